From an optimization exercise on the open Yosys and OpenROAD flow, aimed at small area, a short achievable clock period and few clock cycles; shortcuts taken in it are not production practice. Only simulation tests tie the RTL to the original design; equivalence was not proved. The runs stand in the order in which they began. Some may have run side by side, so a run need not build on the results above it, and the first need not be the original design. Not every run is shown, and edits may drop behaviour that the tests do not exercise. No activity file was given, so power comes from the tool's default toggle rates.

==> flow/design.v <==
module ALU32 (
    in1, in2, op, out
);
    input wire [31:0] in1, in2;
    input wire [5:0] op;
    output reg [31:0] out;
    always @(*) begin
        case(op)
				1: out = in1+in2;							 
				2: out = in1-in2;							 
				3: out = in1&in2;							 
				4: out = in1|in2;							 
				5: out = in1^in2;							 
				6: out = in1<<in2[4:0];					 
				7: out = in1>>in2[4:0];					 
				8: out = $signed(in1)>>>in2[4:0];			 
				9: out = ($signed(in1)<$signed(in2))? 1:0;	 
				10: out = (in1<in2)? 1:0;					 
				11: out = (in1==in2) ? 1:0; 					 
				12: out = (in1!=in2) ? 1:0; 					 
				13: out = ($signed(in1)>=$signed(in2))? 1:0;	 
				14: out = (in1>=in2)? 1:0;					 
				15: out = in2;
				default: out = 0;
		  endcase
    end
endmodule
module Decoder (
    input [31:0] idata,
    output reg [5:0] op,         
    output reg alu_in2_sel,
    output reg [31:0] imm,
    output reg [4:0] ld_st,     
    output reg [1:0] rd_sel,
    output we_rf,            
    output reg [1:0] pc_sel     
);
    reg rf_we;
    assign we_rf = rf_we&(idata[11:7]!=0);
    always @(*) begin
        imm=0;
        op=0;
        alu_in2_sel=1; 
        rd_sel=0;   
        rf_we=0;    
        pc_sel=0;   
        ld_st=0;
        casez (idata[6:0])
            7'b0110111: begin  
                            imm = idata&32'hfffff000;
                            op = 15;
                            rf_we=1;
                        end
            7'b0010111: begin  
                            imm = idata&32'hfffff000;
                            rd_sel = 3;
                            rf_we=1;
                        end 
            7'b1101111: begin   
                            rf_we = 1;
                            rd_sel = 2;
                            pc_sel = 1;
                            imm = {{12{idata[31]}},idata[19:12],idata[20],idata[30:21],1'b0};
                        end
            7'b1100111: begin  
                            rf_we = 1;
                            rd_sel = 2;
                            pc_sel = 2;  
                            op=1;        
                            imm = {{20{idata[31]}},idata[31:20]};
                        end
            7'b1100011: begin
                            imm = {{20{idata[31]}},idata[7],idata[30:25],idata[11:8],1'b0};
                            case (idata[14:12])
                                3'b000 : op=11;     
                                3'b001 : op=12;     
                                3'b100 : op=9;      
                                3'b101 : op=13;     
                                3'b110 : op=10;      
                                3'b111 : op=14;     
                                default: op=0;
                            endcase
                            alu_in2_sel=0;  
                            pc_sel =3;  
                        end
            7'b0000011: begin 
                        imm = {{20{idata[31]}},idata[31:20]}; 
                        op=1 ;  
                        rd_sel=1;
                        ld_st[4]=idata[14];  
                        rf_we=1;  
                        casez (idata[14:12])
                            3'bz00: ld_st[3:2]=1;  
                            3'bz01: ld_st[3:2]=2;  
                            3'b010: ld_st[3:2]=3;    
                            default: begin ld_st[3:2]=0;
                                        rf_we=0; 
                                     end
                        endcase
                        end
            7'b0100011: begin  
                        imm = {{20{idata[31]}},idata[31:25],idata[11:7]};
                        op=1;
                        case (idata[14:12])
                            3'b000: ld_st[1:0]=1;
                            3'b001: ld_st[1:0]=2;
                            3'b010: ld_st[1:0]=3;
                            default: begin ld_st[1:0]=0;
                                     end
                        endcase                     
                        end
            7'b0010011: begin
                rf_we = 1;  
                rd_sel = 0;  
                alu_in2_sel =1; 
                casez({idata[31:25],idata[14:12]})
                    10'bzzzzzzz000: begin op=1;  
                                        imm = {{20{idata[31]}},idata[31:20]};
                                    end
                    10'bzzzzzzz010: begin op=9;  
                                        imm = {{20{idata[31]}},idata[31:20]};
                                    end
                    10'bzzzzzzz011: begin op=10;  
                                        imm = {{20{idata[31]}},idata[31:20]};  
                                    end
                    10'bzzzzzzz100: begin op=5;  
                                        imm = {{20{idata[31]}},idata[31:20]};  
                                    end
                    10'bzzzzzzz110: begin op=4;  
                                        imm = {{20{idata[31]}},idata[31:20]};
                                    end
                    10'bzzzzzzz111: begin op=3;  
                                        imm = {{20{idata[31]}},idata[31:20]};
                                    end
                    10'b0000000001: begin op=6;  
                                        imm = {27'b0,idata[24:20]};
                                    end 
                    10'b0000000101: begin op=7;  
                                        imm = {27'b0,idata[24:20]};
                                    end
                    10'b0100000101: begin op=8;  
                                        imm = {27'b0,idata[24:20]};
                                    end
                    default: rf_we = 0; 
                endcase
                end
            7'b0110011: begin
                rf_we = 1;
                rd_sel = 0;  
                alu_in2_sel =0;
                case({idata[31:25],idata[14:12]})
                    10'b0000000000: op=1;  
                    10'b0100000000: op=2;  
                    17'b0000000001: op=6;  
                    17'b0000000010: op=9;  
                    17'b0000000011: op=10;  
                    17'b0000000100: op=5;  
                    17'b0000000101: op=7;  
                    17'b0100000101: op=8;  
                    17'b0000000110: op=4;  
                    17'b0000000111: op=3;  
                    default: rf_we=0;
                endcase
                end
            default: op=0;
        endcase
    end
endmodule
module forwarder(
	input [4:0] rs1,rs2,   
	input [4:0] rd1,rd2,		 
	input rd_valid1,rd_valid2,	
	output reg [1:0] rv1_sel,rv2_sel
);
	always @(*) begin
		if (rs1==rd1 && rd_valid1==1)
			rv1_sel=1;
		else if (rs1==rd2 && rd_valid2==1) 
			rv1_sel=2;	
		else
			rv1_sel=0;
		if (rs2==rd1 && rd_valid1==1)
			rv2_sel=1; 
		else if (rs2==rd2 && rd_valid2==1) 
			rv2_sel=2; 
		else
			rv2_sel=0; 
	end
endmodule
module RF (
    input wire [4:0] rs1,rs2,rd,
    input wire we,
    input clk,
    input wire [31:0] rwdata,
    output wire [31:0] rv1,rv2,x31
);
    reg[31:0] rf_mem [0:31];
    assign x31 = rf_mem[5'b11111];
    assign rv1 = (rs1==0) ? 32'b0 : rf_mem[rs1];
    assign rv2 = (rs2==0) ? 32'b0 : rf_mem[rs2];
    always @(posedge clk) begin
        if (we==1) begin
            if(rd)
                rf_mem[rd]<=rwdata;
            else
                rf_mem[rd]<=0;
        end
    end
endmodule
module shifter(
    input [31:0] rv2,
    output reg [31:0] mod_drdata,
    input [4:0] ld_st,
    input [31:0] daddr,
    input [31:0] drdata,
    output reg [3:0] we,
    output reg [31:0] dwdata
);
    always @(*) begin
    dwdata=0;
    mod_drdata=0;
    we=0;
    casez({ld_st[1:0],daddr[1:0]}) 
        4'b0100: begin dwdata[7:0]  =rv2[7:0];  we=1; end
        4'b0101: begin dwdata[15:8] =rv2[7:0];  we=2; end
        4'b0110: begin dwdata[23:16]=rv2[7:0];  we=4; end
        4'b0111: begin dwdata[31:24]=rv2[7:0];  we=8; end
        4'b100z: begin dwdata[15:0] =rv2[15:0]; we=3; end
        4'b101z: begin dwdata[31:16]=rv2[15:0]; we=12; end
        4'b11zz: begin dwdata=rv2; we=15; end
    endcase
    casez({ld_st[3:2],daddr[1:0]}) 
        4'b0100: mod_drdata = {{24{ld_st[4]? 1'b0:drdata[7]}},drdata[7:0]};
        4'b0101: mod_drdata = {{24{ld_st[4]? 1'b0:drdata[15]}},drdata[15:8]};
        4'b0110: mod_drdata = {{24{ld_st[4]? 1'b0:drdata[23]}},drdata[23:16]};
        4'b0111: mod_drdata = {{24{ld_st[4]? 1'b0:drdata[31]}},drdata[31:24]};
        4'b100z: mod_drdata = {{16{ld_st[4]? 1'b0:drdata[15]}},drdata[15:0]};
        4'b101z: mod_drdata = {{16{ld_st[4]? 1'b0:drdata[31]}},drdata[31:16]};
        4'b11zz: mod_drdata = drdata;
    endcase
    end
endmodule
module stage1(
    input clk,reset,
    input stall, 
    input [31:0] idata, 
    output [31:0] idata_out, 
    input branch_taken, 
    input [31:0] branch_addr, 
    output [31:0] iaddr,
    output reg [31:0] pc,
    output [31:0] address_predicted 
);
    reg [31:0] imm;
    assign iaddr = pc;
    assign idata_out = idata;
    assign address_predicted = pc + imm;
    always @(*) begin
        imm = 32'h4;
        case(idata[6:0])
            7'b1101111 : imm = {{12{idata[31]}},idata[19:12],idata[20],idata[30:21],1'b0}; 
            7'b1100011 : imm = {{20{idata[31]}},idata[7],idata[30:25],idata[11:8],1'b0}; 
        endcase
    end
    always @(posedge clk) begin
        if(reset) begin
            pc <= 0;
        end else begin
            casez ({stall,branch_taken})
                2'b0z : pc <= pc;                
                2'b11 : pc <= branch_addr;       
                2'b10 : pc <= address_predicted; 
            endcase
        end
    end
endmodule
module stage2(
	input [31:0] idata, 
	input branch_taken, state1,  
    output [1:0] rd_sel,
    output reg [1:0] pc_sel,
	output alu_in2_sel,
	output [5:0] op,
	output [31:0] imm,
	output reg [4:0] ld_st,
  	output [4:0] rs1,rs2,rd,
    output reg we_rf,            
	output reg next_state1,
	input we_rf_prev,
	input [1:0] rd_sel_prev,
	input [4:0] rd_prev,
	output reg stall
);
	reg set_nop;
	wire [4:0] ld_st_d; 
	wire we_rf_d;	    
	wire [1:0] pc_sel_d; 
	Decoder dut(.idata(idata),.op(op),.alu_in2_sel(alu_in2_sel),.imm(imm),
			.ld_st(ld_st_d),.rd_sel(rd_sel),.pc_sel(pc_sel_d),.we_rf(we_rf_d));
	assign rs1 = idata[19:15];
	assign rs2 = idata[24:20];
	assign rd  = idata[11:7];
	always @ (*) begin
		case((rd_sel_prev==1)&&(we_rf_prev)&&((rs1==rd_prev)||((alu_in2_sel==0||ld_st_d[1:0]!=0)&&(rs2==rd_prev))))
			1'b0 : stall = 1;  
			1'b1 : stall = 0;  
		endcase
		casez({branch_taken,state1}) 
			2'b1z : begin next_state1 = 1; set_nop = 1; end
			2'b01 : begin next_state1 = 0; set_nop = 1; end
			2'b00 : begin next_state1 = 0; set_nop = 0; end		
		endcase
		case({set_nop,stall}) 
			2'b01: begin we_rf=we_rf_d; ld_st=ld_st_d;pc_sel=pc_sel_d; end
			default: begin we_rf=0; ld_st=0;pc_sel=0; end
		endcase
	end
endmodule
module stage3(
    input [5:0] op,
    input alu_in2_sel,
    input [31:0] imm,  
    output [31:0] alu_out,
    input [31:0] rv1, rv2,
    input [4:0] rs1,rs2,
    input [4:0] rd_em,
    input [31:0] rwdata_em,
    input rd_valid_em,  
    input [4:0] rd_mw,
    input [31:0] rwdata_mw,
    input rd_valid_mw,
    output reg [31:0] frv2, 
    input we_rf, 
    input [1:0] rd_sel,
    output reg rd_valid,
    output reg [31:0] rwdata,
    input [31:0] pc,
    input [1:0] pc_sel,
    input [31:0] address_predicted,
    output reg branch_taken,
    output reg [31:0] branch_address
);
    reg [31:0] in2;
    reg [31:0] frv1;
    wire [1:0] rv1_sel,rv2_sel;
    ALU32 a1(.in1(frv1),.in2(in2),.op(op),.out(alu_out));
    forwarder alu_f1(.rs1(rs1),.rs2(rs2),.rd1(rd_em),.rd2(rd_mw),
        .rd_valid1(rd_valid_em),.rd_valid2(rd_valid_mw),
        .rv1_sel(rv1_sel),.rv2_sel(rv2_sel));
    always @(*) begin
        case(rv1_sel)
            1: frv1 = rwdata_em;
            2: frv1 = rwdata_mw;
            default: frv1 = rv1;
        endcase
        case(rv2_sel)
            1: frv2 = rwdata_em;
            2: frv2 = rwdata_mw;
            default: frv2 = rv2;
        endcase
        case(alu_in2_sel)
            1'b0: in2=frv2;
            1'b1: in2=imm;
        endcase
        rd_valid = 0;
        rwdata = 0;
            case({we_rf,rd_sel})
                3'b100 : begin rd_valid=1; rwdata=alu_out; end           
                3'b110 : begin rd_valid=1; rwdata=pc+4; end  
                3'b111 : begin rd_valid=1; rwdata=pc+imm; end  
            endcase
        branch_taken = 0;  
        casez(pc_sel)
            2'b00 : begin branch_address = pc+4; end 
            2'b01 : begin branch_address = pc+imm; end 
            2'b10 : begin branch_address = (alu_out)&32'hfffffffe; end  
            2'b11 : case (alu_out[0])
                        1'b0: branch_address = pc+4;
                        1'b1: branch_address = pc + imm;
                    endcase
        endcase
        branch_taken = (pc_sel!=0)&&(branch_address!=address_predicted);
    end
endmodule
module stage4(
	input [1:0] rd_sel,
	input [31:0] rwdata_em,
	input [31:0] rv2,
	output reg [31:0] rwdata,
	input [31:0] daddr,
    input [4:0] ld_st,
	input [31:0] drdata,
	output [3:0] we,
	output [31:0] dwdata
);
	wire [31:0] mod_drdata;
	shifter s1(.rv2(rv2),.mod_drdata(mod_drdata),.ld_st(ld_st),.daddr(daddr),
			   .drdata(drdata),.we(we),.dwdata(dwdata));
	always @(*) begin
		casez(rd_sel)
			2'b01 : rwdata = mod_drdata;
			default : rwdata = rwdata_em;
		endcase
	end
endmodule
module CPU(
    input clk,
    input reset,
    input [31:0] idata,    
    output [31:0] iaddr,   
    input [31:0] drdata,   
    output [31:0] daddr,   
    output [31:0] dwdata,  
    output [3:0] we,       
    output [31:0] x31,
    output [31:0] pc    
);  
wire stall;
    wire [95:0] wire1;
    wire [192:0] wire2;
    wire [142:0] wire3;
    wire [37:0] wire4;
    reg [95:0] buf1;
    reg [192:0] buf2;
    reg [109:0] buf3;
    reg [37:0] buf4;
assign daddr = buf3[102:71];
    stage1 I1(.clk(clk),.reset(reset),.idata(idata),.idata_out(wire1[63:32]),
        .address_predicted(wire1[95:64]),.branch_taken(wire3[110]),
        .branch_addr(wire3[142:111]),.iaddr(iaddr),.pc(wire1[31:0]),.stall(stall));
    stage2 I2 (.idata(buf1[63:32]),.branch_taken(wire3[110]),.state1(buf2[0]),
        .rd_sel(wire2[154:153]),.pc_sel(wire2[152:151]),.alu_in2_sel(wire2[7]),.op(wire2[6:1]),
        .imm(wire2[39:8]),.ld_st(wire2[160:156]),.rs1(wire2[108:104]),.rs2(wire2[113:109]),.rd(wire2[118:114]),
        .we_rf(wire2[155]),.next_state1(wire2[0]),
        .we_rf_prev(buf2[155]),.rd_sel_prev(buf2[154:153]),.rd_prev(buf2[118:114]),.stall(stall));
    RF R1(.rs1(wire2[108:104]),.rs2(wire2[113:109]),
        .clk(clk),.rv1(wire2[71:40]),.rv2(wire2[103:72]),.x31(x31),
        .rd(wire4[4:0]),.we(wire4[37]),.rwdata(wire4[36:5]));
    stage3 I3(.op(buf2[6:1]),
              .alu_in2_sel(buf2[7]),
              .imm(buf2[39:8]),
              .alu_out(wire3[102:71]),
              .rv1(buf2[71:40]),
              .rv2(buf2[103:72]),
              .rs1(buf2[108:104]),
              .rs2(buf2[113:109]),
              .rd_em(buf3[4:0]),
              .rwdata_em(buf3[36:5]),
              .rd_valid_em(buf3[37]),
              .rd_mw(buf4[4:0]),
              .rwdata_mw(buf4[36:5]),
              .rd_valid_mw(buf4[37]),
              .frv2(wire3[70:39]),
              .we_rf(buf2[155]),
              .rd_sel(buf2[154:153]),
              .rd_valid(wire3[37]),
              .rwdata(wire3[36:5]),
              .pc(buf2[150:119]),
              .pc_sel(buf2[152:151]),
              .branch_taken(wire3[110]),
              .branch_address(wire3[142:111]),
              .address_predicted(buf2[192:161])
              );
    stage4 I4(.rd_sel(buf3[109:108]),
              .rwdata_em(buf3[36:5]),
              .rv2(buf3[70:39]),
              .rwdata(wire4[36:5]),
              .ld_st(buf3[107:103]),
              .drdata(drdata),
              .we(we),
              .daddr(buf3[102:71]),
              .dwdata(dwdata)
              );
assign pc = wire1[31:0];
assign wire2[192:161] = buf1[95:64]; 
assign wire2[150:119] = buf1[31:0]; 
assign wire3[4:0] = buf2[118:114]; 
assign wire3[38] = buf2[155]; 
assign wire3[107:103] = buf2[160:156]; 
assign wire3[109:108] = buf2[154:153]; 
assign wire4[4:0] = buf3[4:0]; 
assign wire4[37] = buf3[38]; 
always @(posedge clk) begin
    if(reset) begin
        buf1 <= 0;
        buf2 <= 0;
        buf3 <= 0;
        buf4 <= 0;
    end else begin
        if(stall) begin 
            buf1 <= wire1;
        end
            buf2 <= wire2;
            buf3 <= wire3[109:0];
            buf4 <= wire4;
    end
end
endmodule
==> flow/run.sh <==
#!/bin/bash
# synth_recipe.tcl (not shown) runs the flow's synth.tcl, then flattens the netlist and writes it again
# the make line also repeats each setting of config.mk as NAME=value (left out here)
make -C /OpenROAD-flow-scripts/flow DESIGN_CONFIG=/design/flow/config.mk WORK_HOME=/design/flow/orfs CLKGATE_MAP_FILE= SYNTH_SCRIPT=/design/flow/synth_recipe.tcl finish
==> flow/config.mk <==
export PLATFORM = sky130hd
export DESIGN_NAME = CPU
export DESIGN_NICKNAME = CPU
export VERILOG_FILES = /design/flow/design.v
export SDC_FILE = /design/flow/constraint.sdc
export NUM_CORES = 4
export LEC_CHECK = 0
export CAP_MARGIN = 20
export CORE_MARGIN = 2
export CORE_UTILIZATION = 40
export PLACE_DENSITY = 0.6
export SLEW_MARGIN = 20
==> flow/constraint.sdc <==
create_clock -name core_clock -period 10.0 [get_ports {clk}]
set_input_delay 2.0000 -clock core_clock [delete_from_list [all_inputs] [get_ports {clk}]]
set_output_delay 2.0000 -clock core_clock [all_outputs]
set_load 0.01 [all_outputs]
==> summary.txt, run 1 <==
Outcome
  • Outcome: finished clean

Timing
  • RSZ-0062 raised after global routing: false
  • Slew margin rel.: 16.25%
  • Minimum clock period: 9.123 ns
  • Period utilization: 91.23%
  • Setup TNS: 0 ns
  • Fin. max-slew vios: 0
  • Worst Setup Slack, final: 0.8774 ns
  • Final Hold Fails: 0
  • Worst-Margin Slew: 1.243 ns
  • Achievable Freq: 109.6 MHz
  • Final Skew: 0.06484 ns
  • Setup-failing EPs final: 0

Global route
  • Initial antenna violation count: 18
  • GRT Util Overall: 36.08%
  • First-pass GRT wire length: 520600 um
  • Vias in the first global route: 63049
  • Total gr overflow: 0
  • Largest net degree at the start of global routing: 99

Yosys
  • Syn. warnings: 10
  • Seq/Total Area, Yosys: 49.23%
  • Synth cell types: 113
  • Dominant cells by area after synthesis: edfxtp_1 38%, mux4_2 14%, dfxtp_1 11%
  • Share of flip-flops with an asynchronous set or reset: 0%
  • Syn Area/Cell: 11.89 um^2
  • Yosys reg bits: 1489
  • Top cell type's share of synthesized area: 37.79%
  • Mapped cell area: 81380 um^2
  • Cell taking the most area after synthesis: edfxtp_1
  • Post-Syn Instances: 6847
  • Most common flop cell mapped by yosys: edfxtp_1
  • EDFF count, synth: 1024

Setup path
  • CP most frequent cell: mux2i_1
  • Crit Path Max Fanout: 15
  • Reg2Reg Setup Slack: 0.88 ns
  • CP max stage cell: nor2_4
  • CP startpoint kind: flop
  • Setup crit end kind: flop
  • Setup CP Type: reg2reg
  • Crit path largest cell delay: 0.63 ns
  • WP data arrival: 9.87 ns
  • Reg2reg start: buf4[1]$_SDFF_PP0_
  • Required @ worst endpoint: 10.75 ns
  • CP Launch Point: buf4[1]$_SDFF_PP0_

Floorplan
  • Die Ht: 455.0 um
  • Initial Util: 40.26%
  • Site row count: 165
  • # IOs: 230
  • Die width: 455.0 um
  • Core region area: 202100 um^2
  • Die Footprint: 207100 um^2

Place
  • Pre-CTS WS: 1.159 ns
  • Area post-placement: 87580 um^2
  • Port Buffer Count: 229
  • Post-DP HPWL: 268300 um
  • RePlAce Congestion: 1.086

Run
  • Max Cap Viol: 0

Clock tree
  • Post CTS Setup Buffer Count: 0
  • Total CTS buffers: 160
  • Max clock buf depth: 3
  • Clock transition at the registers of the reported paths: 0.06 ns
  • CTS resizes: 0
  • H-tree depth: 4
  • Clock Sinks: 1489
  • Post-CTS Hold Buffers: 0
  • TritonCTS clock tree: done
  • Clk Latency, worst-skew pair: 0.86 ns
  • CTS Root Cell: clkbuf_16

Worst hold path
  • Min-delay src: buf1[73]$_SDFFE_PP0N_
  • Worst min path class: reg2reg

Final layout
  • Fin nets: 7215
  • Commonest non-fill, non-tap cell in the layout: edfxtp_1
  • Share of cells above drive strength 1: 18.79%
  • Final instance area: 93080 um^2
  • Most frequent cells in the layout: 1024 x edfxtp_1, 508 x mux4_2, 465 x a21oi_1
  • Syn-to-layout area delta: 14.38%

Drt
  • Routed WL: 379600 um
  • Routed wire per std cell: 38.75 um
  • Vias: 65886
  • Antenna viol nets, final: 0
  • 1st-iter DRT viols: 9631
  • Detailed-route vias per instance: 6.725
  • Initial DRT Pass Iterations: 10
  • DR DRC count: 0

Pwr
  • Lkg Pwr: 0.02793 uW
  • Flop pwr share: 48.2%
  • Switching share of total power: 24.93%
  • Int Power: 10340 uW
  • Part of the power in combinational logic: 7.8%
  • Clk pwr share: 44.1%
  • P_sw: 3433 uW
  • Pwr/cell area: 147.9 nW/um^2
  • Maximum VDD drop: 0.2004 mV
## power by group through the flow
| stage | combinational (uW) | sequential, uW | clock (uW) |
|---|---|---|---|
| floorplan | 623 | 6710 | 0 |
| global placement | 1050 | 6760 | 0 |
| detailed placement | 1040 | 6760 | 0 |
| CTS | 1040 | 6630 | 6120 |
| global route | 1100 | 6630 | 6350 |
| finish | 1070 | 6630 | 6070 |
## path summary, 6_finish.rpt
| kind | cells past startpoint | endpoint |
|---|---|---|
| max | 28 | buf2[157]$_SDFF_PP0_ |
| min | 1 | buf2[170]$_SDFF_PP0_ |
| max reg2reg | 28 | buf2[157]$_SDFF_PP0_ |
| min reg2reg | 1 | buf2[170]$_SDFF_PP0_ |
## Yosys cell counts (159+ instances only)
cell      count
clkbuf_1    360
a21oi_1     466
nand3_1     171
edfxtp_1   1024
mux2i_1     227
nor2_1      536
dfxtp_1     465
o21ai_0     269
mux4_2      508
nand2_1     437
nor3_1      176
ha_1        159
## worst max-delay path, delay by kind of cell (launching register included)
family          cells  cell delay, ns
xor+xnor            1            0.22
mux                 3            0.85
fa+ha+maj           1            0.45
flops               1            0.33
buf+inv             3            0.56
simple gates       14            4.85
compound gates      6            1.68
## state kept, by name, summed over array words and instances (netlist names)
signal     count
R1.rf_mem   1024
buf2         190
buf3         110
buf1          95
buf4          38
I1.pc         32
## final cells by class
type                    instances  area, um^2
clock buffers                 229        4523
inverters                     150       565.5
flip-flops and latches       1489       40100
clock inverters                67       787.0
multi-input cells            4647       39030
fillers                     18269      109000
repair buffers                538        4723
diodes                          5       12.51
well taps                    2672        3343
## per-layer routing
metal	up-vias	global-route usage, %	routed length [um]
met4	16	20.73	26420
met2	4152	54.38	166700
li1	27038	-	-
met3	904	8.250	37970
met1	33776	47.85	148400
met5	-	0	109
## cells by family (layout without fill, tap and decap cells)
| kind of cell | Yosys count | in the layout | share of synthesized area [%] |
|---|---|---|---|
| compound gates | 1717 | 1717 | 14.41 |
| xor+xnor | 136 | 136 | 1.482 |
| fa+ha+maj | 163 | 163 | 2.543 |
| buf+inv | 711 | 984 | 3.675 |
| flops | 1489 | 1489 | 49.23 |
| mux | 816 | 816 | 17.97 |
| other cells | 0 | 5 | 0 |
| simple gates | 1815 | 1815 | 10.69 |
## per-stage QoR
step	hold slack (ns)	util (%)	cells	power, uW
global route	0.4471	46.05	9793	14090
global placement	0.4335	43.30	9490	7808
floorplan	0.4138	-	6847	7329
detailed placement	0.4398	43.33	9493	7801
CTS	0.4354	45.96	9789	13790
finish	0.4325	46.05	9797	13770
Testbench counts, summed over its fixed seeds: cycles 46,718.
==> run 2: changes to the inputs <==
==> flow/design.v (replaced) <==
module CPU(
    input clk,
    input reset,
    input [31:0] idata,    
    output [31:0] iaddr,   
    input [31:0] drdata,   
    output [31:0] daddr,   
    output [31:0] dwdata,  
    output [3:0] we,       
    output [31:0] x31,
    output [31:0] pc
);
    reg  [31:2] f_pc;
    assign iaddr = {f_pc, 2'b00};
    assign pc    = iaddr;
    reg  [31:0] d_ins;
    reg         d_v;
    reg d_lui, d_auipc, d_jal, d_jalr, d_br, d_load, d_store, d_opimm, d_op;
    reg d_use1, d_use2, d_wr;
    reg  [31:0] e_a, e_b, e_c;
    reg         e_fam, e_fbm, e_fcm;    
    reg  [4:0]  e_rd;
    reg         e_wen, e_load, e_store, e_br, e_jalr;
    reg  [2:0]  e_f3;
    reg         e_sub, e_sra, e_sgn;
    reg  [7:0]  e_sel;               
    reg  [31:0] m_res;
    reg  [31:0] m_sd;
    reg  [3:0]  m_we;
    reg  [4:0]  m_rd;
    reg         m_wen;
    reg         m_res_sel;                      
    reg  [3:0]  m_b0;                           
    reg         m_b1_1, m_b1_3, m_b1_sx;        
    reg         m_hi_d, m_hi_sx;                
    reg  [3:0]  m_sg;                           
    wire [31:0] d = drdata;
    wire ld_sign = |(m_sg & {d[31], d[23], d[15], d[7]});
    wire [31:0] m_val;
    assign m_val[7:0]   = ({8{m_b0[0]}} & d[7:0])   | ({8{m_b0[1]}} & d[15:8]) |
                          ({8{m_b0[2]}} & d[23:16]) | ({8{m_b0[3]}} & d[31:24]) |
                          ({8{m_res_sel}} & m_res[7:0]);
    assign m_val[15:8]  = ({8{m_b1_1}} & d[15:8]) | ({8{m_b1_3}} & d[31:24]) |
                          ({8{m_b1_sx & ld_sign}}) |
                          ({8{m_res_sel}} & m_res[15:8]);
    assign m_val[31:16] = ({16{m_hi_d}} & d[31:16]) |
                          ({16{m_hi_sx & ld_sign}}) |
                          ({16{m_res_sel}} & m_res[31:16]);
    reg [31:0] rf [1:31];
    genvar gi;
    generate
        for (gi = 1; gi < 32; gi = gi + 1) begin : g_rf
            always @(posedge clk)
                if (m_wen && m_rd == gi)
                    rf[gi] <= m_val;
        end
    endgenerate
    assign x31 = rf[31];
    wire [4:0] rs1  = d_ins[19:15];
    wire [4:0] rs2  = d_ins[24:20];
    wire [4:0] rd   = d_ins[11:7];
    wire [2:0] f3   = d_ins[14:12];
    wire is_lui   = d_lui;
    wire is_auipc = d_auipc;
    wire is_jal   = d_jal;
    wire is_jalr  = d_jalr;
    wire is_br    = d_br;
    wire is_load  = d_load;
    wire is_store = d_store;
    wire is_opimm = d_opimm;
    wire is_op    = d_op;
    wire use1 = d_use1;
    wire use2 = d_use2;
    wire wr   = d_wr;
    wire [4:0] f_op = idata[6:2];
    wire f_lui   = f_op == 5'b01101;
    wire f_auipc = f_op == 5'b00101;
    wire f_jal   = f_op == 5'b11011;
    wire f_jalr  = f_op == 5'b11001;
    wire f_br    = f_op == 5'b11000;
    wire f_load  = f_op == 5'b00000;
    wire f_store = f_op == 5'b01000;
    wire f_opimm = f_op == 5'b00100;
    wire f_opr   = f_op == 5'b01100;
    wire [31:0] imm_i = {{20{d_ins[31]}}, d_ins[31:20]};
    wire [31:0] imm_s = {{20{d_ins[31]}}, d_ins[31:25], d_ins[11:7]};
    wire [31:0] imm_b = {{20{d_ins[31]}}, d_ins[7], d_ins[30:25], d_ins[11:8], 1'b0};
    wire [31:0] imm_u = {d_ins[31:12], 12'b0};
    wire [31:0] imm_j = {{12{d_ins[31]}}, d_ins[19:12], d_ins[20], d_ins[30:21], 1'b0};
    wire [31:0] d_rel_imm = ({32{is_jal}} & imm_j) | ({32{is_br}} & imm_b) |
                            ({32{is_auipc}} & imm_u);
    wire [31:2] rel_s = ~(f_pc ^ d_rel_imm[31:2]);
    wire [31:2] rel_c = f_pc | d_rel_imm[31:2];
    wire [31:2] rel_w = rel_s + {rel_c[30:2], 1'b0};
    wire [31:0] d_rel = {rel_w, d_rel_imm[1:0]};
    wire [31:0] rf1, rf2;
    reg  [31:0] r1, r2;
    integer k;
    always @(*) begin
        r1 = 32'b0;
        r2 = 32'b0;
        for (k = 1; k < 32; k = k + 1) begin
            r1 = r1 | ({32{rs1 == k}} & rf[k]);
            r2 = r2 | ({32{rs2 == k}} & rf[k]);
        end
    end
    assign rf1 = r1;
    assign rf2 = r2;
    wire wm1 = m_wen && (rs1 == m_rd);
    wire wm2 = m_wen && (rs2 == m_rd);
    wire [31:0] v1 = rf1;
    wire [31:0] v2 = rf2;
    wire [31:0] a_n = use1 ? v1 : 32'b0;
    wire [31:0] b_n = (is_op | is_br) ? v2 :
                      is_auipc ? d_rel :
                      is_store ? imm_s :
                      is_lui   ? imm_u : imm_i;
    wire [31:0] c_n = is_store ? v2 : is_br ? d_rel : {f_pc, 2'b00};
    wire stall = d_v && e_load && e_wen &&
                 ((use1 && rs1 == e_rd) || (use2 && rs2 == e_rd));
    wire d_jump = d_v && is_jal;
    wire [31:0] A = e_fam ? m_res : e_a;
    wire [31:0] B = e_fbm ? m_res : e_b;
    wire [31:0] C = e_fcm ? m_res : e_c;
    wire [31:0] Bx = e_sub ? ~B : B;
    wire [32:0] sum33 = {A, 1'b1} + {Bx, e_sub};
    wire [31:0] sum = sum33[32:1];
    wire [31:0] ca = {A[31] ^ e_sgn, A[30:0]};
    wire [31:0] cb = {B[31] ^ e_sgn, B[30:0]};
    wire [31:0] l0 = ~ca & cb;
    wire [31:0] g0 = ca & ~cb;
    wire [15:0] l1, g1;
    wire [7:0]  l2, g2;
    wire [3:0]  l3, g3;
    wire [1:0]  l4, g4;
    genvar gc;
    generate
        for (gc = 0; gc < 16; gc = gc + 1) begin : g_c1
            assign l1[gc] = l0[2*gc+1] | (~g0[2*gc+1] & l0[2*gc]);
            assign g1[gc] = g0[2*gc+1] | (~l0[2*gc+1] & g0[2*gc]);
        end
        for (gc = 0; gc < 8; gc = gc + 1) begin : g_c2
            assign l2[gc] = l1[2*gc+1] | (~g1[2*gc+1] & l1[2*gc]);
            assign g2[gc] = g1[2*gc+1] | (~l1[2*gc+1] & g1[2*gc]);
        end
        for (gc = 0; gc < 4; gc = gc + 1) begin : g_c3
            assign l3[gc] = l2[2*gc+1] | (~g2[2*gc+1] & l2[2*gc]);
            assign g3[gc] = g2[2*gc+1] | (~l2[2*gc+1] & g2[2*gc]);
        end
        for (gc = 0; gc < 2; gc = gc + 1) begin : g_c4
            assign l4[gc] = l3[2*gc+1] | (~g3[2*gc+1] & l3[2*gc]);
            assign g4[gc] = g3[2*gc+1] | (~l3[2*gc+1] & g3[2*gc]);
        end
    endgenerate
    wire lt = l4[1] | (~g4[1] & l4[0]);
    wire gt = g4[1] | (~l4[1] & g4[0]);
    wire eq = ~(lt | gt);
    wire [4:0]  sh  = B[4:0];
    wire [31:0] sll = A << sh;
    wire [63:0] srx = {{32{e_sra & A[31]}}, A} >> sh;
    wire [31:0] sr  = srx[31:0];
    wire [31:0] res = ({32{e_sel[0]}} & sum)
                    | ({32{e_sel[1]}} & {31'b0, lt})
                    | ({32{e_sel[2]}} & (A ^ B))
                    | ({32{e_sel[3]}} & (A | B))
                    | ({32{e_sel[4]}} & (A & B))
                    | ({32{e_sel[5]}} & sll)
                    | ({32{e_sel[6]}} & sr)
                    | ({32{e_sel[7]}} & C);
    wire cond  = (e_f3[2] ? lt : eq) ^ e_f3[0];
    wire redir = (e_br & cond) | e_jalr;
    wire [31:2] redir_pc = e_jalr ? sum[31:2] : e_c[31:2];
    wire ld_b = e_f3[1:0] == 2'b00;
    wire ld_h = e_f3[1:0] == 2'b01;
    wire ld_w = e_f3[1];
    reg [3:0] be;
    always @(*) begin
        case (e_f3[1:0])
            2'b00:   be = 4'b0001 << sum[1:0];
            2'b01:   be = sum[1] ? 4'b1100 : 4'b0011;
            default: be = 4'b1111;
        endcase
    end
    wire [31:0] sd = (e_f3[1:0] == 2'b00) ? {4{C[7:0]}} :
                     (e_f3[1:0] == 2'b01) ? {2{C[15:0]}} : C;
    always @(posedge clk) begin
        if (reset)
            f_pc <= 30'b0;
        else if (redir)
            f_pc <= redir_pc;
        else if (!stall) begin
            if (d_jump)
                f_pc <= d_rel[31:2];
            else
                f_pc <= f_pc + 30'd1;
        end
        if (reset || redir)
            d_v <= 1'b0;
        else if (!stall)
            d_v <= !d_jump;
        if (!stall) begin
            d_ins   <= idata;
            d_lui   <= f_lui;
            d_auipc <= f_auipc;
            d_jal   <= f_jal;
            d_jalr  <= f_jalr;
            d_br    <= f_br;
            d_load  <= f_load;
            d_store <= f_store;
            d_opimm <= f_opimm;
            d_op    <= f_opr;
            d_use1  <= ~(f_lui | f_auipc | f_jal);
            d_use2  <= f_br | f_store | f_opr;
            d_wr    <= ~(f_br | f_store) & (idata[11:7] != 5'd0);
        end
        e_a  <= (use1 && wm1) ? m_val : a_n;
        e_b  <= ((is_op | is_br) && wm2) ? m_val : b_n;
        e_c  <= (is_store && wm2) ? m_val : c_n;
        e_fam <= use1 && e_wen && (rs1 == e_rd);
        e_fbm <= (is_op | is_br) && e_wen && (rs2 == e_rd);
        e_fcm <= is_store && e_wen && (rs2 == e_rd);
        e_rd <= rd;
        e_f3 <= f3;
        e_sub <= is_op && d_ins[30] && f3 == 3'b000;
        e_sra <= d_ins[30];
        e_sgn <= is_br ? ~f3[1] : ~f3[0];
        e_sel[0] <= ~((is_op | is_opimm) && f3 != 3'b000) & ~(is_jal | is_jalr);
        e_sel[1] <= (is_op | is_opimm) && f3[2:1] == 2'b01;
        e_sel[2] <= (is_op | is_opimm) && f3 == 3'b100;
        e_sel[3] <= (is_op | is_opimm) && f3 == 3'b110;
        e_sel[4] <= (is_op | is_opimm) && f3 == 3'b111;
        e_sel[5] <= (is_op | is_opimm) && f3 == 3'b001;
        e_sel[6] <= (is_op | is_opimm) && f3 == 3'b101;
        e_sel[7] <= is_jal | is_jalr;
        if (reset || redir || stall || !d_v) begin
            e_wen   <= 1'b0;
            e_load  <= 1'b0;
            e_store <= 1'b0;
            e_br    <= 1'b0;
            e_jalr  <= 1'b0;
        end else begin
            e_wen   <= wr;
            e_load  <= is_load;
            e_store <= is_store;
            e_br    <= is_br;
            e_jalr  <= is_jalr;
        end
        m_res  <= res;
        m_sd   <= sd;
        m_rd   <= e_rd;
        m_res_sel <= ~e_load;
        m_b0[0] <= e_load & (ld_w | (ld_h & ~sum[1]) | (ld_b & sum[1:0] == 2'd0));
        m_b0[1] <= e_load & ld_b & sum[1:0] == 2'd1;
        m_b0[2] <= e_load & ((ld_b & sum[1:0] == 2'd2) | (ld_h & sum[1]));
        m_b0[3] <= e_load & ld_b & sum[1:0] == 2'd3;
        m_b1_1  <= e_load & (ld_w | (ld_h & ~sum[1]));
        m_b1_3  <= e_load & ld_h & sum[1];
        m_b1_sx <= e_load & ld_b & ~e_f3[2];
        m_hi_d  <= e_load & ld_w;
        m_hi_sx <= e_load & ~ld_w & ~e_f3[2];
        m_sg[0] <= ld_b & sum[1:0] == 2'd0;
        m_sg[1] <= (ld_b & sum[1:0] == 2'd1) | (ld_h & ~sum[1]);
        m_sg[2] <= ld_b & sum[1:0] == 2'd2;
        m_sg[3] <= (ld_b & sum[1:0] == 2'd3) | (ld_h & sum[1]);
        if (reset) begin
            m_wen <= 1'b0;
            m_we  <= 4'b0;
        end else begin
            m_wen <= e_wen;
            m_we  <= e_store ? be : 4'b0;
        end
    end
    assign daddr  = m_res;
    assign dwdata = m_sd;
    assign we     = m_we;
endmodule
--- a/flow/config.mk
+++ b/flow/config.mk
@@ -9,4 +9,5 @@
 export CORE_MARGIN = 2
 export CORE_UTILIZATION = 40
 export PLACE_DENSITY = 0.6
+export SETUP_SLACK_MARGIN = 5
 export SLEW_MARGIN = 20
==> run 2 against run 1 <==
Flip-flop and latch count is 218 lower. Synthesized cell count shrank 19%. Wire length is 12% lower. Worst hold slack got worse by 0.031 ns. Global-route usage grew 3.3 points. Count of clock-buffer cells in the layout fell by 48. Utilization grew 1.1 points. Final area decreased by 20%. Largest power group unchanged.
==> summary.txt, run 2 <==
Worst hold path
  • WHS Path Cells: 0 (-1)
  • Worst min path class: reg2reg
  • Worst hold path endpoint: m_rd[0]$_DFF_P_
  • Min-delay src: e_rd[0]$_DFF_P_

Place
  • Area post-placement: 69310 um^2 (-21%)
  • Port Buffer Count: 223 (-2.6%)
  • Post-DP HPWL: 205000 um (-24%)
  • RePlAce Congestion: 1.034 (-4.8%)

Drt
  • 1st-iter DRT viols: 13169 (+37%)
  • Routed WL: 333100 um (-12%)
  • Initial DRT Pass Iterations: 13 (+3)
  • Vias: 58221 (-12%)
  • DR DRC count: 0 (unchanged)
  • Routed wire per std cell: 42.05 um (+8.5%)
  • Detailed-route vias per instance: 7.350 (+9.3%)
  • Antenna viol nets, final: 0 (unchanged)

Clock tree
  • Clock transition at the registers of the reported paths: 0.06 ns (about the same)
  • Clk Latency, worst-skew pair: 0.83 ns (-0.03 ns)
  • TritonCTS clock tree: done
  • Max clock buf depth: 3 (unchanged)
  • Total CTS buffers: 141 (-12%)
  • CTS Root Cell: clkbuf_16
  • Clock Sinks: 1271 (-15%)
  • H-tree depth: 4 (unchanged)

Pwr
  • Flop pwr share: 43.5% (-4.7 points)
  • P_sw: 5093 uW (+48%)
  • Post-layout power: 15720 uW (+14%)
  • Switching share of total power: 32.40% (+7.5 points)
  • Part of the power in combinational logic: 21.0% (+13 points)
  • Lkg Pwr: 0.02544 uW (-8.9%)
  • Pwr/cell area: 210.4 nW/um^2 (+42%)
  • Clk pwr share: 35.5% (-8.6 points)
  • Maximum VDD drop: 0.1970 mV (-1.7%)
  • Int Power: 10630 uW (+2.8%)

Timing
  • Hold slack: 0.4019 ns (-0.03060 ns)
  • Worst-Margin Slew: 1.334 ns (+0.09035 ns)
  • Achievable Freq: 199.0 MHz (+82%)
  • Final Skew: 0.05343 ns (-0.01140 ns)
  • Final Hold Fails: 0 (unchanged)
  • Slew margin rel.: 10.42% (-5.8 points)
  • Period utilization: 50.26% (-41 points)
  • Setup-failing EPs final: 0 (unchanged)
  • RSZ-0062 raised after global routing: true
  • Fin. max-slew vios: 0 (unchanged)
  • Setup TNS: 0 ns (unchanged)
  • Minimum clock period: 5.026 ns (-4.097 ns)

Yosys
  • Post-Syn Instances: 5559 (-19%)
  • Most common cell in the synthesized netlist: edfxtp_1
  • Yosys reg bits: 1271 (-15%)
  • Synth cell types: 85 (-25%)
  • Dominant cells by area after synthesis: edfxtp_1 48%, dfxtp_1 7.6%, a22oi_1 5.1%
  • Share of flip-flops with an asynchronous set or reset: 0% (unchanged)
  • Post-Synth Simple-Gate Area: 8.851% (-1.8 points)
  • Seq/Total Area, Yosys: 55.98% (+6.8 points)
  • Cell taking the most area after synthesis: edfxtp_1
  • Syn Area/Cell: 11.49 um^2 (-3.3%)
  • XOR/XNOR share of the synthesized area: 1.701% (+0.22 points)
  • Mapped cell area: 63860 um^2 (-22%)
  • Synth Area in Compound Gates: 22.18% (+7.8 points)
  • EDFF count, synth: 1029 (+0.49%)
  • Post-Synth Adder-Cell Area: 4.244% (+1.7 points)
  • Main combinational cell family by area after synthesis: compound AO/OA/AOI/OAI gates
  • Top cell type's share of synthesized area: 48.39% (+11 points)
  • Syn. warnings: 2 (-8)
  • Most common flop cell mapped by yosys: edfxtp_1
  • Mux cell area share after synthesis: 3.115% (-15 points)
  • Top cells by count, synth: 1029 x edfxtp_1, 434 x a22oi_1, 365 x nor2_1

Final layout
  • Number of flip-flops in the largest register: 992 (-3.1%)
  • Share of cells above drive strength 1: 11.86% (-6.9 points)
  • Syn-to-layout area delta: 17.04%
  • Most frequent cells in the layout: 1029 x edfxtp_1, 434 x a22oi_1, 339 x nand2_1
  • Largest Register: rf
  • Final instance area: 74740 um^2 (-20%)
  • Commonest non-fill, non-tap cell in the layout: edfxtp_1
  • Fin nets: 6009 (-17%)

Setup path
  • Setup CP Type: reg2reg
  • Crit path largest cell delay: 0.59 ns (-0.04 ns)
  • Reg2Reg Setup Slack: 4.97 ns (+4.10 ns)
  • Crit-path cells: buf_12 -> mux2i_4 -> inv_1 -> buf_4 -> ha_1 -> nor4_1 -> nand4_1 -> a2111oi_1 -> and4_1 -> a21oi_2 -> o2111ai_4 -> buf_12 -> o21ai_4 -> buf_4 -> o2bb2ai_1 -> a2111oi_1
  • Crit Path Max Fanout: 49 (+34)
  • Critical path's top delay family: compound AO/OA/AOI/OAI gates
  • Reg-to-Reg End: f_pc[27]$_SDFFE_PP0P_
  • Worst r2r path cells: 16 (-43%)
  • Required @ worst endpoint: 10.69 ns (-0.06 ns)
  • Setup crit end kind: flop
  • Worst path bufs/invs: 5 (+2)
  • Reg2reg start: e_fbm$_DFF_P_
  • WP data arrival: 5.71 ns (-4.16 ns)
  • CP max stage cell: dfxtp_4
  • CP startpoint kind: flop

Outcome
  • Outcome: finished clean

Floorplan
  • Die Footprint: 162900 um^2 (-21%)
  • Core region area: 158400 um^2 (-22%)
  • # IOs: 230 (unchanged)
  • Die width: 403.6 um (-11%)
  • Site row count: 146 (-12%)
  • Initial Util: 40.32% (+0.055 points)
  • Die Ht: 403.6 um (-11%)

Global route
  • GRT Util Overall: 39.39% (+3.3 points)
  • First-pass GRT wire length: 443300 um (-15%)
  • Vias in the first global route: 53645 (-15%)
  • Largest net degree at the start of global routing: 70 (-29%)
  • Total gr overflow: 0 (unchanged)
  • Initial antenna violation count: 21 (+3)

Run
  • Max Cap Viol: 0 (unchanged)
## run 2: cell types whose count changed after synthesis, sizes merged, moves of 96 or more
cell    before  now
nand4       40  139
nand2      438  342
dfxtp      465  242
nor2       537  367
o22ai      109    5
nor2b      137   21
mux4       508    0
a22o        43  247
a22oi       34  434
buf        201  101
a21oi      468  271
nor3       179   74
a221oi      75  263
## run 2: cell families after synthesis
family / after synthesis
adder cells (fa/ha/maj): 216
AO/OA/AOI/OAI: 1916
XOR/XNOR: 124
AND/OR/NAND/NOR: 1217
multiplexers: 190
buffers and inverters: 624
other: 1
flip-flops: 1271
## run 2: worst max path at each step
stage | cells past startpoint | endpoint | start | slack (ns)
2_1_floorplan | 18 | f_pc[27]$_SDFFE_PP0P_ | d_br$_DFFE_PN_ | 5.35
3_3_place_gp | 15 | f_pc[31]$_SDFFE_PP0P_ | e_fbm$_DFF_P_ | 4.02
3_5_place_dp | 15 | f_pc[31]$_SDFFE_PP0P_ | e_fbm$_DFF_P_ | 3.97
4_1_cts | 14 | f_pc[23]$_SDFFE_PP0P_ | e_fam$_DFF_P_ | 5.01
5_1_grt | 16 | f_pc[27]$_SDFFE_PP0P_ | e_fbm$_DFF_P_ | 4.96
6_report | 16 | f_pc[27]$_SDFFE_PP0P_ | e_fbm$_DFF_P_ | 4.97
## run 2: layout make-up
cell class | instances | area [um^2]
antenna | 8 | 20.02
fill | 14248 | 83640
timing repair buffer | 450 | 4074
tap | 2072 | 2592
sequential | 1271 | 35760
inverter | 196 | 738.2
clock buffer | 181 | 3825
multi-input combinational | 3667 | 26650
clock inverter | 76 | 1082
## run 2: layer usage
metal | vias up | share of wire (%) | track usage (%)
li1 | 22403 | - | -
met2 | 6052 | 41 | 57.36
met3 | 1790 | 16 | 15.74
met5 | - | 0.052 | 0.4460
met1 | 27960 | 34 | 47.20
met4 | 16 | 9.5 | 28.23
## run 2: worst reg2reg max path, cell delays in order, from the launching register on
cell       delay [ns]
dfxtp_4          0.59
buf_12           0.32
mux2i_4          0.43
inv_1            0.07
buf_4            0.31
ha_1             0.34
nor4_1           0.30
nand4_1          0.32
a2111oi_1        0.51
and4_1           0.27
a21oi_2          0.09
o2111ai_4        0.26
buf_12           0.17
o21ai_4          0.17
buf_4            0.20
o2bb2ai_1        0.19
a2111oi_1        0.37
## run 2: power by group through the flow
stage,logic [uW],clock network (uW),registers (uW)
after floorplan,1590,0,6700
after global placement,3080,0,6920
after detailed placement,3100,0,6920
after CTS,3120,5580,6810
after global routing,3390,5790,6810
final,3300,5580,6840
## run 2: through the flow
stage,utilization (%),cells,setup slack (ns)
floorplan,-,5562,5.353
global placement,43.72,7630,4.024
detailed placement,43.76,7633,3.974
CTS,46.94,7891,5.007
global route,47.18,7913,4.957
finish,47.19,7921,4.974
## run 2: repair_timing
| action | 4_1_cts | 5_1_grt |
|---|---|---|
| setup buffers | 1 | 19 |
| hold buffers | 0 | 0 |
| resized for setup | 31 | 35 |
| setup endpoints to repair | 54 | 44 |
| pin swaps | 1 | 4 |
Testbench counts for the RTL of run 2, summed over its fixed seeds: cycles 50,036.
==> run 3: changes to the inputs <==
--- a/flow/design.v
+++ b/flow/design.v
@@ -17,12 +17,15 @@
     reg         d_v;
     reg d_lui, d_auipc, d_jal, d_jalr, d_br, d_load, d_store, d_opimm, d_op;
     reg d_use1, d_use2, d_wr;
+    reg  [31:2] d_rel;       
+    reg  [31:2] d_link;      
+    reg         d_pred;      
     reg  [31:0] e_a, e_b, e_c;
     reg         e_fam, e_fbm, e_fcm;    
     reg  [4:0]  e_rd;
     reg         e_wen, e_load, e_store, e_br, e_jalr;
     reg  [2:0]  e_f3;
-    reg         e_sub, e_sra, e_sgn;
+    reg         e_sub, e_sra, e_sgn, e_pred;
     reg  [7:0]  e_sel;               
     reg  [31:0] m_res;
     reg  [31:0] m_sd;
@@ -87,12 +90,18 @@
     wire [31:0] imm_b = {{20{d_ins[31]}}, d_ins[7], d_ins[30:25], d_ins[11:8], 1'b0};
     wire [31:0] imm_u = {d_ins[31:12], 12'b0};
     wire [31:0] imm_j = {{12{d_ins[31]}}, d_ins[19:12], d_ins[20], d_ins[30:21], 1'b0};
-    wire [31:0] d_rel_imm = ({32{is_jal}} & imm_j) | ({32{is_br}} & imm_b) |
-                            ({32{is_auipc}} & imm_u);
-    wire [31:2] rel_s = ~(f_pc ^ d_rel_imm[31:2]);
-    wire [31:2] rel_c = f_pc | d_rel_imm[31:2];
-    wire [31:2] rel_w = rel_s + {rel_c[30:2], 1'b0};
-    wire [31:0] d_rel = {rel_w, d_rel_imm[1:0]};
+    wire [31:0] f_imm_j = {{12{idata[31]}}, idata[19:12], idata[20], idata[30:21], 1'b0};
+    wire [31:0] f_imm_b = {{20{idata[31]}}, idata[7], idata[30:25], idata[11:8], 1'b0};
+    wire [31:0] f_imm_u = {idata[31:12], 12'b0};
+    wire f_sel_j = idata[6] & idata[3];
+    wire f_sel_b = idata[6] & ~idata[3];
+    wire f_sel_u = ~idata[6];
+    wire [31:2] f_imm = ({30{f_sel_j}} & f_imm_j[31:2]) | ({30{f_sel_b}} & f_imm_b[31:2]) |
+                        ({30{f_sel_u}} & f_imm_u[31:2]);
+    wire [31:2] f_rel = f_pc + f_imm;
+    wire [31:2] f_inc = f_pc + 30'd1;
+    wire f_taken = idata[6] & idata[5] &
+                   (idata[3] | (~idata[2] & (idata[31] | idata[12])));
     wire [31:0] rf1, rf2;
     reg  [31:0] r1, r2;
     integer k;
@@ -112,13 +121,12 @@
     wire [31:0] v2 = rf2;
     wire [31:0] a_n = use1 ? v1 : 32'b0;
     wire [31:0] b_n = (is_op | is_br) ? v2 :
-                      is_auipc ? d_rel :
+                      is_auipc ? {d_rel, 2'b00} :
                       is_store ? imm_s :
                       is_lui   ? imm_u : imm_i;
-    wire [31:0] c_n = is_store ? v2 : is_br ? d_rel : {f_pc, 2'b00};
+    wire [31:0] c_n = is_store ? v2 : (is_br & ~d_pred) ? {d_rel, 2'b00} : {d_link, 2'b00};
     wire stall = d_v && e_load && e_wen &&
                  ((use1 && rs1 == e_rd) || (use2 && rs2 == e_rd));
-    wire d_jump = d_v && is_jal;
     wire [31:0] A = e_fam ? m_res : e_a;
     wire [31:0] B = e_fbm ? m_res : e_b;
     wire [31:0] C = e_fcm ? m_res : e_c;
@@ -168,7 +176,7 @@
                     | ({32{e_sel[6]}} & sr)
                     | ({32{e_sel[7]}} & C);
     wire cond  = (e_f3[2] ? lt : eq) ^ e_f3[0];
-    wire redir = (e_br & cond) | e_jalr;
+    wire redir = (e_br & (cond ^ e_pred)) | e_jalr;
     wire [31:2] redir_pc = e_jalr ? sum[31:2] : e_c[31:2];
     wire ld_b = e_f3[1:0] == 2'b00;
     wire ld_h = e_f3[1:0] == 2'b01;
@@ -189,17 +197,20 @@
         else if (redir)
             f_pc <= redir_pc;
         else if (!stall) begin
-            if (d_jump)
-                f_pc <= d_rel[31:2];
+            if (f_taken)
+                f_pc <= f_rel;
             else
-                f_pc <= f_pc + 30'd1;
+                f_pc <= f_inc;
         end
         if (reset || redir)
             d_v <= 1'b0;
         else if (!stall)
-            d_v <= !d_jump;
+            d_v <= 1'b1;
         if (!stall) begin
             d_ins   <= idata;
+            d_rel   <= f_rel;
+            d_link  <= f_inc;
+            d_pred  <= f_taken;
             d_lui   <= f_lui;
             d_auipc <= f_auipc;
             d_jal   <= f_jal;
@@ -223,6 +234,7 @@
         e_f3 <= f3;
         e_sub <= is_op && d_ins[30] && f3 == 3'b000;
         e_sra <= d_ins[30];
+        e_pred <= d_pred;
         e_sgn <= is_br ? ~f3[1] : ~f3[0];
         e_sel[0] <= ~((is_op | is_opimm) && f3 != 3'b000) & ~(is_jal | is_jalr);
         e_sel[1] <= (is_op | is_opimm) && f3[2:1] == 2'b01;
==> run 3 against run 2 <==
Via count is 1.9% higher. Worst setup slack better by 0.097 ns. Worst hold slack worse by 0.0019 ns. Die area up 2.9%. The layout now fails its checks (capacitance limit, slew limit). Cell count is 1.6% higher. Clock power down 1%. Maximum frequency is 2.0% higher. Sequential power is 4.7% higher.
==> summary.txt, run 3 <==
Clock tree
  • CTS Root Cell: clkbuf_16
  • Clk Latency, worst-skew pair: 0.83 ns (about the same)
  • Clock transition at the registers of the reported paths: 0.06 ns (about the same)
  • Max clock buf depth: 3 (unchanged)
  • TritonCTS clock tree: done
  • Total CTS buffers: 142 (+0.71%)
  • H-tree depth: 4 (unchanged)
  • Clock Sinks: 1333 (+4.9%)

Timing
  • Setup TNS: 0 ns (unchanged)
  • Final Skew: 0.06339 ns (+0.009962 ns)
  • Achievable Freq: 202.9 MHz (+2.0%)
  • Worst-Margin Slew: 1.482 ns (+0.1489 ns)
  • RSZ-0062 raised after global routing: true
  • Slew margin rel.: -0.07913% (-10 points)
  • Hold slack: 0.4000 ns (-0.001889 ns)
  • Setup-failing EPs final: 0 (unchanged)
  • Fin. max-slew vios: 1 (+1)
  • Minimum clock period: 4.929 ns (-0.09708 ns)
  • Final Hold Fails: 0 (unchanged)
  • Period utilization: 49.29% (-0.97 points)

Yosys
  • XOR/XNOR share of the synthesized area: 1.799% (+0.099 points)
  • Dominant cells by area after synthesis: edfxtp_1 50%, dfxtp_1 7.4%, a22oi_1 4.8%
  • Top cell type's share of synthesized area: 49.81% (+1.4 points)
  • Syn. warnings: 2 (unchanged)
  • Cell taking the most area after synthesis: edfxtp_1
  • Most common flop cell mapped by yosys: edfxtp_1
  • Post-Synth Adder-Cell Area: 3.591% (-0.65 points)
  • Syn Area/Cell: 11.75 um^2 (+2.3%)
  • Yosys reg bits: 1333 (+4.9%)
  • Most common cell in the synthesized netlist: edfxtp_1
  • Mapped cell area: 65710 um^2 (+2.9%)
  • Main combinational cell family by area after synthesis: compound AO/OA/AOI/OAI gates
  • Synth Area in Compound Gates: 21.65% (-0.53 points)
  • Mux cell area share after synthesis: 3.294% (+0.18 points)
  • Post-Synth Simple-Gate Area: 8.753% (-0.098 points)
  • Post-Syn Instances: 5591 (+0.58%)
  • Top cells by count, synth: 1090 x edfxtp_1, 423 x a22oi_1, 357 x nand2_1
  • EDFF count, synth: 1090 (+5.9%)
  • Synth cell types: 92 (+8.2%)
  • Share of flip-flops with an asynchronous set or reset: 0% (unchanged)
  • Seq/Total Area, Yosys: 57.21% (+1.2 points)

Global route
  • Total gr overflow: 0 (unchanged)
  • First-pass GRT wire length: 446200 um (+0.65%)
  • Largest net degree at the start of global routing: 120 (+71%)
  • GRT Util Overall: 38.19% (-1.2 points)
  • Vias in the first global route: 54991 (+2.5%)
  • Initial antenna violation count: 28 (+33%)

Final layout
  • Fin nets: 6005 (-0.067%)
  • Syn-to-layout area delta: 16.36%
  • Multi-input logic area: 26690 um^2 (+0.15%)
  • Sequential Area: 37610 um^2 (+5.2%)
  • Most frequent cells in the layout: 1090 x edfxtp_1, 423 x a22oi_1, 350 x nand2_1
  • Fillers: 14691 (+3.1%)
  • Share of cells above drive strength 1: 11.92% (+0.054 points)
  • Number of flip-flops in the largest register: 992 (unchanged)
  • Commonest non-fill, non-tap cell in the layout: edfxtp_1
  • Largest Register: rf

Pwr
  • Lkg Pwr: 0.02630 uW (+3.3%)
  • Maximum VDD drop: 0.1817 mV (-7.8%)
  • Pwr/cell area: 208.8 nW/um^2 (-0.75%)

Drt
  • Initial DRT Pass Iterations: 13 (unchanged)
  • Antenna viol nets, final: 0 (unchanged)
  • Routed WL: 334000 um (+0.27%)
  • Vias: 59336 (+1.9%)
  • 1st-iter DRT viols: 14303 (+8.6%)
  • Detailed-route vias per instance: 7.376 (+0.36%)
  • Routed wire per std cell: 41.52 um (-1.3%)
  • DR DRC count: 0 (unchanged)

Floorplan
  • # IOs: 230 (unchanged)
  • Site row count: 148 (+1.4%)
  • Core region area: 163000 um^2 (+2.9%)
  • Initial Util: 40.33% (about the same)
  • Die width: 409.3 um (+1.4%)
  • Die Footprint: 167500 um^2 (+2.9%)
  • Die Ht: 409.3 um (+1.4%)

Place
  • RePlAce Congestion: 1.022 (-1.1%)
  • Port Buffer Count: 223 (unchanged)
  • Post-DP HPWL: 203000 um (-0.97%)

Worst hold path
  • Worst min path class: reg2reg

Setup path
  • Crit Path Max Fanout: 4 (-92%)
  • Setup CP Type: in2reg
  • Required @ worst endpoint: 10.73 ns (+0.04 ns)
  • WP data arrival: 5.66 ns (-0.05 ns)
  • Setup crit end kind: flop
  • CP startpoint kind: input port

Run
  • Max Cap Viol: 1 (+1)

Outcome
  • Violated checks: capacitance limit, slew limit
  • Outcome: finished with violations
-- run 3: changes by cell type in the layout (fill, tap and decap cells not counted), sizes merged, moves of 15 or more --
cell and change:
inv -30, ha -28, o41ai -20, nand2 +15
nor3 -26, a21oi -39, mux2i +15, o311ai +30
clkinv +21, edfxtp +61, nand3 +21, a221oi +25
-- run 3: worst paths after layout --
path | startpoint | to | slack, ns | cells past startpoint
hold / removal | e_rd[0]$_DFF_P_ | m_rd[0]$_DFF_P_ | 0.40 | 0
setup reg to reg | e_fam$_DFF_P_ | f_pc[11]$_SDFFE_PP0P_ | 5.11 | 14
hold reg to reg | e_rd[0]$_DFF_P_ | m_rd[0]$_DFF_P_ | 0.40 | 0
setup / recovery | idata[22] | f_pc[30]$_SDFFE_PP0P_ | 5.07 | 15
-- run 3: kinds of logic (layout without fill, tap and decap cells) --
family                     Yosys count  in the layout
and+or+nand+nor                   1227           1227
muxes                              205            205
other                                1              8
DFF                               1333           1333
adders and majority gates          188            188
buffers and inverters              599            870
xor gates and xnor gates           135            135
AOI/OAI and AO/OA                 1903           1903
-- run 3: report_power, final --
part | switching, uW | internal [uW] | leakage, uW | total, uW
Combinational | 2370 | 927 | 0.0119 | 3290
Sequential | 381 | 6770 | 0.0121 | 7160
Clock | 2430 | 3090 | 0.00235 | 5520
Total | 5170 | 10800 | 0.0263 | 16000
-- run 3: repair_timing --
item / 4_1_cts / 5_1_grt
resized for setup: 26 / 23
buffers inserted: 0 / 18
setup endpoints to repair: 56 / 34
pin swaps: 0 / 6
cloned: 0 / 0
hold buffers: 0 / 0
-- run 3: worst max-delay path, stage by stage --
cell and delay, ns:
clkdlybuf4s50_1 0.49, mux2i_1 0.17, nor2_1 0.08, ha_1 0.22
fa_2 0.41, a211oi_2 0.28, o21ai_0 0.19, a32o_1 0.31
o2111a_1 0.32, o21ai_0 0.21, a21boi_0 0.16, o31a_1 0.26
a21oi_1 0.22, nand3_1 0.13, a31oi_1 0.19
-- run 3: cell type report --
type,count,share of cell area [%]
tap,2175,3.559
clock inverter,92,1.409
inverter,161,0.8002
antenna,4,0.01309
clock buffer,166,4.890
timing repair buffer,451,5.238
multi-input combinational,3662,34.91
sequential,1333,49.18
-- run 3: metrics by stage --
step | utilization [%] | instance area [um^2] | cells | setup slack, ns | power (uW)
2_1_floorplan | - | 65750 | 5594 | 5.025 | 8600
3_3_place_gp | 43.73 | 71260 | 7763 | 3.383 | 10280
3_5_place_dp | 43.73 | 71270 | 7763 | 3.406 | 10310
4_1_cts | 46.74 | 76170 | 8021 | 4.933 | 15720
5_1_grt | 46.92 | 76450 | 8041 | 4.865 | 16230
6_report | 46.92 | 76460 | 8044 | 5.071 | 15960
-- run 3: metal layers --
metal | vias to the layer above | wire length, um | global-route usage (%)
met5 | - | 477 | 0.7471
met4 | 32 | 29960 | 25.92
met3 | 1758 | 57130 | 16.72
met2 | 6433 | 135300 | 54.62
met1 | 28506 | 111100 | 46.16
li1 | 22607 | - | -
Testbench counts for the RTL of run 3, summed over its fixed seeds: cycles 45,895.
==> run 4: changes to the inputs <==
--- a/flow/design.v
+++ b/flow/design.v
@@ -17,8 +17,7 @@
     reg         d_v;
     reg d_lui, d_auipc, d_jal, d_jalr, d_br, d_load, d_store, d_opimm, d_op;
     reg d_use1, d_use2, d_wr;
-    reg  [31:2] d_rel;       
-    reg  [31:2] d_link;      
+    reg  [31:2] d_alt;
     reg         d_pred;      
     reg  [31:0] e_a, e_b, e_c;
     reg         e_fam, e_fbm, e_fcm;    
@@ -100,8 +99,15 @@
                         ({30{f_sel_u}} & f_imm_u[31:2]);
     wire [31:2] f_rel = f_pc + f_imm;
     wire [31:2] f_inc = f_pc + 30'd1;
+    wire f_same  = idata[19:15] == idata[24:20];
+    wire f_br_t  = f_same ? ~(idata[14] ^ idata[12]) : (idata[31] | idata[12]);
+    wire f_fuse  = idata[6] & idata[5] & idata[2] & ~idata[3] &
+                   d_v & d_auipc & (d_ins[11:7] == idata[19:15]) &
+                   (idata[19:15] != 5'd0);
+    wire [31:2] f_jt = d_alt + {{10{idata[31]}}, idata[31:22]};
     wire f_taken = idata[6] & idata[5] &
-                   (idata[3] | (~idata[2] & (idata[31] | idata[12])));
+                   (idata[3] | (~idata[2] & f_br_t));
+    wire f_link  = idata[6] & idata[5] & (idata[3] | idata[2] | f_br_t);
     wire [31:0] rf1, rf2;
     reg  [31:0] r1, r2;
     integer k;
@@ -121,10 +127,10 @@
     wire [31:0] v2 = rf2;
     wire [31:0] a_n = use1 ? v1 : 32'b0;
     wire [31:0] b_n = (is_op | is_br) ? v2 :
-                      is_auipc ? {d_rel, 2'b00} :
+                      is_auipc ? {d_alt, 2'b00} :
                       is_store ? imm_s :
                       is_lui   ? imm_u : imm_i;
-    wire [31:0] c_n = is_store ? v2 : (is_br & ~d_pred) ? {d_rel, 2'b00} : {d_link, 2'b00};
+    wire [31:0] c_n = is_store ? v2 : {d_alt, 2'b00};
     wire stall = d_v && e_load && e_wen &&
                  ((use1 && rs1 == e_rd) || (use2 && rs2 == e_rd));
     wire [31:0] A = e_fam ? m_res : e_a;
@@ -176,7 +182,7 @@
                     | ({32{e_sel[6]}} & sr)
                     | ({32{e_sel[7]}} & C);
     wire cond  = (e_f3[2] ? lt : eq) ^ e_f3[0];
-    wire redir = (e_br & (cond ^ e_pred)) | e_jalr;
+    wire redir = (e_br & (cond ^ e_pred)) | (e_jalr & ~e_pred);
     wire [31:2] redir_pc = e_jalr ? sum[31:2] : e_c[31:2];
     wire ld_b = e_f3[1:0] == 2'b00;
     wire ld_h = e_f3[1:0] == 2'b01;
@@ -199,6 +205,8 @@
         else if (!stall) begin
             if (f_taken)
                 f_pc <= f_rel;
+            else if (f_fuse)
+                f_pc <= f_jt;
             else
                 f_pc <= f_inc;
         end
@@ -208,9 +216,8 @@
             d_v <= 1'b1;
         if (!stall) begin
             d_ins   <= idata;
-            d_rel   <= f_rel;
-            d_link  <= f_inc;
-            d_pred  <= f_taken;
+            d_alt   <= f_link ? f_inc : f_rel;
+            d_pred  <= f_taken | f_fuse;
             d_lui   <= f_lui;
             d_auipc <= f_auipc;
             d_jal   <= f_jal;
--- a/flow/config.mk
+++ b/flow/config.mk
@@ -5,9 +5,9 @@
 export SDC_FILE = /design/flow/constraint.sdc
 export NUM_CORES = 4
 export LEC_CHECK = 0
-export CAP_MARGIN = 20
+export CAP_MARGIN = 30
 export CORE_MARGIN = 2
 export CORE_UTILIZATION = 40
 export PLACE_DENSITY = 0.6
 export SETUP_SLACK_MARGIN = 5
-export SLEW_MARGIN = 20
+export SLEW_MARGIN = 30
==> run 4 against run 3 <==
Now clean on timing, DRC and antenna. Sequential power is 1% higher. First-iteration DRC count fell by 1.9%. Global-route usage fell by 0.17 points. Flip-flop and latch count is 30 lower. Clock power down 3%. Critical path depth down 1. Worst setup slack got worse by 0.032 ns. Final area grew 0.13%. Via count increased by 0.86%. Wire length fell by 0.54%. Total power up 1.1%. Die area is essentially flat. Critical endpoint is now e_wen$_SDFF_PP0_. Largest power group unchanged.
==> summary.txt, run 4 <==
Outcome
  • Outcome: finished clean

Yosys
  • Most common cell in the synthesized netlist: edfxtp_1
  • Share of flip-flops with an asynchronous set or reset: 0% (unchanged)
  • Yosys reg bits: 1303 (-2.3%)
  • Seq/Total Area, Yosys: 55.83% (-1.4 points)
  • EDFF count, synth: 1060 (-2.8%)
  • Mapped cell area: 65730 um^2 (about the same)
  • Synth cell types: 87 (-5.4%)
  • Most common flop cell mapped by yosys: edfxtp_1
  • Post-Syn Instances: 5708 (+2.1%)
  • Syn. warnings: 2 (unchanged)
  • Dominant cells by area after synthesis: edfxtp_1 48%, dfxtp_1 7.4%, a221oi_1 4.1%
  • Cell taking the most area after synthesis: edfxtp_1
  • Top cell type's share of synthesized area: 48.43% (-1.4 points)
  • Top cells by count, synth: 1060 x edfxtp_1, 382 x nand2_1, 356 x nor2_1
  • Syn Area/Cell: 11.52 um^2 (-2.0%)

Clock tree
  • Clock Sinks: 1303 (-2.3%)
  • Total CTS buffers: 140 (-1.4%)
  • Clock transition at the registers of the reported paths: 0.06 ns (about the same)
  • CTS Root Cell: clkbuf_16
  • H-tree depth: 4 (unchanged)
  • Max clock buf depth: 3 (unchanged)
  • Clk Latency, worst-skew pair: 0.82 ns (about the same)
  • Post-CTS Hold Buffers: 0 (unchanged)
  • TritonCTS clock tree: done

Final layout
  • Share of cells above drive strength 1: 11.71% (-0.21 points)
  • Most frequent cells in the layout: 1060 x edfxtp_1, 382 x nand2_1, 333 x a22oi_1
  • Largest Register: rf
  • Syn-to-layout area delta: 16.48%
  • Cell Count, Final, Fillers Out: 8149 (+1.3%)
  • Commonest non-fill, non-tap cell in the layout: edfxtp_1
  • Fin nets: 6121 (+1.9%)
  • Number of flip-flops in the largest register: 992 (unchanged)

Setup path
  • Crit path largest cell delay: 0.81 ns (+0.32 ns)
  • CP most frequent cell: or3_1
  • Crit Path Max Fanout: 7 (+3)
  • CP startpoint kind: flop
  • Setup crit end kind: flop
  • Crit-path cells: mux2i_2 -> inv_1 -> ha_1 -> nand2b_1 -> a221oi_1 -> a22oi_1 -> a311oi_2 -> o221ai_1 -> nand3_1 -> a21oi_1 -> or3_1 -> or3_1 -> clkinv_2 -> and4_1
  • Setup CP Type: reg2reg
  • CP max stage cell: dfxtp_1
  • WP data arrival: 5.65 ns (about the same)
  • Required @ worst endpoint: 10.69 ns (-0.04 ns)

Drt
  • Routed wire per std cell: 40.76 um (-1.8%)
  • Antenna viol nets, final: 0 (unchanged)
  • Initial DRT Pass Iterations: 13 (unchanged)
  • DR DRC count: 0 (unchanged)
  • Detailed-route vias per instance: 7.344 (-0.44%)
  • Vias: 59848 (+0.86%)
  • 1st-iter DRT viols: 14025 (-1.9%)
  • Routed WL: 332200 um (-0.54%)

Floorplan
  • Initial Util: 40.33% (about the same)
  • Die width: 409.4 um (about the same)
  • Die Ht: 409.4 um (about the same)
  • Core region area: 163000 um^2 (unchanged)
  • # IOs: 230 (unchanged)
  • Die Footprint: 167600 um^2 (about the same)
  • Site row count: 148 (unchanged)

Global route
  • Initial antenna violation count: 15 (-46%)
  • Total gr overflow: 0 (unchanged)
  • First-pass GRT wire length: 444800 um (-0.29%)
  • Vias in the first global route: 54545 (-0.81%)
  • Largest net degree at the start of global routing: 76 (-37%)
  • GRT Util Overall: 38.02% (-0.17 points)

Worst hold path
  • Worst min path class: reg2reg

Place
  • Post-DP HPWL: 200700 um (-1.1%)
  • RePlAce Congestion: 1.019 (-0.26%)
  • Port Buffer Count: 223 (unchanged)
  • Cell Count Post-Placement: 7871 (+1.4%)

Timing
  • Setup-failing EPs final: 0 (unchanged)
  • RSZ-0062 raised after global routing: false
  • Period utilization: 49.61% (+0.32 points)
  • Slew margin rel.: 19.47% (+20 points)
  • Minimum clock period: 4.961 ns (+0.03208 ns)
  • Fin. max-slew vios: 0 (-1)
  • Worst-Margin Slew: 1.195 ns (-0.2871 ns)
  • Final Hold Fails: 0 (unchanged)
  • Hold slack: 0.3645 ns (-0.03545 ns)
  • Setup TNS: 0 ns (unchanged)
  • Achievable Freq: 201.6 MHz (-0.65%)
  • Final Skew: 0.06292 ns (-0.0004762 ns)

Pwr
  • Clk pwr share: 33.1% (-1.5 points)
  • Switching share of total power: 33.25% (+0.83 points)
  • Int Power: 10780 uW (-0.10%)
  • Post-layout power: 16150 uW (+1.1%)
  • Lkg Pwr: 0.02596 uW (-1.3%)
  • P_sw: 5369 uW (+3.8%)
  • Flop pwr share: 44.8% (about the same)
  • Maximum VDD drop: 0.1482 mV (-18%)
  • Part of the power in combinational logic: 22.1% (+1.5 points)
  • Pwr/cell area: 210.9 nW/um^2 (+1.0%)

Run
  • Max Cap Viol: 0 (-1)
==> run 4: stage by stage <==
| step | util (%) | cell area (um^2) | setup slack, ns |
|---|---|---|---|
| 3_5_place_dp | 43.75 | 71300 | 3.706 |
| 5_1_grt | 46.96 | 76530 | 5.004 |
| 3_3_place_gp | 43.72 | 71250 | 3.705 |
| 2_1_floorplan | - | 65810 | 4.965 |
| 6_report | 46.98 | 76560 | 5.039 |
| 4_1_cts | 46.78 | 76240 | 5.001 |
==> run 4: power groups by stage <==
stage	registers, uW	logic (uW)	clock network, uW
finish	7240	3570	5340
global placement	7290	3320	0
CTS	7190	3380	5340
floorplan	7010	1770	0
global route	7210	3700	5540
detailed placement	7290	3340	0
==> run 4: worst paths after layout <==
path | depth (start not counted) | slack [ns] | startpoint | end
setup reg to reg | 14 | 5.04 | m_res[20]$_DFF_P_ | e_wen$_SDFF_PP0_
setup / recovery | 14 | 5.04 | m_res[20]$_DFF_P_ | e_wen$_SDFF_PP0_
hold / removal | 0 | 0.36 | d_pred$_DFFE_PN_ | e_pred$_DFF_P_
hold reg to reg | 0 | 0.36 | d_pred$_DFFE_PN_ | e_pred$_DFF_P_
==> run 4: metal layers <==
metal | GRT usage, % | part of all wire [%]
met5 | 1.178 | 0.081
met4 | 25.33 | 9.0
met3 | 15.90 | 17
met2 | 52.27 | 39
met1 | 48.39 | 35
==> run 4: critical path: cells and delay by family, from the launching register on <==
kind	cells	cell delay, ns
AND/OR/NAND/NOR	5	1.57
AO/OA/AOI/OAI	5	1.41
flip-flops	1	0.81
multiplexers	1	0.44
buffers and inverters	2	0.43
adder cells (fa/ha/maj)	1	0.17
==> run 4: layout make-up <==
class	count	area (um^2)
flip-flops and latches	1303	36700
fillers	14711	86400
diodes	12	30.03
inverters	126	475.5
repair buffers	429	3943
well taps	2175	2721
clock buffers	189	3842
multi-input cells	3846	27980
clock inverters	69	862.1
==> run 4: repair_timing <==
action	4_1_cts	5_1_grt
setup buffers	3	3
gates resized for setup	56	55
pin swaps	2	10
endpoints found under the setup margin	45	39
cloned	0	1
==> run 4: cell families (layout without fill, tap and decap cells) <==
logic type	count (synthesis)	in the layout	share of synthesized area (%)
AO/OA/AOI/OAI	1992	1992	22.11
XOR/XNOR	170	170	2.265
adder cells (fa/ha/maj)	209	209	4.001
buffers and inverters	562	813	3.463
flip-flops	1303	1303	55.83
multiplexers	195	195	3.147
other	1	16	0.005705
AND/OR/NAND/NOR	1276	1276	9.181
Testbench counts for the RTL of run 4, summed over its fixed seeds: cycles 44,035.
==> run 5: changes to the inputs <==
==> flow/flow/run.sh (new file) <==
#!/bin/bash
set -euo pipefail
bash standard.sh SETUP_SLACK_MARGIN=6 finish > standard_flow.log 2>&1
==> flow/standard.sh (new file) <==
#!/bin/bash
# synth_recipe.tcl (not shown) runs the flow's synth.tcl, then flattens the netlist and writes it again
# the make line also repeats each setting of config.mk as NAME=value (left out here)
make -C /OpenROAD-flow-scripts/flow DESIGN_CONFIG=/design/flow/config.mk WORK_HOME=/design/flow/orfs CLKGATE_MAP_FILE= SYNTH_SCRIPT=/design/flow/synth_recipe.tcl "${@:-finish}"
--- a/flow/config.mk
+++ b/flow/config.mk
@@ -9,5 +9,4 @@
 export CORE_MARGIN = 2
 export CORE_UTILIZATION = 40
 export PLACE_DENSITY = 0.6
-export SETUP_SLACK_MARGIN = 5
 export SLEW_MARGIN = 30
removed: flow/run.sh
==> run 5 against run 4 <==
Cell count increased by 3.2%. Highest routed layer unchanged. Still clean on timing, DRC and antenna. Count of clock-buffer cells in the layout decreased by 18. Critical path depth up 6. Global-route usage is 2.2 points higher. Maximum frequency rose by 14%. Sequential power hardly changed. First-iteration DRC count decreased by 1.6%. Wire length grew 6.3%. Flip-flop and latch count is the same. Sequential share of layout area down 3.0 points. Worst hold slack got worse by 0.051 ns. Largest power group unchanged.
==> summary.txt, run 5 <==
Outcome
  • Outcome: finished clean

Yosys
  • EDFF count, synth: 1060 (unchanged)
  • Syn. warnings: 2 (unchanged)
  • Post-Syn Instances: 5708 (unchanged)
  • Yosys reg bits: 1303 (unchanged)
  • Seq/Total Area, Yosys: 55.83% (unchanged)
  • Top cell type's share of synthesized area: 48.43% (unchanged)
  • Cell taking the most area after synthesis: edfxtp_1
  • Top cells by count, synth: 1060 x edfxtp_1, 382 x nand2_1, 356 x nor2_1
  • Share of flip-flops with an asynchronous set or reset: 0% (unchanged)
  • Dominant cells by area after synthesis: edfxtp_1 48%, dfxtp_1 7.4%, a221oi_1 4.1%
  • Mapped cell area: 65730 um^2 (unchanged)
  • Synth cell types: 87 (unchanged)
  • Syn Area/Cell: 11.52 um^2 (unchanged)
  • Most common flop cell mapped by yosys: edfxtp_1
  • Most common cell in the synthesized netlist: edfxtp_1

Global route
  • Total gr overflow: 0 (unchanged)
  • GRT Util Overall: 40.26% (+2.2 points)
  • Vias in the first global route: 56284 (+3.2%)
  • Initial antenna violation count: 23 (+8)
  • Largest net degree at the start of global routing: 66 (-13%)
  • First-pass GRT wire length: 467600 um (+5.1%)

Drt
  • DR DRC count: 0 (unchanged)
  • Routed wire per std cell: 41.98 um (+3.0%)
  • Routed WL: 353100 um (+6.3%)
  • Initial DRT Pass Iterations: 10 (-3)
  • Antenna viol nets, final: 0 (unchanged)
  • Detailed-route vias per instance: 7.353 (+0.12%)
  • Vias: 61848 (+3.3%)
  • 1st-iter DRT viols: 13807 (-1.6%)

Setup path
  • Setup CP Type: reg2reg
  • Setup crit end kind: flop
  • WP data arrival: 5.01 ns (-0.64 ns)
  • Crit Path Max Fanout: 6 (-1)
  • Required @ worst endpoint: 10.65 ns (-0.04 ns)
  • CP startpoint kind: flop

Clock tree
  • H-tree depth: 4 (unchanged)
  • Max clock buf depth: 3 (unchanged)
  • Total CTS buffers: 139 (-0.71%)
  • Clk Latency, worst-skew pair: 0.82 ns (about the same)
  • TritonCTS clock tree: done
  • Clock transition at the registers of the reported paths: 0.07 ns (about the same)
  • Clock Sinks: 1303 (unchanged)
  • CTS Root Cell: clkbuf_16
  • Post-CTS Hold Buffers: 0 (unchanged)

Final layout
  • Number of flip-flops in the largest register: 992 (unchanged)
  • Syn-to-layout area delta: 24.52%
  • Fin nets: 6382 (+4.3%)
  • Commonest non-fill, non-tap cell in the layout: edfxtp_1
  • Share of cells above drive strength 1: 21.31% (+9.6 points)
  • Fillers: 14279 (-2.9%)
  • Most frequent cells in the layout: 1060 x edfxtp_1, 365 x buf_4, 363 x nand2_1
  • Largest Register: rf
  • Final instance area: 81850 um^2 (+6.9%)

Place
  • RePlAce Congestion: 1.025 (+0.58%)
  • Pre-CTS WS: 3.718 ns (+0.01175 ns)
  • Post-DP HPWL: 211900 um (+5.6%)
  • Area post-placement: 71480 um^2 (+0.25%)
  • Port Buffer Count: 223 (unchanged)

Timing
  • Setup-failing EPs final: 0 (unchanged)
  • Setup TNS: 0 ns (unchanged)
  • Slew margin rel.: 26.95% (+7.5 points)
  • Final Skew: 0.05759 ns (-0.005330 ns)
  • Achievable Freq: 229.1 MHz (+14%)
  • Worst Setup Slack, final: 5.635 ns (+0.5960 ns)
  • RSZ-0062 raised after global routing: true
  • Final Hold Fails: 0 (unchanged)
  • Fin. max-slew vios: 0 (unchanged)
  • Period utilization: 43.65% (-6.0 points)
  • Minimum clock period: 4.365 ns (-0.5960 ns)
  • Worst-Margin Slew: 1.096 ns (-0.09946 ns)

Run
  • Max Cap Viol: 0 (unchanged)

Worst hold path
  • Worst min path class: reg2reg

Pwr
  • Pwr/cell area: 207.4 nW/um^2 (-1.7%)
  • Lkg Pwr: 0.02789 uW (+7.4%)
  • Maximum VDD drop: 0.1955 mV (+32%)
  • Post-layout power: 16980 uW (+5.1%)

Floorplan
  • Die width: 409.4 um (unchanged)
  • Die Footprint: 167600 um^2 (unchanged)
  • Core region area: 163000 um^2 (unchanged)
  • Die Ht: 409.4 um (unchanged)
  • Initial Util: 40.33% (unchanged)
  • Site row count: 148 (unchanged)
  • # IOs: 230 (unchanged)
## run 5: final timing paths
check / startpoint / endpoint / slack (ns) / depth (start not counted)
min: d_pred$_DFFE_PN_ / e_pred$_DFF_P_ / 0.31 / 0
max: e_fam$_DFF_P_ / f_pc[31]$_SDFFE_PP0P_ / 5.64 / 20
min reg2reg: d_pred$_DFFE_PN_ / e_pred$_DFF_P_ / 0.31 / 0
max reg2reg: e_fam$_DFF_P_ / f_pc[31]$_SDFFE_PP0P_ / 5.64 / 20
## run 5: final cells by class
type	instances	area [um^2]	share of cell area, %
diodes	15	37.54	0.04586
well taps	2175	2721	3.325
repair buffers	691	6709	8.197
clock inverters	84	1017	1.243
clock buffers	171	3752	4.585
inverters	126	516.7	0.6314
flip-flops and latches	1303	36780	44.93
multi-input cells	3846	30320	37.04
## run 5: where the power goes
group          total, uW  internal (uW)  switching [uW]
clock network       5490           3100            2390
registers           7250           6710             538
logic               4240           1450            2790
## run 5: cells by family after synthesis
| kind of cell | after synthesis | share of synthesized area (%) |
|---|---|---|
| compound gates | 1992 | 22.11 |
| flops | 1303 | 55.83 |
| simple gates | 1276 | 9.181 |
| buf+inv | 562 | 3.463 |
| fa+ha+maj | 209 | 4.001 |
| mux | 195 | 3.147 |
| xor+xnor | 170 | 2.265 |
| other cells | 1 | 0.005705 |
## run 5: what timing repair did
item / in CTS / in global routing
pin swaps: 94 / 124
cloned: 16 / 3
setup buffers: 146 / 98
resized for setup: 518 / 237
setup endpoints to repair: 200 / 108
## run 5: layer usage
layer / GRT usage, % / up-vias / part of all wire [%]
met5: 0 / - / 0.047
met4: 27.06 / 22 / 8.9
met3: 17.39 / 1838 / 17
met2: 54.97 / 6607 / 39
met1: 51.23 / 29853 / 35
li1: - / 23528 / -
## run 5: through the flow
stage / util, % / std cells / hold slack [ns]
after floorplan: - / 5711 / 0.3233
after global placement: 43.83 / 7875 / 0.3281
after detailed placement: 43.87 / 7877 / 0.3286
after CTS: 49.00 / 8294 / 0.3098
after global routing: 50.20 / 8396 / 0.3334
final: 50.23 / 8411 / 0.3138
## run 5: critical path, cell delays in order, from the launching register on
cell and delay (ns):
dfxtp_4 0.44, buf_6 0.14, buf_16 0.10, mux2i_4 0.28, inv_2 0.13, ha_4 0.18
nand2b_4 0.13, a221o_1 0.38, a22oi_2 0.24, a311oi_4 0.12, buf_6 0.16, buf_6 0.12
o221ai_4 0.18, nand3_2 0.13, o221a_1 0.17, or3_4 0.42, nor2_4 0.28, buf_6 0.18
buf_16 0.14, and4_4 0.23, a2111oi_4 0.05
==> run 6: changes to the inputs <==
--- a/flow/design.v
+++ b/flow/design.v
@@ -24,7 +24,7 @@
     reg  [4:0]  e_rd;
     reg         e_wen, e_load, e_store, e_br, e_jalr;
     reg  [2:0]  e_f3;
-    reg         e_sub, e_sra, e_sgn, e_pred;
+    reg         e_sub, e_sra, e_sgn, e_inv;    
     reg  [7:0]  e_sel;               
     reg  [31:0] m_res;
     reg  [31:0] m_sd;
@@ -89,22 +89,28 @@
     wire [31:0] imm_b = {{20{d_ins[31]}}, d_ins[7], d_ins[30:25], d_ins[11:8], 1'b0};
     wire [31:0] imm_u = {d_ins[31:12], 12'b0};
     wire [31:0] imm_j = {{12{d_ins[31]}}, d_ins[19:12], d_ins[20], d_ins[30:21], 1'b0};
-    wire [31:0] f_imm_j = {{12{idata[31]}}, idata[19:12], idata[20], idata[30:21], 1'b0};
-    wire [31:0] f_imm_b = {{20{idata[31]}}, idata[7], idata[30:25], idata[11:8], 1'b0};
-    wire [31:0] f_imm_u = {idata[31:12], 12'b0};
-    wire f_sel_j = idata[6] & idata[3];
-    wire f_sel_b = idata[6] & ~idata[3];
-    wire f_sel_u = ~idata[6];
-    wire [31:2] f_imm = ({30{f_sel_j}} & f_imm_j[31:2]) | ({30{f_sel_b}} & f_imm_b[31:2]) |
-                        ({30{f_sel_u}} & f_imm_u[31:2]);
-    wire [31:2] f_rel = f_pc + f_imm;
+    wire [20:2] f_off = idata[3] ?
+        {idata[31], idata[19:12], idata[20], idata[30:25], idata[24:22]} :
+        {{9{idata[31]}}, idata[7], idata[30:25], idata[11:9]};
+    wire [19:0] f_lo = {1'b0, f_pc[20:2]} + {1'b0, f_off};
+    wire [31:21] f_hi_p1 = f_pc[31:21] + 11'd1;
+    wire [31:21] f_hi_m1 = f_pc[31:21] - 11'd1;
+    wire [31:21] f_hi = (f_lo[19] & ~idata[31]) ? f_hi_p1 :
+                        (~f_lo[19] & idata[31]) ? f_hi_m1 : f_pc[31:21];
+    wire [31:2] f_rel = {f_hi, f_lo[18:0]};        
+    wire [31:2] f_relu = {f_pc[31:12] + idata[31:12], f_pc[11:2]};
     wire [31:2] f_inc = f_pc + 30'd1;
     wire f_same  = idata[19:15] == idata[24:20];
     wire f_br_t  = f_same ? ~(idata[14] ^ idata[12]) : (idata[31] | idata[12]);
     wire f_fuse  = idata[6] & idata[5] & idata[2] & ~idata[3] &
                    d_v & d_auipc & (d_ins[11:7] == idata[19:15]) &
                    (idata[19:15] != 5'd0);
-    wire [31:2] f_jt = d_alt + {{10{idata[31]}}, idata[31:22]};
+    wire [10:0] f_jlo = {1'b0, d_alt[11:2]} + {1'b0, idata[31:22]};
+    wire [31:12] d_alt_p1 = d_alt[31:12] + 20'd1;
+    wire [31:12] d_alt_m1 = d_alt[31:12] - 20'd1;
+    wire [31:12] f_jhi = (f_jlo[10] & ~idata[31]) ? d_alt_p1 :
+                         (~f_jlo[10] & idata[31]) ? d_alt_m1 : d_alt[31:12];
+    wire [31:2] f_jt = {f_jhi, f_jlo[9:0]};
     wire f_taken = idata[6] & idata[5] &
                    (idata[3] | (~idata[2] & f_br_t));
     wire f_link  = idata[6] & idata[5] & (idata[3] | idata[2] | f_br_t);
@@ -181,8 +187,7 @@
                     | ({32{e_sel[5]}} & sll)
                     | ({32{e_sel[6]}} & sr)
                     | ({32{e_sel[7]}} & C);
-    wire cond  = (e_f3[2] ? lt : eq) ^ e_f3[0];
-    wire redir = (e_br & (cond ^ e_pred)) | (e_jalr & ~e_pred);
+    wire redir = (e_br & ((e_f3[2] ? lt : eq) ^ e_inv)) | e_jalr;
     wire [31:2] redir_pc = e_jalr ? sum[31:2] : e_c[31:2];
     wire ld_b = e_f3[1:0] == 2'b00;
     wire ld_h = e_f3[1:0] == 2'b01;
@@ -216,7 +221,7 @@
             d_v <= 1'b1;
         if (!stall) begin
             d_ins   <= idata;
-            d_alt   <= f_link ? f_inc : f_rel;
+            d_alt   <= f_link ? f_inc : idata[6] ? f_rel : f_relu;
             d_pred  <= f_taken | f_fuse;
             d_lui   <= f_lui;
             d_auipc <= f_auipc;
@@ -241,7 +246,7 @@
         e_f3 <= f3;
         e_sub <= is_op && d_ins[30] && f3 == 3'b000;
         e_sra <= d_ins[30];
-        e_pred <= d_pred;
+        e_inv <= f3[0] ^ d_pred;
         e_sgn <= is_br ? ~f3[1] : ~f3[0];
         e_sel[0] <= ~((is_op | is_opimm) && f3 != 3'b000) & ~(is_jal | is_jalr);
         e_sel[1] <= (is_op | is_opimm) && f3[2:1] == 2'b01;
@@ -262,7 +267,7 @@
             e_load  <= is_load;
             e_store <= is_store;
             e_br    <= is_br;
-            e_jalr  <= is_jalr;
+            e_jalr  <= is_jalr & ~d_pred;
         end
         m_res  <= res;
         m_sd   <= sd;
==> flow/flow/run.sh (replaced) <==
#!/bin/bash
set -euo pipefail
bash standard.sh SETUP_SLACK_MARGIN=6 \
  "BUFFER_PORTS_ARGS=-buffer_cell sky130_fd_sc_hd__buf_1" \
  finish > standard_flow.log 2>&1
==> run 6 against run 5 <==
Critical path type unchanged. Cell count up 0.92%. Maximum frequency up 0.67%. Wire length down 0.41%. Synthesized cell count up 2.4%. Worst setup slack better by 0.029 ns. Largest power group unchanged. Count of clock-buffer cells in the layout down 1. Non-clock buffer count down 55. Clock skew up 0.0086 ns. Die area up 0.94%. Final area down 2.0%.
==> summary.txt, run 6 <==
Timing
  • Setup-failing EPs final: 0 (unchanged)
  • Fin. max-slew vios: 0 (unchanged)
  • RSZ-0062 raised after global routing: true
  • Minimum clock period: 4.336 ns (-0.02915 ns)
  • Final Hold Fails: 0 (unchanged)
  • Slew margin rel.: 2.779% (-24 points)
  • Achievable Freq: 230.6 MHz (+0.67%)
  • Final Skew: 0.06624 ns (+0.008650 ns)
  • Setup TNS: 0 ns (unchanged)
  • Worst-Margin Slew: 1.443 ns (+0.3472 ns)
  • Period utilization: 43.36% (-0.29 points)

Yosys
  • Most common cell in the synthesized netlist: edfxtp_1
  • Top cells by count, synth: 1060 x edfxtp_1, 408 x nand2_1, 399 x a22oi_1
  • Mapped cell area: 66350 um^2 (+0.95%)
  • Top cell type's share of synthesized area: 47.97% (-0.46 points)
  • Share of flip-flops with an asynchronous set or reset: 0% (unchanged)
  • Cell taking the most area after synthesis: edfxtp_1
  • Seq/Total Area, Yosys: 55.30% (-0.53 points)
  • Synth cell types: 93 (+6.9%)
  • Syn. warnings: 2 (unchanged)
  • Most common flop cell mapped by yosys: edfxtp_1
  • EDFF count, synth: 1060 (unchanged)
  • Syn Area/Cell: 11.36 um^2 (-1.4%)
  • Dominant cells by area after synthesis: edfxtp_1 48%, dfxtp_1 7.3%, a22oi_1 4.5%
  • Yosys reg bits: 1303 (unchanged)
  • Post-Syn Instances: 5843 (+2.4%)

Drt
  • Routed WL: 351600 um (-0.41%)
  • Routed wire per std cell: 41.43 um (-1.3%)
  • DR DRC count: 0 (unchanged)
  • M1 wire length: 120200 um (-2.6%)
  • Met3 wire length: 57200 um (-3.5%)
  • Vias: 62351 (+0.81%)
  • Antenna viol nets, final: 0 (unchanged)
  • Detailed-route vias per instance: 7.346 (-0.10%)
  • Initial DRT Pass Iterations: 11 (+1)
  • Highest routed layer: met5
  • Met2 Wirelength: 141800 um (+2.2%)
  • 1st-iter DRT viols: 14056 (+1.8%)

Clock tree
  • Clk Latency, worst-skew pair: 0.83 ns (about the same)
  • TritonCTS clock tree: done
  • Post-CTS Hold Buffers: 0 (unchanged)
  • Total CTS buffers: 142 (+2.2%)
  • Clock Sinks: 1303 (unchanged)
  • Clock transition at the registers of the reported paths: 0.06 ns (about the same)
  • CTS Root Cell: clkbuf_16
  • Max clock buf depth: 3 (unchanged)
  • H-tree depth: 4 (unchanged)

Setup path
  • Setup CP Type: reg2reg
  • Crit Path Max Fanout: 8 (+2)
  • Setup crit end kind: flop
  • WP data arrival: 5.05 ns (+0.04 ns)
  • CP max stage cell: nand4_1
  • Required @ worst endpoint: 10.72 ns (+0.07 ns)
  • Crit-path cells: buf_12 -> buf_16 -> buf_8 -> mux2i_1 -> buf_4 -> xnor2_1 -> ha_1 -> a21o_1 -> a21o_1 -> a21oi_2 -> o21ai_4 -> a221oi_4 -> buf_12 -> o211ai_1 -> a31oi_2 -> mux2i_1 -> nand4_1 -> and4b_1
  • Crit path largest cell delay: 0.44 ns (about the same)
  • CP startpoint kind: flop

Floorplan
  • Site row count: 149 (+0.68%)
  • Initial Util: 40.26% (-0.073 points)
  • # IOs: 230 (unchanged)
  • Die width: 411.3 um (+0.47%)
  • Core region area: 164800 um^2 (+1.1%)
  • Die Ht: 411.3 um (+0.47%)
  • Die Footprint: 169200 um^2 (+0.94%)

Final layout
  • Post-layout util: 48.68% (-1.5 points)
  • Fin nets: 6456 (+1.2%)
  • Number of flip-flops in the largest register: 992 (unchanged)
  • Largest Register: rf
  • Most frequent cells in the layout: 1060 x edfxtp_1, 394 x nand2_1, 394 x a22oi_1
  • Commonest non-fill, non-tap cell in the layout: edfxtp_1
  • Share of cells above drive strength 1: 18.87% (-2.4 points)
  • Syn-to-layout area delta: 20.92%

Pwr
  • Switching share of total power: 34.57% (+0.92 points)
  • Flop pwr share: 43.7% (+1.0 points)
  • Clk pwr share: 32.3% (about the same)
  • Int Power: 10820 uW (-3.9%)
  • Pwr/cell area: 206.1 nW/um^2 (-0.62%)
  • Maximum VDD drop: 0.3020 mV (+54%)
  • P_sw: 5717 uW (about the same)
  • Lkg Pwr: 0.02761 uW (-1.0%)
  • Part of the power in combinational logic: 24.0% (-1.0 points)

Run
  • Max Cap Viol: 0 (unchanged)

Global route
  • Initial antenna violation count: 14 (-39%)
  • GRT Util Overall: 39.85% (-0.41 points)
  • First-pass GRT wire length: 468500 um (+0.18%)
  • Total gr overflow: 0 (unchanged)
  • Largest net degree at the start of global routing: 65 (-1.5%)
  • Vias in the first global route: 57165 (+1.6%)

Place
  • RePlAce Congestion: 1.067 (+4.0%)
  • Port Buffer Count: 223 (unchanged)
  • Post-DP HPWL: 213300 um (+0.68%)

Worst hold path
  • Worst min path class: reg2reg

Outcome
  • Outcome: finished clean
-- run 6: cell count changes after synthesis, sizes merged, moves of 24 or more --
cell	delta
a22o	-28
nand2	+26
nor3	+42
a211oi	-49
nand3	+43
nor2	+29
a221oi	-24
a22oi	+66
-- run 6: worst max-delay path: cells and delay by family (launching register included) --
kind	cells	cell delay [ns]
fa+ha+maj	1	0.34
simple gates	2	0.83
mux	2	0.39
xor+xnor	1	0.12
flops	1	0.36
compound gates	7	1.40
buf+inv	5	0.78
-- run 6: kinds of logic after synthesis --
family	after synthesis	synth area share, %
multiplexers	188	2.991
other	1	0.005652
buffers and inverters	582	3.538
AND/OR/NAND/NOR	1404	9.898
XOR/XNOR	185	2.442
flip-flops	1303	55.30
adder cells (fa/ha/maj)	213	4.050
AO/OA/AOI/OAI	1967	21.77
-- run 6: path summary, 6_finish.rpt --
| path | startpoint | end | slack, ns | cells after the start |
|---|---|---|---|---|
| worst min-delay path | e_rd[4]$_DFF_P_ | m_rd[4]$_DFF_P_ | 0.40 | 0 |
| worst max-delay path | e_fbm$_DFF_P_ | f_pc[31]$_SDFFE_PP0P_ | 5.66 | 18 |
| worst min register to register | e_rd[4]$_DFF_P_ | m_rd[4]$_DFF_P_ | 0.40 | 0 |
| worst max register to register | e_fbm$_DFF_P_ | f_pc[31]$_SDFFE_PP0P_ | 5.66 | 18 |
-- run 6: area by class of cell --
| cell class | count | area (um^2) |
|---|---|---|
| clock inverters | 88 | 972.2 |
| diodes | 8 | 20.02 |
| well taps | 2189 | 2739 |
| inverters | 129 | 523.0 |
| clock buffers | 170 | 3731 |
| repair buffers | 636 | 5020 |
| flip-flops and latches | 1303 | 36710 |
| multi-input cells | 3965 | 30510 |
| fillers | 14679 | 84570 |
-- run 6: power by group through the flow --
stage               Clock [uW]  Sequential [uW]  Combinational, uW
finish                    5340             7230               3970
global route              5530             7200               4050
CTS                       5330             7180               3630
detailed placement           0             7250               3300
global placement             0             7260               3270
floorplan                    0             6990               1790
-- run 6: routing by layer --
layer / vias up / global-route usage (%)
li1: 23866 / -
met1: 30101 / 48.71
met2: 6479 / 56.57
met3: 1891 / 16.94
met4: 14 / 27.50
met5: - / 0.7349
-- run 6: repair_timing --
action,in CTS,in global routing
setup buffers,133,48
gates cloned,19,7
pin swaps,72,80
endpoints found under the setup margin,139,110
resized for setup,345,150
-- run 6: per-stage QoR --
stage | area, um^2 | hold WS (ns) | setup WS [ns] | total power [uW] | std cells
after detailed placement | 70810 | 0.3880 | 3.610 | 10550 | 8011
after floorplan | 66900 | 0.3730 | 5.311 | 8776 | 5846
after global placement | 70760 | 0.3872 | 3.386 | 10520 | 8009
after global routing | 80210 | 0.4095 | 5.687 | 16790 | 8481
final | 80230 | 0.4026 | 5.664 | 16540 | 8488
after CTS | 78790 | 0.4009 | 5.768 | 16130 | 8421
Testbench counts for the RTL of run 6, summed over its fixed seeds: cycles 44,035.
==> run 7: changes to the inputs <==
--- a/flow/design.v
+++ b/flow/design.v
@@ -17,6 +17,7 @@
     reg         d_v;
     reg d_lui, d_auipc, d_jal, d_jalr, d_br, d_load, d_store, d_opimm, d_op;
     reg d_use1, d_use2, d_wr;
+    reg  [4:0]  d_rs1, d_rs2;
     reg  [31:2] d_alt;
     reg         d_pred;      
     reg  [31:0] e_a, e_b, e_c;
@@ -31,6 +32,8 @@
     reg  [3:0]  m_we;
     reg  [4:0]  m_rd;
     reg         m_wen;
+    reg         m_jr;        
+    reg  [31:2] m_jt;
     reg         m_res_sel;                      
     reg  [3:0]  m_b0;                           
     reg         m_b1_1, m_b1_3, m_b1_sx;        
@@ -121,8 +124,8 @@
         r1 = 32'b0;
         r2 = 32'b0;
         for (k = 1; k < 32; k = k + 1) begin
-            r1 = r1 | ({32{rs1 == k}} & rf[k]);
-            r2 = r2 | ({32{rs2 == k}} & rf[k]);
+            r1 = r1 | ({32{d_rs1 == k}} & rf[k]);
+            r2 = r2 | ({32{d_rs2 == k}} & rf[k]);
         end
     end
     assign rf1 = r1;
@@ -139,6 +142,8 @@
     wire [31:0] c_n = is_store ? v2 : {d_alt, 2'b00};
     wire stall = d_v && e_load && e_wen &&
                  ((use1 && rs1 == e_rd) || (use2 && rs2 == e_rd));
+    wire [4:0] n_rs1 = stall ? rs1 : idata[19:15];
+    wire [4:0] n_rs2 = stall ? rs2 : idata[24:20];
     wire [31:0] A = e_fam ? m_res : e_a;
     wire [31:0] B = e_fbm ? m_res : e_b;
     wire [31:0] C = e_fcm ? m_res : e_c;
@@ -187,8 +192,8 @@
                     | ({32{e_sel[5]}} & sll)
                     | ({32{e_sel[6]}} & sr)
                     | ({32{e_sel[7]}} & C);
-    wire redir = (e_br & ((e_f3[2] ? lt : eq) ^ e_inv)) | e_jalr;
-    wire [31:2] redir_pc = e_jalr ? sum[31:2] : e_c[31:2];
+    wire redir = e_br & ((e_f3[2] ? lt : eq) ^ e_inv) & ~m_jr;
+    wire flush = redir | m_jr;
     wire ld_b = e_f3[1:0] == 2'b00;
     wire ld_h = e_f3[1:0] == 2'b01;
     wire ld_w = e_f3[1];
@@ -205,8 +210,10 @@
     always @(posedge clk) begin
         if (reset)
             f_pc <= 30'b0;
+        else if (m_jr)
+            f_pc <= m_jt;
         else if (redir)
-            f_pc <= redir_pc;
+            f_pc <= e_c[31:2];
         else if (!stall) begin
             if (f_taken)
                 f_pc <= f_rel;
@@ -215,7 +222,9 @@
             else
                 f_pc <= f_inc;
         end
-        if (reset || redir)
+        d_rs1 <= n_rs1;
+        d_rs2 <= n_rs2;
+        if (reset || flush)
             d_v <= 1'b0;
         else if (!stall)
             d_v <= 1'b1;
@@ -256,7 +265,7 @@
         e_sel[5] <= (is_op | is_opimm) && f3 == 3'b001;
         e_sel[6] <= (is_op | is_opimm) && f3 == 3'b101;
         e_sel[7] <= is_jal | is_jalr;
-        if (reset || redir || stall || !d_v) begin
+        if (reset || flush || stall || !d_v) begin
             e_wen   <= 1'b0;
             e_load  <= 1'b0;
             e_store <= 1'b0;
@@ -272,6 +281,7 @@
         m_res  <= res;
         m_sd   <= sd;
         m_rd   <= e_rd;
+        m_jt   <= sum[31:2];
         m_res_sel <= ~e_load;
         m_b0[0] <= e_load & (ld_w | (ld_h & ~sum[1]) | (ld_b & sum[1:0] == 2'd0));
         m_b0[1] <= e_load & ld_b & sum[1:0] == 2'd1;
@@ -289,9 +299,11 @@
         if (reset) begin
             m_wen <= 1'b0;
             m_we  <= 4'b0;
+            m_jr  <= 1'b0;
         end else begin
-            m_wen <= e_wen;
-            m_we  <= e_store ? be : 4'b0;
+            m_wen <= e_wen & ~m_jr;
+            m_we  <= (e_store & ~m_jr) ? be : 4'b0;
+            m_jr  <= e_jalr & ~m_jr;
         end
     end
     assign daddr  = m_res;
--- a/flow/config.mk
+++ b/flow/config.mk
@@ -8,5 +8,7 @@
 export CAP_MARGIN = 30
 export CORE_MARGIN = 2
 export CORE_UTILIZATION = 40
+export CTS_CLUSTER_DIAMETER = 100
+export CTS_CLUSTER_SIZE = 24
 export PLACE_DENSITY = 0.6
 export SLEW_MARGIN = 30
==> run 7 against run 6 <==
Cell count fell by 0.11%. Clock skew rose by 0.030 ns. Critical path depth did not move. Wire length rose by 0.54%. Area after synthesis rose by 2.1%. Via count rose by 1.6%. Critical path type is now in2reg. Critical endpoint is now f_pc[25]$_SDFFE_PP0P_. Largest cell class unchanged.
==> summary.txt, run 7 <==
Outcome
  • Outcome: finished clean

Place
  • RePlAce Congestion: 1.027 (-3.7%)
  • Port Buffer Count: 223 (unchanged)
  • Area post-placement: 72370 um^2 (+2.2%)
  • Post-DP HPWL: 212500 um (-0.36%)

Setup path
  • CP max stage cell: o41ai_2
  • Crit Path Max Fanout: 7 (-1)
  • Setup CP Type: in2reg
  • Required @ worst endpoint: 10.63 ns (-0.09 ns)
  • Crit-path cells: buf_4 -> buf_12 -> nand2b_4 -> nand2_4 -> ha_4 -> nand2_4 -> o21ai_4 -> nor4_4 -> o41ai_2 -> buf_4 -> a21oi_4 -> buf_12 -> buf_6 -> nor2_4 -> o2bb2ai_4 -> mux2i_1 -> and4_1 -> o32a_1
  • Setup crit end kind: flop
  • CP startpoint kind: input port
  • Worst path bufs/invs: 5 (unchanged)
  • Critical path's top delay family: compound AO/OA/AOI/OAI gates
  • Crit path largest cell delay: 0.36 ns (-0.08 ns)
  • WP data arrival: 4.97 ns (-0.08 ns)

Yosys
  • Top cell type's share of synthesized area: 47.00% (-0.97 points)
  • Mapped cell area: 67720 um^2 (+2.1%)
  • Share of flip-flops with an asynchronous set or reset: 0% (unchanged)
  • Seq/Total Area, Yosys: 55.40% (+0.097 points)
  • Cell taking the most area after synthesis: edfxtp_1
  • Top cells by count, synth: 1060 x edfxtp_1, 431 x nand2_1, 394 x nor2_1
  • Most common flop cell mapped by yosys: edfxtp_1
  • Syn Area/Cell: 11.42 um^2 (+0.54%)
  • Yosys reg bits: 1344 (+3.1%)
  • Synth cell types: 98 (+5.4%)
  • Post-Syn Instances: 5931 (+1.5%)
  • Dominant cells by area after synthesis: edfxtp_1 47%, dfxtp_1 8.4%, a22oi_1 4.3%
  • Syn. warnings: 2 (unchanged)
  • Most common cell in the synthesized netlist: edfxtp_1
  • EDFF count, synth: 1060 (unchanged)

Timing
  • Setup-failing EPs final: 0 (unchanged)
  • RSZ-0062 raised after global routing: true
  • Achievable Freq: 230.7 MHz (about the same)
  • Period utilization: 43.35% (about the same)
  • Final Hold Fails: 0 (unchanged)
  • Final Skew: 0.09587 ns (+0.02963 ns)
  • Worst-Margin Slew: 1.188 ns (-0.2550 ns)
  • Setup TNS: 0 ns (unchanged)
  • Fin. max-slew vios: 0 (unchanged)
  • Minimum clock period: 4.335 ns (-0.0008300 ns)
  • Hold slack: 0.4001 ns (-0.002509 ns)
  • Slew margin rel.: 20.61% (+18 points)

Clock tree
  • Post-CTS Hold Buffers: 0 (unchanged)
  • Clock Sinks: 1344 (+3.1%)
  • Clk Latency, worst-skew pair: 0.80 ns (-0.03 ns)
  • Max clock buf depth: 3 (unchanged)
  • Clock transition at the registers of the reported paths: 0.10 ns (+0.04 ns)
  • H-tree depth: 3 (-1)
  • TritonCTS clock tree: done
  • Total CTS buffers: 70 (-51%)
  • CTS Root Cell: clkbuf_16

Run
  • Max Cap Viol: 0 (unchanged)

Pwr
  • Int Power: 9414 uW (-13%)
  • Pwr/cell area: 185.4 nW/um^2 (-10%)
  • Post-layout power: 14650 uW (-11%)
  • Part of the power in combinational logic: 27.0% (+3.0 points)
  • Flop pwr share: 50.2% (+6.5 points)
  • Switching share of total power: 35.76% (+1.2 points)
  • Lkg Pwr: 0.02679 uW (-3.0%)
  • Clk pwr share: 22.8% (-9.5 points)
  • P_sw: 5240 uW (-8.3%)
  • Maximum VDD drop: 0.1604 mV (-47%)

Drt
  • Antenna viol nets, final: 0 (unchanged)
  • Routed WL: 353500 um (+0.54%)
  • Initial DRT Pass Iterations: 12 (+1)
  • DR DRC count: 0 (unchanged)
  • Vias: 63325 (+1.6%)
  • Detailed-route vias per instance: 7.468 (+1.7%)
  • 1st-iter DRT viols: 14030 (-0.18%)
  • Routed wire per std cell: 41.69 um (+0.64%)

Final layout
  • Fin nets: 6492 (+0.56%)
  • Most frequent cells in the layout: 1060 x edfxtp_1, 410 x nand2_1, 383 x a22oi_1
  • Largest Register: rf
  • Share of cells above drive strength 1: 17.86% (-1.0 points)
  • Final instance area: 79060 um^2 (-1.5%)
  • Commonest non-fill, non-tap cell in the layout: edfxtp_1
  • Syn-to-layout area delta: 16.75%
  • Number of flip-flops in the largest register: 992 (unchanged)

Floorplan
  • Core region area: 168700 um^2 (+2.4%)
  • Die width: 415.5 um (+1.0%)
  • Initial Util: 40.14% (-0.12 points)
  • Die Footprint: 172600 um^2 (+2.0%)
  • Site row count: 151 (+1.3%)
  • # IOs: 230 (unchanged)
  • Die Ht: 415.5 um (+1.0%)

Global route
  • Vias in the first global route: 57238 (+0.13%)
  • Largest net degree at the start of global routing: 67 (+3.1%)
  • Initial antenna violation count: 34 (+20)
  • GRT Util Overall: 39.01% (-0.84 points)
  • Total gr overflow: 0 (unchanged)
  • First-pass GRT wire length: 469100 um (+0.13%)

Worst hold path
  • Worst min path class: reg2reg
run 7: changes by cell type after synthesis, moves of 10 or more:
cell and change:
nor3_1 -24, nand4_1 +12, o211ai_1 +12, buf_1 -12, nand2_1 +23, dfxtp_1 +41, a22oi_1 -15, nand3_1 -25
mux2i_1 +10
run 7: what timing repair did:
item,4_1_cts,5_1_grt
gates cloned,18,6
pin swaps,65,94
setup buffers,116,65
setup endpoints to repair,145,106
gates resized for setup,314,203
run 7: metal layers:
metal | part of all wire (%) | routed length [um] | global-route usage (%)
met1 | 33 | 115900 | 46.48
met2 | 40 | 141600 | 55.46
met3 | 17 | 59290 | 17.23
met4 | 10 | 36350 | 28.85
met5 | 0.11 | 396 | 0
run 7: stage by stage:
step           setup WS (ns)  util, %  cells
2_1_floorplan          5.180        -   5934
3_3_place_gp           4.028    42.85   8154
3_5_place_dp           4.159    42.90   8154
4_1_cts                5.716    45.82   8389
5_1_grt                5.580    46.83   8461
6_report               5.665    46.86   8479
run 7: worst paths after layout:
| path | from | end | slack [ns] | cells past startpoint |
|---|---|---|---|---|
| max reg2reg | m_res[23]$_DFF_P_ | f_pc[25]$_SDFFE_PP0P_ | 5.67 | 17 |
| min reg2reg | e_rd[3]$_DFF_P_ | m_rd[3]$_DFF_P_ | 0.40 | 0 |
| max | idata[31] | f_pc[25]$_SDFFE_PP0P_ | 5.67 | 18 |
| min | e_rd[3]$_DFF_P_ | m_rd[3]$_DFF_P_ | 0.40 | 0 |
run 7: power by group through the flow:
stage          Clock [uW]  Sequential, uW  Combinational (uW)
3_3_place_gp            0            7420                3250
5_1_grt              3500            7350                4040
2_1_floorplan           0            7200                1790
4_1_cts              3310            7310                3550
6_report             3340            7360                3950
3_5_place_dp            0            7420                3300
run 7: kinds of logic after synthesis:
kind of cell	synth area share [%]
mux	3.137
compound gates	21.87
other cells	0.005538
xor+xnor	2.354
flops	55.40
fa+ha+maj	3.969
buf+inv	3.575
simple gates	9.691
run 7: area by class of cell:
cell class | instances | area, um^2
antenna | 19 | 47.55
clock buffer | 81 | 1793
clock inverter | 20 | 320.3
fill | 15118 | 89650
inverter | 133 | 539.3
multi-input combinational | 4006 | 30890
sequential | 1344 | 37540
tap | 2218 | 2775
timing repair buffer | 658 | 5156
Testbench counts for the RTL of run 7, summed over its fixed seeds: cycles 44,035.
==> run 8: changes to the inputs <==
==> flow/flow/run.sh (replaced) <==
#!/bin/bash
set -euo pipefail
bash standard.sh SETUP_SLACK_MARGIN=6.5 \
  "BUFFER_PORTS_ARGS=-buffer_cell sky130_fd_sc_hd__buf_1" \
  finish > standard_flow.log 2>&1
==> run 8 against run 7 <==
First-iteration DRC count is 0.63% higher. Sequential power increased by 1%. Worst setup slack lost 0.083 ns. Clock power is 1% higher. Count of clock-buffer cells in the layout rose by 1. Maximum frequency down 1.9%. Highest routed layer unchanged. Total power up 3.5%. Critical path depth up 3. Area after synthesis did not move.
==> summary.txt, run 8 <==
Outcome
  • Outcome: finished clean

Yosys
  • Synth cell types: 98 (unchanged)
  • Top cell type's share of synthesized area: 47.00% (unchanged)
  • Dominant cells by area after synthesis: edfxtp_1 47%, dfxtp_1 8.4%, a22oi_1 4.3%
  • Syn. warnings: 2 (unchanged)
  • Yosys reg bits: 1344 (unchanged)
  • Seq/Total Area, Yosys: 55.40% (unchanged)
  • Share of flip-flops with an asynchronous set or reset: 0% (unchanged)
  • Top cells by count, synth: 1060 x edfxtp_1, 431 x nand2_1, 394 x nor2_1
  • Syn Area/Cell: 11.42 um^2 (unchanged)
  • EDFF count, synth: 1060 (unchanged)
  • Post-Syn Instances: 5931 (unchanged)
  • Most common cell in the synthesized netlist: edfxtp_1
  • Cell taking the most area after synthesis: edfxtp_1
  • Most common flop cell mapped by yosys: edfxtp_1
  • Mapped cell area: 67720 um^2 (unchanged)

Run
  • Max Cap Viol: 0 (unchanged)

Final layout
  • Number of flip-flops in the largest register: 992 (unchanged)
  • Cell Count, Final, Fillers Out: 8602 (+1.5%)
  • Largest Register: rf
  • Commonest non-fill, non-tap cell in the layout: edfxtp_1
  • Syn-to-layout area delta: 20.71%
  • Fillers: 14890 (-1.5%)
  • Most frequent cells in the layout: 1060 x edfxtp_1, 404 x nand2_1, 398 x buf_4
  • Share of cells above drive strength 1: 22.02% (+4.2 points)
  • Fin nets: 6616 (+1.9%)

Floorplan
  • Initial Util: 40.14% (unchanged)
  • Site row count: 151 (unchanged)
  • # IOs: 230 (unchanged)
  • Die width: 415.5 um (unchanged)
  • Core region area: 168700 um^2 (unchanged)
  • Die Footprint: 172600 um^2 (unchanged)
  • Die Ht: 415.5 um (unchanged)

Setup path
  • Crit Path Max Fanout: 6 (-1)
  • CP startpoint kind: flop
  • Required @ worst endpoint: 10.64 ns (about the same)
  • Reg2reg start: e_fam$_DFF_P_
  • Setup crit end kind: flop
  • Setup CP Type: reg2reg
  • WP data arrival: 5.05 ns (+0.08 ns)
  • CP Launch Point: e_fam$_DFF_P_

Drt
  • 1st-iter DRT viols: 14119 (+0.63%)
  • Detailed-route vias per instance: 7.425 (-0.59%)
  • Antenna viol nets, final: 0 (unchanged)
  • Routed WL: 368100 um (+4.1%)
  • Initial DRT Pass Iterations: 13 (+1)
  • Routed wire per std cell: 42.79 um (+2.6%)
  • DR DRC count: 0 (unchanged)
  • Vias: 63866 (+0.85%)

Clock tree
  • Max clock buf depth: 3 (unchanged)
  • Total CTS buffers: 72 (+2.9%)
  • CTS Root Cell: clkbuf_16
  • Clock Sinks: 1344 (unchanged)
  • H-tree depth: 3 (unchanged)
  • TritonCTS clock tree: done
  • Clk Latency, worst-skew pair: 0.78 ns (-0.02 ns)
  • Clock transition at the registers of the reported paths: 0.10 ns (about the same)

Global route
  • First-pass GRT wire length: 483100 um (+3.0%)
  • Largest net degree at the start of global routing: 66 (-1.5%)
  • GRT Util Overall: 40.31% (+1.3 points)
  • Vias in the first global route: 58213 (+1.7%)
  • Initial antenna violation count: 22 (-35%)
  • Total gr overflow: 0 (unchanged)

Place
  • RePlAce Congestion: 1.026 (about the same)
  • Pre-CTS WS: 4.106 ns (-0.05320 ns)
  • Cell Count Post-Placement: 8131 (-0.28%)
  • Port Buffer Count: 223 (unchanged)
  • Post-DP HPWL: 214200 um (+0.77%)

Timing
  • Worst Setup Slack, final: 5.582 ns (-0.08341 ns)
  • Final Skew: 0.07404 ns (-0.02183 ns)
  • Worst-Margin Slew: 1.187 ns (-0.001215 ns)
  • Minimum clock period: 4.418 ns (+0.08341 ns)
  • Achievable Freq: 226.3 MHz (-1.9%)
  • Slew margin rel.: 20.88% (+0.27 points)
  • Setup-failing EPs final: 0 (unchanged)
  • Period utilization: 44.18% (+0.83 points)
  • Final Hold Fails: 0 (unchanged)
  • Fin. max-slew vios: 0 (unchanged)
  • Setup TNS: 0 ns (unchanged)
  • RSZ-0062 raised after global routing: true

Pwr
  • Pwr/cell area: 185.6 nW/um^2 (+0.11%)
  • Maximum VDD drop: 0.1552 mV (-3.2%)
  • Post-layout power: 15170 uW (+3.5%)
  • Lkg Pwr: 0.02790 uW (+4.2%)

Worst hold path
  • Worst min path class: reg2reg
  • Min-delay src: e_rd[4]$_DFF_P_
==> run 8: cell count changes in the layout (fill, tap and decap cells not counted), moves of 11 or more <==
| cell | before | now |
|---|---|---|
| xnor2_1 | 107 | 95 |
| a21oi_4 | 11 | 26 |
| a221o_4 | 4 | 16 |
| dfxtp_1 | 272 | 223 |
| dfxtp_2 | 9 | 28 |
| buf_16 | 7 | 22 |
| dfxtp_4 | 3 | 33 |
| o21ai_0 | 231 | 214 |
| buf_1 | 202 | 191 |
| buf_6 | 31 | 71 |
| a21oi_1 | 253 | 239 |
| buf_4 | 355 | 398 |
==> run 8: path summary, 6_finish.rpt <==
check                                             to  slack (ns)  depth (start not counted)
worst max-delay path            f_pc[9]$_SDFFE_PP0P_        5.58                         21
worst min-delay path                 m_rd[4]$_DFF_P_        0.40                          0
worst max register to register  f_pc[9]$_SDFFE_PP0P_        5.58                         21
worst min register to register       m_rd[4]$_DFF_P_        0.40                          0
==> run 8: metal layers <==
metal	vias up	share of wire [%]	track usage, %
met5	-	0.23	1.750
met4	30	11	32.53
met3	2139	16	15.61
met2	6700	41	57.90
met1	30700	33	47.76
li1	24297	-	-
==> run 8: cells by family (layout without fill, tap and decap cells) <==
family	after synthesis	count (layout)	synth area share, %
adders and majority gates	213	213	3.969
xor gates and xnor gates	182	182	2.354
other	1	25	0.005538
AOI/OAI and AO/OA	2004	2011	21.87
muxes	202	202	3.137
DFF	1344	1344	55.40
and+or+nand+nor	1401	1403	9.691
buffers and inverters	584	1004	3.575
==> run 8: critical path: stages (launching register included) <==
cell and delay (ns):
dfxtp_4 0.41, buf_12 0.13, buf_16 0.13, mux2i_1 0.18
buf_4 0.19, clkinvlp_4 0.20, ha_4 0.22, a221o_1 0.38
a22o_1 0.24, o311ai_4 0.35, a21boi_2 0.10, buf_4 0.15
a21bo_4 0.20, a2111oi_4 0.30, buf_6 0.15, buf_6 0.10
buf_12 0.11, buf_6 0.10, clkinvlp_4 0.14, buf_6 0.18
o211ai_1 0.18, a311oi_1 0.13
==> run 8: layout make-up <==
cell class | count | area, um^2 | share of cell area (%)
clock inverter | 18 | 252.7 | 0.3092
tap | 2218 | 2775 | 3.395
antenna | 21 | 52.55 | 0.06429
multi-input combinational | 4015 | 32000 | 39.15
inverter | 133 | 550.5 | 0.6735
clock buffer | 82 | 1862 | 2.278
timing repair buffer | 771 | 6574 | 8.042
sequential | 1344 | 37670 | 46.09
==> run 8: repair_timing <==
item                       in CTS  in global routing
hold buffers                    0                  0
gates cloned                   31                  8
buffers inserted              230                 78
setup endpoints to repair     319                192
gates resized for setup       601                209
pin swaps                     136                104
==> run 8: through the flow <==
step	util, %	hold WS (ns)	cell area [um^2]
after global routing	48.42	0.4114	81690
after global placement	42.93	0.3856	72430
after CTS	47.36	0.4024	79900
after detailed placement	43.02	0.3886	72580
final	48.45	0.4022	81740
after floorplan	-	0.3730	68810
==> run 8: power by group <==
part	internal (uW)	switching, uW
combinational	1430	2890
clock	1400	1980
sequential	6890	572
total	9730	5440
==> run 9: changes to the inputs <==
==> flow/design.v: back to that of run 6 <==
==> flow/flow/run.sh (replaced) <==
#!/bin/bash
set -euo pipefail
bash standard.sh SETUP_SLACK_MARGIN=6 \
  "BUFFER_PORTS_ARGS=-buffer_cell sky130_fd_sc_hd__buf_1" \
  finish > standard_flow.log 2>&1
==> run 9 against run 8 <==
Still clean on timing, DRC and antenna. Area after synthesis down 2.0%. Total power shrank 4.9%. Final area decreased by 4.9%. Synthesized cell count is 1.5% lower. Via count down 3.4%. Worst setup slack better by 0.044 ns. Clock skew down 0.0084 ns. Critical path depth decreased by 7.
==> summary.txt, run 9 <==
Global route
  • Initial antenna violation count: 18 (-18%)
  • Largest net degree at the start of global routing: 65 (-1.5%)
  • Vias in the first global route: 56330 (-3.2%)
  • First-pass GRT wire length: 466300 um (-3.5%)
  • Total gr overflow: 0 (unchanged)
  • GRT Util Overall: 39.67% (-0.64 points)

Timing
  • Minimum clock period: 4.374 ns (-0.04429 ns)
  • RSZ-0062 raised after global routing: true
  • Period utilization: 43.74% (-0.44 points)
  • Slew margin rel.: 10.93% (-9.9 points)
  • Final Skew: 0.06560 ns (-0.008441 ns)
  • Setup TNS: 0 ns (unchanged)
  • Fin. max-slew vios: 0 (unchanged)
  • Setup-failing EPs final: 0 (unchanged)
  • Worst-Margin Slew: 1.322 ns (+0.1352 ns)
  • Final Hold Fails: 0 (unchanged)
  • Achievable Freq: 228.6 MHz (+1.0%)

Drt
  • Routed WL: 350100 um (-4.9%)
  • Detailed-route vias per instance: 7.394 (-0.41%)
  • Vias: 61665 (-3.4%)
  • DR DRC count: 0 (unchanged)
  • Routed wire per std cell: 41.97 um (-1.9%)
  • 1st-iter DRT viols: 13551 (-4.0%)
  • Antenna viol nets, final: 0 (unchanged)
  • Initial DRT Pass Iterations: 11 (-2)

Clock tree
  • CTS Root Cell: clkbuf_16
  • Total CTS buffers: 68 (-5.6%)
  • Clock transition at the registers of the reported paths: 0.10 ns (about the same)
  • Post-CTS Hold Buffers: 0 (unchanged)
  • Max clock buf depth: 3 (unchanged)
  • Clock Sinks: 1303 (-3.1%)
  • Clk Latency, worst-skew pair: 0.76 ns (-0.02 ns)
  • H-tree depth: 3 (unchanged)
  • TritonCTS clock tree: done

Final layout
  • Fin nets: 6389 (-3.4%)
  • Largest Register: rf
  • Syn-to-layout area delta: 17.11%
  • Commonest non-fill, non-tap cell in the layout: edfxtp_1
  • Share of cells above drive strength 1: 17.57% (-4.4 points)
  • Cell Count, Final, Fillers Out: 8340 (-3.0%)
  • Most frequent cells in the layout: 1060 x edfxtp_1, 397 x a22oi_1, 393 x nand2_1
  • Number of flip-flops in the largest register: 992 (unchanged)

Yosys
  • Most common flop cell mapped by yosys: edfxtp_1
  • Share of flip-flops with an asynchronous set or reset: 0% (unchanged)
  • Top cell type's share of synthesized area: 47.97% (+0.97 points)
  • Synth cell types: 93 (-5.1%)
  • Cell taking the most area after synthesis: edfxtp_1
  • Syn. warnings: 2 (unchanged)
  • Dominant cells by area after synthesis: edfxtp_1 48%, dfxtp_1 7.3%, a22oi_1 4.5%
  • EDFF count, synth: 1060 (unchanged)
  • Syn Area/Cell: 11.36 um^2 (-0.54%)
  • Yosys reg bits: 1303 (-3.1%)
  • Seq/Total Area, Yosys: 55.30% (-0.097 points)
  • Most common cell in the synthesized netlist: edfxtp_1
  • Post-Syn Instances: 5843 (-1.5%)
  • Mapped cell area: 66350 um^2 (-2.0%)
  • Top cells by count, synth: 1060 x edfxtp_1, 408 x nand2_1, 399 x a22oi_1

Setup path
  • Worst path bufs/invs: 3 (-8)
  • CP max stage cell: xor2_1
  • WP data arrival: 5.05 ns (about the same)
  • Crit path largest cell delay: 0.69 ns (+0.28 ns)
  • Crit Path Max Fanout: 12 (+6)
  • Required @ worst endpoint: 10.68 ns (+0.04 ns)
  • CP startpoint kind: flop
  • Critical path's top delay family: compound AO/OA/AOI/OAI gates
  • Setup CP Type: reg2reg
  • Setup crit end kind: flop
  • Crit-path cells: buf_12 -> mux2i_1 -> buf_4 -> clkinvlp_4 -> ha_1 -> and4_1 -> and3_1 -> o311ai_4 -> a21oi_4 -> a21o_1 -> xor2_1 -> o21a_1 -> o31a_1 -> o211a_1

Place
  • Cell Count Post-Placement: 8011 (-1.5%)
  • Post-DP HPWL: 213300 um (-0.41%)
  • Port Buffer Count: 223 (unchanged)
  • RePlAce Congestion: 1.067 (+3.9%)

Pwr
  • Pwr/cell area: 185.6 nW/um^2 (about the same)
  • Lkg Pwr: 0.02639 uW (-5.4%)
  • Maximum VDD drop: 0.2744 mV (+77%)
  • Post-layout power: 14420 uW (-4.9%)

Run
  • Max Cap Viol: 0 (unchanged)

Worst hold path
  • Worst min path class: reg2reg

Floorplan
  • Die width: 411.3 um (-1.0%)
  • Die Footprint: 169200 um^2 (-2.0%)
  • Die Ht: 411.3 um (-1.0%)
  • Initial Util: 40.26% (+0.12 points)
  • Core region area: 164800 um^2 (-2.3%)
  • Site row count: 149 (-1.3%)
  • # IOs: 230 (unchanged)

Outcome
  • Outcome: finished clean
-- run 9: cell type report --
cell class	count	area (um^2)
diodes	10	25.02
clock buffers	82	1754
clock inverters	19	287.8
fillers	14942	87100
inverters	129	523.0
multi-input cells	3966	30620
flip-flops and latches	1303	36710
well taps	2189	2739
repair buffers	642	5044
-- run 9: layer usage --
metal | wire length [um] | GRT usage [%] | vias up
met1 | 119500 | 48.98 | 29624
li1 | - | - | 23661
met3 | 57290 | 16.34 | 1829
met5 | 370 | 0.2826 | -
met4 | 31670 | 26.86 | 22
met2 | 141200 | 56.44 | 6529
-- run 9: repair_timing --
item | in CTS | in global routing
cloned | 24 | 0
pin swaps | 91 | 89
setup endpoints to repair | 142 | 116
buffers inserted | 130 | 61
gates resized for setup | 384 | 144
-- run 9: worst register-to-register path, stage by stage (launching register included) --
cell        delay [ns]
dfxtp_4           0.43
buf_12            0.21
mux2i_1           0.21
buf_4             0.22
clkinvlp_4        0.23
ha_1              0.44
and4_1            0.29
and3_1            0.24
o311ai_4          0.16
a21oi_4           0.33
a21o_1            0.25
xor2_1            0.69
o21a_1            0.19
o31a_1            0.26
o211a_1           0.18
-- run 9: power by group --
| group | internal, uW | switching (uW) |
|---|---|---|
| Sequential | 6670 | 546 |
| Clock | 1310 | 1930 |
| Combinational | 1190 | 2770 |
| Total | 9170 | 5250 |
-- run 9: final timing paths --
kind / from / endpoint / slack (ns) / cells after the start
setup / recovery: e_fam$_DFF_P_ / f_pc[24]$_SDFFE_PP0P_ / 5.63 / 14
hold / removal: e_rd[3]$_DFF_P_ / m_rd[3]$_DFF_P_ / 0.41 / 0
setup reg to reg: e_fam$_DFF_P_ / f_pc[24]$_SDFFE_PP0P_ / 5.63 / 14
hold reg to reg: e_rd[3]$_DFF_P_ / m_rd[3]$_DFF_P_ / 0.41 / 0
-- run 9: stage by stage --
stage | worst slack, ns | hold slack, ns | utilization, % | instance area, um^2
floorplan | 5.311 | 0.3730 | - | 66900
CTS | 5.689 | 0.4062 | 46.35 | 76380
global placement | 3.386 | 0.3872 | 42.94 | 70760
global route | 5.589 | 0.4155 | 47.13 | 77680
finish | 5.626 | 0.4077 | 47.15 | 77700
detailed placement | 3.610 | 0.3880 | 42.97 | 70810
-- run 9: cell families after synthesis --
kind of cell / count (synthesis) / synth area share, %
flops: 1303 / 55.30
fa+ha+maj: 213 / 4.050
xor+xnor: 185 / 2.442
compound gates: 1967 / 21.77
simple gates: 1404 / 9.898
other cells: 1 / 0.005652
buf+inv: 582 / 3.538
mux: 188 / 2.991
Testbench counts for the RTL of run 9, summed over its fixed seeds: cycles 44,035.
==> run 10: changes to the inputs <==
==> flow/design.v: back to that of run 7 <==
--- a/flow/config.mk
+++ b/flow/config.mk
@@ -7,8 +7,8 @@
 export LEC_CHECK = 0
 export CAP_MARGIN = 30
 export CORE_MARGIN = 2
-export CORE_UTILIZATION = 40
+export CORE_UTILIZATION = 50
 export CTS_CLUSTER_DIAMETER = 100
 export CTS_CLUSTER_SIZE = 24
-export PLACE_DENSITY = 0.6
+export PLACE_DENSITY = 0.65
 export SLEW_MARGIN = 30
==> run 10 against run 9 <==
Still clean. Total power rose by 0.59%. Non-clock buffer count down 27. First-iteration DRC count up 6.2%. Wire length fell by 3.2%. Worst hold slack lost 0.0033 ns. Critical path type is now in2reg.
==> summary.txt, run 10 <==
Drt
  • Vias: 62925 (+2.0%)
  • 1st-iter DRT viols: 14391 (+6.2%)
  • Initial DRT Pass Iterations: 10 (-1)
  • DR DRC count: 0 (unchanged)
  • Routed WL: 338900 um (-3.2%)
  • Detailed-route vias per instance: 7.863 (+6.3%)
  • Antenna viol nets, final: 0 (unchanged)
  • Routed wire per std cell: 42.34 um (+0.88%)

Setup path
  • Setup CP Type: in2reg
  • Setup crit end kind: flop
  • WP data arrival: 5.03 ns (-0.02 ns)
  • Crit Path Max Fanout: 5 (-7)
  • Required @ worst endpoint: 10.64 ns (-0.04 ns)
  • Worst r2r path cells: 19 (+5)
  • CP startpoint kind: input port

Final layout
  • Syn-to-layout area delta: 15.32%
  • Share of cells above drive strength 1: 16.27% (-1.3 points)
  • Fillers: 11223 (-25%)
  • Fin nets: 6448 (+0.92%)
  • Largest Register: rf
  • Most frequent cells in the layout: 1060 x edfxtp_1, 420 x nand2_1, 382 x a22oi_1
  • Number of flip-flops in the largest register: 992 (unchanged)
  • Commonest non-fill, non-tap cell in the layout: edfxtp_1

Timing
  • Setup-failing EPs final: 0 (unchanged)
  • Worst-Margin Slew: 1.122 ns (-0.2003 ns)
  • Minimum clock period: 4.388 ns (+0.01353 ns)
  • Period utilization: 43.88% (+0.14 points)
  • RSZ-0062 raised after global routing: true
  • Fin. max-slew vios: 0 (unchanged)
  • Achievable Freq: 227.9 MHz (-0.31%)
  • Final Hold Fails: 0 (unchanged)
  • Slew margin rel.: 24.42% (+13 points)
  • Setup TNS: 0 ns (unchanged)
  • Final Skew: 0.07296 ns (+0.007359 ns)

Yosys
  • Top cells by count, synth: 1060 x edfxtp_1, 431 x nand2_1, 394 x nor2_1
  • Syn Area/Cell: 11.42 um^2 (+0.54%)
  • Synth cell types: 98 (+5.4%)
  • EDFF count, synth: 1060 (unchanged)
  • Most common flop cell mapped by yosys: edfxtp_1
  • Post-Syn Instances: 5931 (+1.5%)
  • Cell taking the most area after synthesis: edfxtp_1
  • Most common cell in the synthesized netlist: edfxtp_1
  • Seq/Total Area, Yosys: 55.40% (+0.097 points)
  • Dominant cells by area after synthesis: edfxtp_1 47%, dfxtp_1 8.4%, a22oi_1 4.3%
  • Share of flip-flops with an asynchronous set or reset: 0% (unchanged)
  • Yosys reg bits: 1344 (+3.1%)
  • Mapped cell area: 67720 um^2 (+2.1%)
  • Top cell type's share of synthesized area: 47.00% (-0.97 points)
  • Syn. warnings: 2 (unchanged)

Outcome
  • Outcome: finished clean

Place
  • Post-DP HPWL: 200000 um (-6.2%)
  • RePlAce Congestion: 1.052 (-1.4%)
  • Port Buffer Count: 223 (unchanged)

Pwr
  • Part of the power in combinational logic: 26.0% (-1.5 points)
  • Clk pwr share: 22.7% (+0.2 points)
  • Maximum VDD drop: 0.1459 mV (-47%)
  • Pwr/cell area: 185.7 nW/um^2 (about the same)
  • Int Power: 9392 uW (+2.4%)
  • Post-layout power: 14500 uW (+0.59%)
  • Flop pwr share: 51.4% (+1.4 points)
  • Lkg Pwr: 0.02661 uW (+0.83%)
  • P_sw: 5112 uW (-2.6%)
  • Switching share of total power: 35.25% (-1.1 points)

Clock tree
  • CTS Root Cell: clkbuf_16
  • Clock Sinks: 1344 (+3.1%)
  • Clock transition at the registers of the reported paths: 0.11 ns (about the same)
  • Clk Latency, worst-skew pair: 0.76 ns (about the same)
  • Total CTS buffers: 69 (+1.5%)
  • TritonCTS clock tree: done
  • H-tree depth: 3 (unchanged)
  • Max clock buf depth: 3 (unchanged)

Global route
  • Initial antenna violation count: 21 (+3)
  • First-pass GRT wire length: 450200 um (-3.4%)
  • Largest net degree at the start of global routing: 69 (+6.2%)
  • GRT Util Overall: 47.03% (+7.4 points)
  • GR Layer Usage met1: 57.10% (+8.1 points)
  • Met3 Usage GRT: 19.77% (+3.4 points)
  • Met2 Resource Use GR: 66.69% (+10 points)
  • Busiest grt layer: met2
  • Total gr overflow: 0 (unchanged)
  • Vias in the first global route: 56475 (+0.26%)

Floorplan
  • Die Ht: 372.0 um (-9.5%)
  • # IOs: 230 (unchanged)
  • Initial Util: 50.18% (+9.9 points)
  • Die Footprint: 138400 um^2 (-18%)
  • Core region area: 135000 um^2 (-18%)
  • Site row count: 135 (-9.4%)
  • Die width: 372.0 um (-9.5%)

Run
  • Max Cap Viol: 0 (unchanged)

Worst hold path
  • Worst min path class: reg2reg
  • WHS Path Cells: 0 (unchanged)
-- run 10: cell types whose count changed after synthesis, sizes merged, moves of 9 or more --
cell	change
a221oi	+10
a22oi	-15
buf	-11
dfxtp	+41
nand2	+23
nand3	-25
nand4	+12
nor3	-25
o211ai	+12
o21a	-9
o31ai	+9
-- run 10: metrics by stage --
stage | std cells | hold WS, ns | setup slack [ns] | utilization, % | cell area, um^2
final | 8003 | 0.4045 | 5.613 | 57.86 | 78090
after CTS | 7882 | 0.3998 | 5.761 | 56.33 | 76030
after global routing | 7985 | 0.4122 | 5.526 | 57.83 | 78050
after detailed placement | 7684 | 0.3866 | 4.056 | 53.00 | 71530
after floorplan | 5934 | 0.3730 | 5.180 | - | 68170
after global placement | 7683 | 0.3905 | 4.079 | 52.97 | 71480
-- run 10: power by group through the flow --
stage / clock network [uW] / registers (uW) / logic [uW]
after floorplan: 0 / 7200 / 1790
after global routing: 3430 / 7430 / 3860
after global placement: 0 / 7480 / 3130
after detailed placement: 0 / 7480 / 3170
after CTS: 3260 / 7390 / 3380
final: 3290 / 7450 / 3770
-- run 10: timing repair --
item                       in CTS  in global routing
cloned                         18                  6
pin swaps                      65                109
resized for setup             262                219
buffers inserted               75                 95
hold buffers                    0                  0
setup endpoints to repair     131                 90
-- run 10: worst paths after layout --
kind / start / endpoint / slack [ns]
setup / recovery: idata[23] / f_pc[25]$_SDFFE_PP0P_ / 5.61
hold / removal: e_rd[1]$_DFF_P_ / m_rd[1]$_DFF_P_ / 0.40
setup reg to reg: e_fbm$_DFF_P_ / f_pc[8]$_SDFFE_PP0P_ / 5.67
hold reg to reg: e_rd[1]$_DFF_P_ / m_rd[1]$_DFF_P_ / 0.40
-- run 10: logic make-up (layout without fill, tap and decap cells) --
| family | after synthesis | in the layout | synth area share, % |
|---|---|---|---|
| adder cells (fa/ha/maj) | 213 | 213 | 3.969 |
| AO/OA/AOI/OAI | 2004 | 2004 | 21.87 |
| flip-flops | 1344 | 1344 | 55.40 |
| other | 1 | 23 | 0.005538 |
| multiplexers | 202 | 202 | 3.137 |
| AND/OR/NAND/NOR | 1401 | 1401 | 9.691 |
| XOR/XNOR | 182 | 182 | 2.354 |
| buffers and inverters | 584 | 853 | 3.575 |
-- run 10: layout make-up --
type,instances,area [um^2],share of cell area [%]
flip-flops and latches,1344,37530,48.06
multi-input cells,4006,30750,39.38
repair buffers,615,4901,6.276
well taps,1781,2228,2.854
clock buffers,93,1869,2.394
inverters,133,563.0,0.7210
clock inverters,12,201.4,0.2580
diodes,19,47.55,0.06088
-- run 10: critical path: stages --
cell and delay, ns:
buf_1 0.08, buf_6 0.16, clkinvlp_4 0.20, fa_2 0.44, nor2b_4 0.16, o31a_4 0.17, o211ai_1 0.12, buf_4 0.21
a2111oi_4 0.37, nand3_1 0.15, xnor2_1 0.16, a31oi_1 0.17, o311ai_1 0.11, and4_1 0.22, o32a_1 0.27
-- run 10: layer usage --
metal	part of all wire [%]	vias to the layer above	wire [um]
met4	10	18	34530
met5	0.048	-	163
met2	40	6925	135900
met1	33	29932	111100
li1	-	23912	-
met3	17	2138	57160
Testbench counts for the RTL of run 10, summed over its fixed seeds: cycles 44,035.
==> run 11: changes to the inputs <==
==> flow/design.v: back to that of run 6 <==
==> run 11 against run 10 <==
Still clean. Via count down 0.55%. Total power down 0.88%. Sequential share of layout area decreased by 0.86 points. Clock power decreased by 4%. Worst hold slack lost 0.0073 ns. Worst setup slack improved by 0.057 ns.
==> summary.txt, run 11 <==
Outcome
  • Outcome: finished clean

Timing
  • Worst-Margin Slew: 1.179 ns (+0.05766 ns)
  • Minimum clock period: 4.331 ns (-0.05699 ns)
  • Achievable Freq: 230.9 MHz (+1.3%)
  • Fin. max-slew vios: 0 (unchanged)
  • Final Hold Fails: 0 (unchanged)
  • Period utilization: 43.31% (-0.57 points)
  • Final Skew: 0.05120 ns (-0.02175 ns)
  • RSZ-0062 raised after global routing: true
  • Setup TNS: 0 ns (unchanged)
  • Slew margin rel.: 20.77% (-3.7 points)
  • Worst Setup Slack, final: 5.669 ns (+0.05699 ns)
  • Setup-failing EPs final: 0 (unchanged)

Yosys
  • Dominant cells by area after synthesis: edfxtp_1 48%, dfxtp_1 7.3%, a22oi_1 4.5%
  • Top cells by count, synth: 1060 x edfxtp_1, 408 x nand2_1, 399 x a22oi_1
  • EDFF count, synth: 1060 (unchanged)
  • Post-Synth Simple-Gate Area: 9.898% (+0.21 points)
  • Seq/Total Area, Yosys: 55.30% (-0.097 points)
  • Syn Area/Cell: 11.36 um^2 (-0.54%)
  • Most common cell in the synthesized netlist: edfxtp_1
  • Cell taking the most area after synthesis: edfxtp_1
  • Top cell type's share of synthesized area: 47.97% (+0.97 points)
  • Mux cell area share after synthesis: 2.991% (-0.15 points)
  • Synth cell types: 93 (-5.1%)
  • Synth Area in Compound Gates: 21.77% (-0.095 points)
  • Share of flip-flops with an asynchronous set or reset: 0% (unchanged)
  • Most common flop cell mapped by yosys: edfxtp_1
  • Post-Synth Adder-Cell Area: 4.050% (+0.082 points)
  • Yosys reg bits: 1303 (-3.1%)
  • Mapped cell area: 66350 um^2 (-2.0%)
  • Main combinational cell family by area after synthesis: compound AO/OA/AOI/OAI gates
  • Post-Syn Instances: 5843 (-1.5%)
  • XOR/XNOR share of the synthesized area: 2.442% (+0.088 points)
  • Syn. warnings: 2 (unchanged)

Pwr
  • Maximum VDD drop: 0.1550 mV (+6.2%)
  • Lkg Pwr: 0.02655 uW (-0.23%)
  • Post-layout power: 14380 uW (-0.88%)
  • P_sw: 5153 uW (+0.80%)
  • Clk pwr share: 22.0% (-0.7 points)
  • Flop pwr share: 50.3% (-1.1 points)
  • Switching share of total power: 35.84% (+0.60 points)
  • Part of the power in combinational logic: 27.7% (+1.7 points)
  • Int Power: 9224 uW (-1.8%)
  • Pwr/cell area: 184.8 nW/um^2 (-0.49%)

Final layout
  • Post-layout util: 59.10% (+1.2 points)
  • Most frequent cells in the layout: 1060 x edfxtp_1, 396 x a22oi_1, 383 x nand2_1
  • Share of cells above drive strength 1: 19.05% (+2.8 points)
  • Fillers: 10640 (-5.2%)
  • Sequential Area: 36720 um^2 (-2.2%)
  • Multi-input logic area: 31000 um^2 (+0.83%)
  • Syn-to-layout area delta: 17.24%
  • Largest Register: rf
  • Number of flip-flops in the largest register: 992 (unchanged)
  • Commonest non-fill, non-tap cell in the layout: edfxtp_1
  • Cell Count, Final, Fillers Out: 7933 (-0.87%)
  • Fin nets: 6419 (-0.45%)

Global route
  • Vias in the first global route: 56818 (+0.61%)
  • Initial antenna violation count: 17 (-19%)
  • Largest net degree at the start of global routing: 65 (-5.8%)
  • Total gr overflow: 0 (unchanged)
  • First-pass GRT wire length: 455600 um (+1.2%)
  • GRT Util Overall: 48.27% (+1.2 points)

Worst hold path
  • Worst min path class: reg2reg

Setup path
  • Reg-to-Reg End: f_pc[4]$_SDFFE_PP0P_
  • Worst setup path endpoint: f_pc[4]$_SDFFE_PP0P_
  • Required @ worst endpoint: 10.63 ns (about the same)
  • Setup CP Type: reg2reg
  • Reg2reg start: m_res[14]$_DFF_P_
  • Crit Path Max Fanout: 7 (+2)
  • CP Launch Point: m_res[14]$_DFF_P_
  • Setup crit end kind: flop
  • WP data arrival: 4.96 ns (-0.07 ns)
  • Worst r2r path cells: 14 (-5)
  • Reg2Reg Setup Slack: 5.67 ns (about the same)
  • CP startpoint kind: flop

Floorplan
  • Site row count: 133 (-1.5%)
  • # IOs: 230 (unchanged)
  • Die Ht: 368.3 um (-1.0%)
  • Die Footprint: 135600 um^2 (-2.0%)
  • Initial Util: 50.41% (+0.23 points)
  • Core region area: 131600 um^2 (-2.5%)
  • Die width: 368.3 um (-1.0%)

Place
  • Post-DP HPWL: 201700 um (+0.84%)
  • Cell Count Post-Placement: 7565 (-1.5%)
  • Port Buffer Count: 223 (unchanged)
  • RePlAce Congestion: 1.055 (+0.31%)
  • Pre-CTS WS: 3.608 ns (-0.4482 ns)

Drt
  • DR DRC count: 0 (unchanged)
  • 1st-iter DRT viols: 15024 (+4.4%)
  • Initial DRT Pass Iterations: 12 (+2)
  • Vias: 62577 (-0.55%)
  • Routed WL: 339500 um (+0.18%)
  • Antenna viol nets, final: 0 (unchanged)
  • Routed wire per std cell: 42.79 um (+1.1%)
  • Detailed-route vias per instance: 7.888 (+0.32%)

Clock tree
  • CTS Root Cell: clkbuf_16
  • Clk Latency, worst-skew pair: 0.75 ns (about the same)
  • H-tree depth: 3 (unchanged)
  • Total CTS buffers: 66 (-4.3%)
  • Clock transition at the registers of the reported paths: 0.10 ns (about the same)
  • Max clock buf depth: 3 (unchanged)
  • TritonCTS clock tree: done
  • Clock Sinks: 1303 (-3.1%)
  • Post-CTS Hold Buffers: 0 (unchanged)

Run
  • Max Cap Viol: 0 (unchanged)
==> run 11: cell types whose count changed after synthesis, sizes merged, moves of 11 or more <==
| cell | before | now |
|---|---|---|
| a22oi | 384 | 399 |
| buf | 87 | 98 |
| dfxtp | 284 | 243 |
| nand2 | 431 | 408 |
| nand3 | 128 | 153 |
| nand4 | 146 | 134 |
| nor3 | 87 | 112 |
| o211ai | 65 | 53 |
==> run 11: final cells by class <==
type / count / share of cell area (%)
Sequential cell: 1303 / 47.20
Timing Repair Buffer: 668 / 6.796
Multi-Input combinational cell: 3968 / 39.86
Clock buffer: 79 / 2.241
Tap cell: 1755 / 2.823
Antenna cell: 14 / 0.04504
Inverter: 129 / 0.7029
Timing Repair inverter: 4 / 0.06434
Clock inverter: 13 / 0.2702
==> run 11: power by group through the flow <==
stage	Combinational [uW]	Clock, uW	Sequential (uW)
floorplan	1790	0	6990
finish	3980	3170	7230
detailed placement	3170	0	7240
global placement	3120	0	7250
CTS	3580	3130	7160
global route	4070	3310	7190
==> run 11: kinds of logic (layout without fill, tap and decap cells) <==
family                     after synthesis  count (layout)
adders and majority gates              213             213
DFF                                   1303            1303
AOI/OAI and AO/OA                     1967            1969
and+or+nand+nor                       1404            1409
muxes                                  188             188
other                                    1              18
buffers and inverters                  582             893
xor gates and xnor gates               185             185
==> run 11: through the flow <==
| step | hold slack, ns | cell area (um^2) |
|---|---|---|
| 5_1_grt | 0.3988 | 77750 |
| 4_1_cts | 0.3934 | 76390 |
| 2_1_floorplan | 0.3730 | 66900 |
| 3_3_place_gp | 0.3823 | 70120 |
| 6_report | 0.3972 | 77790 |
| 3_5_place_dp | 0.3839 | 70210 |
==> run 11: timing repair <==
| item | in CTS | in global routing |
|---|---|---|
| pin swaps | 101 | 86 |
| buffers inserted | 177 | 46 |
| gates cloned | 34 | 2 |
| setup endpoints to repair | 124 | 96 |
| endpoints found under the hold margin | 0 | 0 |
| resized for setup | 424 | 179 |
==> run 11: how the worst min path moves through the flow <==
stage / endpoint / cells past startpoint / from
after CTS: m_rd[3]$_DFF_P_ / 0 / e_rd[3]$_DFF_P_
after global placement: m_rd[0]$_DFF_P_ / 0 / e_rd[0]$_DFF_P_
after global routing: m_rd[3]$_DFF_P_ / 0 / e_rd[3]$_DFF_P_
after detailed placement: m_rd[4]$_DFF_P_ / 0 / e_rd[4]$_DFF_P_
final: m_rd[4]$_DFF_P_ / 0 / e_rd[4]$_DFF_P_
after floorplan: m_rd[2]$_DFF_P_ / 0 / e_rd[2]$_DFF_P_
==> run 11: worst max-delay path, cell delays in order (launching register included) <==
cell	delay, ns
dfxtp_1	0.93
mux2i_4	0.26
buf_4	0.25
ha_1	0.18
a21oi_1	0.22
o21a_1	0.17
a21boi_2	0.24
nor2_2	0.07
o311a_4	0.35
or4_4	0.53
a311o_2	0.53
buf_12	0.17
buf_16	0.15
nor2_4	0.11
nor4_2	0.04
==> run 11: metal layers <==
layer | vias to the layer above | part of all wire [%] | global-route usage [%]
met1 | 29849 | 34 | 63.67
met3 | 1891 | 20 | 23.12
met2 | 7127 | 37 | 62.36
met4 | 25 | 8.9 | 31.24
li1 | 23685 | - | -
met5 | - | 0.091 | 0.7835
Testbench counts for the RTL of run 11, summed over its fixed seeds: cycles 44,035.

port drivers added, routing unchanged:
The flow's constraints put no driver on any port. The routed layouts listed below were extracted and timed again, unchanged, in two steps.
Step 1, drivers: a clkbuf_16 drives clk and a buf_2 each remaining input, both assumed.
Step 2 adds t to the input delays and takes it off the output delays; t is the mean of the earliest and latest rising clock arrival at the registers after step 1. Input paths then give back, and output paths get back, about the clock's delay inside the block.
Slacks: ideal / step 1 / step 2; pairs: ideal / step 1.
run	shift t [ns]	setup slack, ns	worst setup path at the end	clock arrival spread, ns	pins driven straight from the clock port
run 1	0.915	0.877 / 0.877 / 0.877	register to register	0.065 / 0.065	1
run 2	0.879	4.974 / 4.974 / 4.916	input to register	0.055 / 0.055	1
run 3	0.877	5.071 / 5.111 / 4.249	input to register	0.064 / 0.064	1
run 4	0.873	5.039 / 5.039 / 4.261	input to register	0.066 / 0.065	1
run 5	0.865	5.635 / 5.635 / 4.770	input to register	0.058 / 0.058	1
run 6	0.891	5.664 / 5.664 / 4.862	input to register	0.079 / 0.079	1
run 7	0.838	5.665 / 5.671 / 4.867	input to register	0.097 / 0.096	1
run 8	0.825	5.582 / 5.582 / 4.893	input to register	0.077 / 0.076	1
run 9	0.815	5.626 / 5.626 / 4.925	input to register	0.079 / 0.079	1
run 10	0.807	5.613 / 5.671 / 4.864	input to register	0.074 / 0.074	1
run 11	0.814	5.669 / 5.669 / 4.924	input to register	0.054 / 0.054	1
For run 5, which loses most, drivers alone change the setup slack by 0.000 ns; drivers and shift together by -0.865 ns.
